Context: an optimization exercise on an open-source flow, tuned for small area and a short achievable clock period. The choices shown serve that exercise and are no tape-out recipe.
Where RTL was checked, it was by simulation tests only, not by an equivalence proof against the original.
The runs stand in the order in which they began. Some may have run side by side, so a run need not build on the results above it, and the first need not be the original design.
The series may have gaps, and a smaller design here may also do less where the tests do not look.
Only the layout flow was run in run 2; the RTL was not checked for function there.
Power figures rest on the tool's default switching activity, not on a simulated workload.

### flow/design.v
module ctrl(Instruction, nPC_sel, RegWr, RegDst, ExtOp, ALUSrc, ALUctr, MemWr, MemtoReg, jumpCtr, rs, rt, rd, tarAddr, imm16);
    input [31:0] Instruction;
    output reg nPC_sel;
    output reg RegWr;
    output reg RegDst;
    output reg ExtOp;
    output reg ALUSrc;
    output reg [3:0] ALUctr;
    output reg MemWr;
    output reg MemtoReg;
    output reg jumpCtr;
    output [4:0] rs, rt, rd;
    output [25:0] tarAddr;
    output [15:0] imm16;
    parameter R = 6'b000000,
              LW = 6'b100011,
              SW = 6'b101011,
              BEQ = 6'b000100,
              ORI = 6'b001101,
              J = 6'b000010,
              LUI = 6'b001111;
    wire [5:0] opcode = Instruction[31:26];
    wire [5:0] funct = Instruction[5:0];
    assign rs = Instruction[25:21];
    assign rt = Instruction[20:16];
    assign rd = Instruction[15:11];
    assign tarAddr = Instruction[25:0];
    assign imm16 = Instruction[15:0];
    always @(*)begin
      case (opcode)
        R : begin
          if (funct == 6'b100001) begin
            ALUctr <= 4'b0010;
            RegDst = 1;
            ALUSrc = 0;
            MemtoReg = 0;
            RegWr = 1;
            MemWr = 0;
            nPC_sel = 0;
            ExtOp = 0;
            jumpCtr = 0;
          end
          else begin
            ALUctr <= 4'b0110;
            RegDst = 1;
            ALUSrc = 0;
            MemtoReg = 0;
            RegWr = 1;
            MemWr = 0;
            nPC_sel = 0;
            ExtOp = 0;
            jumpCtr = 0;
          end
        end
        LW : begin
          ALUctr <= 4'b0010;
            RegDst = 0;
            ALUSrc = 1;
            MemtoReg = 1;
            RegWr = 1;
            MemWr = 0;
            nPC_sel = 0;
            ExtOp = 1;
            jumpCtr = 0;
        end
        SW : begin
          ALUctr <= 4'b0010;
            RegDst = 0;
            ALUSrc = 1;
            MemtoReg = 0;
            RegWr = 0;
            MemWr = 1;
            nPC_sel = 0;
            ExtOp = 1;
            jumpCtr = 0;
        end
        BEQ : begin
          ALUctr <= 4'b0110;
          RegDst = 0;
          ALUSrc = 0;
          MemtoReg = 0;
          RegWr = 0;
          MemWr = 0;
          nPC_sel = 1;
          ExtOp = 0;
          jumpCtr = 0;
        end
        ORI : begin
          ALUctr = 4'b0001;
          RegDst = 0;
          ALUSrc = 1;
          MemtoReg = 0;
          RegWr = 1;
          MemWr = 0;
          nPC_sel = 0;
          ExtOp = 0;
          jumpCtr = 0;
        end
        J : begin
          ALUctr = 4'b0000;
          RegDst = 0;
          ALUSrc = 0;
          MemtoReg = 0;
          RegWr = 0;
          MemWr = 0;
          nPC_sel = 0;
          ExtOp = 0;
          jumpCtr = 1;
        end
        LUI : begin
          ALUctr = 4'b1010;
          RegDst = 0;
          ALUSrc = 1;
          MemtoReg = 0;
          RegWr = 1;
          MemWr = 0;
          nPC_sel = 0;
          ExtOp = 0;
          jumpCtr = 0;
        end
        default : begin
          ALUctr = 4'b0000;
          RegDst = 0;
          ALUSrc = 0;
          MemtoReg = 0;
          RegWr = 0;
          MemWr = 0;
          nPC_sel = 0;
          ExtOp = 0;
          jumpCtr = 0;
        end
    endcase
  end
endmodule
module regfile(clk, reset, busw, regwr, rs, rt, rw, busa, busb, RegDst, rd);
  input clk, regwr, reset, RegDst;
  input [4:0] rs, rt, rd;
  output [4:0] rw;
  input [31:0] busw;
  output [31:0] busa, busb;
  wire [4:0] rw;
  reg [31:0] regstore[31:0];
  integer i;
  integer j;
  assign rw = RegDst ? rd : rt;
  assign busa = regstore[rs];
  assign busb = regstore[rt];
  always @(posedge clk,  posedge reset)
  begin
    if (reset)
      for (i = 0; i < 32; i = i + 1) regstore[i] = 0;
    else
    if (regwr && rw != 0)
      regstore[rw] = busw;
  end
endmodule
module alu(ALUctr, busA, busB, zero, dout);
  input [3:0] ALUctr;
  input [31:0] busA, busB;
  output zero;
  output reg [31:0] dout;
  assign zero = dout == 0 ? 1 : 0;
  always @(ALUctr, busA, busB)
  begin
    case(ALUctr)
        4'b0010 : dout = busA + busB;
        4'b0110 : dout = busA - busB;
        4'b0001 : dout = busA | busB;
        4'b0111 : dout = busA & busB;
        4'b1010 : dout = {busB, 16'h0};
        default : dout = 32'h0;
    endcase
  end
endmodule
module extender (din, dout, ExtOp);
  input [15:0] din;
  output [31:0] dout;
  input ExtOp;
  assign dout = (ExtOp && din[15]) == 1 ? {16'hffff, din} : {16'h0, din};
endmodule
module mux(ina, inb, dout, s);
  input [31:0] ina;
  input [31:0] inb;
  input s;
  output [31:0] dout;
  assign dout = s ? ina : inb;
endmodule
module npc(npc_sel, zero, imm, pc, npcout, jumpCtr, tarAddr);
  input npc_sel, zero, jumpCtr;
  input [25:0] tarAddr;
  input [15:0] imm;
  input [29:0] pc;
  output [29:0] npcout;
  wire [29:0] t0, t1, immext, nextAddr;
  assign nextAddr = {pc[29:26], tarAddr};
  assign immext = (imm[15] == 0) ? {14'b0, imm} : {14'hffff, imm};
  assign t0 = pc + 1;
  assign t1 = t0 + immext;
  assign npcout = jumpCtr ? nextAddr : ((npc_sel && zero) ? t1 : t0);
endmodule
module pc(clk, reset, pcin, pcout);
  input clk, reset;
  input [29:0] pcin;
  output [29:0] pcout;
  reg [29:0] temp;
  assign pcout = temp;
  always@ (posedge clk, posedge reset)
  begin
    if(reset) temp = 30'h0000_0c00;
    else temp = pcin;
  end
endmodule
module mips_core(clk, reset, iaddr, instr, dm_addr, dm_wdata, dm_we, dm_rdata);
  input clk, reset;
  output [29:0] iaddr;
  input [31:0] instr;
  output [31:0] dm_addr;
  output [31:0] dm_wdata;
  output dm_we;
  input [31:0] dm_rdata;
  wire [31:0] ins, busw, busa, busb, dout1, dout2, dout3, dout4;
  wire [25:0] tarAddr;
  wire [15:0] imm16;
  wire [4:0] rs, rt, rw, rd;
  wire [3:0] ALUctr;
  wire nPC_sel, RegWr, RegDst, ExtOp, ALUSrc, MemWr, MemtoReg, jumpCtr, zero;
  wire [29:0] npcout, pcout;
  assign ins = instr;
  assign iaddr = pcout;
  pc pc1(clk, reset, npcout, pcout);
  npc npc1(nPC_sel, zero, ins[15:0], pcout, npcout, jumpCtr, tarAddr);
  ctrl ctrl1(ins, nPC_sel, RegWr, RegDst, ExtOp, ALUSrc, ALUctr, MemWr, MemtoReg, jumpCtr, rs, rt, rd, tarAddr, imm16);
  regfile regfile1(clk, reset, busw, RegWr, rs, rt, rw, busa, busb, RegDst, rd);
  extender extender1(imm16, dout1, ExtOp);
  mux mux1(dout1, busb, dout2, ALUSrc);
  alu alu1(ALUctr, busa, dout2, zero, dout3);
  assign dm_addr = dout3;
  assign dm_wdata = busb;
  assign dm_we = MemWr;
  assign dout4 = dm_rdata;
  mux mux2(dout4, dout3, busw, MemtoReg);
endmodule
### flow/run.sh
#!/bin/bash
# synth_recipe.tcl (not shown) runs the flow's synth.tcl, then flattens the netlist and writes it again
# the make line also repeats each setting of config.mk as NAME=value (left out here)
make -C /OpenROAD-flow-scripts/flow DESIGN_CONFIG=/design/flow/config.mk WORK_HOME=/design/flow/orfs CLKGATE_MAP_FILE= SYNTH_SCRIPT=/design/flow/synth_recipe.tcl finish
### flow/config.mk
export PLATFORM = sky130hd
export DESIGN_NAME = mips_core
export DESIGN_NICKNAME = mips_core
export VERILOG_FILES = /design/flow/design.v
export SDC_FILE = /design/flow/constraint.sdc
export NUM_CORES = 4
export LEC_CHECK = 0
export CAP_MARGIN = 20
export CORE_MARGIN = 2
export CORE_UTILIZATION = 30
export SLEW_MARGIN = 20
### flow/constraint.sdc
create_clock -name core_clock -period 13.0 [get_ports {clk}]
set_input_delay 2.6000 -clock core_clock [delete_from_list [all_inputs] [get_ports {clk}]]
set_output_delay 2.6000 -clock core_clock [all_outputs]
set_load 0.01 [all_outputs]
==> results_dict.tcl, run 1 <==
set metrics [dict create \
    run_status "no timing/DRC/antenna violations" \
    cts.reportedPaths.clkPinSlew_ns 0.06 \
    finalHoldViolCount 0 \
    mappedNetlistNets 6728 \
    totalWireLength_mm 365 \
    grt-ovfl-total 0 \
    global_route.usage.met2_pct 51.1 \
    yosys-top-cells-area "dfrtp_1 45%, o21ai_0 7.6%, a22oi_1 7.2%, nand2_1 6.5%, mux2i_1 4.5%" \
    area_delta_synth_final_pct 18.4 \
    vias_in_the_first_global_route 57169 \
    sum_of_negative_setup_slack_ns 0 \
    synth_top_cell_by_area "dfrtp_1" \
    post_cts_buffers 0 \
    detail_route.iter0.violations 11196 \
    synthesis.area_per_instance_um2 8.85 \
    grt_util_met1_pct 43.8 \
    netlist_area_um2 58400 \
    critical-path-slowest-cell "nor2_4" \
    setup-violations-final 0 \
    worst-setup-path-type "in -> out" \
    rsz0062_at_grt "false" \
    htree_num_levels 3 \
    first_pass_grt_wire_length_mm 493 \
    post_synth_inst_count 6597 \
    grt_most_used_layer "met2" \
    stdcell_count 9358 \
    powerDensity_nw_per_um2 140 \
    global_route.usage.met3_pct 13.8 \
    ys_seq_elements 1054 \
    timing_worst_slew_pin_value_ns 1.27 \
    max-slew-margin-rel_pct 14.7 \
    clock_skew_ns 0.0537 \
    place_congestion 1.06 \
    clkLatencyLatePin_ns 0.84 \
    cts-root-buf "clkbuf_16" \
    drtAntennaViolNets 0 \
    ys.flop_type "dfrtp_1" \
    floorplan.io_pins 161 \
    clock_tree.buffer_depth 3 \
    synth-seq-area-share_pct 45.2 \
    synth_async_reset_ratio_pct 100 \
    timing.hold.ws_ns 0.409 \
    portBuffers 160 \
    drive_above_1_share_pct 12.8 \
    clock_sink_count 1054 \
    multi_input_gate_area_um2 29400 \
    total_leakage_power_nw 29.6 \
    fp.dieArea_um2 198000 \
    worstPathMaxFanout 16 \
    worst-path-buf-inv 5 \
    grt_start_max_net_pins 183 \
    cell_count_post_placement 9129 \
    firstDrtPassIters 9 \
    post-route-min-period_ns 12.75 \
    vias 61148 \
    place_hpwl_mm 248 \
    fill_cells 19781 \
    synth_enable_flop_cells 0 \
    die_width_um 445 \
    yosys.area.top_type_share_pct 45.1 \
    die_h_um 445 \
    hold_class "reg -> reg" \
    max_stage_delay_ns 0.86 \
    post-route-drc-count 0 \
    fin_nets 6854 \
    ir_drop_mv 0.113 \
    post_synth_num_cell_types 100 \
    via_per_inst 6.53 \
    crit_family "compound AO/OA/AOI/OAI gates" \
    worst_setup_ep_type "output pin" \
    wire_per_inst_um 39.0 \
    layout.core_utilization_pct 35.8 \
    drv.max_cap_violation_count 0 \
    starting_density_pct 30.2 \
    grtUsageTotal_pct 35.9 \
    final.setup.worst_slack_ns 0.250 \
    synth_warnings 6 \
    final_min_period_over_clock_period_pct 98.1 \
    antenna_found_initial 32 \
    startpoint_type "input port" \
    regArea_um2 26400 \
    timing.final.max_slew_violations 0 \
    core_area_um2 193000 \
    critical_path_arrival_ns 10.15 \
    dpl_worst_slack_ns 0.486 \
    maxClockFrequency_ghz 0.0784 \
    numCtsBuffers 115 \
    row_count 161 \
    tritoncts "built" \
    required_ns 10.40 \
]
## sequential cells by signal, summed over array words and instances, names as in the netlist
register and cells:
regfile1.regstore 1024, pc1.temp 30
## worst reg2reg max path: cells and delay by family, from the launching register on
kind                       cells  cell delay, ns
adders and majority gates      1            0.37
DFF                            1            0.49
muxes                          1            0.30
buffers and inverters          4            1.22
AOI/OAI and AO/OA              9            2.19
xor gates and xnor gates       2            0.32
and+or+nand+nor               14            3.10
## cell families after synthesis
| logic type | synth area share (%) |
|---|---|
| and+or+nand+nor | 18.2 |
| AOI/OAI and AO/OA | 22.5 |
| DFF | 45.2 |
| buffers and inverters | 6.05 |
| muxes | 4.93 |
| xor gates and xnor gates | 1.65 |
| adders and majority gates | 1.42 |
## path summary, 6_finish.rpt
path | start | end | slack [ns] | cells past startpoint
worst min-delay path | regfile1.regstore[0][19]$_DFFE_PP0P_ | regfile1.regstore[0][19]$_DFFE_PP0P_ | 0.41 | 0
worst min register to register | regfile1.regstore[0][19]$_DFFE_PP0P_ | regfile1.regstore[0][19]$_DFFE_PP0P_ | 0.41 | 0
worst max register to register | regfile1.regstore[18][10]$_DFFE_PP0P_ | pc1.temp[2]$_DFF_PP0_ | 4.86 | 31
max in group asynchronous | reset | regfile1.regstore[7][10]$_DFFE_PP0P_ | 8.41 | 5
min in group asynchronous | reset | regfile1.regstore[28][18]$_DFFE_PP0P_ | 2.28 | 3
worst max-delay path | instr[17] | dm_addr[30] | 0.25 | 30
## layout make-up
cell class	count	share of cell area, %
Antenna cell	17	0.0616
Clock buffer	161	4.81
Multi-Input combinational cell	4711	42.5
Inverter	219	1.19
Sequential cell	1054	38.2
Tap cell	2526	4.57
Clock inverter	48	0.941
Timing Repair Buffer	622	7.71
## power by group
part	internal (mW)	leakage [nW]	switching, mW
clock	2.04	1.95	1.54
combinational	0.774	13.5	1.27
sequential	3.63	14.2	0.438
total	6.44	29.6	3.25
## metrics by stage
step	power [mW]	instance area, µm²
after global routing	9.97	69100
final	9.69	69100
after floorplan	5.11	58400
after global placement	6.04	64900
after detailed placement	6.07	65000
after CTS	9.59	69000
## cell usage in the layout, fill, tap and decap left out, types with 46 or more instances in the layout
cell and instances:
a2111oi_0 53, a21oi_1 148, a221oi_1 71, a22o_1 87, a22oi_1 556, and3_1 183, buf_4 440, clkbuf_16 117
clkdlybuf4s50_1 150, dfrtp_1 1052, ha_1 63, inv_1 218, mux2i_1 240, nand2_1 1000, nand3_1 219, nand4_1 153
nor2_1 210, nor2_4 63, nor3_1 101, nor4_1 46, o21ai_0 877, xnor2_1 67
## cells in the mapped netlist (all sizes together), types with 18 or more instances
library cell / number
ha: 63
nand2b: 20
nor2b: 21
a22oi: 556
a21oi: 153
inv: 219
o21a: 20
a21o: 28
and4: 25
a31oi: 18
nand4: 153
dfrtp: 1052
clkbuf: 428
xor2: 43
a22o: 87
buf: 185
nand3: 222
mux2i: 265
xnor2: 67
nor4: 53
o21ai: 906
nand3b: 24
mux2: 18
a2111oi: 64
nor2: 277
nor3: 104
or3: 18
nand2: 1010
a221oi: 71
and3: 185
## metal layers
layer  routed length [µm]  up-vias
li1                     -    24211
met1               134000    29875
met2               148000     5368
met3                48800     1672
met4                33900       22
met5                  132        -
## timing repair
item                                    4_1_cts  5_1_grt
hold buffers                                  0        0
endpoints found under the setup margin        0        2
resized for setup                             0        2
==> run 2, diff against run 1 <==
==> flow/design.v (replaced) <==
module mips_core(clk, reset, iaddr, instr, dm_addr, dm_wdata, dm_we, dm_rdata);
  input clk, reset;
  output [29:0] iaddr;
  input [31:0] instr;
  output [31:0] dm_addr;
  output [31:0] dm_wdata;
  output dm_we;
  input [31:0] dm_rdata;
  wire [5:0] op = instr[31:26];
  wire [4:0] rs = instr[25:21];
  wire [4:0] rt = instr[20:16];
  wire [4:0] rd = instr[15:11];
  wire [15:0] imm = instr[15:0];
  wire is_r   = op == 6'b000000;
  wire is_addu = is_r & (instr[5:0] == 6'b100001);
  wire is_ori = op == 6'b001101;
  wire is_lui = op == 6'b001111;
  wire is_lw  = op == 6'b100011;
  wire is_sw  = op == 6'b101011;
  wire is_beq = op == 6'b000100;
  wire is_j   = op == 6'b000010;
  wire regwr = is_r | is_ori | is_lui | is_lw;
  wire [4:0] rw = is_r ? rd : rt;
  reg [1023:32] rf;
  reg [31:1] valid;
  reg [31:0] busa, busb;
  wire [31:0] wd;
  reg [31:1] we;
  integer r;
  always @(*) begin
    busa = 32'b0;
    busb = 32'b0;
    for (r = 1; r < 32; r = r + 1) begin
      busa = busa | ({32{valid[r] & (rs == r)}} & rf[r*32 +: 32]);
      busb = busb | ({32{valid[r] & (rt == r)}} & rf[r*32 +: 32]);
      we[r] = regwr & (rw == r);
    end
  end
  always @(posedge clk) begin
    for (r = 1; r < 32; r = r + 1)
      if (we[r]) rf[r*32 +: 32] <= wd;
  end
  always @(posedge clk, posedge reset) begin
    if (reset) valid <= 31'b0;
    else valid <= valid | we;
  end
  wire sub = ~is_addu;
  wire [31:0] alu = busa + (sub ? ~busb : busb) + {31'b0, sub};
  wire eq = alu == 32'b0;
  wire [31:0] sext = {{16{imm[15]}}, imm};
  assign wd = is_lw ? dm_rdata :
              is_lui ? {imm, 16'h0} :
              is_ori ? (busa | {16'h0, imm}) : alu;
  assign dm_addr = busa + sext;
  assign dm_wdata = busb;
  assign dm_we = is_sw;
  reg [29:0] pc;
  wire br = is_beq & eq;
  wire [30:0] pcsum = {pc, 1'b1} + {br ? sext[29:0] : 30'b0, 1'b1};
  wire [29:0] npc = is_j ? {pc[29:26], instr[25:0]} : pcsum[30:1];
  always @(posedge clk, posedge reset) begin
    if (reset) pc <= 30'h0000_0c00;
    else pc <= npc;
  end
  assign iaddr = pc;
endmodule
==> results_dict.tcl, run 2 <==
set metrics [dict create \
    vias_in_the_first_global_route 43465 \
    stdcell_count 6901 \
    place_hpwl_mm 187 \
    grt_start_max_net_pins 62 \
    total_leakage_power_nw 23.0 \
    finalHoldViolCount 0 \
    mostFrequentLayoutCells "992 x edfxtp_1, 720 x buf_4, 465 x a22oi_1" \
    synth_simple_gate_area_share_pct 9.93 \
    clock_skew_ns 0.0607 \
    timing_worst_slew_pin_value_ns 1.23 \
    post_dp_cell_area_um2 60200 \
    die_width_um 411 \
    htree_num_levels 3 \
    ys.flop_type "edfxtp_1" \
    synth_top_family_by_area "compound AO/OA/AOI/OAI gates" \
    synth-adder-area-share_pct 2.79 \
    worst_setup_ep_type "output pin" \
    firstDrtPassIters 10 \
    synth_warnings 1 \
    combinationalPowerShare_pct 19.2 \
    timing.final.max_slew_violations 0 \
    largest_reg_flops 992 \
    startpoint_type "input port" \
    row_count 149 \
    detail_route.iter0.violations 9443 \
    wire_per_inst_um 40.5 \
    ir_drop_mv 0.112 \
    worst-setup-path-type "in -> out" \
    via_per_inst 6.68 \
    mostFrequentLayoutCell "edfxtp_1" \
    synth.cells.most_frequent "992 x edfxtp_1, 465 x a22oi_1, 200 x nor2_1, 193 x a22o_1, 190 x clkbuf_1" \
    critical_path_arrival_ns 10.08 \
    drtAntennaViolNets 0 \
    area_delta_synth_final_pct 29.4 \
    yosys.area.top_type_share_pct 60.0 \
    final_min_period_over_clock_period_pct 97.5 \
    layout.core_utilization_pct 39.0 \
    setup-violations-final 0 \
    synth_top_cell_by_area "edfxtp_1" \
    cts.reportedPaths.clkPinSlew_ns 0.05 \
    post-route-min-period_ns 12.68 \
    portBuffers 160 \
    clock_tree.buffer_depth 3 \
    starting_density_pct 30.1 \
    clock_sink_count 1053 \
    critical-path-slowest-cell "and3_2" \
    post_synth_inst_count 3799 \
    sequential_power_share_pct 45.4 \
    max-slew-margin-rel_pct 18.0 \
    vias 46113 \
    first_pass_grt_wire_length_mm 371 \
    totalWireLength_mm 280 \
    cell_count_post_placement 6680 \
    synthMostInstantiatedCell "edfxtp_1" \
    run_status "no timing/DRC/antenna violations" \
    cpMostUsedCell "buf_4" \
    synth_enable_flop_cells 992 \
    drv.max_cap_violation_count 0 \
    clkLatencyLatePin_ns 0.78 \
    synth-seq-area-share_pct 63.1 \
    final_cell_area_um2 64200 \
    core_area_um2 165000 \
    max_stage_delay_ns 0.66 \
    synth-compound-area-share_pct 19.9 \
    synth_async_reset_ratio_pct 5.79 \
    ys_seq_elements 1053 \
    antenna_found_initial 10 \
    numCtsBuffers 108 \
    fp.dieArea_um2 169000 \
    die_h_um 411 \
    synthesis.area_per_instance_um2 13.1 \
    post-route-drc-count 0 \
    hold_class "reg -> reg" \
    grtUsageTotal_pct 32.0 \
    netlist_area_um2 49600 \
    grt-ovfl-total 0 \
    powerDensity_nw_per_um2 146 \
    internal-power_mw 6.75 \
    clockPowerShare_pct 35.4 \
    synth_xor_xnor_area_share_pct 1.73 \
    tritoncts "built" \
    worstPathMaxFanout 11 \
    crit_family "compound AO/OA/AOI/OAI gates" \
    mappedNetlistNets 3974 \
    switching_power_mw 2.66 \
    fin_nets 4783 \
    drive_above_1_share_pct 24.7 \
    required_ns 10.40 \
    post_synth_num_cell_types 78 \
    floorplan.io_pins 161 \
    yosys-top-cells-area "edfxtp_1 60%, a22oi_1 7.0%, a22o_1 3.4%, dfrtp_1 3.0%, a221oi_1 3.0%" \
    switching_share_pct 28.3 \
    worst-path-buf-inv 8 \
    synth.mux.area_fraction_pct 0.169 \
    cts-root-buf "clkbuf_16" \
    place_congestion 1.05 \
    maxClockFrequency_ghz 0.0789 \
]
[run 2: cell types whose count changed after synthesis, moves of 117 or more]
cell | before | now
buf_2 | 127 | 6
o21ai_0 | 887 | 67
mux2i_1 | 262 | 5
inv_1 | 219 | 69
dfrtp_1 | 1052 | 59
clkbuf_1 | 427 | 190
edfxtp_1 | 0 | 992
nand3_1 | 222 | 105
nand2_1 | 1008 | 139
[run 2: stage by stage]
stage,TNS [ns],total power [mW],hold WS [ns],setup WS (ns)
floorplan,0,5.07,0.444,0.704
global placement,-12.36,6.05,0.499,-1.39
detailed placement,-10.57,6.06,0.519,-1.24
CTS,0,9.32,0.532,0.0117
global route,-0.0352,9.63,0.570,-0.0352
finish,0,9.41,0.520,0.324
[run 2: layout make-up]
class / count / area [µm²]
sequential: 1053 / 31300
antenna: 12 / 30.0
clock buffer: 121 / 2780
inverter: 71 / 267
timing repair buffer: 943 / 8250
tap: 2189 / 2740
fill: 15462 / 100000
multi-input combinational: 2431 / 17900
clock inverter: 81 / 921
[run 2: path summary, 6_finish.rpt]
check,from,cells after the start,to,slack [ns]
max,instr[22],30,dm_addr[29],0.32
min,pc[27]$_DFFE_PP0N_,2,pc[27]$_DFFE_PP0N_,0.52
min in group asynchronous,reset,3,pc[28]$_DFFE_PP0N_,2.46
min reg2reg,pc[27]$_DFFE_PP0N_,2,pc[27]$_DFFE_PP0N_,0.52
max in group asynchronous,reset,3,valid[14]$_DFF_PP0_,9.91
max reg2reg,valid[25]$_DFF_PP0_,45,pc[28]$_DFFE_PP0N_,2.64
[run 2: cell families after synthesis]
| family | after synthesis |
|---|---|
| AO/OA/AOI/OAI | 1283 |
| buffers and inverters | 315 |
| XOR/XNOR | 98 |
| flip-flops | 1053 |
| multiplexers | 7 |
| AND/OR/NAND/NOR | 934 |
| adder cells (fa/ha/maj) | 109 |
[run 2: worst reg2reg max path, delay by kind of cell, from the launching register on]
kind	cells	cell delay, ns
simple gates	13	3.87
compound gates	19	3.34
buf+inv	7	1.24
fa+ha+maj	2	0.59
flops	1	0.51
xor+xnor	3	0.41
mux	1	0.26
[run 2: repair_timing]
| action | CTS | global route |
|---|---|---|
| pin swaps | 2 | 17 |
| buffers inserted | 1 | 5 |
| setup endpoints to repair | 6 | 14 |
| hold buffers | 0 | 0 |
| resized for setup | 8 | 55 |
[run 2: per-layer routing]
layer	GRT usage, %	vias up	wire, µm
li1	-	17412	-
met4	21.8	8	23800
met3	15.3	1332	47400
met2	44.8	4850	112000
met1	38.7	22511	96500
met5	0.254	-	104
[run 2: power by group through the flow]
stage	combinational, mW	clock, mW	sequential (mW)
finish	1.80	3.33	4.27
global route	1.89	3.47	4.27
CTS	1.72	3.33	4.27
detailed placement	1.72	0	4.34
global placement	1.71	0	4.34
floorplan	0.724	0	4.34
==> run 3, diff against run 2 <==
==> flow/design.v (replaced) <==
module rf_wsel(input e, input en, input d, input q, output y);
  assign y = (e & d) | (en & q);
endmodule
module rf_aoi222(input a0, input b0, input a1, input b1, input a2, input b2, output y);
  assign y = ~((a0 & b0) | (a1 & b1) | (a2 & b2));
endmodule
module rf_nand2(input a, input b, output y);
  assign y = ~(a & b);
endmodule
module rf_rbit(input [31:1] s, input [31:1] d, output yn);
  wire [10:0] t;
  genvar i;
  generate for (i = 0; i < 10; i = i + 1) begin : g
    rf_aoi222 u(s[3*i+1], d[3*i+1], s[3*i+2], d[3*i+2], s[3*i+3], d[3*i+3], t[i]);
  end endgenerate
  rf_nand2 u31(s[31], d[31], t[10]);
  wire [2:0] o;
  c_nand4 n0(t[0], t[1], t[2], t[3], o[0]);
  c_nand4 n1(t[4], t[5], t[6], t[7], o[1]);
  c_nand3 n2(t[8], t[9], t[10], o[2]);
  c_nor3 n3(o[0], o[1], o[2], yn);
endmodule
module c_nand2(input a, input b, output y); assign y = ~(a & b); endmodule
module c_nor2(input a, input b, output y); assign y = ~(a | b); endmodule
module c_xor2(input a, input b, output y); assign y = a ^ b; endmodule
module c_xnor2(input a, input b, output y); assign y = ~(a ^ b); endmodule
module c_inv(input a, output y); assign y = ~a; endmodule
module c_nand3(input a, input b, input c, output y); assign y = ~(a & b & c); endmodule
module c_nand4(input a, input b, input c, input d, output y); assign y = ~(a & b & c & d); endmodule
module c_nor3(input a, input b, input c, output y); assign y = ~(a | b | c); endmodule
module c_aoi21(input a1, input a2, input b1, output y); assign y = ~((a1 & a2) | b1); endmodule
module c_oai21(input a1, input a2, input b1, output y); assign y = ~((a1 | a2) & b1); endmodule
module addr_add32n(input [31:0] an, input [31:0] bn, output [31:0] s);
  wire g0_0;
  wire t0_0;
  wire p_0;
  wire g0_1;
  wire t0_1;
  wire p_1;
  wire g0_2;
  wire t0_2;
  wire p_2;
  wire g0_3;
  wire t0_3;
  wire p_3;
  wire g0_4;
  wire t0_4;
  wire p_4;
  wire g0_5;
  wire t0_5;
  wire p_5;
  wire g0_6;
  wire t0_6;
  wire p_6;
  wire g0_7;
  wire t0_7;
  wire p_7;
  wire g0_8;
  wire t0_8;
  wire p_8;
  wire g0_9;
  wire t0_9;
  wire p_9;
  wire g0_10;
  wire t0_10;
  wire p_10;
  wire g0_11;
  wire t0_11;
  wire p_11;
  wire g0_12;
  wire t0_12;
  wire p_12;
  wire g0_13;
  wire t0_13;
  wire p_13;
  wire g0_14;
  wire t0_14;
  wire p_14;
  wire g0_15;
  wire t0_15;
  wire p_15;
  wire g0_16;
  wire t0_16;
  wire p_16;
  wire g0_17;
  wire t0_17;
  wire p_17;
  wire g0_18;
  wire t0_18;
  wire p_18;
  wire g0_19;
  wire t0_19;
  wire p_19;
  wire g0_20;
  wire t0_20;
  wire p_20;
  wire g0_21;
  wire t0_21;
  wire p_21;
  wire g0_22;
  wire t0_22;
  wire p_22;
  wire g0_23;
  wire t0_23;
  wire p_23;
  wire g0_24;
  wire t0_24;
  wire p_24;
  wire g0_25;
  wire t0_25;
  wire p_25;
  wire g0_26;
  wire t0_26;
  wire p_26;
  wire g0_27;
  wire t0_27;
  wire p_27;
  wire g0_28;
  wire t0_28;
  wire p_28;
  wire g0_29;
  wire t0_29;
  wire p_29;
  wire g0_30;
  wire t0_30;
  wire p_30;
  wire g0_31;
  wire t0_31;
  wire p_31;
  wire g1_1;
  wire g1_2;
  wire t1_2;
  wire g1_3;
  wire t1_3;
  wire g1_4;
  wire t1_4;
  wire g1_5;
  wire t1_5;
  wire g1_6;
  wire t1_6;
  wire g1_7;
  wire t1_7;
  wire g1_8;
  wire t1_8;
  wire g1_9;
  wire t1_9;
  wire g1_10;
  wire t1_10;
  wire g1_11;
  wire t1_11;
  wire g1_12;
  wire t1_12;
  wire g1_13;
  wire t1_13;
  wire g1_14;
  wire t1_14;
  wire g1_15;
  wire t1_15;
  wire g1_16;
  wire t1_16;
  wire g1_17;
  wire t1_17;
  wire g1_18;
  wire t1_18;
  wire g1_19;
  wire t1_19;
  wire g1_20;
  wire t1_20;
  wire g1_21;
  wire t1_21;
  wire g1_22;
  wire t1_22;
  wire g1_23;
  wire t1_23;
  wire g1_24;
  wire t1_24;
  wire g1_25;
  wire t1_25;
  wire g1_26;
  wire t1_26;
  wire g1_27;
  wire t1_27;
  wire g1_28;
  wire t1_28;
  wire g1_29;
  wire t1_29;
  wire g1_30;
  wire t1_30;
  wire g1_31;
  wire t1_31;
  wire gi_0_0;
  wire g2_2;
  wire g2_3;
  wire g2_4;
  wire t2_4;
  wire g2_5;
  wire t2_5;
  wire g2_6;
  wire t2_6;
  wire g2_7;
  wire t2_7;
  wire g2_8;
  wire t2_8;
  wire g2_9;
  wire t2_9;
  wire g2_10;
  wire t2_10;
  wire g2_11;
  wire t2_11;
  wire g2_12;
  wire t2_12;
  wire g2_13;
  wire t2_13;
  wire g2_14;
  wire t2_14;
  wire g2_15;
  wire t2_15;
  wire g2_16;
  wire t2_16;
  wire g2_17;
  wire t2_17;
  wire g2_18;
  wire t2_18;
  wire g2_19;
  wire t2_19;
  wire g2_20;
  wire t2_20;
  wire g2_21;
  wire t2_21;
  wire g2_22;
  wire t2_22;
  wire g2_23;
  wire t2_23;
  wire g2_24;
  wire t2_24;
  wire g2_25;
  wire t2_25;
  wire g2_26;
  wire t2_26;
  wire g2_27;
  wire t2_27;
  wire g2_28;
  wire t2_28;
  wire g2_29;
  wire t2_29;
  wire g2_30;
  wire t2_30;
  wire g2_31;
  wire t2_31;
  wire g3_4;
  wire gi_1_1;
  wire g3_5;
  wire g3_6;
  wire g3_7;
  wire g3_8;
  wire t3_8;
  wire g3_9;
  wire t3_9;
  wire g3_10;
  wire t3_10;
  wire g3_11;
  wire t3_11;
  wire g3_12;
  wire t3_12;
  wire g3_13;
  wire t3_13;
  wire g3_14;
  wire t3_14;
  wire g3_15;
  wire t3_15;
  wire g3_16;
  wire t3_16;
  wire g3_17;
  wire t3_17;
  wire g3_18;
  wire t3_18;
  wire g3_19;
  wire t3_19;
  wire g3_20;
  wire t3_20;
  wire g3_21;
  wire t3_21;
  wire g3_22;
  wire t3_22;
  wire g3_23;
  wire t3_23;
  wire g3_24;
  wire t3_24;
  wire g3_25;
  wire t3_25;
  wire g3_26;
  wire t3_26;
  wire g3_27;
  wire t3_27;
  wire g3_28;
  wire t3_28;
  wire g3_29;
  wire t3_29;
  wire g3_30;
  wire t3_30;
  wire g3_31;
  wire t3_31;
  wire g4_8;
  wire g4_9;
  wire gi_2_0;
  wire g4_10;
  wire gi_3_0;
  wire g4_11;
  wire g4_12;
  wire g4_13;
  wire g4_14;
  wire g4_15;
  wire g4_16;
  wire t4_16;
  wire g4_17;
  wire t4_17;
  wire g4_18;
  wire t4_18;
  wire g4_19;
  wire t4_19;
  wire g4_20;
  wire t4_20;
  wire g4_21;
  wire t4_21;
  wire g4_22;
  wire t4_22;
  wire g4_23;
  wire t4_23;
  wire g4_24;
  wire t4_24;
  wire g4_25;
  wire t4_25;
  wire g4_26;
  wire t4_26;
  wire g4_27;
  wire t4_27;
  wire g4_28;
  wire t4_28;
  wire g4_29;
  wire t4_29;
  wire g4_30;
  wire t4_30;
  wire g4_31;
  wire t4_31;
  wire g5_16;
  wire g5_17;
  wire g5_18;
  wire g5_19;
  wire gi_4_1;
  wire g5_20;
  wire gi_5_1;
  wire g5_21;
  wire gi_6_1;
  wire g5_22;
  wire gi_7_1;
  wire g5_23;
  wire g5_24;
  wire g5_25;
  wire g5_26;
  wire g5_27;
  wire g5_28;
  wire g5_29;
  wire g5_30;
  wire g5_31;
  c_nor2 u1(an[0], bn[0], g0_0);
  c_nand2 u2(an[0], bn[0], t0_0);
  c_xor2 u3(an[0], bn[0], p_0);
  c_nor2 u4(an[1], bn[1], g0_1);
  c_nand2 u5(an[1], bn[1], t0_1);
  c_xor2 u6(an[1], bn[1], p_1);
  c_nor2 u7(an[2], bn[2], g0_2);
  c_nand2 u8(an[2], bn[2], t0_2);
  c_xor2 u9(an[2], bn[2], p_2);
  c_nor2 u10(an[3], bn[3], g0_3);
  c_nand2 u11(an[3], bn[3], t0_3);
  c_xor2 u12(an[3], bn[3], p_3);
  c_nor2 u13(an[4], bn[4], g0_4);
  c_nand2 u14(an[4], bn[4], t0_4);
  c_xor2 u15(an[4], bn[4], p_4);
  c_nor2 u16(an[5], bn[5], g0_5);
  c_nand2 u17(an[5], bn[5], t0_5);
  c_xor2 u18(an[5], bn[5], p_5);
  c_nor2 u19(an[6], bn[6], g0_6);
  c_nand2 u20(an[6], bn[6], t0_6);
  c_xor2 u21(an[6], bn[6], p_6);
  c_nor2 u22(an[7], bn[7], g0_7);
  c_nand2 u23(an[7], bn[7], t0_7);
  c_xor2 u24(an[7], bn[7], p_7);
  c_nor2 u25(an[8], bn[8], g0_8);
  c_nand2 u26(an[8], bn[8], t0_8);
  c_xor2 u27(an[8], bn[8], p_8);
  c_nor2 u28(an[9], bn[9], g0_9);
  c_nand2 u29(an[9], bn[9], t0_9);
  c_xor2 u30(an[9], bn[9], p_9);
  c_nor2 u31(an[10], bn[10], g0_10);
  c_nand2 u32(an[10], bn[10], t0_10);
  c_xor2 u33(an[10], bn[10], p_10);
  c_nor2 u34(an[11], bn[11], g0_11);
  c_nand2 u35(an[11], bn[11], t0_11);
  c_xor2 u36(an[11], bn[11], p_11);
  c_nor2 u37(an[12], bn[12], g0_12);
  c_nand2 u38(an[12], bn[12], t0_12);
  c_xor2 u39(an[12], bn[12], p_12);
  c_nor2 u40(an[13], bn[13], g0_13);
  c_nand2 u41(an[13], bn[13], t0_13);
  c_xor2 u42(an[13], bn[13], p_13);
  c_nor2 u43(an[14], bn[14], g0_14);
  c_nand2 u44(an[14], bn[14], t0_14);
  c_xor2 u45(an[14], bn[14], p_14);
  c_nor2 u46(an[15], bn[15], g0_15);
  c_nand2 u47(an[15], bn[15], t0_15);
  c_xor2 u48(an[15], bn[15], p_15);
  c_nor2 u49(an[16], bn[16], g0_16);
  c_nand2 u50(an[16], bn[16], t0_16);
  c_xor2 u51(an[16], bn[16], p_16);
  c_nor2 u52(an[17], bn[17], g0_17);
  c_nand2 u53(an[17], bn[17], t0_17);
  c_xor2 u54(an[17], bn[17], p_17);
  c_nor2 u55(an[18], bn[18], g0_18);
  c_nand2 u56(an[18], bn[18], t0_18);
  c_xor2 u57(an[18], bn[18], p_18);
  c_nor2 u58(an[19], bn[19], g0_19);
  c_nand2 u59(an[19], bn[19], t0_19);
  c_xor2 u60(an[19], bn[19], p_19);
  c_nor2 u61(an[20], bn[20], g0_20);
  c_nand2 u62(an[20], bn[20], t0_20);
  c_xor2 u63(an[20], bn[20], p_20);
  c_nor2 u64(an[21], bn[21], g0_21);
  c_nand2 u65(an[21], bn[21], t0_21);
  c_xor2 u66(an[21], bn[21], p_21);
  c_nor2 u67(an[22], bn[22], g0_22);
  c_nand2 u68(an[22], bn[22], t0_22);
  c_xor2 u69(an[22], bn[22], p_22);
  c_nor2 u70(an[23], bn[23], g0_23);
  c_nand2 u71(an[23], bn[23], t0_23);
  c_xor2 u72(an[23], bn[23], p_23);
  c_nor2 u73(an[24], bn[24], g0_24);
  c_nand2 u74(an[24], bn[24], t0_24);
  c_xor2 u75(an[24], bn[24], p_24);
  c_nor2 u76(an[25], bn[25], g0_25);
  c_nand2 u77(an[25], bn[25], t0_25);
  c_xor2 u78(an[25], bn[25], p_25);
  c_nor2 u79(an[26], bn[26], g0_26);
  c_nand2 u80(an[26], bn[26], t0_26);
  c_xor2 u81(an[26], bn[26], p_26);
  c_nor2 u82(an[27], bn[27], g0_27);
  c_nand2 u83(an[27], bn[27], t0_27);
  c_xor2 u84(an[27], bn[27], p_27);
  c_nor2 u85(an[28], bn[28], g0_28);
  c_nand2 u86(an[28], bn[28], t0_28);
  c_xor2 u87(an[28], bn[28], p_28);
  c_nor2 u88(an[29], bn[29], g0_29);
  c_nand2 u89(an[29], bn[29], t0_29);
  c_xor2 u90(an[29], bn[29], p_29);
  c_nor2 u91(an[30], bn[30], g0_30);
  c_nand2 u92(an[30], bn[30], t0_30);
  c_xor2 u93(an[30], bn[30], p_30);
  c_nor2 u94(an[31], bn[31], g0_31);
  c_nand2 u95(an[31], bn[31], t0_31);
  c_xor2 u96(an[31], bn[31], p_31);
  c_aoi21 u97(t0_1, g0_0, g0_1, g1_1);
  c_aoi21 u98(t0_2, g0_1, g0_2, g1_2);
  c_nand2 u99(t0_2, t0_1, t1_2);
  c_aoi21 u100(t0_3, g0_2, g0_3, g1_3);
  c_nand2 u101(t0_3, t0_2, t1_3);
  c_aoi21 u102(t0_4, g0_3, g0_4, g1_4);
  c_nand2 u103(t0_4, t0_3, t1_4);
  c_aoi21 u104(t0_5, g0_4, g0_5, g1_5);
  c_nand2 u105(t0_5, t0_4, t1_5);
  c_aoi21 u106(t0_6, g0_5, g0_6, g1_6);
  c_nand2 u107(t0_6, t0_5, t1_6);
  c_aoi21 u108(t0_7, g0_6, g0_7, g1_7);
  c_nand2 u109(t0_7, t0_6, t1_7);
  c_aoi21 u110(t0_8, g0_7, g0_8, g1_8);
  c_nand2 u111(t0_8, t0_7, t1_8);
  c_aoi21 u112(t0_9, g0_8, g0_9, g1_9);
  c_nand2 u113(t0_9, t0_8, t1_9);
  c_aoi21 u114(t0_10, g0_9, g0_10, g1_10);
  c_nand2 u115(t0_10, t0_9, t1_10);
  c_aoi21 u116(t0_11, g0_10, g0_11, g1_11);
  c_nand2 u117(t0_11, t0_10, t1_11);
  c_aoi21 u118(t0_12, g0_11, g0_12, g1_12);
  c_nand2 u119(t0_12, t0_11, t1_12);
  c_aoi21 u120(t0_13, g0_12, g0_13, g1_13);
  c_nand2 u121(t0_13, t0_12, t1_13);
  c_aoi21 u122(t0_14, g0_13, g0_14, g1_14);
  c_nand2 u123(t0_14, t0_13, t1_14);
  c_aoi21 u124(t0_15, g0_14, g0_15, g1_15);
  c_nand2 u125(t0_15, t0_14, t1_15);
  c_aoi21 u126(t0_16, g0_15, g0_16, g1_16);
  c_nand2 u127(t0_16, t0_15, t1_16);
  c_aoi21 u128(t0_17, g0_16, g0_17, g1_17);
  c_nand2 u129(t0_17, t0_16, t1_17);
  c_aoi21 u130(t0_18, g0_17, g0_18, g1_18);
  c_nand2 u131(t0_18, t0_17, t1_18);
  c_aoi21 u132(t0_19, g0_18, g0_19, g1_19);
  c_nand2 u133(t0_19, t0_18, t1_19);
  c_aoi21 u134(t0_20, g0_19, g0_20, g1_20);
  c_nand2 u135(t0_20, t0_19, t1_20);
  c_aoi21 u136(t0_21, g0_20, g0_21, g1_21);
  c_nand2 u137(t0_21, t0_20, t1_21);
  c_aoi21 u138(t0_22, g0_21, g0_22, g1_22);
  c_nand2 u139(t0_22, t0_21, t1_22);
  c_aoi21 u140(t0_23, g0_22, g0_23, g1_23);
  c_nand2 u141(t0_23, t0_22, t1_23);
  c_aoi21 u142(t0_24, g0_23, g0_24, g1_24);
  c_nand2 u143(t0_24, t0_23, t1_24);
  c_aoi21 u144(t0_25, g0_24, g0_25, g1_25);
  c_nand2 u145(t0_25, t0_24, t1_25);
  c_aoi21 u146(t0_26, g0_25, g0_26, g1_26);
  c_nand2 u147(t0_26, t0_25, t1_26);
  c_aoi21 u148(t0_27, g0_26, g0_27, g1_27);
  c_nand2 u149(t0_27, t0_26, t1_27);
  c_aoi21 u150(t0_28, g0_27, g0_28, g1_28);
  c_nand2 u151(t0_28, t0_27, t1_28);
  c_aoi21 u152(t0_29, g0_28, g0_29, g1_29);
  c_nand2 u153(t0_29, t0_28, t1_29);
  c_aoi21 u154(t0_30, g0_29, g0_30, g1_30);
  c_nand2 u155(t0_30, t0_29, t1_30);
  c_aoi21 u156(t0_31, g0_30, g0_31, g1_31);
  c_nand2 u157(t0_31, t0_30, t1_31);
  c_inv u158(g0_0, gi_0_0);
  c_oai21 u159(t1_2, gi_0_0, g1_2, g2_2);
  c_oai21 u160(t1_3, g1_1, g1_3, g2_3);
  c_oai21 u161(t1_4, g1_2, g1_4, g2_4);
  c_nor2 u162(t1_4, t1_2, t2_4);
  c_oai21 u163(t1_5, g1_3, g1_5, g2_5);
  c_nor2 u164(t1_5, t1_3, t2_5);
  c_oai21 u165(t1_6, g1_4, g1_6, g2_6);
  c_nor2 u166(t1_6, t1_4, t2_6);
  c_oai21 u167(t1_7, g1_5, g1_7, g2_7);
  c_nor2 u168(t1_7, t1_5, t2_7);
  c_oai21 u169(t1_8, g1_6, g1_8, g2_8);
  c_nor2 u170(t1_8, t1_6, t2_8);
  c_oai21 u171(t1_9, g1_7, g1_9, g2_9);
  c_nor2 u172(t1_9, t1_7, t2_9);
  c_oai21 u173(t1_10, g1_8, g1_10, g2_10);
  c_nor2 u174(t1_10, t1_8, t2_10);
  c_oai21 u175(t1_11, g1_9, g1_11, g2_11);
  c_nor2 u176(t1_11, t1_9, t2_11);
  c_oai21 u177(t1_12, g1_10, g1_12, g2_12);
  c_nor2 u178(t1_12, t1_10, t2_12);
  c_oai21 u179(t1_13, g1_11, g1_13, g2_13);
  c_nor2 u180(t1_13, t1_11, t2_13);
  c_oai21 u181(t1_14, g1_12, g1_14, g2_14);
  c_nor2 u182(t1_14, t1_12, t2_14);
  c_oai21 u183(t1_15, g1_13, g1_15, g2_15);
  c_nor2 u184(t1_15, t1_13, t2_15);
  c_oai21 u185(t1_16, g1_14, g1_16, g2_16);
  c_nor2 u186(t1_16, t1_14, t2_16);
  c_oai21 u187(t1_17, g1_15, g1_17, g2_17);
  c_nor2 u188(t1_17, t1_15, t2_17);
  c_oai21 u189(t1_18, g1_16, g1_18, g2_18);
  c_nor2 u190(t1_18, t1_16, t2_18);
  c_oai21 u191(t1_19, g1_17, g1_19, g2_19);
  c_nor2 u192(t1_19, t1_17, t2_19);
  c_oai21 u193(t1_20, g1_18, g1_20, g2_20);
  c_nor2 u194(t1_20, t1_18, t2_20);
  c_oai21 u195(t1_21, g1_19, g1_21, g2_21);
  c_nor2 u196(t1_21, t1_19, t2_21);
  c_oai21 u197(t1_22, g1_20, g1_22, g2_22);
  c_nor2 u198(t1_22, t1_20, t2_22);
  c_oai21 u199(t1_23, g1_21, g1_23, g2_23);
  c_nor2 u200(t1_23, t1_21, t2_23);
  c_oai21 u201(t1_24, g1_22, g1_24, g2_24);
  c_nor2 u202(t1_24, t1_22, t2_24);
  c_oai21 u203(t1_25, g1_23, g1_25, g2_25);
  c_nor2 u204(t1_25, t1_23, t2_25);
  c_oai21 u205(t1_26, g1_24, g1_26, g2_26);
  c_nor2 u206(t1_26, t1_24, t2_26);
  c_oai21 u207(t1_27, g1_25, g1_27, g2_27);
  c_nor2 u208(t1_27, t1_25, t2_27);
  c_oai21 u209(t1_28, g1_26, g1_28, g2_28);
  c_nor2 u210(t1_28, t1_26, t2_28);
  c_oai21 u211(t1_29, g1_27, g1_29, g2_29);
  c_nor2 u212(t1_29, t1_27, t2_29);
  c_oai21 u213(t1_30, g1_28, g1_30, g2_30);
  c_nor2 u214(t1_30, t1_28, t2_30);
  c_oai21 u215(t1_31, g1_29, g1_31, g2_31);
  c_nor2 u216(t1_31, t1_29, t2_31);
  c_aoi21 u217(t2_4, g0_0, g2_4, g3_4);
  c_inv u218(g1_1, gi_1_1);
  c_aoi21 u219(t2_5, gi_1_1, g2_5, g3_5);
  c_aoi21 u220(t2_6, g2_2, g2_6, g3_6);
  c_aoi21 u221(t2_7, g2_3, g2_7, g3_7);
  c_aoi21 u222(t2_8, g2_4, g2_8, g3_8);
  c_nand2 u223(t2_8, t2_4, t3_8);
  c_aoi21 u224(t2_9, g2_5, g2_9, g3_9);
  c_nand2 u225(t2_9, t2_5, t3_9);
  c_aoi21 u226(t2_10, g2_6, g2_10, g3_10);
  c_nand2 u227(t2_10, t2_6, t3_10);
  c_aoi21 u228(t2_11, g2_7, g2_11, g3_11);
  c_nand2 u229(t2_11, t2_7, t3_11);
  c_aoi21 u230(t2_12, g2_8, g2_12, g3_12);
  c_nand2 u231(t2_12, t2_8, t3_12);
  c_aoi21 u232(t2_13, g2_9, g2_13, g3_13);
  c_nand2 u233(t2_13, t2_9, t3_13);
  c_aoi21 u234(t2_14, g2_10, g2_14, g3_14);
  c_nand2 u235(t2_14, t2_10, t3_14);
  c_aoi21 u236(t2_15, g2_11, g2_15, g3_15);
  c_nand2 u237(t2_15, t2_11, t3_15);
  c_aoi21 u238(t2_16, g2_12, g2_16, g3_16);
  c_nand2 u239(t2_16, t2_12, t3_16);
  c_aoi21 u240(t2_17, g2_13, g2_17, g3_17);
  c_nand2 u241(t2_17, t2_13, t3_17);
  c_aoi21 u242(t2_18, g2_14, g2_18, g3_18);
  c_nand2 u243(t2_18, t2_14, t3_18);
  c_aoi21 u244(t2_19, g2_15, g2_19, g3_19);
  c_nand2 u245(t2_19, t2_15, t3_19);
  c_aoi21 u246(t2_20, g2_16, g2_20, g3_20);
  c_nand2 u247(t2_20, t2_16, t3_20);
  c_aoi21 u248(t2_21, g2_17, g2_21, g3_21);
  c_nand2 u249(t2_21, t2_17, t3_21);
  c_aoi21 u250(t2_22, g2_18, g2_22, g3_22);
  c_nand2 u251(t2_22, t2_18, t3_22);
  c_aoi21 u252(t2_23, g2_19, g2_23, g3_23);
  c_nand2 u253(t2_23, t2_19, t3_23);
  c_aoi21 u254(t2_24, g2_20, g2_24, g3_24);
  c_nand2 u255(t2_24, t2_20, t3_24);
  c_aoi21 u256(t2_25, g2_21, g2_25, g3_25);
  c_nand2 u257(t2_25, t2_21, t3_25);
  c_aoi21 u258(t2_26, g2_22, g2_26, g3_26);
  c_nand2 u259(t2_26, t2_22, t3_26);
  c_aoi21 u260(t2_27, g2_23, g2_27, g3_27);
  c_nand2 u261(t2_27, t2_23, t3_27);
  c_aoi21 u262(t2_28, g2_24, g2_28, g3_28);
  c_nand2 u263(t2_28, t2_24, t3_28);
  c_aoi21 u264(t2_29, g2_25, g2_29, g3_29);
  c_nand2 u265(t2_29, t2_25, t3_29);
  c_aoi21 u266(t2_30, g2_26, g2_30, g3_30);
  c_nand2 u267(t2_30, t2_26, t3_30);
  c_aoi21 u268(t2_31, g2_27, g2_31, g3_31);
  c_nand2 u269(t2_31, t2_27, t3_31);
  c_oai21 u270(t3_8, gi_0_0, g3_8, g4_8);
  c_oai21 u271(t3_9, g1_1, g3_9, g4_9);
  c_inv u272(g2_2, gi_2_0);
  c_oai21 u273(t3_10, gi_2_0, g3_10, g4_10);
  c_inv u274(g2_3, gi_3_0);
  c_oai21 u275(t3_11, gi_3_0, g3_11, g4_11);
  c_oai21 u276(t3_12, g3_4, g3_12, g4_12);
  c_oai21 u277(t3_13, g3_5, g3_13, g4_13);
  c_oai21 u278(t3_14, g3_6, g3_14, g4_14);
  c_oai21 u279(t3_15, g3_7, g3_15, g4_15);
  c_oai21 u280(t3_16, g3_8, g3_16, g4_16);
  c_nor2 u281(t3_16, t3_8, t4_16);
  c_oai21 u282(t3_17, g3_9, g3_17, g4_17);
  c_nor2 u283(t3_17, t3_9, t4_17);
  c_oai21 u284(t3_18, g3_10, g3_18, g4_18);
  c_nor2 u285(t3_18, t3_10, t4_18);
  c_oai21 u286(t3_19, g3_11, g3_19, g4_19);
  c_nor2 u287(t3_19, t3_11, t4_19);
  c_oai21 u288(t3_20, g3_12, g3_20, g4_20);
  c_nor2 u289(t3_20, t3_12, t4_20);
  c_oai21 u290(t3_21, g3_13, g3_21, g4_21);
  c_nor2 u291(t3_21, t3_13, t4_21);
  c_oai21 u292(t3_22, g3_14, g3_22, g4_22);
  c_nor2 u293(t3_22, t3_14, t4_22);
  c_oai21 u294(t3_23, g3_15, g3_23, g4_23);
  c_nor2 u295(t3_23, t3_15, t4_23);
  c_oai21 u296(t3_24, g3_16, g3_24, g4_24);
  c_nor2 u297(t3_24, t3_16, t4_24);
  c_oai21 u298(t3_25, g3_17, g3_25, g4_25);
  c_nor2 u299(t3_25, t3_17, t4_25);
  c_oai21 u300(t3_26, g3_18, g3_26, g4_26);
  c_nor2 u301(t3_26, t3_18, t4_26);
  c_oai21 u302(t3_27, g3_19, g3_27, g4_27);
  c_nor2 u303(t3_27, t3_19, t4_27);
  c_oai21 u304(t3_28, g3_20, g3_28, g4_28);
  c_nor2 u305(t3_28, t3_20, t4_28);
  c_oai21 u306(t3_29, g3_21, g3_29, g4_29);
  c_nor2 u307(t3_29, t3_21, t4_29);
  c_oai21 u308(t3_30, g3_22, g3_30, g4_30);
  c_nor2 u309(t3_30, t3_22, t4_30);
  c_oai21 u310(t3_31, g3_23, g3_31, g4_31);
  c_nor2 u311(t3_31, t3_23, t4_31);
  c_aoi21 u312(t4_16, g0_0, g4_16, g5_16);
  c_aoi21 u313(t4_17, gi_1_1, g4_17, g5_17);
  c_aoi21 u314(t4_18, g2_2, g4_18, g5_18);
  c_aoi21 u315(t4_19, g2_3, g4_19, g5_19);
  c_inv u316(g3_4, gi_4_1);
  c_aoi21 u317(t4_20, gi_4_1, g4_20, g5_20);
  c_inv u318(g3_5, gi_5_1);
  c_aoi21 u319(t4_21, gi_5_1, g4_21, g5_21);
  c_inv u320(g3_6, gi_6_1);
  c_aoi21 u321(t4_22, gi_6_1, g4_22, g5_22);
  c_inv u322(g3_7, gi_7_1);
  c_aoi21 u323(t4_23, gi_7_1, g4_23, g5_23);
  c_aoi21 u324(t4_24, g4_8, g4_24, g5_24);
  c_aoi21 u325(t4_25, g4_9, g4_25, g5_25);
  c_aoi21 u326(t4_26, g4_10, g4_26, g5_26);
  c_aoi21 u327(t4_27, g4_11, g4_27, g5_27);
  c_aoi21 u328(t4_28, g4_12, g4_28, g5_28);
  c_aoi21 u329(t4_29, g4_13, g4_29, g5_29);
  c_aoi21 u330(t4_30, g4_14, g4_30, g5_30);
  c_aoi21 u331(t4_31, g4_15, g4_31, g5_31);
  assign s[0] = p_0;
  c_xor2 u332(p_1, g0_0, s[1]);
  c_xnor2 u333(p_2, g1_1, s[2]);
  c_xor2 u334(p_3, g2_2, s[3]);
  c_xor2 u335(p_4, g2_3, s[4]);
  c_xnor2 u336(p_5, g3_4, s[5]);
  c_xnor2 u337(p_6, g3_5, s[6]);
  c_xnor2 u338(p_7, g3_6, s[7]);
  c_xnor2 u339(p_8, g3_7, s[8]);
  c_xor2 u340(p_9, g4_8, s[9]);
  c_xor2 u341(p_10, g4_9, s[10]);
  c_xor2 u342(p_11, g4_10, s[11]);
  c_xor2 u343(p_12, g4_11, s[12]);
  c_xor2 u344(p_13, g4_12, s[13]);
  c_xor2 u345(p_14, g4_13, s[14]);
  c_xor2 u346(p_15, g4_14, s[15]);
  c_xor2 u347(p_16, g4_15, s[16]);
  c_xnor2 u348(p_17, g5_16, s[17]);
  c_xnor2 u349(p_18, g5_17, s[18]);
  c_xnor2 u350(p_19, g5_18, s[19]);
  c_xnor2 u351(p_20, g5_19, s[20]);
  c_xnor2 u352(p_21, g5_20, s[21]);
  c_xnor2 u353(p_22, g5_21, s[22]);
  c_xnor2 u354(p_23, g5_22, s[23]);
  c_xnor2 u355(p_24, g5_23, s[24]);
  c_xnor2 u356(p_25, g5_24, s[25]);
  c_xnor2 u357(p_26, g5_25, s[26]);
  c_xnor2 u358(p_27, g5_26, s[27]);
  c_xnor2 u359(p_28, g5_27, s[28]);
  c_xnor2 u360(p_29, g5_28, s[29]);
  c_xnor2 u361(p_30, g5_29, s[30]);
  c_xnor2 u362(p_31, g5_30, s[31]);
endmodule
module mips_core(clk, reset, iaddr, instr, dm_addr, dm_wdata, dm_we, dm_rdata);
  input clk, reset;
  output [29:0] iaddr;
  input [31:0] instr;
  output [31:0] dm_addr;
  output [31:0] dm_wdata;
  output dm_we;
  input [31:0] dm_rdata;
  wire [5:0] op = instr[31:26];
  wire [4:0] rs = instr[25:21];
  wire [4:0] rt = instr[20:16];
  wire [4:0] rd = instr[15:11];
  wire [15:0] imm = instr[15:0];
  wire is_r    = op == 6'b000000;
  wire is_addu = is_r & (instr[5:0] == 6'b100001);
  wire is_ori  = op == 6'b001101;
  wire is_lui  = op == 6'b001111;
  wire is_lw   = op == 6'b100011;
  wire is_sw   = op == 6'b101011;
  wire is_beq  = op == 6'b000100;
  wire is_j    = op == 6'b000010;
  wire regwr = is_r | is_ori | is_lui | is_lw;
  wire [4:0] rw = is_r ? rd : rt;
  reg [1023:32] rf;
  reg [31:1] valid;
  reg [31:1] sa, sb, we;
  wire [1023:32] rf_next;
  wire [31:0] busa_n, busb_n, wd;
  wire [31:0] busa = ~busa_n;
  wire [31:0] busb = ~busb_n;
  integer r;
  always @(*) begin
    for (r = 1; r < 32; r = r + 1) begin
      sa[r] = valid[r] & (rs == r);
      sb[r] = valid[r] & (rt == r);
      we[r] = regwr & (rw == r);
    end
  end
  genvar b, k;
  generate for (b = 0; b < 32; b = b + 1) begin : rb
    wire [31:1] col;
    for (k = 1; k < 32; k = k + 1) begin : c
      assign col[k] = rf[k*32 + b];
      rf_wsel w(we[k], ~we[k], wd[b], rf[k*32 + b], rf_next[k*32 + b]);
    end
    rf_rbit ua(sa, col, busa_n[b]);
    rf_rbit ub(sb, col, busb_n[b]);
  end endgenerate
  always @(posedge clk) rf <= rf_next;
  always @(posedge clk, posedge reset) begin
    if (reset) valid <= 31'b0;
    else valid <= valid | we;
  end
  wire sub = ~is_addu;
  wire [31:0] alu = busa + (sub ? ~busb : busb) + {31'b0, sub};
  wire eq = busa == busb;
  wire [31:0] sext = {{16{imm[15]}}, imm};
  assign wd = is_lw ? dm_rdata :
              is_lui ? {imm, 16'h0} :
              is_ori ? (busa | {16'h0, imm}) : alu;
  addr_add32n addr_add(busa_n, ~sext, dm_addr);
  assign dm_wdata = busb;
  assign dm_we = is_sw;
  reg [29:0] pc;
  wire [29:0] pc1 = pc + 30'd1;
  wire [29:0] pcb = pc1 + sext[29:0];
  wire [29:0] npc = is_j ? {pc[29:26], instr[25:0]} : (is_beq & eq) ? pcb : pc1;
  always @(posedge clk, posedge reset) begin
    if (reset) pc <= 30'h0000_0c00;
    else pc <= npc;
  end
  assign iaddr = pc;
endmodule
--- a/flow/config.mk
+++ b/flow/config.mk
@@ -7,5 +7,7 @@
 export LEC_CHECK = 0
 export CAP_MARGIN = 20
 export CORE_MARGIN = 2
-export CORE_UTILIZATION = 30
+export CORE_UTILIZATION = 55
+export PLACE_DENSITY = 0.68
 export SLEW_MARGIN = 20
+export SYNTH_HIERARCHICAL = 1
==> results_dict.tcl, run 3 <==
set metrics [dict create \
    regArea_um2 21400 \
    portBuffers 160 \
    netlist_area_um2 47700 \
    clock_skew_ns 0.0432 \
    final_min_period_over_clock_period_pct 84.0 \
    cts-resized-gates 0 \
    synth_enable_flop_cells 0 \
    synthesis.area_per_instance_um2 10.5 \
    internal-power_mw 5.58 \
    die_h_um 298 \
    clockPowerShare_pct 43.2 \
    synth_warnings 7 \
    htree_num_levels 3 \
    post-route-min-period_ns 10.91 \
    cell_count_post_placement 5964 \
    critical_path_arrival_ns 8.31 \
    post_synth_inst_count 4547 \
    timing.critical_path.from "instr[23]" \
    worstHoldPathCells 1 \
    final.setup.worst_slack_ns 2.09 \
    synth_async_reset_ratio_pct 5.79 \
    yosys-top-cells-area "dfxtp_1 42%, a22o_1 18%, a222oi_1 13%, dfrtp_1 3.1%, xnor2_1 2.3%" \
    mappedNetlistNets 4675 \
    place_hpwl_mm 134 \
    timing.final.max_slew_violations 0 \
    ys_seq_elements 1053 \
    powerDensity_nw_per_um2 134 \
    clock_tree.buffer_depth 3 \
    first_pass_grt_wire_length_mm 312 \
    switching_power_mw 1.94 \
    hold_class "reg -> reg" \
    clkLatencyLatePin_ns 0.71 \
    multi_input_gate_area_um2 26100 \
    via_per_inst 7.99 \
    global_route.usage.met2_pct 66.5 \
    ys.flop_type "dfxtp_1" \
    rr_worst_depth 20 \
    place_congestion 0.995 \
    finalHoldViolCount 0 \
    grt_start_max_net_pins 62 \
    firstDrtPassIters 16 \
    sum_of_negative_setup_slack_ns 0 \
    fin_nets 5063 \
    synth_top_cell_by_area "dfxtp_1" \
    ir_drop_mv 0.128 \
    antennaDiodeCount 0 \
    sequential_power_share_pct 45.1 \
    grtUsageTotal_pct 46.6 \
    fill_cells 6970 \
    drive_above_1_share_pct 11.7 \
    r2r-start "valid[21]$_DFF_PP0_" \
    row_count 107 \
    largest_reg_flops 992 \
    min_from "valid[23]$_DFF_PP0_" \
    layout.core_utilization_pct 65.6 \
    vias 49320 \
    max-slew-margin-rel_pct 15.2 \
    synth-seq-area-share_pct 44.8 \
    tritoncts "built" \
    combinationalPowerShare_pct 11.7 \
    total_leakage_power_nw 21.7 \
    worst_setup_ep_type "output pin" \
    die_width_um 298 \
    worst-setup-path-type "in -> out" \
    rsz0062_at_grt "false" \
    run_status "no timing/DRC/antenna violations" \
    drtAntennaViolNets 0 \
    required_ns 10.40 \
    floorplan.io_pins 161 \
    post-route-drc-count 0 \
    timing_worst_slew_pin_value_ns 1.27 \
    cts.reportedPaths.clkPinSlew_ns 0.06 \
    yosys.area.top_type_share_pct 41.6 \
    numCtsBuffers 108 \
    worstPathMaxFanout 19 \
    grt_util_met1_pct 58.1 \
    switching_share_pct 25.7 \
    global_route.usage.met3_pct 17.5 \
    mostFrequentLayoutCells "992 x a22o_1, 992 x dfxtp_1, 640 x a222oi_1" \
    antenna_found_initial 0 \
    totalWireLength_mm 220 \
    post_synth_num_cell_types 67 \
    startpoint_type "input port" \
    drv.max_cap_violation_count 0 \
    stdcell_count 6173 \
    cts_hold_repair.buffers 0 \
    synth.cells.most_frequent "992 x a22o_1, 992 x dfxtp_1, 640 x a222oi_1, 240 x nand2_1, 213 x nor2_1" \
    starting_density_pct 55.7 \
    maxClockFrequency_ghz 0.0916 \
    grt-ovfl-total 0 \
    fp.dieArea_um2 89100 \
    vias_in_the_first_global_route 45659 \
    wire_per_inst_um 35.7 \
    cts-root-buf "clkbuf_16" \
    post_cts_buffers 0 \
    area_delta_synth_final_pct 17.6 \
    core_area_um2 85500 \
    setup-violations-final 0 \
    clock_sink_count 1053 \
    dpl_worst_slack_ns 2.40 \
    grt_most_used_layer "met2" \
    detail_route.iter0.violations 12507 \
]
[run 3: final cells by class]
| type | instances | share of cell area (%) |
|---|---|---|
| flip-flops and latches | 1053 | 38.1 |
| clock inverters | 36 | 0.803 |
| repair buffers | 326 | 5.32 |
| multi-input cells | 3307 | 46.5 |
| clock buffers | 168 | 5.80 |
| well taps | 1144 | 2.55 |
| inverters | 139 | 0.930 |
[run 3: final timing paths]
path,to,slack (ns)
worst max-delay path,dm_addr[28],2.09
worst min register to register,valid[23]$_DFF_PP0_,0.47
max in group asynchronous,valid[2]$_DFF_PP0_,9.88
min in group asynchronous,pc[15]$_DFF_PP0_,2.50
worst max register to register,rf[696]$_DFF_P_,6.02
worst min-delay path,valid[23]$_DFF_PP0_,0.47
[run 3: worst max-delay path, stage by stage]
cell and delay [ns]:
clkdlybuf4s50_1 0.65, nor2b_1 0.35, and3_1 0.64, buf_4 0.43, a222oi_1 0.42, nand4_1 0.41, nor3_2 0.99, nand2_1 0.26
a21oi_2 0.21, o21ai_1 0.13, a21oi_2 0.17, o21ai_1 0.10, a21oi_2 0.21, xnor2_1 0.16, clkdlybuf4s50_1 0.56
[run 3: metal layers]
layer / part of all wire, % / vias to the layer above
li1: - / 20233
met1: 35 / 23579
met2: 40 / 4597
met3: 16 / 905
met4: 7.9 / 6
met5: 0.13 / -
[run 3: metrics by stage]
step | power (mW) | cell area [µm²] | hold slack, ns
6_report | 7.52 | 56100 | 0.475
5_1_grt | 7.72 | 56100 | 0.502
4_1_cts | 7.49 | 56000 | 0.479
3_5_place_dp | 4.32 | 52300 | 0.464
3_3_place_gp | 4.31 | 52200 | 0.465
2_1_floorplan | 3.99 | 47700 | 0.440
[run 3: power by group through the flow]
stage / Sequential [mW] / Clock [mW] / Combinational (mW)
2_1_floorplan: 3.46 / 0 / 0.530
3_3_place_gp: 3.46 / 0 / 0.848
3_5_place_dp: 3.46 / 0 / 0.856
4_1_cts: 3.39 / 3.24 / 0.861
5_1_grt: 3.40 / 3.37 / 0.952
6_report: 3.39 / 3.25 / 0.876
[run 3: kinds of logic after synthesis]
logic type | count (synthesis) | share of synthesized area [%]
mux | 9 | 0.192
buf+inv | 187 | 1.49
xor+xnor | 203 | 3.73
flops | 1053 | 44.8
fa+ha+maj | 62 | 1.66
simple gates | 964 | 10.6
compound gates | 2069 | 37.5
[run 3: modules after synthesis, one instance, submodules excluded, excerpt]
| module | flip-flops and latches | cell area (µm²) | times used |
|---|---|---|---|
| c_aoi21 | 0 | 8.76 | 72 |
| c_nand2 | 0 | 3.75 | 82 |
| c_oai21 | 0 | 5.00 | 52 |
| rf_nand2 | 0 | 3.75 | 64 |
| rf_wsel | 0 | 8.76 | 992 |
| addr_add32n | 0 | 7.51 | 1 |
| c_xnor2 | 0 | 8.76 | 20 |
| c_nand3 | 0 | 5.00 | 64 |
==> run 4, diff against run 3 <==
--- a/flow/config.mk
+++ b/flow/config.mk
@@ -9,5 +9,6 @@
 export CORE_MARGIN = 2
 export CORE_UTILIZATION = 55
 export PLACE_DENSITY = 0.68
+export SETUP_SLACK_MARGIN = 4.0
 export SLEW_MARGIN = 20
 export SYNTH_HIERARCHICAL = 1
==> results_dict.tcl, run 4 <==
set metrics [dict create \
    run_status "no timing/DRC/antenna violations" \
    worstPathCellList "buf_4 -> nor3b_2 -> and3_1 -> buf_12 -> a222oi_1 -> nand4_1 -> nor3_4 -> buf_6 -> nand2_1 -> a21oi_2 -> o21ai_1 -> a21oi_2 -> o21ai_1 -> a21oi_2 -> xnor2_1 -> clkdlybuf4s50_1" \
    synthesis.area_per_instance_um2 10.5 \
    ys.flop_type "dfxtp_1" \
    die_h_um 298 \
    drv.max_cap_violation_count 0 \
    required_ns 10.40 \
    total_power_mw 7.54 \
    first_pass_grt_wire_length_mm 318 \
    critical-path-slowest-cell "nand4_1" \
    synth_xor_xnor_area_share_pct 3.73 \
    post_synth_num_cell_types 67 \
    maxClockFrequency_ghz 0.109 \
    startpoint_type "input port" \
    synth_async_reset_ratio_pct 5.79 \
    synth_warnings 7 \
    grt-ovfl-total 0 \
    post_synth_inst_count 4547 \
    drive_above_1_share_pct 13.9 \
    synth-seq-area-share_pct 44.8 \
    die_width_um 298 \
    clock_skew_ns 0.0386 \
    antenna_found_initial 3 \
    max_stage_delay_ns 0.62 \
    synth.mux.area_fraction_pct 0.192 \
    cts-root-buf "clkbuf_16" \
    synth_top_cell_by_area "dfxtp_1" \
    yosys-top-cells-area "dfxtp_1 42%, a22o_1 18%, a222oi_1 13%, dfrtp_1 3.1%, xnor2_1 2.3%" \
    numCtsBuffers 108 \
    clock_sink_count 1053 \
    yosys.area.top_type_share_pct 41.6 \
    detail_route.iter0.violations 12396 \
    core_area_um2 85500 \
    worst-setup-path-type "in -> out" \
    row_count 107 \
    worst_setup_ep_type "output pin" \
    post-route-drc-count 0 \
    fp.dieArea_um2 89100 \
    wire_per_inst_um 36.1 \
    max-slew-margin-rel_pct 19.3 \
    cts.reportedPaths.clkPinSlew_ns 0.06 \
    powerDensity_nw_per_um2 131 \
    totalWireLength_mm 226 \
    timing_worst_slew_pin_value_ns 1.21 \
    multi_input_gate_area_um2 26600 \
    netlist_area_um2 47700 \
    tritoncts "built" \
    vias_in_the_first_global_route 46164 \
    cpMostUsedCell "a21oi_2" \
    ys_seq_elements 1053 \
    sum_of_negative_setup_slack_ns 0 \
    synth_top_family_by_area "compound AO/OA/AOI/OAI gates" \
    portBuffers 160 \
    htree_num_levels 3 \
    vias 50086 \
    mappedNetlistNets 4675 \
    place_hpwl_mm 134 \
    via_per_inst 8.00 \
    synth_simple_gate_area_share_pct 10.6 \
    hold_class "reg -> reg" \
    worstPathMaxFanout 32 \
    ir_drop_mv 0.128 \
    area_delta_synth_final_pct 20.5 \
    grt_start_max_net_pins 62 \
    final_min_period_over_clock_period_pct 70.7 \
    clkLatencyLatePin_ns 0.71 \
    rsz0062_at_grt "true" \
    critical_path_arrival_ns 6.59 \
    synth-adder-area-share_pct 1.66 \
    synth-compound-area-share_pct 37.5 \
    starting_density_pct 55.7 \
    floorplan.io_pins 161 \
    synth_enable_flop_cells 0 \
    fill_cells 6873 \
    firstDrtPassIters 15 \
    regArea_um2 21400 \
    largest_reg_flops 992 \
    mostFrequentLayoutCells "992 x a22o_1, 992 x dfxtp_1, 640 x a222oi_1" \
    timing.final.max_slew_violations 0 \
    synth.cells.most_frequent "992 x a22o_1, 992 x dfxtp_1, 640 x a222oi_1, 240 x nand2_1, 213 x nor2_1" \
    setup-violations-final 0 \
    cts_hold_repair.buffers 0 \
    fin_nets 5151 \
    total_leakage_power_nw 22.5 \
    drtAntennaViolNets 0 \
    grtUsageTotal_pct 47.8 \
    place_congestion 0.995 \
    post-route-min-period_ns 9.19 \
    finalHoldViolCount 0 \
    clock_tree.buffer_depth 3 \
]
-- run 4: power by group --
part | internal, mW | switching (mW)
logic | 0.383 | 0.506
registers | 3.30 | 0.0927
clock network | 1.90 | 1.36
total | 5.59 | 1.96
-- run 4: through the flow --
stage                     cell area [µm²]  instances  util, %  setup slack (ns)  hold WS [ns]
final                               57500       6263     67.2              3.81         0.478
after global placement              52200       5962     61.0              2.53         0.465
after floorplan                     47700       4547        -              4.30         0.440
after CTS                           56900       6227     66.5              4.00         0.480
after detailed placement            52300       5964     61.1              2.40         0.464
after global routing                57500       6261     67.2              3.79         0.502
-- run 4: per-layer routing --
metal,GRT usage [%],part of all wire [%]
met5,0.106,0.0049
met3,19.8,17
met4,33.8,8.8
met2,67.0,40
met1,59.1,35
-- run 4: final timing paths --
check                                         start                 end  slack [ns]  cells past startpoint
worst max-delay path                      instr[22]         dm_addr[23]        3.81                     16
worst min-delay path             pc[29]$_DFFE_PP0N_  pc[29]$_DFFE_PP0N_        0.48                      1
worst max register to register  valid[24]$_DFF_PP0_     rf[380]$_DFF_P_        6.44                     18
worst min register to register   pc[29]$_DFFE_PP0N_  pc[29]$_DFFE_PP0N_        0.48                      1
max in group asynchronous                     reset  valid[2]$_DFF_PP0_        9.91                      3
min in group asynchronous                     reset    pc[15]$_DFF_PP0_        2.48                      3
-- run 4: modules after synthesis, one instance, submodules excluded, a selection --
module | copies in the design | flops+latches | area, µm²
c_nor2 | 73 | 0 | 3.75
c_aoi21 | 72 | 0 | 8.76
c_nor3 | 64 | 0 | 10.0
c_xor2 | 43 | 0 | 8.76
c_xnor2 | 20 | 0 | 8.76
rf_wsel | 992 | 0 | 8.76
c_nand3 | 64 | 0 | 5.00
c_oai21 | 52 | 0 | 5.00
rf_aoi222 | 640 | 0 | 10.0
addr_add32n | 1 | 0 | 7.51
c_inv | 8 | 0 | 3.75
c_nand2 | 82 | 0 | 3.75
c_nand4 | 128 | 0 | 6.26
mips_core | 1 | 1053 | 28500
rf_nand2 | 64 | 0 | 3.75
-- run 4: area by class of cell --
class	count	share of cell area (%)
sequential	1053	37.2
timing repair buffer	408	6.66
tap	1144	2.49
clock inverter	36	0.784
inverter	139	0.908
clock buffer	168	5.66
multi-input combinational	3313	46.3
antenna	2	0.00871
-- run 4: what timing repair did --
action | 4_1_cts | 5_1_grt
gates resized for setup | 139 | 50
endpoints found under the setup margin | 136 | 229
pin swaps | 77 | 54
setup buffers | 54 | 27
gates cloned | 5 | 1
-- run 4: cells by family (layout without fill, tap and decap cells) --
kind of cell / after synthesis / after routing
AO/OA/AOI/OAI: 2069 / 2069
XOR/XNOR: 203 / 203
adder cells (fa/ha/maj): 62 / 62
buffers and inverters: 187 / 751
flip-flops: 1053 / 1053
multiplexers: 9 / 9
other: 0 / 2
AND/OR/NAND/NOR: 964 / 970
-- run 4: worst max-delay path, delay by kind of cell --
kind / cells / cell delay [ns]
AOI/OAI and AO/OA: 6 / 1.23
xor gates and xnor gates: 1 / 0.13
buffers and inverters: 4 / 1.11
and+or+nand+nor: 5 / 1.49
==> run 5, diff against run 4 <==
==> flow/flow/run.sh (new file) <==
#!/bin/bash
# The standard layout, with the port buffers that buffer_ports inserts made
# plain buf_4 cells (the default pick is a delay cell, clkdlybuf4s50_1,
# that the later timing repair leaves in place on the output paths).
set -euo pipefail
bash standard.sh BUFFER_PORTS_ARGS="-buffer_cell sky130_fd_sc_hd__buf_4" finish > standard.log 2>&1
==> flow/standard.sh (new file) <==
#!/bin/bash
# synth_recipe.tcl (not shown) runs the flow's synth.tcl, then flattens the netlist and writes it again
# the make line also repeats each setting of config.mk as NAME=value (left out here)
make -C /OpenROAD-flow-scripts/flow DESIGN_CONFIG=/design/flow/config.mk WORK_HOME=/design/flow/orfs CLKGATE_MAP_FILE= SYNTH_SCRIPT=/design/flow/synth_recipe.tcl "${@:-finish}"
--- a/flow/config.mk
+++ b/flow/config.mk
@@ -7,8 +7,8 @@
 export LEC_CHECK = 0
 export CAP_MARGIN = 20
 export CORE_MARGIN = 2
-export CORE_UTILIZATION = 55
-export PLACE_DENSITY = 0.68
-export SETUP_SLACK_MARGIN = 4.0
+export CORE_UTILIZATION = 50
+export PLACE_DENSITY = 0.64
+export SETUP_SLACK_MARGIN = 5.0
 export SLEW_MARGIN = 20
 export SYNTH_HIERARCHICAL = 1
removed: flow/run.sh
==> results_dict.tcl, run 5 <==
set metrics [dict create \
    run_status "no timing/DRC/antenna violations" \
    synth.cells.most_frequent "992 x a22o_1, 992 x dfxtp_1, 640 x a222oi_1, 240 x nand2_1, 213 x nor2_1" \
    die_h_um 313 \
    first_pass_grt_wire_length_mm 333 \
    fp.dieArea_um2 97900 \
    portBuffers 160 \
    tritoncts "built" \
    via_per_inst 7.90 \
    cts.reportedPaths.clkPinSlew_ns 0.06 \
    synth-seq-area-share_pct 44.8 \
    post_synth_num_cell_types 67 \
    clkLatencyLatePin_ns 0.74 \
    final.setup.worst_slack_ns 4.13 \
    timing.final.max_slew_violations 0 \
    vias 51292 \
    clock_sink_count 1053 \
    post-route-drc-count 0 \
    clock_skew_ns 0.0281 \
    regArea_um2 21400 \
    finalHoldViolCount 0 \
    rr_endpoint "rf[82]$_DFF_P_" \
    required_ns 10.40 \
    powerDensity_nw_per_um2 127 \
    firstDrtPassIters 15 \
    floorplan.io_pins 161 \
    worstHoldPathCells 1 \
    rr_worst_depth 24 \
    min_from "pc[29]$_DFFE_PP0N_" \
    r2r-start "valid[7]$_DFF_PP0_" \
    timing_worst_slew_pin_value_ns 1.23 \
    synth_enable_flop_cells 0 \
    detail_route.iter0.violations 13591 \
    antenna_found_initial 8 \
    largest_reg_flops 992 \
    drv.max_cap_violation_count 0 \
    synthesis.area_per_instance_um2 10.5 \
    yosys-top-cells-area "dfxtp_1 42%, a22o_1 18%, a222oi_1 13%, dfrtp_1 3.1%, xnor2_1 2.3%" \
    worstPathMaxFanout 9 \
    grt_start_max_net_pins 62 \
    worst_setup_ep_type "output pin" \
    hold_class "reg -> reg" \
    worst-r2r-setup-slack_ns 6.81 \
    starting_density_pct 50.3 \
    dpl_worst_slack_ns 3.46 \
    post-route-min-period_ns 8.87 \
    cts-root-buf "clkbuf_16" \
    mostFrequentLayoutCells "992 x a22o_1, 992 x dfxtp_1, 640 x a222oi_1" \
    drive_above_1_share_pct 20.7 \
    mappedNetlistNets 4675 \
    clock_tree.buffer_depth 3 \
    min_to "pc[29]$_DFFE_PP0N_" \
    startpoint_type "input port" \
    total_leakage_power_nw 23.2 \
    row_count 113 \
    numCtsBuffers 109 \
    grtUsageTotal_pct 46.3 \
    synth_top_cell_by_area "dfxtp_1" \
    sum_of_negative_setup_slack_ns 0 \
    max-slew-margin-rel_pct 18.2 \
    ys_seq_elements 1053 \
    core_area_um2 94700 \
    drtAntennaViolNets 0 \
    critical_path_arrival_ns 6.27 \
    netlist_area_um2 47700 \
    maxClockFrequency_ghz 0.113 \
    grt-ovfl-total 0 \
    fin_nets 5265 \
    setup-violations-final 0 \
    die_width_um 313 \
    final_min_period_over_clock_period_pct 68.2 \
    fill_cells 7795 \
    yosys.area.top_type_share_pct 41.6 \
    place_congestion 0.967 \
    ys.flop_type "dfxtp_1" \
    totalWireLength_mm 243 \
    worst-setup-path-type "in -> out" \
    wire_per_inst_um 37.4 \
    htree_num_levels 3 \
    synth_warnings 7 \
    synth_async_reset_ratio_pct 5.79 \
    place_hpwl_mm 135 \
    rsz0062_at_grt "true" \
    ir_drop_mv 0.107 \
    multi_input_gate_area_um2 27500 \
    post_synth_inst_count 4547 \
    area_delta_synth_final_pct 24.0 \
    vias_in_the_first_global_route 46484 \
]
-- run 5: cell counts after synthesis --
No cell type changed its count.
-- run 5: through the flow --
stage,instance area [µm²],total power [mW],hold WS [ns],instances,util (%)
after CTS,57900,7.45,0.479,6413,61.1
after global routing,59100,7.71,0.504,6487,62.4
after floorplan,47800,3.99,0.440,4547,-
final,59200,7.52,0.480,6489,62.4
after global placement,51900,4.28,0.459,6073,54.8
after detailed placement,52000,4.29,0.461,6074,54.8
-- run 5: modules after synthesis, one instance, submodules excluded, excerpt --
module	cells	flip-flops and latches
addr_add32n	1	0
c_aoi21	1	0
c_nand2	1	0
c_nand3	1	0
c_nand4	1	0
c_nor2	1	0
c_oai21	1	0
c_xor2	1	0
mips_core	2244	1053
rf_nand2	1	0
rf_wsel	1	0
-- run 5: cell families (layout without fill, tap and decap cells) --
family	after synthesis	count (layout)	share of synthesized area [%]
AOI/OAI and AO/OA	2069	2070	37.5
DFF	1053	1053	44.8
and+or+nand+nor	964	993	10.6
xor gates and xnor gates	203	203	3.73
buffers and inverters	187	830	1.49
adders and majority gates	62	62	1.66
muxes	9	9	0.192
other	0	4	0
-- run 5: final cells by class --
type | count | area share [%]
clock inverter | 31 | 0.590
sequential | 1053 | 36.2
clock buffer | 163 | 5.48
tap | 1265 | 2.68
multi-input combinational | 3337 | 46.4
antenna | 4 | 0.0169
inverter | 139 | 0.907
timing repair buffer | 497 | 7.72
-- run 5: routing by layer --
metal / vias up / track usage, % / wire length [µm]
li1: 20727 / - / -
met1: 24513 / 58.4 / 85000
met2: 4929 / 62.9 / 94900
met3: 1117 / 19.3 / 41100
met4: 6 / 33.8 / 21600
met5: - / 0.532 / 78
-- run 5: worst max path at each step --
stage	start	endpoint	slack [ns]	cells past startpoint
after floorplan	instr[20]	rf[1008]$_DFF_P_	5.01	20
after global placement	instr[25]	dm_addr[28]	3.54	14
after detailed placement	instr[25]	dm_addr[28]	3.46	14
after CTS	instr[23]	dm_addr[30]	4.50	16
after global routing	instr[23]	dm_addr[31]	4.20	17
final	instr[22]	dm_addr[31]	4.13	18
-- run 5: where the power goes --
group	leakage (nW)	switching [mW]	internal [mW]
sequential	8.76	0.103	3.30
clock	1.78	1.38	1.84
combinational	12.7	0.528	0.369
total	23.2	2.01	5.51
-- run 5: worst max-delay path: stages --
cell,delay [ns]
buf_8,0.13
nand2_2,0.09
nor2_4,0.07
and3_4,0.20
buf_12,0.15
a222oi_1,0.56
nand4_1,0.65
nor3_2,0.35
buf_6,0.21
nor2_2,0.09
a21oi_4,0.20
buf_6,0.13
o21ai_4,0.06
a21oi_2,0.18
o21ai_2,0.10
a21oi_2,0.15
xnor2_1,0.13
buf_4,0.15
-- run 5: what timing repair did --
action,CTS,global route
gates resized for setup,224,108
pin swaps,141,84
cloned,33,6
hold buffers,0,0
setup buffers,112,62
setup endpoints to repair,304,363
==> run 6, diff against run 5 <==
--- a/flow/design.v
+++ b/flow/design.v
@@ -7,7 +7,7 @@
 module rf_nand2(input a, input b, output y);
   assign y = ~(a & b);
 endmodule
-module rf_rbit(input [31:1] s, input [31:1] d, output yn);
+module rf_rbit(input [31:1] s, input [31:1] d, output yn, output yn2);
   wire [10:0] t;
   genvar i;
   generate for (i = 0; i < 10; i = i + 1) begin : g
@@ -19,6 +19,7 @@
   c_nand4 n1(t[4], t[5], t[6], t[7], o[1]);
   c_nand3 n2(t[8], t[9], t[10], o[2]);
   c_nor3 n3(o[0], o[1], o[2], yn);
+  c_nor3 n4(o[0], o[1], o[2], yn2);
 endmodule
 module c_nand2(input a, input b, output y); assign y = ~(a & b); endmodule
 module c_nor2(input a, input b, output y); assign y = ~(a | b); endmodule
@@ -753,7 +754,7 @@
   reg [31:1] valid;
   reg [31:1] sa, sb, we;
   wire [1023:32] rf_next;
-  wire [31:0] busa_n, busb_n, wd;
+  wire [31:0] busa_n, busa_n2, busb_n, busb_n2, wd;
   wire [31:0] busa = ~busa_n;
   wire [31:0] busb = ~busb_n;
   integer r;
@@ -771,8 +772,8 @@
       assign col[k] = rf[k*32 + b];
       rf_wsel w(we[k], ~we[k], wd[b], rf[k*32 + b], rf_next[k*32 + b]);
     end
-    rf_rbit ua(sa, col, busa_n[b]);
-    rf_rbit ub(sb, col, busb_n[b]);
+    rf_rbit ua(sa, col, busa_n[b], busa_n2[b]);
+    rf_rbit ub(sb, col, busb_n[b], busb_n2[b]);
   end endgenerate
   always @(posedge clk) rf <= rf_next;
   always @(posedge clk, posedge reset) begin
@@ -786,8 +787,8 @@
   assign wd = is_lw ? dm_rdata :
               is_lui ? {imm, 16'h0} :
               is_ori ? (busa | {16'h0, imm}) : alu;
-  addr_add32n addr_add(busa_n, ~sext, dm_addr);
-  assign dm_wdata = busb;
+  addr_add32n addr_add(busa_n2, ~sext, dm_addr);
+  assign dm_wdata = ~busb_n2;
   assign dm_we = is_sw;
   reg [29:0] pc;
   wire [29:0] pc1 = pc + 30'd1;
--- a/flow/config.mk
+++ b/flow/config.mk
@@ -8,6 +8,7 @@
 export CAP_MARGIN = 20
 export CORE_MARGIN = 2
 export CORE_UTILIZATION = 50
+export CTS_BUF_LIST = sky130_fd_sc_hd__clkbuf_4 sky130_fd_sc_hd__clkbuf_8
 export PLACE_DENSITY = 0.64
 export SETUP_SLACK_MARGIN = 5.0
 export SLEW_MARGIN = 20
==> results_dict.tcl, run 6 <==
set metrics [dict create \
    run_status "no timing/DRC/antenna violations" \
    synth-seq-area-share_pct 44.1 \
    worst-setup-path-type "in -> out" \
    wire_per_inst_um 36.4 \
    switching_share_pct 27.4 \
    synth_simple_gate_area_share_pct 12.2 \
    final_min_period_over_clock_period_pct 65.7 \
    floorplan.io_pins 161 \
    post_synth_num_cell_types 69 \
    fp.dieArea_um2 99600 \
    clkLatencyLatePin_ns 0.93 \
    combinationalPowerShare_pct 11.7 \
    mappedNetlistNets 4779 \
    cts_hold_repair.buffers 0 \
    cell_count_post_placement 6162 \
    row_count 114 \
    timing_worst_slew_pin_value_ns 1.44 \
    grt-ovfl-total 0 \
    ys.flop_type "dfxtp_1" \
    largest_reg_flops 992 \
    portBuffers 160 \
    setup-violations-final 0 \
    totalWireLength_mm 246 \
    clock_tree.buffer_depth 3 \
    place_hpwl_mm 142 \
    vias_in_the_first_global_route 47805 \
    synth.cells.most_frequent "992 x a22o_1, 992 x dfxtp_1, 640 x a222oi_1, 273 x nand2_1, 199 x nor2_1" \
    synth_top_cell_by_area "dfxtp_1" \
    first_pass_grt_wire_length_mm 340 \
    mostFrequentLayoutCells "992 x a22o_1, 992 x dfxtp_1, 640 x a222oi_1" \
    drive_above_1_share_pct 23.6 \
    netlist_area_um2 48500 \
    yosys-top-cells-area "dfxtp_1 41%, a22o_1 18%, a222oi_1 13%, dfrtp_1 3.0%, nor3_2 2.6%" \
    hold_class "reg -> reg" \
    switching_power_mw 2.06 \
    max-slew-margin-rel_pct 3.55 \
    antenna_found_initial 5 \
    synth-compound-area-share_pct 37.0 \
    grt_start_max_net_pins 62 \
    synth_warnings 7 \
    synth_enable_flop_cells 0 \
    starting_density_pct 50.3 \
    tritoncts "built" \
    via_per_inst 7.76 \
    place_congestion 1.00 \
    post-route-drc-count 0 \
    sum_of_negative_setup_slack_ns 0 \
    synth.mux.area_fraction_pct 0.124 \
    die_h_um 316 \
    vias 52377 \
    internal-power_mw 5.44 \
    synth_async_reset_ratio_pct 5.79 \
    startpoint_type "input port" \
    area_delta_synth_final_pct 24.3 \
    required_ns 10.40 \
    cts-root-buf "clkbuf_8" \
    worst_setup_ep_type "output pin" \
    numCtsBuffers 171 \
    drv.max_cap_violation_count 0 \
    clock_sink_count 1053 \
    ys_seq_elements 1053 \
    timing.final.max_slew_violations 0 \
    synth-adder-area-share_pct 1.63 \
    drtAntennaViolNets 0 \
    ir_drop_mv 0.105 \
    finalHoldViolCount 0 \
    cts.reportedPaths.clkPinSlew_ns 0.06 \
    critical_path_arrival_ns 5.94 \
    clock_skew_ns 0.0645 \
    post-route-min-period_ns 8.54 \
    stdcell_count 6749 \
    synthesis.area_per_instance_um2 10.4 \
    clockPowerShare_pct 43.0 \
    synth_xor_xnor_area_share_pct 3.50 \
    synth_top_family_by_area "compound AO/OA/AOI/OAI gates" \
    core_area_um2 96400 \
    sequential_power_share_pct 45.3 \
    fill_cells 8008 \
    powerDensity_nw_per_um2 124 \
    fin_nets 5463 \
    die_width_um 316 \
    worstPathMaxFanout 7 \
    detail_route.iter0.violations 13302 \
    maxClockFrequency_ghz 0.117 \
    htree_num_levels 4 \
    firstDrtPassIters 15 \
    yosys.area.top_type_share_pct 40.9 \
    rsz0062_at_grt "true" \
    post_synth_inst_count 4651 \
    total_leakage_power_nw 24.0 \
    grtUsageTotal_pct 46.7 \
]
## run 6: cell types whose count changed in the layout (fill, tap and decap cells not counted), sizes merged, moves of 13 or more
cell,change
a21oi,-30
inv,+13
xnor2,-39
nor2,-14
xor2,+30
buf,+43
nor3,+71
nand2,+34
clkbuf,+104
## run 6: power groups by stage
stage | Sequential [mW] | Clock, mW | Combinational [mW]
2_1_floorplan | 3.45 | 0 | 0.531
3_5_place_dp | 3.45 | 0 | 0.818
3_3_place_gp | 3.44 | 0 | 0.814
4_1_cts | 3.39 | 3.20 | 0.845
6_report | 3.39 | 3.22 | 0.875
5_1_grt | 3.40 | 3.35 | 0.943
## run 6: repair_timing
| item | 4_1_cts | 5_1_grt |
|---|---|---|
| setup endpoints to repair | 81 | 286 |
| cloned | 29 | 3 |
| pin swaps | 150 | 82 |
| resized for setup | 229 | 105 |
| setup buffers | 196 | 44 |
## run 6: final cells by class
class	count	area, µm²	area share [%]
clock inverter	34	387	0.641
clock buffer	272	3410	5.65
tap	1276	1600	2.65
multi-input combinational	3435	28200	46.8
sequential	1053	21400	35.4
timing repair buffer	532	4770	7.91
inverter	142	533	0.883
antenna	5	12.5	0.0207
## run 6: cell families after synthesis
family / count (synthesis)
fa+ha+maj: 62
xor+xnor: 194
flops: 1053
buf+inv: 191
mux: 6
simple gates: 1070
compound gates: 2075
## run 6: per-stage QoR
| step | setup slack [ns] | total power [mW] | utilization [%] | hold slack (ns) | cell area (µm²) |
|---|---|---|---|---|---|
| after floorplan | 5.00 | 3.98 | - | 0.439 | 48600 |
| after global placement | 3.45 | 4.26 | 54.5 | 0.458 | 52500 |
| after detailed placement | 3.41 | 4.27 | 54.5 | 0.460 | 52500 |
| after CTS | 4.58 | 7.43 | 61.5 | 0.489 | 59300 |
| after global routing | 4.39 | 7.69 | 62.6 | 0.506 | 60300 |
| final | 4.46 | 7.49 | 62.6 | 0.492 | 60300 |
## run 6: worst paths after layout
path,startpoint,endpoint,slack [ns],depth (start not counted)
setup reg to reg,valid[19]$_DFF_PP0_,rf[988]$_DFF_P_,6.80,21
max in group asynchronous,reset,valid[2]$_DFF_PP0_,10.40,3
setup / recovery,instr[21],dm_addr[29],4.46,17
min in group asynchronous,reset,pc[6]$_DFF_PP0_,1.95,3
hold / removal,valid[28]$_DFF_PP0_,valid[28]$_DFF_PP0_,0.49,1
hold reg to reg,valid[28]$_DFF_PP0_,valid[28]$_DFF_PP0_,0.49,1
## run 6: per-module statistics from Yosys (local to each module, per instance), excerpt
module | cells inside | times used | area [µm²]
mips_core | 2284 | 1 | 28700
rf_aoi222 | 1 | 640 | 10.0
c_xnor2 | 1 | 20 | 8.76
rf_wsel | 1 | 992 | 8.76
addr_add32n | 1 | 1 | 7.51
c_nand4 | 1 | 128 | 6.26
c_nand2 | 1 | 82 | 3.75
c_nor2 | 1 | 73 | 3.75
c_inv | 1 | 8 | 3.75
## run 6: layer usage
metal	track usage (%)	vias to the layer above	wire, µm
met2	65.4	4833	97600
met5	1.28	-	421
met4	34.9	8	22100
met3	18.1	1085	38700
li1	-	21349	-
met1	57.9	25102	87000
## run 6: critical path, stage by stage
cell and delay [ns]:
buf_12 0.13, and2_4 0.17, buf_4 0.20, and3_4 0.21, buf_4 0.20, a222oi_1 0.46
nand4_1 0.16, buf_4 0.22, nor3_4 0.33, nand2_2 0.17, a21oi_4 0.24, o21ai_2 0.11
a21oi_2 0.16, o21ai_2 0.13, a21oi_2 0.16, xnor2_1 0.14, buf_4 0.15
==> run 7, diff against run 6 <==
--- a/flow/design.v
+++ b/flow/design.v
@@ -7,7 +7,7 @@
 module rf_nand2(input a, input b, output y);
   assign y = ~(a & b);
 endmodule
-module rf_rbit(input [31:1] s, input [31:1] d, output yn, output yn2);
+module rf_rbit(input [31:1] s, input [31:1] d, output yn);
   wire [10:0] t;
   genvar i;
   generate for (i = 0; i < 10; i = i + 1) begin : g
@@ -19,7 +19,6 @@
   c_nand4 n1(t[4], t[5], t[6], t[7], o[1]);
   c_nand3 n2(t[8], t[9], t[10], o[2]);
   c_nor3 n3(o[0], o[1], o[2], yn);
-  c_nor3 n4(o[0], o[1], o[2], yn2);
 endmodule
 module c_nand2(input a, input b, output y); assign y = ~(a & b); endmodule
 module c_nor2(input a, input b, output y); assign y = ~(a | b); endmodule
@@ -754,7 +753,7 @@
   reg [31:1] valid;
   reg [31:1] sa, sb, we;
   wire [1023:32] rf_next;
-  wire [31:0] busa_n, busa_n2, busb_n, busb_n2, wd;
+  wire [31:0] busa_n, busb_n, wd;
   wire [31:0] busa = ~busa_n;
   wire [31:0] busb = ~busb_n;
   integer r;
@@ -772,8 +771,8 @@
       assign col[k] = rf[k*32 + b];
       rf_wsel w(we[k], ~we[k], wd[b], rf[k*32 + b], rf_next[k*32 + b]);
     end
-    rf_rbit ua(sa, col, busa_n[b], busa_n2[b]);
-    rf_rbit ub(sb, col, busb_n[b], busb_n2[b]);
+    rf_rbit ua(sa, col, busa_n[b]);
+    rf_rbit ub(sb, col, busb_n[b]);
   end endgenerate
   always @(posedge clk) rf <= rf_next;
   always @(posedge clk, posedge reset) begin
@@ -787,8 +786,8 @@
   assign wd = is_lw ? dm_rdata :
               is_lui ? {imm, 16'h0} :
               is_ori ? (busa | {16'h0, imm}) : alu;
-  addr_add32n addr_add(busa_n2, ~sext, dm_addr);
-  assign dm_wdata = ~busb_n2;
+  addr_add32n addr_add(busa_n, ~sext, dm_addr);
+  assign dm_wdata = busb;
   assign dm_we = is_sw;
   reg [29:0] pc;
   wire [29:0] pc1 = pc + 30'd1;
==> flow/flow/run.sh (replaced) <==
#!/bin/bash
# The standard layout, with two changes:
# - the port buffers that buffer_ports inserts are plain buf_2 cells (the
#   default pick is a delay cell, clkdlybuf4s50_1, that the later timing
#   repair leaves in place on the output paths);
# - before floorplan, flow/downsize.tcl gives each combinational cell its
#   smallest drive strength, and the flow's repair sizes up what it needs.
set -euo pipefail
bash standard.sh BUFFER_PORTS_ARGS="-buffer_cell sky130_fd_sc_hd__buf_2" \
  PRE_FLOORPLAN_TCL="$PWD/flow/downsize.tcl" finish > standard.log 2>&1
==> flow/flow/downsize.tcl (new file) <==
# Before floorplan: give every combinational cell the smallest drive strength
# of its kind (synthesis maps each gate with a fixed load model and often
# picks a larger one); the timing repair of the flow sizes up what it needs.
set db [ord::get_db]
set smallest [dict create]
foreach lib [$db getLibs] {
  foreach m [$lib getMasters] {
    set n [$m getName]
    if {[regexp {^(sky130_fd_sc_hd__[a-z0-9]+)_[0-9]+$} $n -> base]} {
      if {[string match *lpflow* $n] || [string match *__df* $n] || [string match *__sdf* $n] || [string match *__edf* $n]} { continue }
      set a [expr {[$m getWidth] * [$m getHeight]}]
      if {![dict exists $smallest $base] || $a < [lindex [dict get $smallest $base] 0]} {
        dict set smallest $base [list $a $m]
      }
    }
  }
}
set n_swapped 0
foreach inst [[ord::get_db_block] getInsts] {
  set m [$inst getMaster]
  if {[regexp {^(sky130_fd_sc_hd__[a-z0-9]+)_[0-9]+$} [$m getName] -> base]} {
    if {![dict exists $smallest $base]} { continue }
    set s [lindex [dict get $smallest $base] 1]
    if {[$s getName] ne [$m getName]} {
      if {[$inst swapMaster $s]} { incr n_swapped }
    }
  }
}
puts "downsize: $n_swapped cells set to their smallest drive strength"
--- a/flow/config.mk
+++ b/flow/config.mk
@@ -8,8 +8,9 @@
 export CAP_MARGIN = 20
 export CORE_MARGIN = 2
 export CORE_UTILIZATION = 50
-export CTS_BUF_LIST = sky130_fd_sc_hd__clkbuf_4 sky130_fd_sc_hd__clkbuf_8
+export CTS_CLUSTER_DIAMETER = 80
+export CTS_CLUSTER_SIZE = 24
 export PLACE_DENSITY = 0.64
-export SETUP_SLACK_MARGIN = 5.0
+export SETUP_SLACK_MARGIN = 4.4
 export SLEW_MARGIN = 20
 export SYNTH_HIERARCHICAL = 1
==> results_dict.tcl, run 7 <==
set metrics [dict create \
    antenna_found_initial 9 \
    run_status "no timing/DRC/antenna violations" \
    drive_above_1_share_pct 15.7 \
    rsz0062_at_grt "true" \
    worst-setup-path-type "in -> out" \
    die_width_um 311 \
    combinationalPowerShare_pct 13.6 \
    timing.critical_path.from "instr[23]" \
    grtUsageTotal_pct 45.3 \
    clkLatencyLatePin_ns 0.72 \
    floorplan.io_pins 161 \
    required_ns 10.40 \
    die_h_um 311 \
    finalHoldViolCount 0 \
    largest_reg_flops 992 \
    post_dp_cell_area_um2 51400 \
    sequential_power_share_pct 54.5 \
    stdcell_count 6300 \
    setup-violations-final 0 \
    clock_tree.buffer_depth 3 \
    post-route-min-period_ns 9.02 \
    maxClockFrequency_ghz 0.111 \
    cell_count_post_placement 6127 \
    sum_of_negative_setup_slack_ns 0 \
    post-route-drc-count 0 \
    startpoint_type "input port" \
    powerDensity_nw_per_um2 112 \
    wire_per_inst_um 37.2 \
    via_per_inst 7.84 \
    mostFrequentLayoutCells "992 x a22o_1, 992 x dfxtp_1, 640 x a222oi_1" \
    timing_worst_slew_pin_value_ns 1.26 \
    htree_num_levels 2 \
    cts.reportedPaths.clkPinSlew_ns 0.07 \
    starting_density_pct 50.4 \
    post_synth_inst_count 4547 \
    firstDrtPassIters 22 \
    tritoncts "built" \
    clockPowerShare_pct 31.8 \
    portBuffers 160 \
    drtAntennaViolNets 0 \
    drv.max_cap_violation_count 0 \
    critical_path_arrival_ns 6.42 \
    fp.dieArea_um2 96600 \
    fin_nets 5147 \
    mappedNetlistNets 4675 \
    row_count 112 \
    vias_in_the_first_global_route 43993 \
    worstPathMaxFanout 16 \
    final_cell_area_um2 55400 \
    hold_class "reg -> reg" \
    final.setup.worst_slack_ns 3.98 \
    place_congestion 1.07 \
    dpl_worst_slack_ns 2.98 \
    synth_warnings 7 \
    totalWireLength_mm 235 \
    r2r-start "valid[7]$_DFF_PP0_" \
    final_min_period_over_clock_period_pct 69.4 \
    internal-power_mw 4.45 \
    total_leakage_power_nw 21.7 \
    vias 49372 \
    total_power_mw 6.20 \
    layout.core_utilization_pct 59.3 \
    min_from "pc[29]$_DFFE_PP0N_" \
    clock_skew_ns 0.0385 \
    switching_power_mw 1.76 \
    core_area_um2 93300 \
    timing.final.max_slew_violations 0 \
    ir_drop_mv 0.106 \
    numCtsBuffers 54 \
    cts_hold_repair.buffers 0 \
    grt_start_max_net_pins 62 \
    detail_route.iter0.violations 12460 \
    timing.hold.ws_ns 0.468 \
    worst_setup_ep_type "output pin" \
    clock_sink_count 1053 \
    max-slew-margin-rel_pct 15.7 \
    grt-ovfl-total 0 \
    cts-root-buf "clkbuf_16" \
    switching_share_pct 28.3 \
    place_hpwl_mm 150 \
    first_pass_grt_wire_length_mm 325 \
]
## run 7: power by group through the flow
stage                     combinational [mW]  clock, mW  sequential [mW]
after global routing                   0.913       2.08             3.39
after CTS                              0.814       1.97             3.38
after detailed placement               0.799          0             3.45
final                                  0.845       1.97             3.38
after global placement                 0.794          0             3.45
after floorplan                        0.526          0             3.46
## run 7: worst max-delay path: stages
cell and delay (ns):
buf_12 0.12, and2_4 0.20, and3_4 0.21, buf_4 0.16, clkbuf_16 0.20, a222oi_1 0.49
nand4_1 0.53, nor3_1 0.30, buf_4 0.25, nor2_1 0.11, a21oi_2 0.27, o21ai_2 0.17
a21oi_4 0.20, o21ai_4 0.11, a21oi_2 0.18, xnor2_2 0.14, buf_2 0.16
## run 7: final cells by class
class | instances | area, µm²
fillers | 8071 | 37900
multi-input cells | 3309 | 26600
flip-flops and latches | 1053 | 21400
repair buffers | 462 | 3710
well taps | 1254 | 1570
clock buffers | 61 | 1410
inverters | 139 | 522
clock inverters | 16 | 200
diodes | 6 | 15.0
## run 7: final timing paths
check | end | slack (ns) | cells after the start
max | dm_addr[25] | 3.98 | 17
max reg2reg | rf[346]$_DFF_P_ | 6.57 | 20
min reg2reg | pc[29]$_DFFE_PP0N_ | 0.47 | 1
min in group asynchronous | pc[20]$_DFF_PP0_ | 2.15 | 3
max in group asynchronous | valid[22]$_DFF_PP0_ | 10.24 | 3
min | pc[29]$_DFFE_PP0N_ | 0.47 | 1
## run 7: per-layer routing
metal,GRT usage (%),up-vias,share of wire [%],routed length [µm]
met5,0,-,0.026,61
met4,26.2,6,7.4,17500
li1,-,20354,-,-
met3,16.4,750,16,37400
met2,63.8,4325,40,93300
met1,59.6,23937,37,86400
## run 7: repair_timing
item,CTS,global route
pin swaps,128,104
endpoints found under the setup margin,251,356
resized for setup,227,141
cloned,8,5
endpoints found under the hold margin,0,0
buffers inserted,44,31
==> run 8, diff against run 7 <==
--- a/flow/design.v
+++ b/flow/design.v
@@ -7,7 +7,7 @@
 module rf_nand2(input a, input b, output y);
   assign y = ~(a & b);
 endmodule
-module rf_rbit(input [31:1] s, input [31:1] d, output yn);
+module rf_rbit(input [31:1] s, input [31:1] d, output yn, output yn2);
   wire [10:0] t;
   genvar i;
   generate for (i = 0; i < 10; i = i + 1) begin : g
@@ -19,6 +19,7 @@
   c_nand4 n1(t[4], t[5], t[6], t[7], o[1]);
   c_nand3 n2(t[8], t[9], t[10], o[2]);
   c_nor3 n3(o[0], o[1], o[2], yn);
+  c_nor3 n4(o[0], o[1], o[2], yn2);
 endmodule
 module c_nand2(input a, input b, output y); assign y = ~(a & b); endmodule
 module c_nor2(input a, input b, output y); assign y = ~(a | b); endmodule
@@ -753,7 +754,7 @@
   reg [31:1] valid;
   reg [31:1] sa, sb, we;
   wire [1023:32] rf_next;
-  wire [31:0] busa_n, busb_n, wd;
+  wire [31:0] busa_n, busa_n2, busb_n, busb_n2, wd;
   wire [31:0] busa = ~busa_n;
   wire [31:0] busb = ~busb_n;
   integer r;
@@ -771,8 +772,8 @@
       assign col[k] = rf[k*32 + b];
       rf_wsel w(we[k], ~we[k], wd[b], rf[k*32 + b], rf_next[k*32 + b]);
     end
-    rf_rbit ua(sa, col, busa_n[b]);
-    rf_rbit ub(sb, col, busb_n[b]);
+    rf_rbit ua(sa, col, busa_n[b], busa_n2[b]);
+    rf_rbit ub(sb, col, busb_n[b], busb_n2[b]);
   end endgenerate
   always @(posedge clk) rf <= rf_next;
   always @(posedge clk, posedge reset) begin
@@ -786,8 +787,8 @@
   assign wd = is_lw ? dm_rdata :
               is_lui ? {imm, 16'h0} :
               is_ori ? (busa | {16'h0, imm}) : alu;
-  addr_add32n addr_add(busa_n, ~sext, dm_addr);
-  assign dm_wdata = busb;
+  addr_add32n addr_add(busa_n2, ~sext, dm_addr);
+  assign dm_wdata = ~busb_n2;
   assign dm_we = is_sw;
   reg [29:0] pc;
   wire [29:0] pc1 = pc + 30'd1;
==> results_dict.tcl, run 8 <==
set metrics [dict create \
    post-route-min-period_ns 8.79 \
    grt-ovfl-total 0 \
    floorplan.io_pins 161 \
    vias_in_the_first_global_route 45914 \
    critical_path_arrival_ns 6.19 \
    cts_hold_repair.buffers 0 \
    maxClockFrequency_ghz 0.114 \
    worstPathMaxFanout 20 \
    mappedNetlistNets 4779 \
    antennaDiodeCount 0 \
    clock_skew_ns 0.0580 \
    startpoint_type "input port" \
    row_count 113 \
    cts-root-buf "clkbuf_16" \
    clkLatencyLatePin_ns 0.72 \
    drtAntennaViolNets 0 \
    largest_reg_flops 992 \
    worst_setup_ep_type "output pin" \
    sum_of_negative_setup_slack_ns 0 \
    tritoncts "built" \
    fin_nets 5282 \
    firstDrtPassIters 14 \
    finalHoldViolCount 0 \
    starting_density_pct 50.2 \
    antenna_found_initial 4 \
    grtUsageTotal_pct 47.5 \
    place_hpwl_mm 155 \
    setup-violations-final 0 \
    timing.hold.ws_ns 0.487 \
    htree_num_levels 2 \
    worst-setup-path-type "in -> out" \
    portBuffers 160 \
    first_pass_grt_wire_length_mm 341 \
    max-slew-margin-rel_pct 15.1 \
    drive_above_1_share_pct 17.1 \
    post-route-drc-count 0 \
    required_ns 10.40 \
    post_dp_cell_area_um2 51700 \
    drv.max_cap_violation_count 0 \
    hold_class "reg -> reg" \
    vias 50968 \
    rsz0062_at_grt "true" \
    cts.reportedPaths.clkPinSlew_ns 0.10 \
    core_area_um2 94700 \
    ir_drop_mv 0.119 \
    mostFrequentLayoutCells "992 x a22o_1, 992 x dfxtp_1, 640 x a222oi_1" \
    die_h_um 313 \
    final_cell_area_um2 56500 \
    critical-path-slowest-cell "nor3_1" \
    powerDensity_nw_per_um2 109 \
    detail_route.iter0.violations 13691 \
    place_congestion 1.10 \
    totalWireLength_mm 248 \
    post_synth_inst_count 4651 \
    final_min_period_over_clock_period_pct 67.6 \
    max_stage_delay_ns 1.00 \
    timing_worst_slew_pin_value_ns 1.27 \
    die_width_um 313 \
    run_status "no timing/DRC/antenna violations" \
    numCtsBuffers 52 \
    wire_per_inst_um 38.6 \
    timing.final.max_slew_violations 0 \
    grt_start_max_net_pins 62 \
    worstPathCellList "buf_2 -> inv_1 -> nor3_1 -> buf_4 -> and3_1 -> buf_4 -> a222oi_1 -> nand4_1 -> nor3_1 -> inv_1 -> buf_2" \
    synth_warnings 7 \
    clock_sink_count 1053 \
    clock_tree.buffer_depth 3 \
    via_per_inst 7.92 \
    total_leakage_power_nw 22.2 \
    fill_cells 8213 \
    fp.dieArea_um2 97700 \
]
[run 8: worst max-delay path, delay by kind of cell]
family	cells	cell delay, ns
AOI/OAI and AO/OA	1	0.47
buffers and inverters	6	1.20
and+or+nand+nor	4	1.90
[run 8: per-layer routing]
metal  vias to the layer above  track usage (%)  share of wire (%)
li1                      20844                -                  -
met5                         -            0.919               0.14
met2                      4646             66.7                 39
met3                       949             17.2                 16
met1                     24519             60.3                 35
met4                        10             33.2                9.1
[run 8: area by class of cell]
type / count / area, µm² / share of cell area (%)
Multi-Input combinational cell: 3418 / 27500 / 48.7
Sequential cell: 1053 / 21400 / 37.9
Timing Repair Buffer: 487 / 3950 / 6.99
Tap cell: 1265 / 1580 / 2.80
Clock buffer: 61 / 1380 / 2.44
Inverter: 142 / 533 / 0.944
Clock inverter: 9 / 135 / 0.239
[run 8: final timing paths]
kind	start	end	slack (ns)	cells after the start
max	instr[18]	dm_wdata[1]	4.21	11
min	valid[29]$_DFF_PP0_	valid[29]$_DFF_PP0_	0.49	1
max reg2reg	valid[9]$_DFF_PP0_	rf[829]$_DFF_P_	6.54	17
min reg2reg	valid[29]$_DFF_PP0_	valid[29]$_DFF_PP0_	0.49	1
max in group asynchronous	reset	pc[9]$_DFF_PP0_	10.18	3
min in group asynchronous	reset	valid[16]$_DFF_PP0_	2.19	3
[run 8: report_power, final]
group / switching [mW] / internal [mW] / total [mW]
clock: 1.13 / 0.784 / 1.91
combinational: 0.520 / 0.322 / 0.842
sequential: 0.0815 / 3.30 / 3.38
[run 8: through the flow]
stage / instances / util, % / setup slack, ns / power, mW
after floorplan: 4651 / - / 4.51 / 3.97
after global placement: 6192 / 54.5 / 2.95 / 4.23
after detailed placement: 6194 / 54.6 / 2.98 / 4.24
after CTS: 6377 / 58.4 / 4.40 / 6.08
after global routing: 6435 / 59.6 / 4.25 / 6.31
final: 6435 / 59.6 / 4.21 / 6.13
[run 8: what timing repair did]
action                     in CTS  in global routing
gates cloned                    8                  8
pin swaps                     157                118
setup endpoints to repair      75                220
resized for setup             251                159
setup buffers                 105                 50
==> run 9, diff against run 8 <==
==> flow/flow/run.sh (replaced) <==
#!/bin/bash
# The standard layout, with the port buffers that buffer_ports inserts made
# plain buf_2 cells (the default pick is a delay cell, clkdlybuf4s50_1,
# that the later timing repair leaves in place on the output paths).
set -euo pipefail
bash standard.sh BUFFER_PORTS_ARGS="-buffer_cell sky130_fd_sc_hd__buf_2" finish > standard.log 2>&1
--- a/flow/config.mk
+++ b/flow/config.mk
@@ -7,10 +7,10 @@
 export LEC_CHECK = 0
 export CAP_MARGIN = 20
 export CORE_MARGIN = 2
-export CORE_UTILIZATION = 50
+export CORE_UTILIZATION = 58
 export CTS_CLUSTER_DIAMETER = 80
 export CTS_CLUSTER_SIZE = 24
-export PLACE_DENSITY = 0.64
-export SETUP_SLACK_MARGIN = 4.4
+export PLACE_DENSITY = 0.72
+export SETUP_SLACK_MARGIN = 4.3
 export SLEW_MARGIN = 20
 export SYNTH_HIERARCHICAL = 1
removed: flow/flow/downsize.tcl
==> results_dict.tcl, run 9 <==
set metrics [dict create \
    run_status "no timing/DRC/antenna violations" \
    tritoncts "built" \
    combinationalPowerShare_pct 13.6 \
    synth-seq-area-share_pct 44.1 \
    firstDrtPassIters 17 \
    clockPowerShare_pct 30.7 \
    ir_drop_mv 0.106 \
    place_congestion 1.00 \
    setup-violations-final 0 \
    multi_input_gate_area_um2 27300 \
    vias_in_the_first_global_route 45645 \
    starting_density_pct 58.3 \
    final_cell_area_um2 55200 \
    largest_reg_flops 992 \
    synth_top_cell_by_area "dfxtp_1" \
    sequential_power_share_pct 55.7 \
    post_synth_num_cell_types 69 \
    clock_tree.buffer_depth 3 \
    startpoint_type "input port" \
    ys_seq_elements 1053 \
    yosys-top-cells-area "dfxtp_1 41%, a22o_1 18%, a222oi_1 13%, dfrtp_1 3.0%, nor3_2 2.6%" \
    total_leakage_power_nw 21.7 \
    worst-setup-path-type "in -> out" \
    worstPathMaxFanout 32 \
    global_route.usage.met2_pct 66.9 \
    critical_path_arrival_ns 6.18 \
    global_route.usage.met3_pct 19.5 \
    post_dp_cell_area_um2 52100 \
    sum_of_negative_setup_slack_ns 0 \
    final_min_period_over_clock_period_pct 67.5 \
    switching_power_mw 1.68 \
    detail_route.iter0.violations 13446 \
    die_h_um 293 \
    synth.cells.most_frequent "992 x a22o_1, 992 x dfxtp_1, 640 x a222oi_1, 273 x nand2_1, 199 x nor2_1" \
    numCtsBuffers 52 \
    timing.final.max_slew_violations 0 \
    clkLatencyLatePin_ns 0.69 \
    synth_async_reset_ratio_pct 5.79 \
    grtUsageTotal_pct 48.6 \
    fp.dieArea_um2 86000 \
    final.setup.worst_slack_ns 4.22 \
    clock_skew_ns 0.0567 \
    cts-root-buf "clkbuf_16" \
    antenna_found_initial 3 \
    place_hpwl_mm 138 \
    row_count 106 \
    grt-ovfl-total 0 \
    synthesis.area_per_instance_um2 10.4 \
    fill_cells 6788 \
    first_pass_grt_wire_length_mm 312 \
    netlist_area_um2 48500 \
    ys.flop_type "dfxtp_1" \
    switching_share_pct 27.8 \
    floorplan.io_pins 161 \
    synth_warnings 7 \
    cts.reportedPaths.clkPinSlew_ns 0.09 \
    wire_per_inst_um 36.4 \
    post-route-drc-count 0 \
    fin_nets 5222 \
    worst_setup_ep_type "output pin" \
    portBuffers 160 \
    clock_sink_count 1053 \
    finalHoldViolCount 0 \
    die_width_um 293 \
    post-route-min-period_ns 8.78 \
    rsz0062_at_grt "true" \
    grt_start_max_net_pins 62 \
    vias 50769 \
    cts_hold_repair.buffers 0 \
    core_area_um2 83300 \
    via_per_inst 8.20 \
    layout.core_utilization_pct 66.3 \
    maxClockFrequency_ghz 0.114 \
    mostFrequentLayoutCells "992 x a22o_1, 992 x dfxtp_1, 640 x a222oi_1" \
    timing_worst_slew_pin_value_ns 1.20 \
    post_synth_inst_count 4651 \
    required_ns 10.40 \
    area_delta_synth_final_pct 13.8 \
    hold_class "reg -> reg" \
    max-slew-margin-rel_pct 19.6 \
    drtAntennaViolNets 0 \
    mappedNetlistNets 4779 \
    grt_most_used_layer "met2" \
    grt_util_met1_pct 61.9 \
    drv.max_cap_violation_count 0 \
    yosys.area.top_type_share_pct 40.9 \
    drive_above_1_share_pct 16.2 \
    powerDensity_nw_per_um2 110 \
    internal-power_mw 4.38 \
    timing.hold.ws_ns 0.498 \
    totalWireLength_mm 225 \
    regArea_um2 21400 \
    dpl_worst_slack_ns 3.54 \
    htree_num_levels 2 \
    synth_enable_flop_cells 0 \
]
run 9: critical path, stage by stage:
cell	delay [ns]
clkbuf_4	0.19
nor2b_2	0.21
and3_1	0.19
buf_4	0.30
a222oi_1	0.58
nand4_1	0.21
buf_6	0.20
nor3_4	0.36
nand2_2	0.13
a21oi_2	0.17
o21ai_1	0.13
a21oi_2	0.26
o21ai_1	0.12
a21oi_2	0.12
xnor2_1	0.18
buf_2	0.20
run 9: layer usage:
layer  up-vias  wire [µm]
li1      20700          -
met1     24058      78700
met2      4992      87600
met3      1015      39200
met4         4      19800
met5         -         23
run 9: power by group through the flow:
| stage | logic, mW | registers (mW) | clock network (mW) |
|---|---|---|---|
| after floorplan | 0.531 | 3.45 | 0 |
| after global placement | 0.776 | 3.44 | 0 |
| after detailed placement | 0.783 | 3.44 | 0 |
| after CTS | 0.788 | 3.37 | 1.85 |
| after global routing | 0.886 | 3.38 | 1.95 |
| final | 0.821 | 3.38 | 1.86 |
run 9: final cells by class:
class,count,share of cell area (%)
inverters,142,0.965
diodes,1,0.00453
well taps,1080,2.45
flip-flops and latches,1053,38.7
clock inverters,9,0.206
multi-input cells,3414,49.4
repair buffers,431,5.77
clock buffers,59,2.46
run 9: path summary, 6_finish.rpt:
kind / end / start / slack [ns] / cells past startpoint
setup / recovery: dm_addr[23] / instr[23] / 4.22 / 16
hold / removal: valid[25]$_DFF_PP0_ / valid[25]$_DFF_PP0_ / 0.50 / 1
hold reg to reg: valid[25]$_DFF_PP0_ / valid[25]$_DFF_PP0_ / 0.50 / 1
min in group asynchronous: pc[27]$_DFFE_PP0N_ / reset / 2.16 / 3
max in group asynchronous: valid[24]$_DFF_PP0_ / reset / 10.22 / 3
setup reg to reg: rf[255]$_DFF_P_ / valid[4]$_DFF_PP0_ / 6.46 / 20
run 9: metrics by stage:
step | total power, mW | std cells
global route | 6.22 | 6188
CTS | 6.00 | 6135
floorplan | 3.98 | 4651
finish | 6.06 | 6189
detailed placement | 4.22 | 5990
global placement | 4.22 | 5989
run 9: per-module statistics from Yosys, one instance, submodules excluded, a selection:
| module | flip-flops and latches | cells | cell area [µm²] |
|---|---|---|---|
| c_nor2 | 0 | 1 | 3.75 |
| c_oai21 | 0 | 1 | 5.00 |
| c_nor3 | 0 | 1 | 10.0 |
| c_inv | 0 | 1 | 3.75 |
| c_nand3 | 0 | 1 | 5.00 |
| addr_add32n | 0 | 1 | 7.51 |
| c_xnor2 | 0 | 1 | 8.76 |
| rf_nand2 | 0 | 1 | 3.75 |
| c_xor2 | 0 | 1 | 8.76 |
| c_nand2 | 0 | 1 | 3.75 |
| rf_wsel | 0 | 1 | 8.76 |
| c_aoi21 | 0 | 1 | 8.76 |
| mips_core | 1053 | 2284 | 28700 |
| rf_aoi222 | 0 | 1 | 10.0 |
run 9: repair_timing:
action | CTS | global route
hold endpoints to repair | 0 | 0
cloned | 1 | 6
gates resized for setup | 46 | 94
pin swaps | 57 | 74
setup buffers | 76 | 42
endpoints found under the setup margin | 30 | 121
run 9: cell families (layout without fill, tap and decap cells):
logic type | Yosys count | in the layout | synth area share, %
AO/OA/AOI/OAI | 2075 | 2075 | 37.0
AND/OR/NAND/NOR | 1070 | 1077 | 12.2
flip-flops | 1053 | 1053 | 44.1
XOR/XNOR | 194 | 194 | 3.50
buffers and inverters | 191 | 641 | 1.49
adder cells (fa/ha/maj) | 62 | 62 | 1.63
multiplexers | 6 | 6 | 0.124
other | 0 | 1 | 0
==> run 10, diff against run 9 <==
--- a/flow/config.mk
+++ b/flow/config.mk
@@ -7,10 +7,10 @@
 export LEC_CHECK = 0
 export CAP_MARGIN = 20
 export CORE_MARGIN = 2
-export CORE_UTILIZATION = 58
+export CORE_UTILIZATION = 50
 export CTS_CLUSTER_DIAMETER = 80
 export CTS_CLUSTER_SIZE = 24
-export PLACE_DENSITY = 0.72
+export PLACE_DENSITY = 0.64
 export SETUP_SLACK_MARGIN = 4.3
 export SLEW_MARGIN = 20
 export SYNTH_HIERARCHICAL = 1
==> results_dict.tcl, run 10 <==
set metrics [dict create \
    clock_tree.buffer_depth 3 \
    setup-violations-final 0 \
    row_count 114 \
    post_synth_num_cell_types 69 \
    synthesis.area_per_instance_um2 10.4 \
    sum_of_negative_setup_slack_ns 0 \
    critical_path_arrival_ns 6.10 \
    firstDrtPassIters 14 \
    startpoint_type "input port" \
    tritoncts "built" \
    worst-setup-path-type "in -> out" \
    cts-root-buf "clkbuf_16" \
    synth-seq-area-share_pct 44.1 \
    clock_sink_count 1053 \
    final_min_period_over_clock_period_pct 66.9 \
    starting_density_pct 50.3 \
    drv.max_cap_violation_count 0 \
    netlist_area_um2 48500 \
    synth_enable_flop_cells 0 \
    synth_top_cell_by_area "dfxtp_1" \
    clkLatencyLatePin_ns 0.73 \
    floorplan.io_pins 161 \
    timing.final.max_slew_violations 0 \
    drive_above_1_share_pct 16.2 \
    fill_cells 8505 \
    max-slew-margin-rel_pct 19.7 \
    finalHoldViolCount 0 \
    hold_class "reg -> reg" \
    area_delta_synth_final_pct 14.4 \
    vias 49782 \
    core_area_um2 96400 \
    clock_skew_ns 0.0595 \
    htree_num_levels 2 \
    layout.core_utilization_pct 57.6 \
    wire_per_inst_um 36.4 \
    worst_setup_ep_type "output pin" \
    rsz0062_at_grt "true" \
    via_per_inst 7.81 \
    ys_seq_elements 1053 \
    post-route-min-period_ns 8.70 \
    numCtsBuffers 54 \
    post-route-drc-count 0 \
    mostFrequentLayoutCells "992 x a22o_1, 992 x dfxtp_1, 640 x a222oi_1" \
    ys.flop_type "dfxtp_1" \
    synth_async_reset_ratio_pct 5.79 \
    synth.cells.most_frequent "992 x a22o_1, 992 x dfxtp_1, 640 x a222oi_1, 273 x nand2_1, 199 x nor2_1" \
    portBuffers 160 \
    maxClockFrequency_ghz 0.115 \
    cts_hold_repair.buffers 0 \
    powerDensity_nw_per_um2 111 \
    drtAntennaViolNets 0 \
    place_hpwl_mm 142 \
    worstPathMaxFanout 16 \
    grt_start_max_net_pins 62 \
    grt-ovfl-total 0 \
    antenna_found_initial 4 \
    timing_worst_slew_pin_value_ns 1.21 \
    totalWireLength_mm 232 \
    fin_nets 5204 \
    ir_drop_mv 0.115 \
    fp.dieArea_um2 99600 \
    die_width_um 316 \
    post_synth_inst_count 4651 \
    first_pass_grt_wire_length_mm 323 \
    die_h_um 316 \
    run_status "no timing/DRC/antenna violations" \
    largest_reg_flops 992 \
    detail_route.iter0.violations 12063 \
    grtUsageTotal_pct 44.1 \
    total_leakage_power_nw 21.6 \
    synth_warnings 7 \
    vias_in_the_first_global_route 45200 \
    required_ns 10.40 \
    place_congestion 1.02 \
    yosys-top-cells-area "dfxtp_1 41%, a22o_1 18%, a222oi_1 13%, dfrtp_1 3.0%, nor3_2 2.6%" \
    cts.reportedPaths.clkPinSlew_ns 0.10 \
    yosys.area.top_type_share_pct 40.9 \
    mappedNetlistNets 4779 \
]
==> run 10: layout make-up <==
type | instances | area [µm²] | area share [%]
flip-flops and latches | 1053 | 21400 | 38.5
clock inverters | 11 | 144 | 0.259
multi-input cells | 3419 | 27400 | 49.4
inverters | 142 | 533 | 0.960
repair buffers | 406 | 2960 | 5.34
diodes | 1 | 2.50 | 0.00451
well taps | 1276 | 1600 | 2.88
clock buffers | 63 | 1450 | 2.61
==> run 10: worst max-delay path, cell delays in order <==
cell	delay [ns]
clkbuf_4	0.20
nor2b_2	0.22
and2_4	0.22
and3_2	0.39
a222oi_1	0.43
nand4_1	0.46
nor3_4	0.30
buf_4	0.20
nand2_1	0.12
a21oi_2	0.22
o21ai_1	0.11
a21oi_2	0.10
o21ai_1	0.08
a21oi_2	0.13
xnor2_1	0.13
buf_2	0.15
==> run 10: stage by stage <==
step           worst slack, ns  hold WS [ns]  instances  area, µm²  power [mW]
6_report                  4.30         0.502       6371      55500        6.18
5_1_grt                   4.24         0.514       6370      55500        6.36
4_1_cts                   4.28         0.499       6336      54900        6.14
3_5_place_dp              3.39         0.469       6172      52200        4.23
3_3_place_gp              3.47         0.462       6170      52200        4.22
2_1_floorplan             4.77         0.439       4651      48500        3.98
==> run 10: Yosys stat by module (local to each module, per instance), excerpt <==
| module | area (µm²) | flip-flops and latches | cells inside | copies in the design |
|---|---|---|---|---|
| c_nand4 | 6.26 | 0 | 1 | 128 |
| c_nand3 | 5.00 | 0 | 1 | 64 |
| mips_core | 28700 | 1053 | 2284 | 1 |
| rf_wsel | 8.76 | 0 | 1 | 992 |
| rf_aoi222 | 10.0 | 0 | 1 | 640 |
| c_inv | 3.75 | 0 | 1 | 8 |
| c_xor2 | 8.76 | 0 | 1 | 43 |
| c_xnor2 | 8.76 | 0 | 1 | 20 |
| c_nor2 | 3.75 | 0 | 1 | 73 |
| rf_nand2 | 3.75 | 0 | 1 | 64 |
| addr_add32n | 7.51 | 0 | 1 | 1 |
| c_nor3 | 10.0 | 0 | 1 | 128 |
==> run 10: worst paths after layout <==
| kind | from | end | slack [ns] | cells past startpoint |
|---|---|---|---|---|
| hold reg to reg | valid[1]$_DFF_PP0_ | valid[1]$_DFF_PP0_ | 0.50 | 1 |
| setup / recovery | instr[24] | dm_addr[28] | 4.30 | 16 |
| min in group asynchronous | reset | pc[8]$_DFF_PP0_ | 2.14 | 3 |
| max in group asynchronous | reset | valid[6]$_DFF_PP0_ | 10.21 | 3 |
| setup reg to reg | valid[13]$_DFF_PP0_ | rf[315]$_DFF_P_ | 6.43 | 19 |
| hold / removal | valid[1]$_DFF_PP0_ | valid[1]$_DFF_PP0_ | 0.50 | 1 |
==> run 10: repair_timing <==
action,in CTS,in global routing
buffers inserted,79,31
cloned,11,1
endpoints found under the hold margin,0,0
pin swaps,75,50
gates resized for setup,74,80
endpoints found under the setup margin,30,25
==> run 10: where the power goes <==
part           internal (mW)  total [mW]  switching, mW
logic                  0.319       0.824          0.506
registers               3.30        3.38         0.0781
clock network          0.814        1.98           1.16
total                   4.43        6.18           1.75
==> run 10: logic make-up after synthesis <==
kind of cell | after synthesis | synth area share, %
xor gates and xnor gates | 194 | 3.50
muxes | 6 | 0.124
buffers and inverters | 191 | 1.49
and+or+nand+nor | 1070 | 12.2
adders and majority gates | 62 | 1.63
DFF | 1053 | 44.1
AOI/OAI and AO/OA | 2075 | 37.0
==> run 10: per-layer routing <==
layer	wire, µm	track usage, %
met5	161	0
met2	94200	63.1
met3	34600	15.8
met1	84800	56.2
met4	18000	28.3
==> run 11, diff against run 10 <==
--- a/flow/config.mk
+++ b/flow/config.mk
@@ -11,6 +11,6 @@
 export CTS_CLUSTER_DIAMETER = 80
 export CTS_CLUSTER_SIZE = 24
 export PLACE_DENSITY = 0.64
-export SETUP_SLACK_MARGIN = 4.3
+export SETUP_SLACK_MARGIN = 4.7
 export SLEW_MARGIN = 20
 export SYNTH_HIERARCHICAL = 1
==> results_dict.tcl, run 11 <==
set metrics [dict create \
    run_status "no timing/DRC/antenna violations" \
    post_synth_num_cell_types 69 \
    timing.final.max_slew_violations 0 \
    die_width_um 316 \
    final_cell_area_um2 58300 \
    startpoint_type "input port" \
    synth_enable_flop_cells 0 \
    yosys-top-cells-area "dfxtp_1 41%, a22o_1 18%, a222oi_1 13%, dfrtp_1 3.0%, nor3_2 2.6%" \
    ys_seq_elements 1053 \
    core_area_um2 96400 \
    synth-seq-area-share_pct 44.1 \
    final_min_period_over_clock_period_pct 65.4 \
    max-slew-margin-rel_pct 18.6 \
    cts.reportedPaths.clkPinSlew_ns 0.10 \
    place_congestion 1.02 \
    synthesis.area_per_instance_um2 10.4 \
    fp.dieArea_um2 99600 \
    area_delta_synth_final_pct 20.0 \
    row_count 114 \
    netlist_area_um2 48500 \
    clock_skew_ns 0.0646 \
    cts-root-buf "clkbuf_16" \
    total_leakage_power_nw 22.7 \
    synth.cells.most_frequent "992 x a22o_1, 992 x dfxtp_1, 640 x a222oi_1, 273 x nand2_1, 199 x nor2_1" \
    mostFrequentLayoutCells "992 x a22o_1, 992 x dfxtp_1, 640 x a222oi_1" \
    clock_sink_count 1053 \
    place_hpwl_mm 142 \
    grt_start_max_net_pins 62 \
    synth_async_reset_ratio_pct 5.79 \
    yosys.area.top_type_share_pct 40.9 \
    critical_path_arrival_ns 5.90 \
    cts_hold_repair.buffers 0 \
    starting_density_pct 50.3 \
    post_dp_cell_area_um2 52200 \
    post-route-drc-count 0 \
    setup-violations-final 0 \
    worstPathCellList "buf_12 -> nor2b_4 -> and2_4 -> and3_4 -> buf_12 -> buf_12 -> a222oi_1 -> nand3_2 -> nor3_4 -> nand2_2 -> a21oi_4 -> o21ai_4 -> a21oi_2 -> o21ai_2 -> a21oi_2 -> xnor2_1 -> buf_2" \
    post_synth_inst_count 4651 \
    worst_setup_ep_type "output pin" \
    firstDrtPassIters 15 \
    cpMostUsedCell "buf_12" \
    maxClockFrequency_ghz 0.118 \
    grtUsageTotal_pct 45.3 \
    first_pass_grt_wire_length_mm 331 \
    rsz0062_at_grt "true" \
    global_route.usage.met2_pct 63.6 \
    grt_util_met1_pct 56.9 \
    largest_reg_flops 992 \
    layout.core_utilization_pct 60.4 \
    tritoncts "built" \
    portBuffers 160 \
    ir_drop_mv 0.111 \
    drv.max_cap_violation_count 0 \
    clock_tree.buffer_depth 3 \
    vias_in_the_first_global_route 46377 \
    mappedNetlistNets 4779 \
    die_h_um 316 \
    via_per_inst 7.86 \
    synth_warnings 7 \
    antenna_found_initial 5 \
    worst-r2r-setup-slack_ns 6.63 \
    powerDensity_nw_per_um2 107 \
    clkLatencyLatePin_ns 0.73 \
    post-route-min-period_ns 8.50 \
    drive_above_1_share_pct 20.7 \
    timing_worst_slew_pin_value_ns 1.22 \
    critical-path-slowest-cell "a222oi_1" \
    hold_class "reg -> reg" \
    finalHoldViolCount 0 \
    fill_cells 8206 \
    worst-setup-path-type "in -> out" \
    wire_per_inst_um 37.1 \
    vias 51227 \
    worstPathMaxFanout 7 \
    sum_of_negative_setup_slack_ns 0 \
    detail_route.iter0.violations 13179 \
    grt_most_used_layer "met2" \
    floorplan.io_pins 161 \
    required_ns 10.40 \
    multi_input_gate_area_um2 28300 \
    ys.flop_type "dfxtp_1" \
    grt-ovfl-total 0 \
    drtAntennaViolNets 0 \
    htree_num_levels 2 \
    numCtsBuffers 54 \
    regArea_um2 21400 \
    max_stage_delay_ns 0.45 \
    synth_top_cell_by_area "dfxtp_1" \
    global_route.usage.met3_pct 17.3 \
    totalWireLength_mm 242 \
    fin_nets 5348 \
]
[run 11: power breakdown]
group | total [mW] | switching (mW) | internal [mW]
Clock | 1.98 | 1.17 | 0.813
Combinational | 0.852 | 0.522 | 0.331
Sequential | 3.38 | 0.0806 | 3.30
Total | 6.22 | 1.77 | 4.44
[run 11: layer usage]
layer	up-vias	share of wire, %
met2	4621	40
met3	944	16
li1	21009	-
met4	10	8.7
met1	24643	35
met5	-	0.11
[run 11: timing repair]
| action | 4_1_cts | 5_1_grt |
|---|---|---|
| cloned | 31 | 9 |
| resized for setup | 242 | 192 |
| setup buffers | 164 | 62 |
| endpoints found under the hold margin | 0 | 0 |
| pin swaps | 191 | 159 |
| setup endpoints to repair | 31 | 358 |
[run 11: layout make-up]
cell class	instances	area share, %
Sequential cell	1053	36.7
Antenna cell	5	0.0215
Timing Repair Buffer	538	8.23
Tap cell	1276	2.74
Multi-Input combinational cell	3431	48.6
Clock inverter	11	0.247
Clock buffer	63	2.49
Inverter	142	0.915
[run 11: path summary, 6_finish.rpt]
check                                          from            endpoint  depth (start not counted)
min in group asynchronous                     reset     pc[8]$_DFF_PP0_                          3
worst max register to register  valid[24]$_DFF_PP0_     rf[222]$_DFF_P_                         18
worst min-delay path                rf[270]$_DFF_P_     rf[270]$_DFF_P_                          1
worst max-delay path                      instr[24]         dm_addr[31]                         17
worst min register to register      rf[270]$_DFF_P_     rf[270]$_DFF_P_                          1
max in group asynchronous                     reset  valid[8]$_DFF_PP0_                          3
[run 11: per-stage QoR]
| stage | instances | hold WS (ns) | setup WS (ns) | power, mW |
|---|---|---|---|---|
| final | 6519 | 0.506 | 4.50 | 6.22 |
| after global routing | 6516 | 0.517 | 4.42 | 6.39 |
| after CTS | 6441 | 0.499 | 4.69 | 6.15 |
| after detailed placement | 6172 | 0.469 | 3.39 | 4.23 |
| after global placement | 6170 | 0.462 | 3.47 | 4.22 |
| after floorplan | 4651 | 0.439 | 4.77 | 3.98 |
[run 11: critical path, delay by kind of cell]
kind,cells,cell delay [ns]
buffers and inverters,4,0.60
and+or+nand+nor,6,1.28
xor gates and xnor gates,1,0.14
AOI/OAI and AO/OA,6,1.25
[run 11: kinds of logic (layout without fill, tap and decap cells)]
| family | count (synthesis) | after routing | share of synthesized area (%) |
|---|---|---|---|
| buffers and inverters | 191 | 754 | 1.49 |
| multiplexers | 6 | 6 | 0.124 |
| XOR/XNOR | 194 | 194 | 3.50 |
| flip-flops | 1053 | 1053 | 44.1 |
| adder cells (fa/ha/maj) | 62 | 62 | 1.63 |
| AO/OA/AOI/OAI | 2075 | 2076 | 37.0 |
| other | 0 | 5 | 0 |
| AND/OR/NAND/NOR | 1070 | 1093 | 12.2 |
[run 11: per-module statistics from Yosys (local to each module, per instance), excerpt]
module | area, µm² | flops+latches | times used
c_nor3 | 10.0 | 0 | 128
rf_aoi222 | 10.0 | 0 | 640
c_xnor2 | 8.76 | 0 | 20
c_nand4 | 6.26 | 0 | 128
c_oai21 | 5.00 | 0 | 52
c_nand3 | 5.00 | 0 | 64
c_nor2 | 3.75 | 0 | 73
rf_nand2 | 3.75 | 0 | 64
c_inv | 3.75 | 0 | 8
==> run 12, diff against run 11 <==
--- a/flow/design.v
+++ b/flow/design.v
@@ -1,5 +1,7 @@
-module rf_wsel(input e, input en, input d, input q, output y);
-  assign y = (e & d) | (en & q);
+module rf_wsel(input en, input dn, input q, output y);
+  wire x;
+  c_nand2 u0(en, q, x);
+  c_oai21 u1(en, dn, x, y);
 endmodule
 module rf_aoi222(input a0, input b0, input a1, input b1, input a2, input b2, output y);
   assign y = ~((a0 & b0) | (a1 & b1) | (a2 & b2));
@@ -770,7 +772,7 @@
     wire [31:1] col;
     for (k = 1; k < 32; k = k + 1) begin : c
       assign col[k] = rf[k*32 + b];
-      rf_wsel w(we[k], ~we[k], wd[b], rf[k*32 + b], rf_next[k*32 + b]);
+      rf_wsel w(~we[k], ~wd[b], rf[k*32 + b], rf_next[k*32 + b]);
     end
     rf_rbit ua(sa, col, busa_n[b], busa_n2[b]);
     rf_rbit ub(sb, col, busb_n[b], busb_n2[b]);
--- a/flow/config.mk
+++ b/flow/config.mk
@@ -11,6 +11,6 @@
 export CTS_CLUSTER_DIAMETER = 80
 export CTS_CLUSTER_SIZE = 24
 export PLACE_DENSITY = 0.64
-export SETUP_SLACK_MARGIN = 4.7
+export SETUP_SLACK_MARGIN = 4.5
 export SLEW_MARGIN = 20
 export SYNTH_HIERARCHICAL = 1
==> results_dict.tcl, run 12 <==
set metrics [dict create \
    finalHoldViolCount 0 \
    synth_enable_flop_cells 0 \
    synth_top_cell_by_area "dfxtp_1" \
    portBuffers 160 \
    post_synth_num_cell_types 72 \
    firstDrtPassIters 14 \
    wl_met2_mm 90.4 \
    ir_drop_mv 0.113 \
    fin_nets 6204 \
    mappedNetlistNets 5692 \
    final_min_period_over_clock_period_pct 65.9 \
    ys.flop_type "dfxtp_1" \
    sum_of_negative_setup_slack_ns 0 \
    drive_above_1_share_pct 15.8 \
    post-route-drc-count 0 \
    wire_per_inst_um 30.4 \
    largest_reg_flops 992 \
    synth-seq-area-share_pct 44.3 \
    yosys-top-cells-area "dfxtp_1 41%, a222oi_1 13%, o21ai_1 11%, nand2_1 10%, dfrtp_1 3.1%" \
    worstPathCellList "buf_2 -> inv_1 -> and2_1 -> and3_2 -> buf_4 -> a222oi_1 -> nand4_1 -> nor3_2 -> inv_1 -> buf_2" \
    antenna_found_initial 1 \
    synthesis.area_per_instance_um2 8.68 \
    post_synth_inst_count 5564 \
    critical_path_arrival_ns 5.97 \
    synthMostInstantiatedCell "nand2_1" \
    worstPathMaxFanout 32 \
    timing_worst_slew_pin_value_ns 1.07 \
    rsz0062_at_grt "true" \
    timing.hold.ws_ns 0.467 \
    startpoint_type "input port" \
    clock_tree.buffer_depth 3 \
    vias_in_the_first_global_route 45649 \
    starting_density_pct 50.2 \
    cts_hold_repair.buffers 0 \
    cts.reportedPaths.clkPinSlew_ns 0.08 \
    vias 51483 \
    place_hpwl_mm 135 \
    highest_layer "met4" \
    worst-setup-path-type "in -> out" \
    worst_setup_ep_type "output pin" \
    drtAntennaViolNets 0 \
    clkLatencyLatePin_ns 0.71 \
    mostFrequentLayoutCells "1,234 x nand2_1, 1,020 x o21ai_1, 992 x dfxtp_1" \
    total_power_mw 6.17 \
    post-route-min-period_ns 8.57 \
    synth.cells.most_frequent "1,283 x nand2_1, 1,047 x o21ai_1, 992 x dfxtp_1, 640 x a222oi_1, 152 x nor2_1" \
    total_leakage_power_nw 20.1 \
    stdcell_count 7371 \
    timing.final.max_slew_violations 0 \
    metal1_wirelength_mm 81.9 \
    clock_skew_ns 0.0388 \
    maxClockFrequency_ghz 0.117 \
    cts-root-buf "clkbuf_16" \
    yosys.area.top_type_share_pct 41.1 \
    fp.dieArea_um2 99100 \
    ys_seq_elements 1053 \
    grtUsageTotal_pct 42.8 \
    via_per_inst 6.98 \
    mostFrequentLayoutCell "nand2_1" \
    numCtsBuffers 53 \
    crit_family "simple AND/OR/NAND/NOR gates" \
    cell_count_post_placement 7079 \
    required_ns 10.40 \
    die_h_um 315 \
    grt_start_max_net_pins 66 \
    synth_warnings 7 \
    powerDensity_nw_per_um2 109 \
    first_pass_grt_wire_length_mm 313 \
    floorplan.io_pins 161 \
    place_congestion 1.00 \
    wl_met3_mm 34.0 \
    synth_async_reset_ratio_pct 5.79 \
    totalWireLength_mm 224 \
    htree_num_levels 2 \
    core_area_um2 96300 \
    max_stage_delay_ns 0.73 \
    tritoncts "built" \
    setup-violations-final 0 \
    detail_route.iter0.violations 10874 \
    area_delta_synth_final_pct 16.7 \
    worst-path-buf-inv 5 \
    grt-ovfl-total 0 \
    row_count 114 \
    critical-path-slowest-cell "nor3_2" \
    clock_sink_count 1053 \
    drv.max_cap_violation_count 0 \
    max-slew-margin-rel_pct 28.8 \
    hold_class "reg -> reg" \
    die_width_um 315 \
    netlist_area_um2 48300 \
    run_status "no timing/DRC/antenna violations" \
]
==> run 12: cell count changes in the layout (fill, tap and decap cells not counted), moves of 15 or more <==
cell     before   now
a21oi_4      33    11
a22o_1      992     0
buf_12       44    26
buf_4       269   252
buf_6        47    32
inv_1       129   102
nand2_1     232  1234
nand2_2      33    49
nor2_4       30     3
o21ai_0      28    50
o21ai_1      45  1020
or2_1        21     0
==> run 12: metrics by stage <==
step,utilization (%),instance area [µm²],setup slack (ns)
2_1_floorplan,-,48300,4.74
3_3_place_gp,53.7,51700,3.43
3_5_place_dp,53.7,51700,3.33
4_1_cts,57.4,55300,4.50
5_1_grt,58.6,56400,4.45
6_report,58.6,56400,4.43
==> run 12: final cells by class <==
cell class / count / area (µm²)
Clock inverter: 12 / 158
Clock buffer: 61 / 1380
Tap cell: 1276 / 1600
Fill cell: 8864 / 39900
Timing Repair Buffer: 478 / 3860
Multi-Input combinational cell: 4384 / 27600
Sequential cell: 1053 / 21400
Inverter: 106 / 398
Antenna cell: 1 / 2.50
==> run 12: Yosys stat by module, one instance, submodules excluded, a selection <==
module       area [µm²]  times used
c_nand2            3.75        1074
addr_add32n        7.51           1
c_xor2             8.76          43
rf_nand2           3.75          64
mips_core         28500           1
c_nand4            6.26         128
c_nor2             3.75          73
rf_aoi222          10.0         640
c_nor3             10.0         128
c_inv              3.75           8
c_xnor2            8.76          20
c_oai21            5.00        1044
c_nand3            5.00          64
c_aoi21            8.76          72
==> run 12: worst paths after layout <==
check                      slack (ns)  cells after the start                 from                 end
max reg2reg                      6.62                     18  valid[16]$_DFF_PP0_     rf[216]$_DFF_P_
min in group asynchronous        2.15                      3                reset    pc[16]$_DFF_PP0_
min reg2reg                      0.47                      2      rf[541]$_DFF_P_     rf[541]$_DFF_P_
min                              0.47                      2      rf[541]$_DFF_P_     rf[541]$_DFF_P_
max                              4.43                     10            instr[16]         dm_wdata[4]
max in group asynchronous       10.24                      3                reset  valid[4]$_DFF_PP0_
==> run 12: timing repair <==
action                                  CTS  global route
setup buffers                           139            48
resized for setup                       146           127
pin swaps                               121           171
cloned                                   21            10
endpoints found under the setup margin   31           262
==> run 12: kinds of logic after synthesis <==
group                      synth area share [%]
AOI/OAI and AO/OA                          29.6
adders and majority gates                  1.64
xor gates and xnor gates                   3.59
buffers and inverters                      1.16
and+or+nand+nor                            19.5
DFF                                        44.3
muxes                                     0.215
==> run 12: routing by layer <==
metal | global-route usage (%) | vias up
li1 | - | 22934
met1 | 54.4 | 23909
met2 | 61.0 | 3887
met3 | 14.3 | 753
met4 | 29.5 | 0
met5 | 0 | -
==> run 12: power by group <==
group	switching (mW)	leakage (nW)	internal, mW
clock	1.13	0.744	0.790
combinational	0.535	10.6	0.324
sequential	0.0882	8.76	3.30
total	1.76	20.1	4.41
==> run 12: tightest hold or removal path, stage by stage, from the launching register on <==
cell	delay (ns)
dfxtp_1	0.33
nand2_1	0.05
o21ai_1	0.05
==> run 13, diff against run 12 <==
--- a/flow/config.mk
+++ b/flow/config.mk
@@ -11,6 +11,6 @@
 export CTS_CLUSTER_DIAMETER = 80
 export CTS_CLUSTER_SIZE = 24
 export PLACE_DENSITY = 0.64
-export SETUP_SLACK_MARGIN = 4.5
+export SETUP_SLACK_MARGIN = 4.6
 export SLEW_MARGIN = 20
 export SYNTH_HIERARCHICAL = 1
==> results_dict.tcl, run 13 <==
set metrics [dict create \
    run_status "no timing/DRC/antenna violations" \
    synth_async_reset_ratio_pct 5.79 \
    switching_share_pct 28.5 \
    via_per_inst 6.97 \
    die_h_um 315 \
    startpoint_type "input port" \
    numCtsBuffers 53 \
    worst_setup_ep_type "output pin" \
    r2r-start "valid[16]$_DFF_PP0_" \
    drv.max_cap_violation_count 0 \
    drtAntennaViolNets 0 \
    htree_num_levels 2 \
    firstDrtPassIters 14 \
    max-slew-margin-rel_pct 26.7 \
    netlist_area_um2 48300 \
    total_leakage_power_nw 20.4 \
    ys_seq_elements 1053 \
    tritoncts "built" \
    worst-path-buf-inv 4 \
    timing_worst_slew_pin_value_ns 1.10 \
    synthesis.area_per_instance_um2 8.68 \
    ys.flop_type "dfxtp_1" \
    fin_nets 6241 \
    max_stage_delay_ns 0.72 \
    cts_hold_repair.buffers 0 \
    clock_skew_ns 0.0373 \
    post_dp_cell_area_um2 51700 \
    post-route-min-period_ns 8.54 \
    antenna_found_initial 1 \
    mappedNetlistNets 5692 \
    cts-root-buf "clkbuf_16" \
    finalHoldViolCount 0 \
    dpl_worst_slack_ns 3.33 \
    cpMostUsedCell "buf_2" \
    yosys.area.top_type_share_pct 41.1 \
    die_width_um 315 \
    powerDensity_nw_per_um2 108 \
    worstPathMaxFanout 23 \
    timing.critical_path.from "instr[20]" \
    final.setup.worst_slack_ns 4.46 \
    grtUsageTotal_pct 42.8 \
    setup-violations-final 0 \
    final_min_period_over_clock_period_pct 65.7 \
    grt-ovfl-total 0 \
    core_area_um2 96300 \
    vias 51606 \
    worstPathCellList "buf_2 -> nor2b_1 -> and2_1 -> and3_2 -> buf_4 -> a222oi_1 -> nand4_1 -> nor3_2 -> inv_1 -> buf_2" \
    clock_sink_count 1053 \
    synth.cells.most_frequent "1,283 x nand2_1, 1,047 x o21ai_1, 992 x dfxtp_1, 640 x a222oi_1, 152 x nor2_1" \
    post_synth_inst_count 5564 \
    switching_power_mw 1.76 \
    mostFrequentLayoutCell "nand2_1" \
    clkLatencyLatePin_ns 0.71 \
    ir_drop_mv 0.113 \
    timing.final.max_slew_violations 0 \
    combinationalPowerShare_pct 14.0 \
    first_pass_grt_wire_length_mm 314 \
    place_congestion 1.00 \
    critical_path_arrival_ns 5.94 \
    floorplan.io_pins 161 \
    synth-seq-area-share_pct 44.3 \
    required_ns 10.40 \
    portBuffers 160 \
    grt_start_max_net_pins 66 \
    final_cell_area_um2 57000 \
    cts.reportedPaths.clkPinSlew_ns 0.10 \
    largest_reg_flops 992 \
    rsz0062_at_grt "true" \
    starting_density_pct 50.2 \
    clockPowerShare_pct 31.1 \
    post-route-drc-count 0 \
    sum_of_negative_setup_slack_ns 0 \
    min_from "rf[455]$_DFF_P_" \
    totalWireLength_mm 226 \
    yosys-top-cells-area "dfxtp_1 41%, a222oi_1 13%, o21ai_1 11%, nand2_1 10%, dfrtp_1 3.1%" \
    place_hpwl_mm 135 \
    sequential_power_share_pct 54.9 \
    hold_class "reg -> reg" \
    synth_top_cell_by_area "dfxtp_1" \
    area_delta_synth_final_pct 18.0 \
    maxClockFrequency_ghz 0.117 \
    worst-setup-path-type "in -> out" \
    critical-path-slowest-cell "nand4_1" \
    synth_enable_flop_cells 0 \
    vias_in_the_first_global_route 45787 \
    mostFrequentLayoutCells "1,215 x nand2_1, 1,018 x o21ai_1, 992 x dfxtp_1" \
    drive_above_1_share_pct 17.0 \
    total_power_mw 6.17 \
    wire_per_inst_um 30.5 \
    internal-power_mw 4.42 \
    row_count 114 \
    crit_family "simple AND/OR/NAND/NOR gates" \
    post_synth_num_cell_types 72 \
    fp.dieArea_um2 99100 \
    synthMostInstantiatedCell "nand2_1" \
    synth_warnings 7 \
    clock_tree.buffer_depth 3 \
    detail_route.iter0.violations 10883 \
]
-- run 13: cell types whose count changed in the layout (fill, tap and decap cells not counted), sizes merged --
cell    before  now
and3       100  103
bufbuf       1    2
buf        470  503
-- run 13: stage by stage --
stage                     hold slack [ns]  utilization, %  cells
final                               0.468            59.2   7408
after global routing                0.482            59.2   7408
after CTS                           0.467            57.7   7321
after detailed placement            0.455            53.7   7079
after global placement              0.447            53.7   7079
after floorplan                     0.440               -   5564
-- run 13: layout make-up --
class / count / area, µm²
well taps: 1276 / 1600
fillers: 8780 / 39300
repair buffers: 512 / 4180
inverters: 106 / 398
clock inverters: 12 / 158
flip-flops and latches: 1053 / 21400
clock buffers: 61 / 1380
multi-input cells: 4387 / 27900
diodes: 1 / 2.50
-- run 13: what timing repair did --
item	CTS	global route
endpoints found under the setup margin	51	330
gates resized for setup	178	174
setup buffers	147	73
pin swaps	145	199
gates cloned	22	13
-- run 13: worst register-to-register path, delay by kind of cell (launching register included) --
kind                       cells  cell delay (ns)
AOI/OAI and AO/OA              8             2.52
and+or+nand+nor                5             1.44
buffers and inverters          2             0.75
DFF                            1             0.60
adders and majority gates      1             0.38
muxes                          1             0.38
xor gates and xnor gates       1             0.13
-- run 13: path summary, 6_finish.rpt --
path                                      end  slack (ns)  cells past startpoint
min in group asynchronous    pc[16]$_DFF_PP0_        2.16                      3
max reg2reg                   rf[670]$_DFF_P_        6.65                     18
min                           rf[455]$_DFF_P_        0.47                      2
max in group asynchronous  valid[4]$_DFF_PP0_       10.25                      3
max                              dm_wdata[27]        4.46                     10
min reg2reg                   rf[455]$_DFF_P_        0.47                      2
-- run 13: per-layer routing --
metal	track usage [%]	routed length (µm)	vias to the layer above
li1	-	-	23006
met1	54.5	83000	24055
met2	61.1	91800	3777
met3	13.9	32500	766
met4	30.1	18400	2
met5	1.55	154	-
-- run 13: modules after synthesis, one instance, submodules excluded, excerpt --
module / times used / cells inside / flops+latches
addr_add32n: 1 / 1 / 0
c_aoi21: 72 / 1 / 0
c_inv: 8 / 1 / 0
c_nand2: 1074 / 1 / 0
c_nand3: 64 / 1 / 0
c_nand4: 128 / 1 / 0
c_nor2: 73 / 1 / 0
c_nor3: 128 / 1 / 0
c_xnor2: 20 / 1 / 0
mips_core: 1 / 2205 / 1053
rf_aoi222: 640 / 1 / 0
rf_nand2: 64 / 1 / 0
-- run 13: power groups by stage --
stage | clock (mW) | combinational, mW | sequential, mW
final | 1.92 | 0.865 | 3.39
after global routing | 2.04 | 0.942 | 3.40
after CTS | 1.93 | 0.832 | 3.38
after detailed placement | 0 | 0.813 | 3.45
after global placement | 0 | 0.809 | 3.44
after floorplan | 0 | 0.541 | 3.45
-- run 13: cell families (layout without fill, tap and decap cells) --
logic type,count (synthesis),count (layout),share of synthesized area (%)
adders and majority gates,62,62,1.64
AOI/OAI and AO/OA,2071,2071,29.6
other,0,1,0
buffers and inverters,148,691,1.16
xor gates and xnor gates,198,198,3.59
and+or+nand+nor,2022,2046,19.5
DFF,1053,1053,44.3
muxes,10,10,0.215
==> run 14, diff against run 13 <==
--- a/flow/config.mk
+++ b/flow/config.mk
@@ -7,10 +7,10 @@
 export LEC_CHECK = 0
 export CAP_MARGIN = 20
 export CORE_MARGIN = 2
-export CORE_UTILIZATION = 50
+export CORE_UTILIZATION = 54
 export CTS_CLUSTER_DIAMETER = 80
 export CTS_CLUSTER_SIZE = 24
-export PLACE_DENSITY = 0.64
-export SETUP_SLACK_MARGIN = 4.6
+export PLACE_DENSITY = 0.68
+export SETUP_SLACK_MARGIN = 4.4
 export SLEW_MARGIN = 20
 export SYNTH_HIERARCHICAL = 1
==> results_dict.tcl, run 14 <==
set metrics [dict create \
    run_status "no timing/DRC/antenna violations" \
    grt-ovfl-total 0 \
    worst-r2r-setup-slack_ns 6.54 \
    drive_above_1_share_pct 14.4 \
    clkLatencyLatePin_ns 0.71 \
    finalHoldViolCount 0 \
    fill_cells 7953 \
    synth.cells.most_frequent "1,283 x nand2_1, 1,047 x o21ai_1, 992 x dfxtp_1, 640 x a222oi_1, 152 x nor2_1" \
    synth_async_reset_ratio_pct 5.79 \
    fp.dieArea_um2 91900 \
    sum_of_negative_setup_slack_ns 0 \
    largest_reg_flops 992 \
    clock_sink_count 1053 \
    detail_route.iter0.violations 11012 \
    setup-violations-final 0 \
    core_area_um2 88500 \
    row_count 109 \
    max-slew-margin-rel_pct 22.9 \
    worst-setup-path-type "in -> reg" \
    regArea_um2 21400 \
    worstPathMaxFanout 32 \
    synth_top_cell_by_area "dfxtp_1" \
    r2r-start "valid[21]$_DFF_PP0_" \
    wire_per_inst_um 30.3 \
    clock_skew_ns 0.0427 \
    critical_path_arrival_ns 9.22 \
    total_leakage_power_nw 19.7 \
    layout.core_utilization_pct 62.7 \
    synthMostInstantiatedCell "nand2_1" \
    timing_worst_slew_pin_value_ns 1.15 \
    ys.flop_type "dfxtp_1" \
    clock_tree.buffer_depth 3 \
    powerDensity_nw_per_um2 112 \
    cts.reportedPaths.clkPinSlew_ns 0.09 \
    drtAntennaViolNets 0 \
    timing.final.max_slew_violations 0 \
    ir_drop_mv 0.123 \
    drv.max_cap_violation_count 0 \
    worstHoldPathCells 2 \
    rr_endpoint "rf[252]$_DFF_P_" \
    numCtsBuffers 53 \
    die_width_um 303 \
    cp_capture_point "rf[252]$_DFF_P_" \
    synth_enable_flop_cells 0 \
    die_h_um 303 \
    place_hpwl_mm 131 \
    fin_nets 6138 \
    synth-seq-area-share_pct 44.3 \
    hold_class "reg -> reg" \
    final_min_period_over_clock_period_pct 66.2 \
    post_synth_inst_count 5564 \
    timing.critical_path.from "instr[16]" \
    mostFrequentLayoutCell "nand2_1" \
    dpl_worst_slack_ns 3.62 \
    cts-root-buf "clkbuf_16" \
    required_ns 13.61 \
    floorplan.io_pins 161 \
    totalWireLength_mm 218 \
    vias_in_the_first_global_route 45213 \
    synth_warnings 7 \
    worst_setup_ep_type "flop" \
    startpoint_type "input port" \
    post_synth_num_cell_types 72 \
    mostFrequentLayoutCells "1,247 x nand2_1, 1,026 x o21ai_1, 992 x dfxtp_1" \
    post-route-min-period_ns 8.61 \
    first_pass_grt_wire_length_mm 302 \
    rsz0062_at_grt "false" \
    antenna_found_initial 1 \
    grtUsageTotal_pct 44.6 \
    rr_worst_depth 16 \
    via_per_inst 7.07 \
    post-route-drc-count 0 \
    firstDrtPassIters 17 \
    synthesis.area_per_instance_um2 8.68 \
    area_delta_synth_final_pct 14.8 \
    htree_num_levels 2 \
    final.setup.worst_slack_ns 4.39 \
    yosys.area.top_type_share_pct 41.1 \
    ys_seq_elements 1053 \
    starting_density_pct 54.6 \
    multi_input_gate_area_um2 27400 \
    portBuffers 160 \
    yosys-top-cells-area "dfxtp_1 41%, a222oi_1 13%, o21ai_1 11%, nand2_1 10%, dfrtp_1 3.1%" \
    netlist_area_um2 48300 \
    mappedNetlistNets 5692 \
    place_congestion 0.991 \
    maxClockFrequency_ghz 0.116 \
    vias 50871 \
    tritoncts "built" \
    grt_start_max_net_pins 66 \
]
[run 14: cell counts after synthesis]
No cell type changed its count.
[run 14: Yosys stat by module, one instance, submodules excluded, excerpt]
| module | cells | times used |
|---|---|---|
| c_xor2 | 1 | 43 |
| mips_core | 2205 | 1 |
| c_xnor2 | 1 | 20 |
| addr_add32n | 1 | 1 |
| c_nand3 | 1 | 64 |
| c_nor3 | 1 | 128 |
| c_nand2 | 1 | 1074 |
| c_aoi21 | 1 | 72 |
| c_nand4 | 1 | 128 |
| c_oai21 | 1 | 1044 |
| c_inv | 1 | 8 |
| rf_aoi222 | 1 | 640 |
| c_nor2 | 1 | 73 |
| rf_nand2 | 1 | 64 |
[run 14: logic make-up (layout without fill, tap and decap cells)]
| group | count (synthesis) | in the layout | share of synthesized area (%) |
|---|---|---|---|
| DFF | 1053 | 1053 | 44.3 |
| other | 0 | 1 | 0 |
| muxes | 10 | 10 | 0.215 |
| AOI/OAI and AO/OA | 2071 | 2071 | 29.6 |
| xor gates and xnor gates | 198 | 198 | 3.59 |
| adders and majority gates | 62 | 62 | 1.64 |
| buffers and inverters | 148 | 600 | 1.16 |
| and+or+nand+nor | 2022 | 2033 | 19.5 |
[run 14: routing by layer]
metal	track usage [%]	wire length, µm
met5	0.828	100
met4	30.2	16200
met2	63.6	88300
met1	56.1	79100
met3	16.5	34300
[run 14: report_power, final]
part	internal, mW	switching (mW)
clock	0.813	1.13
combinational	0.321	0.543
sequential	3.30	0.0819
total	4.43	1.76
[run 14: area by class of cell]
type	count	area share, %
multi-input combinational	4374	49.3
sequential	1053	38.5
timing repair buffer	422	5.95
tap	1165	2.63
clock buffer	62	2.57
inverter	106	0.717
clock inverter	10	0.293
antenna	1	0.00451
[run 14: how the worst min path moves through the flow]
stage / slack, ns / endpoint / start
5_1_grt: 0.48 / rf[992]$_DFF_P_ / rf[992]$_DFF_P_
6_report: 0.47 / rf[262]$_DFF_P_ / rf[262]$_DFF_P_
4_1_cts: 0.47 / rf[566]$_DFF_P_ / rf[566]$_DFF_P_
3_5_place_dp: 0.45 / rf[566]$_DFF_P_ / rf[566]$_DFF_P_
3_3_place_gp: 0.45 / rf[570]$_DFF_P_ / rf[570]$_DFF_P_
2_1_floorplan: 0.44 / valid[10]$_DFF_PP0_ / valid[10]$_DFF_PP0_
[run 14: per-stage QoR]
stage	hold WS, ns	total power, mW	instance area (µm²)	cells
3_3_place_gp	0.448	4.25	51700	6977
5_1_grt	0.484	6.37	55500	7192
4_1_cts	0.468	6.15	54600	7159
6_report	0.466	6.19	55500	7193
2_1_floorplan	0.440	3.99	48300	5564
3_5_place_dp	0.455	4.26	51700	6977
[run 14: repair_timing]
item | CTS | global route
pin swaps | 91 | 89
hold endpoints to repair | 0 | 0
endpoints found under the setup margin | 30 | 87
setup buffers | 100 | 22
gates resized for setup | 102 | 116
cloned | 10 | 10
hold buffers | 0 | 0
[run 14: critical path, cell delays in order]
cell,delay [ns]
buf_2,0.29
inv_1,0.29
and2_1,0.31
and3_2,0.22
buf_4,0.31
a222oi_1,0.38
nand4_1,0.45
nor3_2,0.57
xnor2_1,0.14
ha_1,0.33
and2_1,0.20
o31a_1,0.31
o31a_1,0.37
o31a_1,0.43
a311o_1,0.43
a31oi_4,0.26
mux2i_1,0.10
or3_2,0.87
o21ai_1,0.27

-- separate check: timing with driven ports --
No port has a modelled driver above. Below, the same layouts with a new extraction and two added sets of constraints. Step 1 assumes that a clkbuf_16 drives the clock port and a buf_2 every other input. Step 2 adds t to the input delays and takes it off the output delays; t is the mean of the earliest and latest rising clock arrival at the registers after step 1. Input paths then give back, and output paths get back, about the clock's delay inside the block. Slacks: ideal ports / drivers / drivers and shift; pairs: ideal ports / drivers.
run	t, ns	slack for setup (ns)	worst setup path at the end
run 1	0.895	0.250 / 0.097 / 0.097	input to output
run 2	0.839	0.324 / 0.292 / -0.294	input to register
run 3	0.760	2.086 / 2.062 / 2.062	input to output
run 4	0.773	3.810 / 3.785 / 3.207	input to register
run 5	0.796	4.134 / 4.086 / 4.086	input to output
run 6	0.967	4.456 / 4.405 / 4.005	input to register
run 7	0.771	3.975 / 3.924 / 3.711	input to register
run 8	0.762	4.208 / 4.187 / 3.682	input to register
run 9	0.736	4.219 / 4.195 / 3.634	input to register
run 10	0.764	4.298 / 4.269 / 3.646	input to register
run 11	0.772	4.495 / 4.440 / 3.976	input to register
run 12	0.768	4.432 / 4.364 / 3.850	input to register
run 13	0.764	4.465 / 4.402 / 3.850	input to register
run 14	0.760	4.393 / 4.389 / 3.683	input to register
With both steps, setup timing fails in run 2, where it was met with ideal ports. For run 14, which loses most, drivers alone change the setup slack by -0.004 ns; drivers and shift together by -0.710 ns.
